Source: an optimization exercise on an open RTL-to-GDS flow (aim: small area). Production flows keep margins and buffers that such runs may drop. RTL that was checked went through simulation tests only; none was proved equivalent to the original. Runs are listed by start time; runs that overlapped did not see each other's results, and the first one shown may already differ from the original design. Not every run is shown, and edits may drop behaviour that the tests do not exercise. Function not checked in runs 5 to 8 and 10: the RTL went through the layout flow alone. Power figures rest on the tool's default switching activity, not on a simulated workload.

===== design.v =====
package hex_pkg;
  localparam MEM_ADDR_WIDTH = 21;
  localparam MEM_ADDR_MSB = MEM_ADDR_WIDTH-1;
  localparam MEM_ADDR_WORD_LSB = 2;
  localparam MEM_ADDR_BYTE_LSB = 0;
  localparam MEM_WIDTH = 32;
  localparam MEM_DEPTH = 1 << (MEM_ADDR_WIDTH - 2);
  localparam DATA_WIDTH = 32;
  localparam INSTR_OPC_WIDTH = 4;
  localparam INSTR_OPR_WIDTH = 4;
  localparam INSTR_WIDTH = INSTR_OPC_WIDTH + INSTR_OPR_WIDTH;
  localparam SYSCALL_OPC_WIDTH = 2;
  localparam NUM_LINKS = 4;
  localparam NUM_CORES = 4;
  localparam SLOT_W    = $clog2(NUM_LINKS);  
  localparam CID_W     = $clog2(NUM_CORES);  
  typedef logic [MEM_ADDR_WIDTH-1:0]  iaddr_t;  
  typedef logic [MEM_ADDR_WIDTH-1:2]  waddr_t;  
  typedef logic [MEM_WIDTH-1:0]       data_t;
  typedef logic [INSTR_OPR_WIDTH-1:0] operand_t;
  typedef enum logic [INSTR_OPC_WIDTH-1:0] {
    LDAM = 'h0,
    LDBM = 'h1,
    STAM = 'h2,
    LDAC = 'h3,
    LDBC = 'h4,
    LDAP = 'h5,
    LDAI = 'h6,
    LDBI = 'h7,
    STAI = 'h8,
    BR   = 'h9,
    BRZ  = 'hA,
    BRN  = 'hB,
    OPR  = 'hD,
    PFIX = 'hE,
    NFIX = 'hF
  } opcode_t;
  typedef enum logic [INSTR_OPR_WIDTH-1:0] {
    BRB = 0,
    ADD = 1,
    SUB = 2,
    SVC = 3,
    IN  = 4,
    OUT = 5
  } opr_opcode_t;
  typedef enum logic [SYSCALL_OPC_WIDTH-1:0] {
    EXIT  = 0,
    WRITE = 1,
    READ  = 2
  } syscall_t;
  typedef struct packed {
    opcode_t  opcode;
    operand_t operand;
  } instr_t;
  typedef logic [CID_W-1:0]  core_id_t;
  typedef logic [SLOT_W-1:0] slot_t;
  typedef struct packed {
    core_id_t dst_core;
    slot_t    dst_slot;
    core_id_t src_core;
    data_t    word;
  } data_flit_t;
  typedef struct packed {
    core_id_t dst_core;
  } ack_flit_t;
endpackage
module processor
  (
    input logic               i_rst,
    input logic               i_clk,
    output logic              o_f_valid,
    output hex_pkg::iaddr_t   o_f_addr,
    input  hex_pkg::instr_t   i_f_data,
    output logic              o_d_valid,
    output logic              o_d_we,
    output hex_pkg::waddr_t   o_d_addr,
    output hex_pkg::data_t    o_d_data,
    input  hex_pkg::data_t    i_d_data,
    output logic              o_syscall_valid,
    output hex_pkg::syscall_t o_syscall,
    output logic              o_op_out,
    output logic              o_op_in,
    output hex_pkg::slot_t    o_chan_slot,
    output hex_pkg::data_t    o_chan_areg,
    input  logic              i_liu_busy,
    input  hex_pkg::data_t    i_liu_in_word
  );
  hex_pkg::iaddr_t   pc_q;
  hex_pkg::data_t    areg_q;
  hex_pkg::data_t    breg_q;
  hex_pkg::data_t    oreg_q;
  hex_pkg::instr_t   instr;
  logic              instr_svc;
  logic              instr_in;
  logic              instr_out;
  logic              stall;
  hex_pkg::iaddr_t   pc_d;
  hex_pkg::data_t    areg_d;
  hex_pkg::data_t    breg_d;
  hex_pkg::data_t    oreg_d;
  hex_pkg::data_t    opr_d;
  hex_pkg::iaddr_t   opr_iaddr;
  hex_pkg::opcode_t  instr_opc;
  hex_pkg::operand_t instr_opr;
  always_ff @(posedge i_clk or posedge i_rst)
    if (i_rst) begin
      pc_q   <= '0;
      areg_q <= '0;
      breg_q <= '0;
      oreg_q <= '0;
    end else if (!stall) begin
      pc_q   <= pc_d;
      areg_q <= areg_d;
      breg_q <= breg_d;
      oreg_q <= oreg_d;
    end
  assign o_f_valid = 1'b1;
  assign o_f_addr = pc_q;
  assign instr = i_f_data;
  assign instr_opc = instr.opcode;
  assign instr_opr = instr.operand;
  assign instr_svc = instr.opcode == hex_pkg::OPR && instr.operand == hex_pkg::SVC;
  assign instr_in  = instr.opcode == hex_pkg::OPR && instr.operand == hex_pkg::IN;
  assign instr_out = instr.opcode == hex_pkg::OPR && instr.operand == hex_pkg::OUT;
  assign o_op_out    = instr_out;
  assign o_op_in     = instr_in;
  assign o_chan_slot = breg_q[hex_pkg::SLOT_W-1:0];
  assign o_chan_areg = areg_q;
  assign stall       = (instr_in || instr_out) && i_liu_busy;
  assign opr_d = oreg_q | {28'b0, instr.operand};
  always_comb begin
    pc_d = {pc_q + 20'b1};
    unique case (instr.opcode)
      hex_pkg::BR:
        pc_d = {pc_d + signed'(opr_d[hex_pkg::MEM_ADDR_WIDTH-1:0])};
      hex_pkg::BRZ:
        pc_d = (areg_q == '0) ? {pc_d + signed'(opr_d[hex_pkg::MEM_ADDR_WIDTH-1:0])} : pc_d;
      hex_pkg::BRN:
        pc_d = (signed'(areg_q) < 0) ? {pc_d + signed'(opr_d[hex_pkg::MEM_ADDR_WIDTH-1:0])} : pc_d;
      hex_pkg::OPR:
        pc_d = (instr.operand == hex_pkg::BRB) ? breg_q[hex_pkg::MEM_ADDR_WIDTH-1:0] : pc_d;
      default:;
    endcase
  end
  always_comb begin
    unique case (instr.opcode)
      hex_pkg::PFIX: oreg_d = opr_d << 4;
      hex_pkg::NFIX: oreg_d = 32'hFFFFFF00 | (opr_d << 4);
      default:       oreg_d = 0;
    endcase
  end
  always_comb begin
    areg_d = areg_q;
    unique case (instr.opcode)
      hex_pkg::LDAM: areg_d = i_d_data;
      hex_pkg::LDAC: areg_d = opr_d;
      hex_pkg::LDAP: areg_d = {11'b0, pc_d + signed'(opr_d[hex_pkg::MEM_ADDR_WIDTH-1:0])};
      hex_pkg::LDAI: areg_d = i_d_data;
      hex_pkg::OPR:
        unique case(instr.operand)
          hex_pkg::ADD: areg_d = {areg_q + breg_q};
          hex_pkg::SUB: areg_d = {areg_q - breg_q};
          hex_pkg::IN:  areg_d = i_liu_in_word;
          default:;
        endcase
      default:;
    endcase
  end
  always_comb begin
    breg_d = breg_q;
    unique case (instr.opcode)
      hex_pkg::LDBM,
      hex_pkg::LDBI: breg_d = i_d_data;
      hex_pkg::LDBC: breg_d = opr_d;
      default:;
    endcase
  end
  assign o_d_valid = (instr.opcode == hex_pkg::LDAM) || (instr.opcode == hex_pkg::LDBM) ||
                     (instr.opcode == hex_pkg::STAM) || (instr.opcode == hex_pkg::LDAI) ||
                     (instr.opcode == hex_pkg::LDBI) || (instr.opcode == hex_pkg::STAI);
  assign o_d_we = (instr.opcode == hex_pkg::STAM) || (instr.opcode == hex_pkg::STAI);
  always_comb begin
    o_d_addr = '0;
    unique case (instr.opcode)
      hex_pkg::LDAM,
      hex_pkg::LDBM,
      hex_pkg::STAM:
        o_d_addr = opr_d[hex_pkg::MEM_ADDR_WIDTH-3:0];
      hex_pkg::LDAI:
        o_d_addr = {areg_q[hex_pkg::MEM_ADDR_WIDTH-3:0]
                     + signed'(opr_d[hex_pkg::MEM_ADDR_WIDTH-3:0])};
      hex_pkg::LDBI,
      hex_pkg::STAI:
        o_d_addr = {breg_q[hex_pkg::MEM_ADDR_WIDTH-3:0]
                     + signed'(opr_d[hex_pkg::MEM_ADDR_WIDTH-3:0])};
      default:;
    endcase
  end
  assign o_d_data = areg_q;
  assign o_syscall_valid = instr_svc;
  assign o_syscall = hex_pkg::syscall_t'(areg_q);
endmodule
module link_interface (
    input  logic               i_clk,
    input  logic               i_rst,
    input  hex_pkg::core_id_t  i_core_id,
    input  logic               i_op_out,
    input  logic               i_op_in,
    input  hex_pkg::slot_t     i_slot,
    input  hex_pkg::data_t     i_areg,
    output logic               o_busy,
    output logic               o_done,
    output hex_pkg::data_t     o_in_word,
    input  logic               i_cfg_we,
    input  hex_pkg::slot_t     i_cfg_slot,
    input  hex_pkg::core_id_t  i_cfg_dst_core,
    input  hex_pkg::slot_t     i_cfg_dst_slot,
    output logic                o_dnet_valid,
    output hex_pkg::core_id_t   o_dnet_dst,
    output hex_pkg::data_flit_t o_dnet_flit,
    input  logic                i_dnet_in_ready,
    input  logic                i_dnet_valid,
    input  hex_pkg::data_flit_t i_dnet_flit,
    output logic                o_dnet_out_ready,
    output logic               o_anet_valid,
    output hex_pkg::core_id_t  o_anet_dst,
    output hex_pkg::ack_flit_t o_anet_flit,
    input  logic               i_anet_in_ready,
    input  logic               i_anet_valid,
    input  hex_pkg::ack_flit_t i_anet_flit,
    output logic               o_anet_out_ready
  );
  hex_pkg::core_id_t rt_core [hex_pkg::NUM_LINKS];
  hex_pkg::slot_t    rt_slot [hex_pkg::NUM_LINKS];
  always_ff @(posedge i_clk)
    if (i_cfg_we) begin
      rt_core[i_cfg_slot] <= i_cfg_dst_core;
      rt_slot[i_cfg_slot] <= i_cfg_dst_slot;
    end
  logic [hex_pkg::NUM_LINKS-1:0] rx_valid;
  hex_pkg::core_id_t             rx_src  [hex_pkg::NUM_LINKS];
  hex_pkg::data_t                rx_word [hex_pkg::NUM_LINKS];
  assign o_dnet_out_ready = i_dnet_valid && !rx_valid[i_dnet_flit.dst_slot];
  assign o_anet_out_ready = 1'b1;
  typedef enum logic [1:0] { IDLE, OUT_SEND, OUT_WAIT, IN_ACK } state_t;
  state_t st;
  always_comb begin
    o_dnet_valid = 1'b0;
    o_dnet_dst   = '0;
    o_dnet_flit  = '0;
    o_anet_valid = 1'b0;
    o_anet_dst   = '0;
    o_anet_flit  = '0;
    o_done       = 1'b0;
    o_in_word    = rx_word[i_slot];
    o_busy       = (i_op_out || i_op_in);
    unique case (st)
      OUT_SEND: begin
        o_dnet_valid         = 1'b1;
        o_dnet_dst           = rt_core[i_slot];
        o_dnet_flit.dst_core = rt_core[i_slot];
        o_dnet_flit.dst_slot = rt_slot[i_slot];
        o_dnet_flit.src_core = i_core_id;
        o_dnet_flit.word     = i_areg;
      end
      OUT_WAIT: begin
        if (i_anet_valid) o_done = 1'b1;  
      end
      IN_ACK: begin
        o_anet_valid         = 1'b1;
        o_anet_dst           = rx_src[i_slot];
        o_anet_flit.dst_core = rx_src[i_slot];
        if (i_anet_in_ready) o_done = 1'b1;
      end
      default: ;  
    endcase
    if (o_done) o_busy = 1'b0;
  end
  always_ff @(posedge i_clk or posedge i_rst)
    if (i_rst) begin
      st <= IDLE;
      rx_valid <= '0;
    end else begin
      if (i_dnet_valid && o_dnet_out_ready) begin
        rx_valid[i_dnet_flit.dst_slot] <= 1'b1;
        rx_src  [i_dnet_flit.dst_slot] <= i_dnet_flit.src_core;
        rx_word [i_dnet_flit.dst_slot] <= i_dnet_flit.word;
      end
      unique case (st)
        IDLE: begin
          if (i_op_out)                         st <= OUT_SEND;
          else if (i_op_in && rx_valid[i_slot]) st <= IN_ACK;
        end
        OUT_SEND: if (i_dnet_in_ready) st <= OUT_WAIT;
        OUT_WAIT: if (i_anet_valid)    st <= IDLE;
        IN_ACK:   if (i_anet_in_ready) begin
                    rx_valid[i_slot] <= 1'b0;
                    st <= IDLE;
                  end
      endcase
    end
endmodule
module router #(
    parameter int FLIT_W = 32
  ) (
    input  logic                          i_clk,
    input  logic                          i_rst,
    input  logic [hex_pkg::NUM_CORES-1:0] i_in_valid,
    input  logic [hex_pkg::NUM_CORES*hex_pkg::CID_W-1:0] i_in_dst_flat,
    input  logic [hex_pkg::NUM_CORES*FLIT_W-1:0]         i_in_flit_flat,
    output logic [hex_pkg::NUM_CORES-1:0] o_in_ready,
    output logic [hex_pkg::NUM_CORES-1:0] o_out_valid,
    output logic [hex_pkg::NUM_CORES*FLIT_W-1:0]         o_out_flit_flat,
    input  logic [hex_pkg::NUM_CORES-1:0] i_out_ready
  );
  localparam int N = hex_pkg::NUM_CORES;
  hex_pkg::core_id_t    i_in_dst   [N];
  logic [FLIT_W-1:0]    i_in_flit  [N];
  logic [FLIT_W-1:0]    o_out_flit [N];
  always_comb
    for (int i = 0; i < N; i++) begin
      i_in_dst[i]  = i_in_dst_flat[i*hex_pkg::CID_W +: hex_pkg::CID_W];
      i_in_flit[i] = i_in_flit_flat[i*FLIT_W +: FLIT_W];
      o_out_flit_flat[i*FLIT_W +: FLIT_W] = o_out_flit[i];
    end
  logic [N-1:0]         ibuf_valid;
  hex_pkg::core_id_t    ibuf_dst  [N];
  logic [FLIT_W-1:0]    ibuf_flit [N];
  logic [N-1:0]         obuf_valid;
  logic [FLIT_W-1:0]    obuf_flit [N];
  hex_pkg::core_id_t    rr [N];
  always_comb
    for (int i = 0; i < N; i++)
      o_in_ready[i] = !ibuf_valid[i];
  logic [N-1:0]      grant_vld;
  hex_pkg::core_id_t grant_idx [N];
  hex_pkg::core_id_t cand;
  always_comb begin
    cand = '0;
    for (int j = 0; j < N; j++) begin
      grant_vld[j] = 1'b0;
      grant_idx[j] = '0;
      for (int k = 0; k < N; k++) begin
        cand = hex_pkg::core_id_t'((int'(rr[j]) + k) % N);
        if (!grant_vld[j] && ibuf_valid[cand] && (ibuf_dst[cand] == j[hex_pkg::CID_W-1:0])) begin
          grant_vld[j] = 1'b1;
          grant_idx[j] = cand;
        end
      end
    end
  end
  assign o_out_valid = obuf_valid;
  always_comb
    for (int j = 0; j < N; j++)
      o_out_flit[j] = obuf_flit[j];
  always_ff @(posedge i_clk or posedge i_rst)
    if (i_rst) begin
      ibuf_valid <= '0;
      obuf_valid <= '0;
      for (int i = 0; i < N; i++) rr[i] <= '0;
    end else begin
      for (int i = 0; i < N; i++)
        if (!ibuf_valid[i] && i_in_valid[i]) begin
          ibuf_valid[i] <= 1'b1;
          ibuf_dst[i]   <= i_in_dst[i];
          ibuf_flit[i]  <= i_in_flit[i];
        end
      for (int j = 0; j < N; j++) begin
        if (obuf_valid[j] && i_out_ready[j])
          obuf_valid[j] <= 1'b0;
        if ((!obuf_valid[j] || i_out_ready[j]) && grant_vld[j]) begin
          obuf_valid[j]            <= 1'b1;
          obuf_flit[j]             <= ibuf_flit[grant_idx[j]];
          ibuf_valid[grant_idx[j]] <= 1'b0;
          rr[j]                    <= hex_pkg::core_id_t'((int'(grant_idx[j]) + 1) % N);
        end
      end
    end
endmodule
module hex_network
  (
    input  logic               i_clk,
    input  logic               i_rst,
    output logic [hex_pkg::NUM_CORES*hex_pkg::MEM_ADDR_WIDTH-1:0] o_f_addr,
    input  logic [hex_pkg::NUM_CORES*hex_pkg::INSTR_WIDTH-1:0]    i_f_data,
    output logic [hex_pkg::NUM_CORES-1:0]                         o_d_valid,
    output logic [hex_pkg::NUM_CORES-1:0]                         o_d_we,
    output logic [hex_pkg::NUM_CORES*(hex_pkg::MEM_ADDR_WIDTH-2)-1:0] o_d_addr,
    output logic [hex_pkg::NUM_CORES*hex_pkg::DATA_WIDTH-1:0]     o_d_data,
    input  logic [hex_pkg::NUM_CORES*hex_pkg::DATA_WIDTH-1:0]     i_d_data,
    output logic [hex_pkg::NUM_CORES-1:0]                         o_syscall_valid,
    output logic [hex_pkg::NUM_CORES*hex_pkg::SYSCALL_OPC_WIDTH-1:0] o_syscall,
    input  logic               i_cfg_we,
    input  hex_pkg::core_id_t  i_cfg_core,
    input  hex_pkg::slot_t     i_cfg_slot,
    input  hex_pkg::core_id_t  i_cfg_dst_core,
    input  hex_pkg::slot_t     i_cfg_dst_slot
  );
  localparam int N  = hex_pkg::NUM_CORES;
  localparam int DW = 2*hex_pkg::CID_W + hex_pkg::SLOT_W + hex_pkg::DATA_WIDTH;  
  localparam int AW = hex_pkg::CID_W;                                     
  logic [N-1:0]        dnet_in_valid;
  logic [N*hex_pkg::CID_W-1:0] dnet_in_dst;
  logic [N*DW-1:0]     dnet_in_flit;
  logic [N-1:0]        dnet_in_ready;
  logic [N-1:0]        dnet_out_valid;
  logic [N*DW-1:0]     dnet_out_flit;
  logic [N-1:0]        dnet_out_ready;
  logic [N-1:0]        anet_in_valid;
  logic [N*hex_pkg::CID_W-1:0] anet_in_dst;
  logic [N*AW-1:0]     anet_in_flit;
  logic [N-1:0]        anet_in_ready;
  logic [N-1:0]        anet_out_valid;
  logic [N*AW-1:0]     anet_out_flit;
  logic [N-1:0]        anet_out_ready;
  logic [N-1:0] cfg_we;
  always_comb
    for (int k = 0; k < N; k++)
      cfg_we[k] = i_cfg_we && (i_cfg_core == k[hex_pkg::CID_W-1:0]);
  genvar k;
  generate
    for (k = 0; k < N; k++) begin : g_core
      logic           op_out;
      logic           op_in;
      hex_pkg::slot_t chan_slot;
      hex_pkg::data_t chan_areg;
      logic           liu_busy;
      logic           liu_done;
      hex_pkg::data_t liu_in_word;
      logic           f_valid;
      hex_pkg::data_flit_t dflit_in, dflit_out;
      hex_pkg::ack_flit_t  aflit_in, aflit_out;
      assign dnet_in_flit[k*DW +: DW] = dflit_out;
      assign dflit_in = dnet_out_flit[k*DW +: DW];
      assign anet_in_flit[k*AW +: AW] = aflit_out;
      assign aflit_in = anet_out_flit[k*AW +: AW];
      processor u_processor (
        .i_rst           (i_rst),
        .i_clk           (i_clk),
        .o_f_valid       (f_valid),
        .o_f_addr        (o_f_addr[k*hex_pkg::MEM_ADDR_WIDTH +: hex_pkg::MEM_ADDR_WIDTH]),
        .i_f_data        (i_f_data[k*hex_pkg::INSTR_WIDTH +: hex_pkg::INSTR_WIDTH]),
        .o_d_valid       (o_d_valid[k]),
        .o_d_we          (o_d_we[k]),
        .o_d_addr        (o_d_addr[k*(hex_pkg::MEM_ADDR_WIDTH-2) +: (hex_pkg::MEM_ADDR_WIDTH-2)]),
        .o_d_data        (o_d_data[k*hex_pkg::DATA_WIDTH +: hex_pkg::DATA_WIDTH]),
        .i_d_data        (i_d_data[k*hex_pkg::DATA_WIDTH +: hex_pkg::DATA_WIDTH]),
        .o_syscall_valid (o_syscall_valid[k]),
        .o_syscall       (o_syscall[k*hex_pkg::SYSCALL_OPC_WIDTH +: hex_pkg::SYSCALL_OPC_WIDTH]),
        .o_op_out        (op_out),
        .o_op_in         (op_in),
        .o_chan_slot     (chan_slot),
        .o_chan_areg     (chan_areg),
        .i_liu_busy      (liu_busy),
        .i_liu_in_word   (liu_in_word)
      );
      link_interface u_liu (
        .i_clk            (i_clk),
        .i_rst            (i_rst),
        .i_core_id        (k[hex_pkg::CID_W-1:0]),
        .i_op_out         (op_out),
        .i_op_in          (op_in),
        .i_slot           (chan_slot),
        .i_areg           (chan_areg),
        .o_busy           (liu_busy),
        .o_done           (liu_done),
        .o_in_word        (liu_in_word),
        .i_cfg_we         (cfg_we[k]),
        .i_cfg_slot       (i_cfg_slot),
        .i_cfg_dst_core   (i_cfg_dst_core),
        .i_cfg_dst_slot   (i_cfg_dst_slot),
        .o_dnet_valid     (dnet_in_valid[k]),
        .o_dnet_dst       (dnet_in_dst[k*hex_pkg::CID_W +: hex_pkg::CID_W]),
        .o_dnet_flit      (dflit_out),
        .i_dnet_in_ready  (dnet_in_ready[k]),
        .i_dnet_valid     (dnet_out_valid[k]),
        .i_dnet_flit      (dflit_in),
        .o_dnet_out_ready (dnet_out_ready[k]),
        .o_anet_valid     (anet_in_valid[k]),
        .o_anet_dst       (anet_in_dst[k*hex_pkg::CID_W +: hex_pkg::CID_W]),
        .o_anet_flit      (aflit_out),
        .i_anet_in_ready  (anet_in_ready[k]),
        .i_anet_valid     (anet_out_valid[k]),
        .i_anet_flit      (aflit_in),
        .o_anet_out_ready (anet_out_ready[k])
      );
    end
  endgenerate
  router #(.FLIT_W(DW)) u_dnet (
    .i_clk           (i_clk),
    .i_rst           (i_rst),
    .i_in_valid      (dnet_in_valid),
    .i_in_dst_flat   (dnet_in_dst),
    .i_in_flit_flat  (dnet_in_flit),
    .o_in_ready      (dnet_in_ready),
    .o_out_valid     (dnet_out_valid),
    .o_out_flit_flat (dnet_out_flit),
    .i_out_ready     (dnet_out_ready)
  );
  router #(.FLIT_W(AW)) u_anet (
    .i_clk           (i_clk),
    .i_rst           (i_rst),
    .i_in_valid      (anet_in_valid),
    .i_in_dst_flat   (anet_in_dst),
    .i_in_flit_flat  (anet_in_flit),
    .o_in_ready      (anet_in_ready),
    .o_out_valid     (anet_out_valid),
    .o_out_flit_flat (anet_out_flit),
    .i_out_ready     (anet_out_ready)
  );
endmodule

===== run.sh =====
#!/bin/bash
# synth_recipe.tcl (not shown) runs the flow's synth.tcl, then flattens the netlist and writes it again
# the make line also repeats each setting of config.mk as NAME=value (left out here)
make -C /OpenROAD-flow-scripts/flow DESIGN_CONFIG=/design/flow/config.mk WORK_HOME=/design/flow/orfs CLKGATE_MAP_FILE= SYNTH_SCRIPT=/design/flow/synth_recipe.tcl finish

===== config.mk =====
export PLATFORM = sky130hd
export DESIGN_NAME = hex_network
export DESIGN_NICKNAME = hex_network
export VERILOG_FILES = /design/flow/design.v
export SDC_FILE = /design/flow/constraint.sdc
export NUM_CORES = 8
export LEC_CHECK = 0
export CAP_MARGIN = 20
export CORE_MARGIN = 2
export CORE_UTILIZATION = 40
export PLACE_DENSITY = 0.6
export SLEW_MARGIN = 20

===== constraint.sdc =====
create_clock -name core_clock -period 12.0 [get_ports {i_clk}]
set_input_delay 2.4000 -clock core_clock [delete_from_list [all_inputs] [get_ports {i_clk}]]
set_output_delay 2.4000 -clock core_clock [all_outputs]
set_load 0.01 [all_outputs]

==> results.txt, run 1 <==
Crit path max-delay family simple AND/OR/NAND/NOR gates; Sink Count 1,415; first-pass GRT wire length 493 mm; synthesized area 87,800 µm²; slowest stage delay, CP 0.83 ns; TritonRoute pass-1 iters 19; hold_ws 0.485 ns; worst path cell trace clkdlybuf4s50_1 > nor2b_1 > nand2_1 > nand2_1 > mux2_2 > ha_1 > a21oi_1 > nor2b_1 > o21a_1 > o311a_1 > o31ai_4 > o21ai_1 > or4_1 > a31oi_1 > xnor2_1 > a22o_1 > clkdlybuf4s50_1; CP Data Required Time 9.60 ns; share of cells above drive strength 1 7.68%; Worst-Skew Late Latency 0.85 ns; critical path capture point type output pin; worst-margin pin slew 1.10 ns; net count after synthesis 9,374; via density per instance 6.32; Post-synth EDFFs 907; CP max stage cell clkdlybuf4s50_1; Worst VDD drop 0.000260 V; core area 218,000 µm²; leakage 39.8 nW; initial DRC count 10,600; Fin. Hold Viols 0; Die Span X 472 µm; drt wl/cell 28.2 µm; skew final 0.0430 ns; Fin Setup TNS 0 ns; Post-synth ARST share 35.9%; Worst EP arrival 8.09 ns; Rows 171; synthesized flop and latch total 1,415; Clock Root Buffer clkbuf_16; CP Launch Type input port; final wirelength 339 mm; Yosys warnings 23; Vias 76,000; Unique masters post-synth 102; # H-tree levels 4; fmax 0.0954 GHz; Die Area 223,000 µm²; Buffers on Ports 478; CP bufs+invs 2; min Tclk post-route 10.49 ns; initial antenna violation count 25; Max-slew headroom 26.5%; synthesized instance count 8,690; sequential area share after synthesis 45.5%; Post-DP HPWL 246 mm; Routed Antenna Nets 0; status finished clean; io pins 479; Syn-to-layout area delta 15.6%; CTS buffer count 159; CTS tree built; postcts setup bufs 0; gr ovfl total 0; worst-path fanout max 21; CTS Hold Bufs 0; die height 472 µm; gpl congestion 0.977; Hold Path Class flip-flop to flip-flop; CTS clk-pin slew, worst paths 0.06 ns; final worst path period share 87.4%; largest net degree at the start of global routing 139; Top FF cell, synth edfxtp_1; max-slew violations 0; maximum capacitance violations 0; Setup-failing EPs final 0; Power Density 200 nW/µm²; DR DRC count 0; Starting Density 40.3%; post-CTS sizing 0; Avg Cell Area, Syn 10.1 µm²; vias in the first global route 71,700; critical path type input port to output pin; layout net count 9,699; RSZ-0062 raised after global routing no; clock buffer depth 3; Tot GR Track Use 29.4%
[through the flow]
step | worst slack [ns] | utilization (%) | total power (W) | area, µm² | cells
2_1_floorplan | 0.845 | - | 0.0118 | 87800 | 8690
3_3_place_gp | 1.67 | 44.1 | 0.0150 | 96000 | 11700
3_5_place_dp | 1.59 | 44.1 | 0.0150 | 96000 | 11700
4_1_cts | 1.58 | 46.6 | 0.0202 | 101000 | 12000
5_1_grt | 1.13 | 46.6 | 0.0212 | 101000 | 12000
6_report | 1.51 | 46.6 | 0.0203 | 101000 | 12000
[synth_stat cells (19+ instances only)]
cell type	instances	share of area (%)
o211ai_1	74	0.63
nand3_1	129	0.74
and3_1	121	0.86
xor2_1	195	1.9
nand4_1	35	0.25
dfrtp_1	508	14
or3_1	52	0.37
ha_1	497	7.1
mux2_2	101	1.3
o21bai_1	44	0.38
o22ai_1	51	0.36
a221oi_1	65	0.65
mux2i_1	297	3.4
nor2_1	814	3.5
buf_1	22	0.094
a221o_1	30	0.34
a22oi_1	35	0.30
a22o_1	35	0.35
o31ai_1	56	0.48
xnor2_1	287	2.9
nor4_1	40	0.29
o21a_1	71	0.61
inv_1	256	1.1
a211o_1	19	0.19
edfxtp_1	907	31
clkbuf_1	465	2.0
a211oi_1	58	0.50
a222oi_1	338	3.9
o21ai_0	552	3.1
a31oi_1	113	0.81
a21oi_1	703	4.0
mux4_2	45	1.2
and2_1	184	1.3
nor3_1	159	0.91
buf_4	21	0.18
a21o_1	114	0.97
o21ai_1	32	0.18
o221ai_1	30	0.30
nand2b_1	91	0.65
nor2b_1	78	0.56
nand2_1	696	3.0
[cell usage in the layout (no fill, tap or decap), types with 114 or more instances in the layout]
master           count
nor3_1             132
mux2i_1            297
a222oi_1           338
and2_1             184
xnor2_1            287
nand3_1            129
ha_1               478
inv_1              256
a21oi_1            701
nand2_1            696
xor2_1             195
buf_4              193
a21o_1             114
nor2_1             804
dfrtp_1            508
edfxtp_1           907
clkdlybuf4s50_1    478
clkbuf_16          161
o21ai_0            552
and3_1             119
[routing by layer]
metal	up-vias	GRT usage (%)	share of wire, %
li1	33500	-	-
met1	37600	40.8	42
met2	4058	45.8	45
met3	714	5.42	9.3
met4	10	10.7	4.0
met5	-	0	0.025
[worst paths after layout]
| kind | from | to | slack [ns] | depth (start not counted) |
|---|---|---|---|---|
| worst min register to register | u_dnet.obuf_flit[0][24]$_DFFE_PP_ | g_core[0].u_liu.rx_word[3][24]$_DFFE_PP_ | 0.48 | 0 |
| worst min-delay path | u_dnet.obuf_flit[0][24]$_DFFE_PP_ | g_core[0].u_liu.rx_word[3][24]$_DFFE_PP_ | 0.48 | 0 |
| worst max register to register | g_core[3].u_processor.areg_q[26]$_DFFE_PP0P_ | g_core[3].u_processor.areg_q[19]$_DFFE_PP0P_ | 5.19 | 18 |
| worst max-delay path | i_f_data[15] | o_d_addr[36] | 1.51 | 17 |
| max in group asynchronous | i_rst | g_core[2].u_processor.oreg_q[10]$_DFFE_PP0N_ | 7.10 | 6 |
| min in group asynchronous | i_rst | u_anet.ibuf_valid[3]$_DFF_PP0_ | 2.20 | 3 |
[cells by family (layout without fill, tap and decap cells)]
group | count (synthesis) | count (layout) | share of synthesized area (%)
and+or+nand+nor | 2497 | 2497 | 13.3
buffers and inverters | 770 | 1230 | 3.38
DFF | 1415 | 1415 | 45.5
muxes | 443 | 443 | 5.84
xor gates and xnor gates | 484 | 484 | 4.86
other | 0 | 10 | 0
adders and majority gates | 513 | 513 | 7.45
AOI/OAI and AO/OA | 2568 | 2568 | 19.7
[registers in the layout, indices dropped and copies added, names as in the netlist, 16 cells and up]
signal	cells
u_dnet.obuf_flit	144
u_dnet.ibuf_flit	139
g_core.u_processor.pc_q	84
g_core.u_liu.rt_core	32
g_core.u_liu.rx_word	512
g_core.u_processor.oreg_q	112
g_core.u_processor.areg_q	128
g_core.u_liu.rx_valid	16
g_core.u_processor.breg_q	128
g_core.u_liu.rt_slot	32
g_core.u_liu.rx_src	32
[final cells by class]
cell class / instances / area [µm²]
fillers: 20100 / 116000
repair buffers: 673 / 6280
well taps: 2854 / 3570
clock buffers: 206 / 4340
diodes: 10 / 25.0
inverters: 261 / 996
clock inverters: 90 / 1080
flip-flops and latches: 1415 / 39900
multi-input cells: 6505 / 45200
[power by group]
| group | total, W | switching (W) | internal [W] | leakage [nW] |
|---|---|---|---|---|
| Sequential | 0.00647 | 0.000876 | 0.00559 | 14.4 |
| Combinational | 0.00871 | 0.00515 | 0.00356 | 22.8 |
| Clock | 0.00511 | 0.00216 | 0.00294 | 2.61 |
| Total | 0.0203 | 0.00819 | 0.0121 | 39.8 |
==> run 2: changes to the inputs <==
==> design.v (replaced) <==
package hex_pkg;
  localparam MEM_ADDR_WIDTH = 21;
  localparam MEM_ADDR_MSB = MEM_ADDR_WIDTH-1;
  localparam MEM_ADDR_WORD_LSB = 2;
  localparam MEM_ADDR_BYTE_LSB = 0;
  localparam MEM_WIDTH = 32;
  localparam MEM_DEPTH = 1 << (MEM_ADDR_WIDTH - 2);
  localparam DATA_WIDTH = 32;
  localparam INSTR_OPC_WIDTH = 4;
  localparam INSTR_OPR_WIDTH = 4;
  localparam INSTR_WIDTH = INSTR_OPC_WIDTH + INSTR_OPR_WIDTH;
  localparam SYSCALL_OPC_WIDTH = 2;
  localparam NUM_LINKS = 4;
  localparam NUM_CORES = 4;
  localparam SLOT_W    = $clog2(NUM_LINKS);  
  localparam CID_W     = $clog2(NUM_CORES);  
  typedef logic [MEM_ADDR_WIDTH-1:0]  iaddr_t;  
  typedef logic [MEM_ADDR_WIDTH-1:2]  waddr_t;  
  typedef logic [MEM_WIDTH-1:0]       data_t;
  typedef logic [INSTR_OPR_WIDTH-1:0] operand_t;
  typedef enum logic [INSTR_OPC_WIDTH-1:0] {
    LDAM = 'h0,
    LDBM = 'h1,
    STAM = 'h2,
    LDAC = 'h3,
    LDBC = 'h4,
    LDAP = 'h5,
    LDAI = 'h6,
    LDBI = 'h7,
    STAI = 'h8,
    BR   = 'h9,
    BRZ  = 'hA,
    BRN  = 'hB,
    OPR  = 'hD,
    PFIX = 'hE,
    NFIX = 'hF
  } opcode_t;
  typedef enum logic [INSTR_OPR_WIDTH-1:0] {
    BRB = 0,
    ADD = 1,
    SUB = 2,
    SVC = 3,
    IN  = 4,
    OUT = 5
  } opr_opcode_t;
  typedef enum logic [SYSCALL_OPC_WIDTH-1:0] {
    EXIT  = 0,
    WRITE = 1,
    READ  = 2
  } syscall_t;
  typedef struct packed {
    opcode_t  opcode;
    operand_t operand;
  } instr_t;
  typedef logic [CID_W-1:0]  core_id_t;
  typedef logic [SLOT_W-1:0] slot_t;
  typedef struct packed {
    core_id_t dst_core;
    slot_t    dst_slot;
    core_id_t src_core;
    data_t    word;
  } data_flit_t;
  typedef struct packed {
    core_id_t dst_core;
  } ack_flit_t;
endpackage
module hex_network
  (
    input  logic               i_clk,
    input  logic               i_rst,
    output logic [4*21-1:0]    o_f_addr,
    input  logic [4*8-1:0]     i_f_data,
    output logic [3:0]         o_d_valid,
    output logic [3:0]         o_d_we,
    output logic [4*19-1:0]    o_d_addr,
    output logic [4*32-1:0]    o_d_data,
    input  logic [4*32-1:0]    i_d_data,
    output logic [3:0]         o_syscall_valid,
    output logic [4*2-1:0]     o_syscall,
    input  logic               i_cfg_we,
    input  logic [1:0]         i_cfg_core,
    input  logic [1:0]         i_cfg_slot,
    input  logic [1:0]         i_cfg_dst_core,
    input  logic [1:0]         i_cfg_dst_slot
  );
  localparam int N = 4;
  logic [20:0] pc   [N];
  logic [31:0] areg [N];
  logic [31:0] breg [N];
  logic [27:0] oreg [N];    
  localparam logic [1:0] IDLE = 2'd0, OUT_SEND = 2'd1, OUT_WAIT = 2'd2, IN_ACK = 2'd3;
  logic [1:0] st [N];
  logic [1:0] rt_core [N][4];
  logic [1:0] rt_slot [N][4];
  logic [3:0] rx_valid [N];
  logic [1:0] rx_src [N][4];
  logic [N-1:0] ibuf_valid;
  logic [1:0]   ibuf_dst  [N];
  logic [1:0]   ibuf_slot [N];
  logic [N-1:0] obuf_valid;
  logic [1:0]   obuf_slot [N];
  logic [1:0]   obuf_src  [N];
  logic [1:0]   rr [N];
  logic [N-1:0] ack1, ack2;
  logic [1:0]  slot    [N];
  logic        op_in   [N];
  logic        op_out  [N];
  logic        done    [N];
  logic        in_ack  [N];
  logic [1:0]  ack_dst [N];
  logic [31:0] in_word [N];
  logic [N-1:0] out_ready;
  genvar k;
  generate
    for (k = 0; k < N; k++) begin : g_core
      logic [3:0]  op, opd;
      logic [31:0] opr;
      logic        is_opr, alu, sub, taken, stall;
      logic [31:0] x, y, sum;
      logic [20:0] pc_inc;
      assign op     = i_f_data[8*k+4 +: 4];
      assign opd    = i_f_data[8*k +: 4];
      assign opr    = {oreg[k], opd};
      assign is_opr = op == 4'hD;
      assign op_in[k]  = is_opr && opd == 4'd4;
      assign op_out[k] = is_opr && opd == 4'd5;
      assign slot[k]   = breg[k][1:0];
      assign stall  = (op_in[k] || op_out[k]) && !done[k];
      assign alu    = is_opr && (opd == 4'd1 || opd == 4'd2);
      assign sub    = is_opr && opd == 4'd2;
      always_comb begin
        case (op)
          4'h6, 4'hD:         x = areg[k];
          4'h7, 4'h8:         x = breg[k];
          4'h5, 4'h9, 4'hA, 4'hB: x = {11'b0, pc[k]};
          default:            x = '0;
        endcase
        y = alu ? (breg[k] ^ {32{sub}}) : opr;
      end
      assign sum = x + y + {31'b0, sub | (op == 4'h5) | (op == 4'h9) | (op == 4'hA) | (op == 4'hB)};
      assign pc_inc = pc[k] + 21'd1;
      assign taken = (op == 4'h9) || (op == 4'hA && areg[k] == '0) || (op == 4'hB && areg[k][31]);
      always_ff @(posedge i_clk or posedge i_rst)
        if (i_rst) begin
          pc[k]   <= '0;
          areg[k] <= '0;
          breg[k] <= '0;
          oreg[k] <= '0;
        end else if (!stall) begin
          if (taken)                     pc[k] <= sum[20:0];
          else if (is_opr && opd == 4'd0) pc[k] <= breg[k][20:0];
          else                           pc[k] <= pc_inc;
          case (op)
            4'h0, 4'h6: areg[k] <= i_d_data[32*k +: 32];
            4'h3:       areg[k] <= opr;
            4'h5:       areg[k] <= {11'b0, sum[20:0]};
            4'hD: if (alu) areg[k] <= sum;
                  else if (opd == 4'd4) areg[k] <= in_word[k];
            default: ;
          endcase
          case (op)
            4'h1, 4'h7: breg[k] <= i_d_data[32*k +: 32];
            4'h4:       breg[k] <= opr;
            default: ;
          endcase
          case (op)
            4'hE:    oreg[k] <= opr[27:0];
            4'hF:    oreg[k] <= {24'hFFFFFF, opd};
            default: oreg[k] <= '0;
          endcase
        end
      assign o_f_addr[21*k +: 21]  = pc[k];
      assign o_d_valid[k]          = op == 4'h0 || op == 4'h1 || op == 4'h2 ||
                                     op == 4'h6 || op == 4'h7 || op == 4'h8;
      assign o_d_we[k]             = op == 4'h2 || op == 4'h8;
      assign o_d_addr[19*k +: 19]  = sum[18:0];
      assign o_d_data[32*k +: 32]  = areg[k];
      assign o_syscall_valid[k]    = is_opr && opd == 4'd3;
      assign o_syscall[2*k +: 2]   = areg[k][1:0];
      assign in_ack[k]  = st[k] == IN_ACK;
      assign done[k]    = (st[k] == OUT_WAIT && ack2[k]) || in_ack[k];
      assign ack_dst[k] = rx_src[k][slot[k]];
      assign in_word[k] = areg[ack_dst[k]];
      assign out_ready[k] = obuf_valid[k] && !rx_valid[k][obuf_slot[k]];
      always_ff @(posedge i_clk)
        if (i_cfg_we && i_cfg_core == k) begin
          rt_core[k][i_cfg_slot] <= i_cfg_dst_core;
          rt_slot[k][i_cfg_slot] <= i_cfg_dst_slot;
        end
      always_ff @(posedge i_clk)
        if (out_ready[k]) rx_src[k][obuf_slot[k]] <= obuf_src[k];
      always_ff @(posedge i_clk or posedge i_rst)
        if (i_rst) begin
          st[k]       <= IDLE;
          rx_valid[k] <= '0;
        end else begin
          if (out_ready[k]) rx_valid[k][obuf_slot[k]] <= 1'b1;
          case (st[k])
            IDLE:
              if (op_out[k])                                st[k] <= OUT_SEND;
              else if (op_in[k] && rx_valid[k][slot[k]])    st[k] <= IN_ACK;
            OUT_SEND: if (!ibuf_valid[k]) st[k] <= OUT_WAIT;
            OUT_WAIT: if (ack2[k])        st[k] <= IDLE;
            IN_ACK: begin
              rx_valid[k][slot[k]] <= 1'b0;
              st[k] <= IDLE;
            end
          endcase
        end
    end
  endgenerate
  logic [N-1:0] grant_vld;
  logic [1:0]   grant_idx [N];
  always_comb
    for (int j = 0; j < N; j++) begin
      grant_vld[j] = 1'b0;
      grant_idx[j] = '0;
      for (int m = 0; m < N; m++) begin
        logic [1:0] c;
        c = rr[j] + m[1:0];
        if (!grant_vld[j] && ibuf_valid[c] && ibuf_dst[c] == j[1:0]) begin
          grant_vld[j] = 1'b1;
          grant_idx[j] = c;
        end
      end
    end
  always_ff @(posedge i_clk)
    for (int i = 0; i < N; i++)
      if (!ibuf_valid[i] && st[i] == OUT_SEND) begin
        ibuf_dst[i]  <= rt_core[i][slot[i]];
        ibuf_slot[i] <= rt_slot[i][slot[i]];
      end
  always_ff @(posedge i_clk)
    for (int j = 0; j < N; j++)
      if ((!obuf_valid[j] || out_ready[j]) && grant_vld[j]) begin
        obuf_slot[j] <= ibuf_slot[grant_idx[j]];
        obuf_src[j]  <= grant_idx[j];
      end
  always_ff @(posedge i_clk or posedge i_rst)
    if (i_rst) begin
      ibuf_valid <= '0;
      obuf_valid <= '0;
      for (int j = 0; j < N; j++) rr[j] <= '0;
      ack1 <= '0;
      ack2 <= '0;
    end else begin
      for (int i = 0; i < N; i++)
        if (!ibuf_valid[i] && st[i] == OUT_SEND) ibuf_valid[i] <= 1'b1;
      for (int j = 0; j < N; j++) begin
        if (out_ready[j]) obuf_valid[j] <= 1'b0;
        if ((!obuf_valid[j] || out_ready[j]) && grant_vld[j]) begin
          obuf_valid[j]            <= 1'b1;
          ibuf_valid[grant_idx[j]] <= 1'b0;
          rr[j]                    <= grant_idx[j] + 2'd1;
        end
      end
      for (int i = 0; i < N; i++)
        ack1[i] <= in_ack[0] && ack_dst[0] == i || in_ack[1] && ack_dst[1] == i ||
                   in_ack[2] && ack_dst[2] == i || in_ack[3] && ack_dst[3] == i;
      ack2 <= ack1;
    end
endmodule
--- a/config.mk
+++ b/config.mk
@@ -7,2 +7,3 @@
 export LEC_CHECK = 0
+export ABC_AREA = 1
 export CAP_MARGIN = 20
==> run 2 against run 1 <==
Register-to-register slack improved by 1.3 ns. Critical path depth is 1 higher. Largest power group unchanged. Power is 43% lower. Setup slack improved by 0.35 ns. Die area down 40%. Worst hold slack got worse by 0.13 ns. Sequential power shrank 46%. Clock power down 45%. Final area shrank 39%. Clock skew down 0.0052 ns.
==> results.txt, run 2 <==
status finished clean; first-pass GRT wire length 404 mm (-18%); CTS clk-pin slew, worst paths 0.06 ns (about the same); Tot GR Track Use 41.2% (+12 points); Clock Root Buffer clkbuf_16; Starting Density 40.2% (-0.15 points); Worst-Skew Late Latency 0.74 ns (-0.11 ns); synthesized flop and latch total 628 (-56%); Rows 133 (-22%); Worst EP arrival 7.74 ns (-0.35 ns); worst path cell trace clkdlybuf4s50_1 > inv_1 > nor2_2 > nand2_1 > nor2_2 > buf_4 > inv_2 > o21ai_0 > inv_1 > fa_1 > nand3_1 > nand3_1 > nand2_1 > nand2_1 > nand2_1 > nand2_1 > xor2_1 > clkdlybuf4s50_1; Post-synth EDFFs 128 (-86%); Top FF cell, synth dfrtp_1; Yosys top cell by area dfrtp_1; via density per instance 5.85 (-7.5%); Worst VDD drop 0.000158 V (-39%); skew final 0.0377 ns (-0.00523 ns); most frequent cells in the layout nand2_1, inv_1, o21ai_0; core area 131,000 µm² (-40%); number of fill cells in the layout 13,700 (-32%); CP Capture Point o_d_addr[31]; layout net count 8,864 (-8.6%); drt wl/cell 27.8 µm (-1.6%); initial DRC count 7,939 (-25%); Die Span X 367 µm (-22%); RR Endpoint areg[3][2]$_DFFE_PP0P_; critical path capture point type output pin; Worst Setup SP i_f_data[12]; FF+latch area 16,400 µm² (-59%); Vias 60,400 (-21%); Post-synth ARST share 79.6% (+44 points); cell mode on critical path nand2_1; worst r2r src breg[3][1]$_DFFE_PP0P_; synthesized instance count 8,192 (-5.7%); area occupied by multi-input gates 30,300 µm² (-33%); postcts setup bufs 0 (unchanged); vias in the first global route 56,000 (-22%); maximum capacitance violations 0 (unchanged); io pins 479 (unchanged); most frequent cell after synthesis nand2_1; Fin. Hold Viols 0 (unchanged); gpl congestion 1.09 (+12%); # H-tree levels 3 (-1); critical path type input port to output pin; sequential area share after synthesis 31.1% (-14 points); worst-margin pin slew 1.22 ns (+0.124 ns); CTS Hold Bufs 0 (unchanged); worst-path fanout max 53 (+150%); Avg Cell Area, Syn 6.43 µm² (-36%); net count after synthesis 8,559 (-8.7%); final wirelength 287 mm (-15%); Sink Count 628 (-56%); biggest regs areg x128, breg x128, oreg x112; leakage 29.9 nW (-25%); RSZ-0062 raised after global routing no; Hold Path Class flip-flop to flip-flop; Post-DP HPWL 225 mm (-8.3%); synthesized area 52,600 µm² (-40%); post-place setup slack 1.99 ns (+0.404 ns); FF-to-FF path depth 12 (-6); Yosys warnings 20 (-13%); TritonRoute pass-1 iters 9 (-10); max-slew violations 0 (unchanged); CP Data Required Time 9.60 ns (about the same); initial antenna violation count 22 (-12%); Power Density 186 nW/µm² (-7.1%); top-area cell type share of the netlist area 23.8% (-7.3 points); CP max stage cell clkdlybuf4s50_1; synth cell count leaders nand2_1, inv_1, o21ai_0; DR DRC count 0 (unchanged); fmax 0.0986 GHz (+3.4%); slowest stage delay, CP 1.17 ns (+0.34 ns); internal reg-to-reg setup slack 6.44 ns (+1.25 ns); gr ovfl total 0 (unchanged); share of cells above drive strength 1 3.95% (-3.7 points); die height 367 µm (-22%); Max-slew headroom 17.6% (-8.9 points); Fin Setup TNS 0 ns (unchanged); final worst path period share 84.5% (-2.9 points); Unique masters post-synth 62 (-39%); Area contributors post-synth dfrtp_1, nand2_1, inv_1; largest net degree at the start of global routing 146 (+5.0%); CTS buffer count 80 (-50%); Setup-failing EPs final 0 (unchanged); most common cell after layout, fill and taps aside nand2_1; final worst slack 1.86 ns (+0.348 ns); Buffers on Ports 478 (unchanged); CTS tree built; clock buffer depth 3 (unchanged); post-CTS sizing 0 (unchanged); Routed Antenna Nets 0 (unchanged); Syn-to-layout area delta 17.4%; CP Launch Type input port; Die Area 135,000 µm² (-40%); min Tclk post-route 10.14 ns (-0.348 ns)
run 2: changes by cell type in the layout (fill, tap and decap cells not counted), sizes merged, moves of 271 or more:
| cell | change |
|---|---|
| a222oi | -338 |
| mux2i | -297 |
| inv | +939 |
| xnor2 | -271 |
| nand3 | +302 |
| a21oi | -471 |
| nand2 | +1997 |
| edfxtp | -779 |
| ha | -309 |
run 2: logic make-up (layout without fill, tap and decap cells):
group                    after synthesis  after routing  share of synthesized area [%]
AND/OR/NAND/NOR                     4086           4086                           32.0
AO/OA/AOI/OAI                       1562           1562                           17.6
buffers and inverters               1539           1910                           11.6
flip-flops                           628            628                           31.1
adder cells (fa/ha/maj)              196            196                           4.77
XOR/XNOR                             181            181                           3.01
other                                  0              9                              0
run 2: power by group:
part	total (W)	internal (W)	switching, W
registers	0.00349	0.00267	0.000817
clock network	0.00280	0.00167	0.00113
logic	0.00519	0.00172	0.00347
total	0.0115	0.00606	0.00542
run 2: layout make-up:
type	count	share of cell area, %
Sequential cell	628	26.5
Multi-Input combinational cell	6025	49.0
Clock inverter	49	1.35
Clock buffer	99	3.50
Antenna cell	9	0.0364
Tap cell	1755	3.55
Timing Repair Buffer	554	8.74
Inverter	1208	7.35
run 2: critical path, delay by kind of cell:
kind | cells | cell delay (ns)
xor+xnor | 1 | 0.41
fa+ha+maj | 1 | 0.49
simple gates | 9 | 1.35
buf+inv | 6 | 2.69
compound gates | 1 | 0.35
run 2: per-stage QoR:
step           hold slack (ns)  power [W]  utilization, %  instance area, µm²  instances
2_1_floorplan            0.331    0.00599               -               52600       8192
3_3_place_gp             0.341    0.00845            44.9               58700      10200
3_5_place_dp             0.337    0.00850            44.9               58800      10200
4_1_cts                  0.357     0.0113            47.2               61800      10300
5_1_grt                  0.367     0.0120            47.2               61800      10300
6_report                 0.355     0.0115            47.2               61800      10300
run 2: worst min path at each step:
| stage | startpoint | endpoint | slack (ns) | cells past startpoint |
|---|---|---|---|---|
| global placement | ack1[0]$_DFF_PP0_ | ack2[0]$_DFF_PP0_ | 0.34 | 0 |
| detailed placement | ack1[3]$_DFF_PP0_ | ack2[3]$_DFF_PP0_ | 0.34 | 0 |
| finish | ack1[0]$_DFF_PP0_ | ack2[0]$_DFF_PP0_ | 0.36 | 0 |
| CTS | ack1[0]$_DFF_PP0_ | ack2[0]$_DFF_PP0_ | 0.36 | 0 |
| global route | ack1[2]$_DFF_PP0_ | ack2[2]$_DFF_PP0_ | 0.37 | 0 |
| floorplan | ack1[0]$_DFF_PP0_ | ack2[0]$_DFF_PP0_ | 0.33 | 0 |
run 2: metal layers:
metal	vias up	routed length, µm	global-route usage [%]
met5	-	165	0
met4	22	21800	25.9
met3	854	32500	12.4
met2	3753	121000	61.6
met1	28500	112000	51.8
li1	27200	-	-
==> run 3: changes to the inputs <==
==> design.v (replaced) <==
package hex_pkg;
  localparam MEM_ADDR_WIDTH = 21;
  localparam MEM_ADDR_MSB = MEM_ADDR_WIDTH-1;
  localparam MEM_ADDR_WORD_LSB = 2;
  localparam MEM_ADDR_BYTE_LSB = 0;
  localparam MEM_WIDTH = 32;
  localparam MEM_DEPTH = 1 << (MEM_ADDR_WIDTH - 2);
  localparam DATA_WIDTH = 32;
  localparam INSTR_OPC_WIDTH = 4;
  localparam INSTR_OPR_WIDTH = 4;
  localparam INSTR_WIDTH = INSTR_OPC_WIDTH + INSTR_OPR_WIDTH;
  localparam SYSCALL_OPC_WIDTH = 2;
  localparam NUM_LINKS = 4;
  localparam NUM_CORES = 4;
  localparam SLOT_W    = $clog2(NUM_LINKS);  
  localparam CID_W     = $clog2(NUM_CORES);  
  typedef logic [MEM_ADDR_WIDTH-1:0]  iaddr_t;  
  typedef logic [MEM_ADDR_WIDTH-1:2]  waddr_t;  
  typedef logic [MEM_WIDTH-1:0]       data_t;
  typedef logic [INSTR_OPR_WIDTH-1:0] operand_t;
  typedef enum logic [INSTR_OPC_WIDTH-1:0] {
    LDAM = 'h0,
    LDBM = 'h1,
    STAM = 'h2,
    LDAC = 'h3,
    LDBC = 'h4,
    LDAP = 'h5,
    LDAI = 'h6,
    LDBI = 'h7,
    STAI = 'h8,
    BR   = 'h9,
    BRZ  = 'hA,
    BRN  = 'hB,
    OPR  = 'hD,
    PFIX = 'hE,
    NFIX = 'hF
  } opcode_t;
  typedef enum logic [INSTR_OPR_WIDTH-1:0] {
    BRB = 0,
    ADD = 1,
    SUB = 2,
    SVC = 3,
    IN  = 4,
    OUT = 5
  } opr_opcode_t;
  typedef enum logic [SYSCALL_OPC_WIDTH-1:0] {
    EXIT  = 0,
    WRITE = 1,
    READ  = 2
  } syscall_t;
  typedef struct packed {
    opcode_t  opcode;
    operand_t operand;
  } instr_t;
  typedef logic [CID_W-1:0]  core_id_t;
  typedef logic [SLOT_W-1:0] slot_t;
  typedef struct packed {
    core_id_t dst_core;
    slot_t    dst_slot;
    core_id_t src_core;
    data_t    word;
  } data_flit_t;
  typedef struct packed {
    core_id_t dst_core;
  } ack_flit_t;
endpackage
module processor (
    input  logic        i_clk,
    input  logic        i_rst,
    input  logic [7:0]  i_instr,
    input  logic [31:0] i_d_data,
    input  logic        i_done,
    input  logic [2:0]  i_in_sel,
    input  logic [95:0] i_in_words,
    output logic [20:0] o_pc,
    output logic [31:0] o_areg,
    output logic [1:0]  o_slot,
    output logic        o_op_in,
    output logic        o_op_out,
    output logic        o_d_valid,
    output logic        o_d_we,
    output logic [18:0] o_d_addr,
    output logic        o_syscall_valid
  );
  logic [20:0] pc;
  logic [31:0] areg, breg;
  logic [27:0] oreg;    
  logic [3:0]  op, opd;
  logic [31:0] opr, x, y, sum;
  logic [20:0] pc_inc;
  logic        is_opr, alu, sub, cin, taken, brb, stall;
  logic        sel_a, sel_b, sel_pc;
  logic        ld_a_mem, ld_a_sum, ld_a_in, ld_b_mem, ld_b_sum;
  logic [31:0] in_word;
  assign op     = i_instr[7:4];
  assign opd    = i_instr[3:0];
  assign opr    = {oreg, opd};
  assign is_opr = op == 4'hD;
  assign o_op_in  = is_opr && opd == 4'd4;
  assign o_op_out = is_opr && opd == 4'd5;
  assign alu    = is_opr && (opd == 4'd1 || opd == 4'd2);
  assign sub    = is_opr && opd == 4'd2;
  assign brb    = is_opr && opd == 4'd0;
  assign stall  = (o_op_in || o_op_out) && !i_done;
  assign sel_a  = op == 4'h6 || alu;
  assign sel_b  = op == 4'h7 || op == 4'h8;
  assign sel_pc = op == 4'h5 || op == 4'h9 || op == 4'hA || op == 4'hB;
  assign cin    = sub || sel_pc;
  assign x = ({32{sel_a}} & areg) | ({32{sel_b}} & breg) | ({32{sel_pc}} & {11'b0, pc});
  assign y = alu ? (breg ^ {32{sub}}) : opr;
  always_comb begin
    logic c, cb;
    logic [31:0] s0, t;
    s0 = '0;
    t = '0;
    c = cin;
    for (int b = 0; b < 11; b++) begin
      sum[b] = x[b] ^ y[b] ^ c;
      c      = (x[b] & y[b]) | (c & (x[b] ^ y[b]));
    end
    cb = c;
    c = 1'b0;
    for (int b = 11; b < 21; b++) begin
      s0[b] = x[b] ^ y[b] ^ c;
      c     = (x[b] & y[b]) | (c & (x[b] ^ y[b]));
    end
    t[11] = 1'b1;
    for (int b = 12; b < 21; b++) t[b] = t[b-1] & s0[b-1];
    for (int b = 11; b < 21; b++) sum[b] = s0[b] ^ (cb & t[b]);
    cb = c | (cb & t[20] & s0[20]);
    c = 1'b0;
    for (int b = 21; b < 32; b++) begin
      s0[b] = x[b] ^ y[b] ^ c;
      c     = (x[b] & y[b]) | (c & (x[b] ^ y[b]));
    end
    t[21] = 1'b1;
    for (int b = 22; b < 32; b++) t[b] = t[b-1] & s0[b-1];
    for (int b = 21; b < 32; b++) sum[b] = s0[b] ^ (cb & t[b]);
    cb = c | (cb & t[31] & s0[31]);
  end
  always_comb begin
    logic c;
    c = 1'b1;
    for (int b = 0; b < 21; b++) begin
      pc_inc[b] = pc[b] ^ c;
      c         = pc[b] & c;
    end
  end
  assign taken = (op == 4'h9) || (op == 4'hA && areg == '0) || (op == 4'hB && areg[31]);
  assign ld_a_mem = op == 4'h0 || op == 4'h6;
  assign ld_a_sum = op == 4'h3 || op == 4'h5 || alu;
  assign ld_a_in  = |i_in_sel;
  assign ld_b_mem = op == 4'h1 || op == 4'h7;
  assign ld_b_sum = op == 4'h4;
  always_comb begin
    in_word = '0;
    for (int i = 0; i < 3; i++)
      in_word = in_word | ({32{i_in_sel[i]}} & i_in_words[32*i +: 32]);
  end
  always_ff @(posedge i_clk or posedge i_rst)
    if (i_rst) begin
      pc   <= '0;
      areg <= '0;
      breg <= '0;
      oreg <= '0;
    end else begin
      pc <= ({21{!stall && taken}} & sum[20:0]) |
            ({21{!stall && brb}} & breg[20:0]) |
            ({21{!stall && !taken && !brb}} & pc_inc) |
            ({21{stall}} & pc);
      areg <= ({32{ld_a_mem}} & i_d_data) |
              ({32{ld_a_sum}} & {sum[31:21] & {11{op != 4'h5}}, sum[20:0]}) |
              ({32{!(ld_a_mem || ld_a_sum || ld_a_in)}} & areg) |
              in_word;
      breg <= ({32{ld_b_mem}} & i_d_data) | ({32{ld_b_sum}} & sum) |
              ({32{!(ld_b_mem || ld_b_sum)}} & breg);
      case (op)
        4'hE:    oreg <= opr[27:0];
        4'hF:    oreg <= {24'hFFFFFF, opd};
        default: oreg <= '0;
      endcase
    end
  assign o_pc            = pc;
  assign o_areg          = areg;
  assign o_slot          = breg[1:0];
  assign o_d_valid       = op == 4'h0 || op == 4'h1 || op == 4'h2 ||
                           op == 4'h6 || op == 4'h7 || op == 4'h8;
  assign o_d_we          = op == 4'h2 || op == 4'h8;
  assign o_d_addr        = sum[18:0];
  assign o_syscall_valid = is_opr && opd == 4'd3;
endmodule
module router (
    input  logic       i_clk,
    input  logic       i_rst,
    input  logic [3:0] i_op_in,
    input  logic [3:0] i_op_out,
    input  logic [7:0] i_slot,
    input  logic       i_cfg_we,
    input  logic [1:0] i_cfg_core,
    input  logic [1:0] i_cfg_slot,
    input  logic [1:0] i_cfg_dst_core,
    input  logic [1:0] i_cfg_dst_slot,
    output logic [3:0] o_done,
    output logic [15:0] o_in_src    
  );
  localparam int N = 4;
  localparam logic [2:0] IDLE = 3'd0, IN_ACK = 3'd1, SEND = 3'd2, IBUF = 3'd3,
                         OBUF = 3'd4, RX = 3'd5, ACK1 = 3'd6, ACK2 = 3'd7;
  logic [2:0] st [N];
  logic [1:0] dcore [N];    
  logic [1:0] dslot [N];
  logic [1:0] rt_core [N][4];
  logic [1:0] rt_slot [N][4];
  logic [1:0] rr [N];
  logic [1:0]   slot [N];
  logic [N-1:0] in_ibuf, in_obuf, in_rx;
  logic [N-1:0] match [N];      
  logic [N-1:0] deliver;        
  logic [N-1:0] busy_out;       
  logic [N-1:0] grant;          
  logic [N-1:0] win [N];        
  logic [N-1:0] gvld;           
  logic [N-1:0] taken;          
  always_comb begin
    for (int i = 0; i < N; i++) begin
      slot[i]    = i_slot[2*i +: 2];
      in_ibuf[i] = st[i] == IBUF;
      in_obuf[i] = st[i] == OBUF;
      in_rx[i]   = st[i] == RX;
    end
    for (int j = 0; j < N; j++)
      for (int i = 0; i < N; i++)
        match[j][i] = i != j && in_rx[i] && dcore[i] == j && dslot[i] == slot[j];
    for (int i = 0; i < N; i++) begin
      deliver[i] = in_obuf[i];
      for (int m = 0; m < N; m++)
        if (m != i && in_rx[m] && dcore[m] == dcore[i] && dslot[m] == dslot[i])
          deliver[i] = 1'b0;
    end
    for (int j = 0; j < N; j++) begin
      busy_out[j] = 1'b0;
      for (int i = 0; i < N; i++)
        if (in_obuf[i] && !deliver[i] && dcore[i] == j) busy_out[j] = 1'b1;
    end
    for (int j = 0; j < N; j++) begin
      logic [N-1:0] cand;
      for (int i = 0; i < N; i++) cand[i] = in_ibuf[i] && dcore[i] == j;
      win[j] = '0;
      for (int p = 0; p < N; p++)
        if (rr[j] == p) begin
          logic found;
          found = 1'b0;
          for (int m = 0; m < N; m++)
            if (!found && cand[(p + m) % N]) begin
              found = 1'b1;
              win[j][(p + m) % N] = 1'b1;
            end
        end
      gvld[j] = |cand && !busy_out[j];
    end
    for (int i = 0; i < N; i++) begin
      grant[i]  = 1'b0;
      taken[i] = 1'b0;
      for (int j = 0; j < N; j++) begin
        grant[i] = grant[i] || (win[j][i] && gvld[j]);
        taken[i] = taken[i] || (st[j] == IN_ACK && match[j][i]);
      end
    end
    for (int j = 0; j < N; j++) begin
      o_done[j] = st[j] == ACK2 || st[j] == IN_ACK;
      for (int i = 0; i < N; i++)
        o_in_src[4*j+i] = st[j] == IN_ACK && match[j][i];
    end
  end
  always_ff @(posedge i_clk)
    for (int k = 0; k < N; k++)
      if (i_cfg_we && i_cfg_core == k) begin
        rt_core[k][i_cfg_slot] <= i_cfg_dst_core;
        rt_slot[k][i_cfg_slot] <= i_cfg_dst_slot;
      end
  always_ff @(posedge i_clk)
    for (int k = 0; k < N; k++)
      if (st[k] == SEND) begin
        dcore[k] <= rt_core[k][slot[k]];
        dslot[k] <= rt_slot[k][slot[k]];
      end
  always_ff @(posedge i_clk or posedge i_rst)
    if (i_rst) begin
      for (int k = 0; k < N; k++) begin
        st[k] <= IDLE;
        rr[k] <= '0;
      end
    end else begin
      for (int j = 0; j < N; j++)
        if (gvld[j])
          for (int i = 0; i < N; i++)
            if (win[j][i]) rr[j] <= 2'((i + 1) % N);
      for (int k = 0; k < N; k++)
        case (st[k])
          IDLE:
            if (i_op_out[k])                   st[k] <= SEND;
            else if (i_op_in[k] && |match[k]) st[k] <= IN_ACK;
          IN_ACK: st[k] <= IDLE;
          SEND:   st[k] <= IBUF;
          IBUF:   if (grant[k]) st[k] <= OBUF;
          OBUF:   if (deliver[k]) st[k] <= RX;
          RX:     if (taken[k]) st[k] <= ACK1;
          ACK1:   st[k] <= ACK2;
          ACK2:   st[k] <= IDLE;
        endcase
    end
endmodule
module hex_network
  (
    input  logic               i_clk,
    input  logic               i_rst,
    output logic [4*21-1:0]    o_f_addr,
    input  logic [4*8-1:0]     i_f_data,
    output logic [3:0]         o_d_valid,
    output logic [3:0]         o_d_we,
    output logic [4*19-1:0]    o_d_addr,
    output logic [4*32-1:0]    o_d_data,
    input  logic [4*32-1:0]    i_d_data,
    output logic [3:0]         o_syscall_valid,
    output logic [4*2-1:0]     o_syscall,
    input  logic               i_cfg_we,
    input  logic [1:0]         i_cfg_core,
    input  logic [1:0]         i_cfg_slot,
    input  logic [1:0]         i_cfg_dst_core,
    input  logic [1:0]         i_cfg_dst_slot
  );
  logic [3:0]  op_in, op_out, done;
  logic [7:0]  slot;
  logic [15:0] in_src;
  genvar k;
  generate
    for (k = 0; k < 4; k++) begin : g_core
      logic [95:0] in_words;
      logic [2:0]  in_sel;
      for (genvar i = 0; i < 4; i++) begin : g_src
        if (i != k) begin : g_o
          localparam int M = (i < k) ? i : i - 1;
          assign in_words[32*M +: 32] = o_d_data[32*i +: 32];
          assign in_sel[M] = in_src[4*k+i];
        end
      end
      processor u_processor (
        .i_clk           (i_clk),
        .i_rst           (i_rst),
        .i_instr         (i_f_data[8*k +: 8]),
        .i_d_data        (i_d_data[32*k +: 32]),
        .i_done          (done[k]),
        .i_in_sel        (in_sel),
        .i_in_words      (in_words),
        .o_pc            (o_f_addr[21*k +: 21]),
        .o_areg          (o_d_data[32*k +: 32]),
        .o_slot          (slot[2*k +: 2]),
        .o_op_in         (op_in[k]),
        .o_op_out        (op_out[k]),
        .o_d_valid       (o_d_valid[k]),
        .o_d_we          (o_d_we[k]),
        .o_d_addr        (o_d_addr[19*k +: 19]),
        .o_syscall_valid (o_syscall_valid[k])
      );
      assign o_syscall[2*k +: 2] = o_d_data[32*k +: 2];
    end
  endgenerate
  router u_net (
    .i_clk          (i_clk),
    .i_rst          (i_rst),
    .i_op_in        (op_in),
    .i_op_out       (op_out),
    .i_slot         (slot),
    .i_cfg_we       (i_cfg_we),
    .i_cfg_core     (i_cfg_core),
    .i_cfg_slot     (i_cfg_slot),
    .i_cfg_dst_core (i_cfg_dst_core),
    .i_cfg_dst_slot (i_cfg_dst_slot),
    .o_done         (done),
    .o_in_src       (in_src)
  );
endmodule
==> flow/run.sh (new file) <==
#!/bin/bash
# The standard layout, with plain buf_1 cells as the port buffers (the
# standard flow picks a delay cell, clkdlybuf4s50_1, for them) and a clock
# tree of clkbuf_8 cells in larger clusters, without dummy loads.
set -euo pipefail
export BUFFER_PORTS_ARGS="-buffer_cell sky130_fd_sc_hd__buf_1"
export CTS_ARGS="-sink_clustering_enable -repair_clock_nets -dont_use_dummy_load -sink_clustering_size 20 -sink_clustering_max_diameter 60 -buf_list sky130_fd_sc_hd__clkbuf_8"
bash standard.sh > standard_flow.log 2>&1
==> standard.sh (new file) <==
#!/bin/bash
# synth_recipe.tcl (not shown) runs the flow's synth.tcl, then flattens the netlist and writes it again
# the make line also repeats each setting of config.mk as NAME=value (left out here)
make -C /OpenROAD-flow-scripts/flow DESIGN_CONFIG=/design/flow/config.mk WORK_HOME=/design/flow/orfs CLKGATE_MAP_FILE= SYNTH_SCRIPT=/design/flow/synth_recipe.tcl "${@:-finish}"
--- a/config.mk
+++ b/config.mk
@@ -7,3 +7,2 @@
 export LEC_CHECK = 0
-export ABC_AREA = 1
 export CAP_MARGIN = 20
removed: run.sh
==> run 3 against run 2 <==
Global-route usage is 5.4 points lower. Critical endpoint is now o_d_addr[56]. Setup slack worse by 1.7 ns. Highest routed layer unchanged. Synthesized cell count is 53% lower. Via count is 40% lower. Area after synthesis is 31% lower. Power is 42% lower. Worst hold slack better by 0.11 ns. Combinational power is 58% lower. Largest cell class unchanged. Still clean on timing, DRC and antenna.
==> results.txt, run 3 <==
status finished clean; gr ovfl total 0 (unchanged); Post-DP HPWL 128 mm (-43%); synthesized flop and latch total 552 (-12%); final wirelength 172 mm (-40%); drt wl/cell 31.8 µm (+14%); fin area 41,100 µm² (-34%); most frequent cell after synthesis dfrtp_1; Post-Synth XOR/XNOR Area 5.59% (+2.6 points); area share of fa/ha/maj cells after synthesis 9.65% (+4.9 points); maximum capacitance violations 0 (unchanged); gpl congestion 0.995 (-8.8%); biggest regs g_core.u_processor.areg x128, g_core.u_processor.breg x128, g_core.u_processor.oreg x112; Die Area 93,700 µm² (-30%); skew final 0.130 ns (+0.0923 ns); min Tclk post-route 11.79 ns (+1.65 ns); critical path capture point type output pin; CP Launch Type input port; io pins 479 (unchanged); Post-synth ARST share 85.5% (+5.9 points); Worst EP arrival 9.39 ns (+1.65 ns); Post-synth EDFFs 80 (-38%); initial antenna violation count 29 (+32%); share of cells above drive strength 1 9.25% (+5.3 points); Yosys warnings 9 (-55%); hold_ws 0.464 ns (+0.109 ns); Worst VDD drop 0.000102 V (-36%); post-place setup slack -0.120 ns (-2.11 ns); CP Data Required Time 9.60 ns (about the same); worst-margin pin slew 1.05 ns (-0.168 ns); Sink Count 552 (-12%); clock buffer depth 3 (unchanged); critical path type input port to output pin; final worst path period share 98.2% (+14 points); Unique masters post-synth 83 (+34%); Starting Density 40.5% (+0.29 points); Hold Path Class flip-flop to flip-flop; die height 306 µm (-17%); vias in the first global route 34,200 (-39%); Vias 36,100 (-40%); Clock Root Buffer clkbuf_8; Fin Setup TNS 0 ns (unchanged); Area contributors post-synth dfrtp_1, a22oi_1, edfxtp_1; max-slew violations 0 (unchanged); multiplexer share of the synthesized area 1.15% (+1.2 points); CTS tree built; core area 90,100 µm² (-31%); Die Span X 306 µm (-17%); top-area cell type share of the netlist area 32.4% (+8.6 points); net count after synthesis 4,196 (-51%); final worst slack 0.212 ns (-1.65 ns); fmax 0.0848 GHz (-14%); Max-slew headroom 29.5% (+12 points); TritonRoute pass-1 iters 9 (unchanged); leakage 17.3 nW (-42%); final core utilization 45.6% (-1.6 points); sequential area share after synthesis 38.9% (+7.9 points); DR DRC count 0 (unchanged); synth cell count leaders dfrtp_1, nor2_1, a22oi_1; Worst-Skew Late Latency 0.77 ns (+0.03 ns); Yosys top cell by area dfrtp_1; Buffers on Ports 478 (unchanged); largest family of logic cells by synthesized area compound AO/OA/AOI/OAI gates; Top FF cell, synth dfrtp_1; most frequent cells in the layout dfrtp_1, buf_1, nor2_1; first-pass GRT wire length 245 mm (-39%); synthesized instance count 3,813 (-53%); layout net count 4,599 (-48%); simple-gate area share of the yosys netlist 13.8% (-18 points); Setup-failing EPs final 0 (unchanged); CTS buffer count 66 (-18%); Routed Antenna Nets 0 (unchanged); Synth Area in Compound Gates 25.2% (+7.6 points); worst-path fanout max 4 (-92%); CTS Hold Bufs 0 (unchanged); Avg Cell Area, Syn 9.57 µm² (+49%); largest net degree at the start of global routing 150 (+2.7%); via density per instance 6.68 (+14%); initial DRC count 5,482 (-31%); # H-tree levels 3 (unchanged); CTS clk-pin slew, worst paths 0.11 ns (+0.05 ns); synthesized area 36,500 µm² (-31%); Power Density 163 nW/µm² (-12%); Fin. Hold Viols 0 (unchanged); placed inst area 40,000 µm² (-32%); Rows 110 (-17%); Syn-to-layout area delta 12.6%; Tot GR Track Use 35.8% (-5.4 points)
[run 3: repair_timing]
item,CTS,global route
pin swaps,3,8
hold endpoints to repair,0,0
resized for setup,7,29
endpoints found under the setup margin,5,13
buffers inserted,1,2
[run 3: cells by family after synthesis]
group           count (synthesis)
flops                         552
compound gates               1189
simple gates                 1108
mux                            22
buf+inv                       497
xor+xnor                      233
fa+ha+maj                     212
[run 3: worst paths after layout]
kind	slack (ns)	start	end	depth (start not counted)
max	0.21	i_f_data[17]	o_d_addr[56]	24
min	0.46	g_core[3].u_processor.oreg[1]$_DFF_PP0_	g_core[3].u_processor.oreg[5]$_DFF_PP0_	2
max reg2reg	2.95	g_core[3].u_processor.breg[0]$_DFF_PP0_	g_core[3].u_processor.areg[31]$_DFF_PP0_	28
min reg2reg	0.46	g_core[3].u_processor.oreg[1]$_DFF_PP0_	g_core[3].u_processor.oreg[5]$_DFF_PP0_	2
max in group asynchronous	7.84	i_rst	g_core[0].u_processor.breg[15]$_DFF_PP0_	5
min in group asynchronous	1.83	i_rst	g_core[1].u_processor.oreg[15]$_DFF_PP0_	3
[run 3: final cells by class]
type | count | area (µm²)
multi-input combinational | 2764 | 20600
antenna | 19 | 47.5
inverter | 172 | 649
clock buffer | 66 | 908
tap | 1176 | 1470
fill | 8726 | 49100
sequential | 552 | 14200
timing repair buffer | 660 | 3210
[run 3: stage by stage]
stage | cells | power [W]
2_1_floorplan | 3813 | 0.00410
3_3_place_gp | 5320 | 0.00533
3_5_place_dp | 5321 | 0.00536
4_1_cts | 5388 | 0.00655
5_1_grt | 5399 | 0.00690
6_report | 5409 | 0.00668
[run 3: worst max-delay path, stage by stage]
cell and delay, ns:
buf_1 0.11, xor2_1 0.19, or4b_4 0.51, o31ai_4 0.09, a222oi_1 0.18, fa_2 0.42
fa_1 0.47, fa_1 0.46, fa_1 0.47, fa_2 0.41, fa_2 0.40, fa_1 0.46
fa_2 0.41, fa_2 0.40, fa_2 0.40, fa_1 0.42, inv_1 0.09, and3_4 0.21
and3_4 0.20, nand3_2 0.13, nor3_2 0.22, nand2b_4 0.16, inv_1 0.04, clkbuf_2 0.12
[run 3: report_power, final]
| group | switching, W | internal (W) |
|---|---|---|
| clock | 0.000723 | 0.000488 |
| combinational | 0.00133 | 0.000857 |
| sequential | 0.00103 | 0.00225 |
| total | 0.00309 | 0.00360 |
[run 3: routing by layer]
metal	track usage (%)	routed length [µm]	vias to the layer above
li1	-	-	15100
met2	52.2	72600	2719
met3	11.6	22400	605
met1	46.5	64800	17700
met5	0	167	-
met4	20.7	12100	24
==> run 4: changes to the inputs <==
==> flow/run.sh (replaced) <==
#!/bin/bash
# The standard layout, with plain buf_1 cells as the port buffers (the
# standard flow picks a delay cell, clkdlybuf4s50_1, for them).
set -euo pipefail
export BUFFER_PORTS_ARGS="-buffer_cell sky130_fd_sc_hd__buf_1"
bash standard.sh > standard_flow.log 2>&1
==> run 4 against run 3 <==
Cell count rose by 1.2%. Clock skew is 0.091 ns lower. Routed wire length rose by 0.51%. Global-route usage rose by 0.14 points. Area after synthesis stayed put. Clock power grew 82%. Still clean.
==> results.txt, run 4 <==
synth cell count leaders dfrtp_1, nor2_1, a22oi_1; # H-tree levels 3 (unchanged); initial DRC count 5,693 (+3.8%); synthesized flop and latch total 552 (unchanged); gr ovfl total 0 (unchanged); Sink Count 552 (unchanged); post-place setup slack -0.120 ns (unchanged); critical path capture point type output pin; hold path cells 2 (unchanged); Worst VDD drop 0.000114 V (+12%); share of cells above drive strength 1 10.2% (+0.95 points); Top FF cell, synth dfrtp_1; Fin. Hold Viols 0 (unchanged); via density per instance 6.66 (-0.33%); Vias 36,400 (+0.83%); number of fill cells in the layout 8,614 (-1.3%); Yosys warnings 9 (unchanged); Post-synth ARST share 85.5% (unchanged); Power Density 181 nW/µm² (+11%); Worst-Skew Late Latency 0.66 ns (-0.11 ns); io pins 479 (unchanged); synthesized area 36,500 µm² (unchanged); skew final 0.0390 ns (-0.0911 ns); CTS clk-pin slew, worst paths 0.06 ns (-0.05 ns); simple-gate area share of the yosys netlist 13.8% (unchanged); worst r2r src g_core[2].u_processor.breg[0]$_DFF_PP0_; final worst path period share 98.2% (about the same); maximum capacitance violations 0 (unchanged); first-pass GRT wire length 247 mm (+0.56%); Layout Cells excl Fill 5,472 (+1.2%); CTS tree built; Die Area 93,700 µm² (unchanged); Worst Setup SP i_f_data[17]; synthesized instance count 3,813 (unchanged); Setup-failing EPs final 0 (unchanged); biggest regs g_core.u_processor.areg x128, g_core.u_processor.breg x128, g_core.u_processor.oreg x112; Buffers on Ports 478 (unchanged); Post-DP HPWL 128 mm (unchanged); Avg Cell Area, Syn 9.57 µm² (unchanged); largest family of logic cells by synthesized area compound AO/OA/AOI/OAI gates; Starting Density 40.5% (unchanged); worst-path fanout max 4 (unchanged); Worst EP arrival 9.38 ns (about the same); CTS buffer count 69 (+4.5%); worst-margin pin slew 1.06 ns (+0.00377 ns); largest net degree at the start of global routing 150 (unchanged); Clock Root Buffer clkbuf_16; most frequent cells in the layout dfrtp_1, buf_1, nor2_1; Routed Antenna Nets 0 (unchanged); initial antenna violation count 31 (+6.9%); Rows 110 (unchanged); drt wl/cell 31.6 µm (-0.65%); top-area cell type share of the netlist area 32.4% (unchanged); final core utilization 47.2% (+1.6 points); Max-slew headroom 29.2% (-0.25 points); hold wc startpoint g_core[0].u_processor.oreg[17]$_DFF_PP0_; internal reg-to-reg setup slack 2.93 ns (-0.02 ns); FF-to-FF path depth 28 (unchanged); Die Span X 306 µm (unchanged); Yosys top cell by area dfrtp_1; status finished clean; Area contributors post-synth dfrtp_1, a22oi_1, edfxtp_1; final wirelength 173 mm (+0.51%); Unique masters post-synth 83 (unchanged); fmax 0.0849 GHz (about the same); net count after synthesis 4,196 (unchanged); leakage 17.9 nW (+3.8%); min Tclk post-route 11.78 ns (-0.00866 ns); Post-synth EDFFs 80 (unchanged); Hold Path Class flip-flop to flip-flop; FF+latch area 14,200 µm² (unchanged); critical path type input port to output pin; max-slew violations 0 (unchanged); TritonRoute pass-1 iters 13 (+4); DP Cell Count 5,321 (unchanged); Post-Synth XOR/XNOR Area 5.59% (unchanged); area occupied by multi-input gates 20,600 µm² (unchanged); vias in the first global route 34,500 (+1.0%); final worst slack 0.221 ns (+0.00866 ns); clock buffer depth 3 (unchanged); CP Data Required Time 9.60 ns (about the same); multiplexer share of the synthesized area 1.15% (unchanged); die height 306 µm (unchanged); area share of fa/ha/maj cells after synthesis 9.65% (unchanged); DR DRC count 0 (unchanged); RR Endpoint g_core[2].u_processor.areg[31]$_DFF_PP0_; sequential area share after synthesis 38.9% (unchanged); CP Launch Type input port; core area 90,100 µm² (unchanged); Hold EP g_core[0].u_processor.oreg[21]$_DFF_PP0_; gpl congestion 0.995 (unchanged); Tot GR Track Use 35.9% (+0.14 points); Syn-to-layout area delta 16.5%; Synth Area in Compound Gates 25.2% (unchanged); layout net count 4,601 (+0.043%); most frequent cell after synthesis dfrtp_1
==> run 4: cell types whose count changed in the layout (fill, tap and decap cells not counted), sizes merged <==
cell / change
buf: -1
bufinv: +6
clkbuf: +26
clkinv: +18
clkinvlp: +8
diode: +5
inv: +1
==> run 4: layout make-up <==
cell class | instances | share of cell area [%]
inverter | 172 | 1.53
multi-input combinational | 2764 | 48.4
timing repair buffer | 659 | 7.54
sequential | 552 | 33.4
clock inverter | 33 | 0.956
clock buffer | 92 | 4.55
antenna | 24 | 0.141
tap | 1176 | 3.46
==> run 4: repair_timing <==
item                                    4_1_cts  5_1_grt
gates resized for setup                       7       29
endpoints found under the setup margin        5       13
hold buffers                                  0        0
pin swaps                                     3        8
setup buffers                                 1        1
==> run 4: worst max-delay path: stages <==
cell and delay [ns]:
buf_1 0.11, xor2_1 0.19, or4b_4 0.51, o31ai_4 0.09, a222oi_1 0.17, fa_2 0.43
fa_2 0.42, fa_2 0.40, fa_1 0.45, fa_1 0.46, fa_2 0.41, fa_1 0.45
fa_1 0.47, fa_2 0.41, fa_2 0.40, fa_1 0.42, inv_1 0.09, and3_4 0.21
and3_4 0.20, nand3_2 0.13, nor3_2 0.22, nand2b_4 0.17, inv_1 0.04, clkbuf_2 0.12
==> run 4: how the worst max path moves through the flow <==
stage	endpoint
4_1_cts	o_d_addr[56]
2_1_floorplan	o_d_addr[56]
5_1_grt	o_d_addr[56]
3_5_place_dp	o_d_addr[56]
6_report	o_d_addr[56]
3_3_place_gp	o_d_addr[56]
==> run 4: kinds of logic after synthesis <==
logic type,count (synthesis)
AOI/OAI and AO/OA,1189
DFF,552
muxes,22
and+or+nand+nor,1108
buffers and inverters,497
xor gates and xnor gates,233
adders and majority gates,212
==> run 4: per-stage QoR <==
step	power (W)	TNS, ns	hold slack (ns)	instance area [µm²]
floorplan	0.00410	0	0.455	36500
global placement	0.00533	-0.0334	0.474	40000
detailed placement	0.00536	-0.187	0.484	40000
CTS	0.00755	-0.0225	0.485	42400
global route	0.00790	-0.0399	0.523	42500
finish	0.00768	0	0.481	42500
==> run 4: power by group <==
part / switching [W] / leakage [nW] / internal [W]
Clock: 0.000923 / 1.13 / 0.00128
Combinational: 0.00133 / 9.97 / 0.000857
Sequential: 0.00104 / 6.84 / 0.00225
Total: 0.00329 / 17.9 / 0.00439
==> run 4: metal layers <==
| layer | vias up | share of wire (%) | wire length (µm) | global-route usage [%] |
|---|---|---|---|---|
| met4 | 20 | 7.3 | 12700 | 21.7 |
| met1 | 17800 | 38 | 65100 | 46.9 |
| met2 | 2819 | 42 | 72700 | 51.9 |
| li1 | 15100 | - | - | - |
| met5 | - | 0.090 | 155 | 0 |
| met3 | 604 | 13 | 22300 | 11.5 |
==> run 5: changes to the inputs <==
--- a/design.v
+++ b/design.v
@@ -112,5 +112,5 @@
     logic c, cb;
-    logic [31:0] s0, t;
+    logic [31:0] s0, u;
     s0 = '0;
-    t = '0;
+    u = '0;
     c = cin;
@@ -126,6 +126,6 @@
     end
-    t[11] = 1'b1;
-    for (int b = 12; b < 21; b++) t[b] = t[b-1] & s0[b-1];
-    for (int b = 11; b < 21; b++) sum[b] = s0[b] ^ (cb & t[b]);
-    cb = c | (cb & t[20] & s0[20]);
+    u[11] = cb;
+    for (int b = 12; b < 21; b++) u[b] = u[b-1] & s0[b-1];
+    for (int b = 11; b < 21; b++) sum[b] = s0[b] ^ u[b];
+    cb = c | (u[20] & s0[20]);
     c = 1'b0;
@@ -135,6 +135,6 @@
     end
-    t[21] = 1'b1;
-    for (int b = 22; b < 32; b++) t[b] = t[b-1] & s0[b-1];
-    for (int b = 21; b < 32; b++) sum[b] = s0[b] ^ (cb & t[b]);
-    cb = c | (cb & t[31] & s0[31]);
+    u[21] = cb;
+    for (int b = 22; b < 32; b++) u[b] = u[b-1] & s0[b-1];
+    for (int b = 21; b < 32; b++) sum[b] = s0[b] ^ u[b];
+    cb = c | (u[31] & s0[31]);
   end
==> flow/run.sh (replaced) <==
#!/bin/bash
# The standard layout with three changes:
#  - the combinational logic of the standard synthesis is mapped again with
#    an area-oriented ABC script (flow/remap.tcl, flow/area.abc); registers
#    and adder cells are kept as the standard synthesis made them, with
#    their names;
#  - plain buf_1 cells as the port buffers (the standard flow picks a delay
#    cell, clkdlybuf4s50_1, for them);
#  - a clock tree of clkbuf_8 cells in larger clusters, without dummy loads.
# Each tool's output goes to a log file here (and ORFS's own logs under orfs/).
set -euo pipefail
export BUFFER_PORTS_ARGS="-buffer_cell sky130_fd_sc_hd__buf_1"
export CTS_ARGS="-sink_clustering_enable -repair_clock_nets -dont_use_dummy_load -sink_clustering_size 12 -sink_clustering_max_diameter 60 -buf_list sky130_fd_sc_hd__clkbuf_8"
YOSYS=$(command -v yosys || echo "$FLOW_HOME/../tools/install/yosys/bin/yosys")
R=orfs/results/$FLOW_PLATFORM/hex_network/base

bash standard.sh synth > flow_1_standard_synth.log 2>&1
cp "$R/1_2_yosys.v" "$R/1_2_yosys_standard.v"
LIB="$FLOW_HOME/platforms/$FLOW_PLATFORM/lib/sky130_fd_sc_hd__tt_025C_1v80.lib" \
IN_V="$R/1_2_yosys_standard.v" OUT_V="$R/1_2_yosys.v" TOP="$FLOW_TOP" \
ABC_SCRIPT="$PWD/flow/area.abc" STAT="$PWD/flow_2_remap_stat.txt" \
  "$YOSYS" -c flow/remap.tcl > flow_2_remap.log 2>&1
bash standard.sh > flow_3_standard_layout.log 2>&1
==> flow/area.abc (new file) <==
strash
&get -n
&st
&syn2
&dch
&nf -a
&st
&syn2
&dch
&nf -a
&put
topo
==> flow/remap.tcl (new file) <==
# Re-map the combinational logic of the standard synthesis with an
# area-oriented ABC script. Registers (and the full/half adder cells) are
# kept as they are, with their names.
yosys read_liberty -ignore_miss_func $::env(LIB)
yosys read_verilog $::env(IN_V)
yosys hierarchy -top $::env(TOP)
yosys blackbox sky130_fd_sc_hd__dfrtp_1 sky130_fd_sc_hd__dfstp_1 sky130_fd_sc_hd__dfxtp_1 sky130_fd_sc_hd__edfxtp_1 sky130_fd_sc_hd__fa_1 sky130_fd_sc_hd__fa_2 sky130_fd_sc_hd__ha_1 sky130_fd_sc_hd__conb_1
yosys flatten
yosys opt_clean -purge
yosys abc -script $::env(ABC_SCRIPT) -liberty $::env(LIB) -dont_use sky130_fd_sc_hd__probe_p_8 -dont_use sky130_fd_sc_hd__probec_p_8 -dont_use sky130_fd_sc_hd__lpflow_bleeder_1 -dont_use sky130_fd_sc_hd__lpflow_clkbufkapwr_1 -dont_use sky130_fd_sc_hd__lpflow_clkbufkapwr_16 -dont_use sky130_fd_sc_hd__lpflow_clkbufkapwr_2 -dont_use sky130_fd_sc_hd__lpflow_clkbufkapwr_4 -dont_use sky130_fd_sc_hd__lpflow_clkbufkapwr_8 -dont_use sky130_fd_sc_hd__lpflow_clkinvkapwr_1 -dont_use sky130_fd_sc_hd__lpflow_clkinvkapwr_16 -dont_use sky130_fd_sc_hd__lpflow_clkinvkapwr_2 -dont_use sky130_fd_sc_hd__lpflow_clkinvkapwr_4 -dont_use sky130_fd_sc_hd__lpflow_clkinvkapwr_8 -dont_use sky130_fd_sc_hd__lpflow_decapkapwr_12 -dont_use sky130_fd_sc_hd__lpflow_decapkapwr_3 -dont_use sky130_fd_sc_hd__lpflow_decapkapwr_4 -dont_use sky130_fd_sc_hd__lpflow_decapkapwr_6 -dont_use sky130_fd_sc_hd__lpflow_decapkapwr_8 -dont_use sky130_fd_sc_hd__lpflow_inputiso0n_1 -dont_use sky130_fd_sc_hd__lpflow_inputiso0p_1 -dont_use sky130_fd_sc_hd__lpflow_inputiso1n_1 -dont_use sky130_fd_sc_hd__lpflow_inputiso1p_1 -dont_use sky130_fd_sc_hd__lpflow_inputisolatch_1 -dont_use sky130_fd_sc_hd__lpflow_isobufsrc_1 -dont_use sky130_fd_sc_hd__lpflow_isobufsrc_16 -dont_use sky130_fd_sc_hd__lpflow_isobufsrc_2 -dont_use sky130_fd_sc_hd__lpflow_isobufsrc_4 -dont_use sky130_fd_sc_hd__lpflow_isobufsrc_8 -dont_use sky130_fd_sc_hd__lpflow_isobufsrckapwr_16 -dont_use sky130_fd_sc_hd__lpflow_lsbuf_lh_hl_isowell_tap_1 -dont_use sky130_fd_sc_hd__lpflow_lsbuf_lh_hl_isowell_tap_2 -dont_use sky130_fd_sc_hd__lpflow_lsbuf_lh_hl_isowell_tap_4 -dont_use sky130_fd_sc_hd__lpflow_lsbuf_lh_isowell_4 -dont_use sky130_fd_sc_hd__lpflow_lsbuf_lh_isowell_tap_1 -dont_use sky130_fd_sc_hd__lpflow_lsbuf_lh_isowell_tap_2 -dont_use sky130_fd_sc_hd__lpflow_lsbuf_lh_isowell_tap_4 
yosys setundef -zero
yosys hilomap -singleton -hicell sky130_fd_sc_hd__conb_1 HI -locell sky130_fd_sc_hd__conb_1 LO
yosys splitnets
yosys rename -hide w:_*
yosys opt_clean -purge
yosys tee -o $::env(STAT) stat -liberty $::env(LIB)
yosys select $::env(TOP)
yosys write_verilog -noattr -nohex -nodec -selected $::env(OUT_V)
==> run 5 against run 4 <==
Flip-flop and latch count stayed put. Sequential power is 7.9% lower. First-iteration DRC count is 1.1% higher.
==> results.txt, run 5 <==
biggest regs g_core.u_processor.areg x128, g_core.u_processor.breg x128, g_core.u_processor.oreg x112; synthesized area 34,400 µm² (-5.9%); DR DRC count 0 (unchanged); hold_ws 0.481 ns (-0.0000190 ns); Hold EP g_core[1].u_processor.oreg[7]$_DFF_PP0_; worst r2r src g_core[3].u_processor.areg[0]$_DFF_PP0_; M3 GR Usage 17.2% (+5.7 points); Worst EP arrival 9.35 ns (-0.03 ns); max-slew violations 0 (unchanged); GR Layer Usage met2 54.9% (+3.0 points); Routed Antenna Nets 0 (unchanged); vias in the first global route 34,500 (+0.049%); synthesized instance count 3,430 (-10%); first-pass GRT wire length 251 mm (+1.6%); Avg Cell Area, Syn 10.0 µm² (+4.6%); status finished clean; final worst path period share 97.9% (-0.27 points); CTS clk-pin slew, worst paths 0.08 ns (+0.02 ns); Power Density 165 nW/µm² (-8.5%); Clock Root Buffer clkbuf_8; most common cell after layout, fill and taps aside nand2_1; initial DRC count 5,753 (+1.1%); Syn-to-layout area delta 19.0%; leakage 17.1 nW (-4.7%); # H-tree levels 3 (unchanged); Die Span X 297 µm (-2.9%); share of cells above drive strength 1 9.90% (-0.30 points); critical path type input port to output pin; met1 Usage GRT 46.7% (-0.17 points); RSZ-0062 raised after global routing no; worst-path fanout max 11 (+7); CTS buffer count 66 (-4.3%); hold path cells 2 (unchanged); Yosys warnings 9 (unchanged); slowest stage delay, CP 0.42 ns (-0.09 ns); RR Endpoint g_core[3].u_processor.areg[31]$_DFF_PP0_; worst-margin pin slew 1.14 ns (+0.0851 ns); CP max stage cell fa_2; die height 297 µm (-2.9%); final wirelength 177 mm (+2.1%); internal reg-to-reg setup slack 2.44 ns (-0.49 ns); Worst VDD drop 0.0000725 V (-37%); io pins 479 (unchanged); layout net count 4,614 (+0.28%); fmax 0.0851 GHz (+0.27%); net count after synthesis 3,881 (-7.5%); hold wc startpoint g_core[1].u_processor.oreg[3]$_DFF_PP0_; Rows 107 (-2.7%); DP Cell Count 5,237 (-1.6%); gr ovfl total 0 (unchanged); Hold Path Class flip-flop to flip-flop; GRT Max-Usage Layer met2; Setup-failing EPs final 0 (unchanged); Fin. Hold Viols 0 (unchanged); Layout Cells excl Fill 5,341 (-2.4%); Tot GR Track Use 39.1% (+3.1 points); Worst-Skew Late Latency 0.73 ns (+0.07 ns); Buffers on Ports 478 (unchanged); TritonRoute pass-1 iters 13 (unchanged); min Tclk post-route 11.75 ns (-0.0320 ns); initial antenna violation count 24 (-23%); largest net degree at the start of global routing 137 (-8.7%); CP Data Required Time 9.60 ns (about the same); gpl congestion 0.974 (-2.1%); CTS Hold Bufs 0 (unchanged); most frequent cells in the layout nand2_1, dfrtp_1, buf_1; clock buffer depth 3 (unchanged); CTS tree built; FF-to-FF path depth 39 (+39%); Post-DP HPWL 122 mm (-4.5%); drt wl/cell 33.0 µm (+4.6%); Max-slew headroom 23.7% (-5.5 points); CP Launch Type input port; final core utilization 48.0% (+0.83 points); Die Area 88,200 µm² (-5.8%); cell mode on critical path fa_2; Starting Density 40.3% (-0.14 points); via density per instance 6.72 (+0.94%); Sink Count 552 (unchanged); skew final 0.111 ns (+0.0716 ns); core area 85,100 µm² (-5.5%); maximum capacitance violations 0 (unchanged); critical path capture point type output pin; Vias 35,900 (-1.5%)
[run 5: worst max-delay path: cells and delay by family]
family        cells  cell delay (ns)
buf+inv           4             0.65
fa+ha+maj        19             5.58
simple gates      3             0.72
[run 5: cell type report]
type	instances	area, µm²
fill	8419	44300
multi-input combinational	2736	20500
sequential	552	14200
antenna	36	90.1
clock buffer	66	908
inverter	142	542
timing repair buffer	665	3230
tap	1144	1430
[run 5: metal layers]
metal	part of all wire, %	up-vias
met1	36	17800
met3	14	635
met5	0.21	-
met2	42	2633
met4	8.3	15
li1	-	14800
[run 5: where the power goes]
| group | switching [W] | internal, W |
|---|---|---|
| clock | 0.000727 | 0.000490 |
| combinational | 0.00167 | 0.000843 |
| sequential | 0.000770 | 0.00226 |
| total | 0.00317 | 0.00359 |
[run 5: worst max path at each step]
| stage | start | to | slack [ns] |
|---|---|---|---|
| detailed placement | i_f_data[21] | o_d_addr[56] | 0.10 |
| global route | i_f_data[28] | o_d_addr[75] | 0.009 |
| CTS | i_f_data[21] | o_d_addr[56] | 0.12 |
| finish | i_f_data[16] | o_d_addr[56] | 0.25 |
| global placement | i_f_data[28] | o_d_addr[75] | 0.20 |
| floorplan | i_f_data[3] | o_d_addr[18] | -0.29 |
[run 5: stage by stage]
step	setup TNS [ns]	total power [W]	instance area [µm²]	worst slack [ns]
after floorplan	-0.535	0.00393	34900	-0.285
after global placement	0	0.00537	39800	0.205
after detailed placement	0	0.00540	39800	0.102
after CTS	0	0.00660	40700	0.120
after global routing	0	0.00695	40800	0.00886
final	0	0.00676	40900	0.253
[run 5: timing repair]
item / 4_1_cts / 5_1_grt
gates resized for setup: 0 / 8
endpoints found under the setup margin: 0 / 4
setup buffers: 0 / 2
==> run 6: changes to the inputs <==
--- a/flow/run.sh
+++ b/flow/run.sh
@@ -1,3 +1,3 @@
 #!/bin/bash
-# The standard layout with three changes:
+# The standard layout with these changes:
 #  - the combinational logic of the standard synthesis is mapped again with
@@ -8,2 +8,3 @@
 #    cell, clkdlybuf4s50_1, for them);
+#  - no timing repair at the floorplan (later steps repair timing);
 #  - a clock tree of clkbuf_8 cells in larger clusters, without dummy loads.
@@ -12,2 +13,3 @@
 export BUFFER_PORTS_ARGS="-buffer_cell sky130_fd_sc_hd__buf_1"
+export REMOVE_ABC_BUFFERS=1
 export CTS_ARGS="-sink_clustering_enable -repair_clock_nets -dont_use_dummy_load -sink_clustering_size 12 -sink_clustering_max_diameter 60 -buf_list sky130_fd_sc_hd__clkbuf_8"
==> run 6 against run 5 <==
Worst hold slack worse by 0.0018 ns. Cell count shrank 0.15%. Clock power is essentially flat. Routed wire length decreased by 4.3%. Final area decreased by 0.83%. Global-route usage down 1.8 points. Sequential share of layout area increased by 0.29 points. First-iteration DRC count rose by 0.59%.
==> results.txt, run 6 <==
Worst-Skew Late Latency 0.72 ns (about the same); DR DRC count 0 (unchanged); synthesized area 34,400 µm² (unchanged); share of cells above drive strength 1 9.17% (-0.73 points); first-pass GRT wire length 243 mm (-2.9%); Worst EP arrival 9.38 ns (+0.03 ns); final wirelength 169 mm (-4.3%); Power Density 160 nW/µm² (-2.9%); CTS buffer count 68 (+3.0%); via density per instance 6.66 (-0.83%); Clock Root Buffer clkbuf_8; initial DRC count 5,787 (+0.59%); TritonRoute pass-1 iters 11 (-2); Crit path max-delay family adder cells; fmax 0.0849 GHz (-0.27%); Starting Density 40.3% (unchanged); min Tclk post-route 11.78 ns (+0.0318 ns); leakage 17.2 nW (+0.54%); CTS tree built; CTS clk-pin slew, worst paths 0.09 ns (about the same); clock buffer depth 3 (unchanged); Max-slew headroom 25.7% (+2.0 points); CP bufs+invs 4 (unchanged); gr ovfl total 0 (unchanged); Yosys warnings 9 (unchanged); Tot GR Track Use 37.3% (-1.8 points); synthesized instance count 3,430 (unchanged); Vias 35,500 (-0.98%); Syn-to-layout area delta 18.0%; drt wl/cell 31.7 µm (-4.2%); gpl congestion 0.989 (+1.5%); critical path capture point type output pin; # H-tree levels 3 (unchanged); Fin. Hold Viols 0 (unchanged); core area 85,100 µm² (unchanged); status finished clean; biggest regs g_core.u_processor.areg x128, g_core.u_processor.breg x128, g_core.u_processor.oreg x112; CP max stage cell fa_1; worst-path fanout max 9 (-2); Power Total 0.00650 W (-3.8%); Post-DP HPWL 126 mm (+3.1%); most frequent cells in the layout nand2_1, dfrtp_1, buf_1; critical path type input port to output pin; CP Data Required Time 9.60 ns (about the same); maximum capacitance violations 0 (unchanged); worst-margin pin slew 1.11 ns (-0.0296 ns); final worst path period share 98.2% (+0.26 points); final core utilization 47.6% (-0.40 points); RSZ-0062 raised after global routing no; largest net degree at the start of global routing 164 (+20%); initial antenna violation count 27 (+13%); most common cell after layout, fill and taps aside nand2_1; cell mode on critical path fa_1; skew final 0.0865 ns (-0.0241 ns); Worst VDD drop 0.0000830 V (+14%); slowest stage delay, CP 0.47 ns (+0.05 ns); Die Area 88,200 µm² (unchanged); layout net count 4,629 (+0.33%); Rows 107 (unchanged); Hold Path Class flip-flop to flip-flop; io pins 479 (unchanged); CTS Hold Bufs 0 (unchanged); vias in the first global route 33,600 (-2.6%); CP Launch Type input port; die height 297 µm (unchanged); max-slew violations 0 (unchanged); Routed Antenna Nets 0 (unchanged); Buffers on Ports 478 (unchanged); Setup-failing EPs final 0 (unchanged); number of fill cells in the layout 8,332 (-1.0%); Avg Cell Area, Syn 10.0 µm² (unchanged); Sink Count 552 (unchanged); Die Span X 297 µm (unchanged)
-- run 6: worst register-to-register path: cells and delay by family (launching register included) --
family / cells / cell delay, ns
xor gates and xnor gates: 3 / 0.52
DFF: 1 / 0.86
and+or+nand+nor: 4 / 0.59
buffers and inverters: 1 / 0.07
adders and majority gates: 31 / 7.53
muxes: 1 / 0.18
-- run 6: path summary, 6_finish.rpt --
check                           slack, ns                                     from  cells past startpoint                                  endpoint
max in group asynchronous            7.88                                    i_rst                      4    g_core[0].u_processor.pc[14]$_DFF_PP0_
worst min register to register       0.48  g_core[2].u_processor.oreg[1]$_DFF_PP0_                      2   g_core[2].u_processor.oreg[5]$_DFF_PP0_
worst min-delay path                 0.48  g_core[2].u_processor.oreg[1]$_DFF_PP0_                      2   g_core[2].u_processor.oreg[5]$_DFF_PP0_
worst max register to register       2.12  g_core[3].u_processor.breg[0]$_DFF_PP0_                     40  g_core[3].u_processor.areg[31]$_DFF_PP0_
worst max-delay path                 0.22                              i_f_data[7]                     27                              o_d_addr[18]
min in group asynchronous            1.88                                    i_rst                      2     g_core[1].u_processor.pc[1]$_DFF_PP0_
-- run 6: final cells by class --
class	instances	area, µm²	share of cell area [%]
Antenna cell	13	32.5	0.0803
Inverter	142	541	1.33
Sequential cell	552	14200	35.1
Clock buffer	68	936	2.31
Multi-Input combinational cell	2736	20000	49.4
Tap cell	1144	1430	3.53
Timing Repair Buffer	678	3340	8.24
-- run 6: stage by stage --
step | std cells | hold WS, ns | instance area (µm²) | TNS [ns] | worst slack [ns]
3_5_place_dp | 5251 | 0.479 | 39400 | -3.62 | -0.671
3_3_place_gp | 5251 | 0.474 | 39400 | -2.69 | -0.596
5_1_grt | 5326 | 0.501 | 40500 | 0 | 0.000702
2_1_floorplan | 3430 | 0.455 | 34400 | -306.89 | -3.48
4_1_cts | 5318 | 0.475 | 40400 | 0 | 0.0165
6_report | 5333 | 0.479 | 40500 | 0 | 0.221
-- run 6: routing by layer --
layer  part of all wire, %  up-vias  wire length (µm)  GRT usage [%]
li1                      -    14800                 -              -
met1                    39    17600             65200           50.5
met2                    42     2625             70500           53.3
met3                    14      452             23100           11.8
met4                   5.8       28              9840           19.4
met5                  0.10        -               172              0
-- run 6: power by group --
part,internal [W],leakage [nW],total (W),switching (W)
sequential,0.00225,6.84,0.00321,0.000954
combinational,0.000789,9.87,0.00207,0.00129
clock,0.000503,0.489,0.00122,0.000717
-- run 6: timing repair --
item / 4_1_cts / 5_1_grt
endpoints found under the setup margin: 7 / 8
pin swaps: 4 / 10
gates resized for setup: 17 / 29
gates cloned: 0 / 0
buffers inserted: 0 / 2
==> run 7: changes to the inputs <==
--- a/config.mk
+++ b/config.mk
@@ -7,3 +7,3 @@
 export LEC_CHECK = 0
-export CAP_MARGIN = 20
+export CAP_MARGIN = 0
 export CORE_MARGIN = 2
@@ -11,2 +11,2 @@
 export PLACE_DENSITY = 0.6
-export SLEW_MARGIN = 20
+export SLEW_MARGIN = 0
==> run 7 against run 6 <==
Utilization unchanged. Routed wire length unchanged. Still clean. Worst hold slack unchanged. Cell count unchanged. Highest routed layer unchanged. Clock skew unchanged. Synthesized cell count unchanged. Final area unchanged. Clock power about the same. Flip-flop and latch count unchanged. Area after synthesis unchanged. Fmax unchanged.
==> results.txt, run 7 <==
Yosys warnings 9 (unchanged); CTS tree built; RSZ-0062 raised after global routing no; Die Area 88,200 µm² (unchanged); hold_ws 0.479 ns (unchanged); Buffers on Ports 478 (unchanged); DR DRC count 0 (unchanged); Sink Count 552 (unchanged); worst-margin pin slew 1.11 ns (unchanged); worst r2r src g_core[3].u_processor.breg[0]$_DFF_PP0_; Syn-to-layout area delta 18.0% (unchanged); Vias 35,500 (unchanged); gr ovfl total 0 (unchanged); WL met2 70.5 mm (unchanged); maximum capacitance violations 0 (unchanged); Setup-failing EPs final 0 (unchanged); Worst VDD drop 0.0000830 V (unchanged); top layer in use met5; wire length on met1 65.2 mm (unchanged); Starting Density 40.3% (unchanged); Max-slew headroom 25.7% (unchanged); Worst Setup SP i_f_data[7]; Clock Root Buffer clkbuf_8; CTS buffer count 68 (unchanged); largest net degree at the start of global routing 164 (unchanged); Rows 107 (unchanged); worst-path fanout max 9 (unchanged); drt wl/cell 31.7 µm (unchanged); Post-DP HPWL 126 mm (unchanged); CP max stage cell fa_1; skew final 0.0865 ns (unchanged); Worst-Skew Late Latency 0.72 ns (about the same); Worst EP arrival 9.38 ns (about the same); first-pass GRT wire length 243 mm (unchanged); via density per instance 6.66 (unchanged); CP bufs+invs 4 (unchanged); share of cells above drive strength 1 9.17% (unchanged); biggest regs g_core.u_processor.areg x128, g_core.u_processor.breg x128, g_core.u_processor.oreg x112; die height 297 µm (unchanged); Power Total 0.00650 W (unchanged); final wirelength 169 mm (unchanged); CP Launch Type input port; most frequent cells in the layout nand2_1, dfrtp_1, buf_1; Crit path max-delay family adder cells; fin area 40,500 µm² (unchanged); slowest stage delay, CP 0.47 ns (about the same); leakage 17.2 nW (unchanged); placed inst area 39,400 µm² (unchanged); Fin Setup TNS 0 ns (unchanged); Avg Cell Area, Syn 10.0 µm² (unchanged); Hold Path Class flip-flop to flip-flop; synthesized instance count 3,430 (unchanged); io pins 479 (unchanged); cell mode on critical path fa_1; Die Span X 297 µm (unchanged); wire length on met3 23.1 mm (unchanged); status finished clean; Tot GR Track Use 37.3% (unchanged); critical path capture point type output pin; CP Data Required Time 9.60 ns (about the same); gpl congestion 0.989 (unchanged); clock buffer depth 3 (unchanged); vias in the first global route 33,600 (unchanged); final worst path period share 98.2% (unchanged); Routed Antenna Nets 0 (unchanged); Power Density 160 nW/µm² (unchanged); core area 85,100 µm² (unchanged); TritonRoute pass-1 iters 11 (unchanged); CTS clk-pin slew, worst paths 0.09 ns (about the same); initial antenna violation count 27 (unchanged); min Tclk post-route 11.78 ns (unchanged); max-slew violations 0 (unchanged); most common cell after layout, fill and taps aside nand2_1; critical path type input port to output pin; synthesized area 34,400 µm² (unchanged); layout net count 4,629 (unchanged); initial DRC count 5,787 (unchanged); # H-tree levels 3 (unchanged); final core utilization 47.6% (unchanged); Fin. Hold Viols 0 (unchanged); fmax 0.0849 GHz (unchanged); hold wc startpoint g_core[2].u_processor.oreg[1]$_DFF_PP0_
## run 7: per-layer routing
layer	vias up	global-route usage, %
li1	14800	-
met1	17600	50.5
met2	2625	53.3
met3	452	11.8
met4	28	19.4
met5	-	0
## run 7: area by class of cell
| class | count | area (µm²) |
|---|---|---|
| inverters | 142 | 541 |
| clock buffers | 68 | 936 |
| multi-input cells | 2736 | 20000 |
| repair buffers | 678 | 3340 |
| well taps | 1144 | 1430 |
| flip-flops and latches | 552 | 14200 |
| fillers | 8332 | 44600 |
| diodes | 13 | 32.5 |
## run 7: power breakdown
group,internal [W],switching [W]
registers,0.00225,0.000954
logic,0.000789,0.00129
clock network,0.000503,0.000717
## run 7: repair_timing
item                                    in CTS  in global routing
gates resized for setup                     17                 29
hold buffers                                 0                  0
buffers inserted                             0                  2
pin swaps                                    4                 10
endpoints found under the setup margin       7                  8
## run 7: metrics by stage
step	worst slack, ns	std cells
after floorplan	-3.48	3430
final	0.221	5333
after global placement	-0.596	5251
after detailed placement	-0.671	5251
after CTS	0.0165	5318
after global routing	0.000702	5326
## run 7: path summary, 6_finish.rpt
| kind | end | slack (ns) | cells after the start |
|---|---|---|---|
| max in group asynchronous | g_core[0].u_processor.pc[14]$_DFF_PP0_ | 7.88 | 4 |
| hold / removal | g_core[2].u_processor.oreg[5]$_DFF_PP0_ | 0.48 | 2 |
| min in group asynchronous | g_core[1].u_processor.pc[1]$_DFF_PP0_ | 1.88 | 2 |
| hold reg to reg | g_core[2].u_processor.oreg[5]$_DFF_PP0_ | 0.48 | 2 |
| setup / recovery | o_d_addr[18] | 0.22 | 27 |
| setup reg to reg | g_core[3].u_processor.areg[31]$_DFF_PP0_ | 2.12 | 40 |
## run 7: tightest hold or removal path: stages, from the launching register on
cell and delay (ns):
dfrtp_1 0.37, nor2_1 0.06, nor2_1 0.08
==> run 8: changes to the inputs <==
--- a/config.mk
+++ b/config.mk
@@ -7,6 +7,6 @@
 export LEC_CHECK = 0
-export CAP_MARGIN = 0
+export CAP_MARGIN = 20
 export CORE_MARGIN = 2
-export CORE_UTILIZATION = 40
-export PLACE_DENSITY = 0.6
-export SLEW_MARGIN = 0
+export CORE_UTILIZATION = 50
+export PLACE_DENSITY = 0.65
+export SLEW_MARGIN = 20
==> run 8 against run 7 <==
First-iteration DRC count rose by 12%. Synthesized cell count unchanged. Sequential power decreased by 2%. Die area down 20%.
==> results.txt, run 8 <==
initial DRC count 6,490 (+12%); largest net degree at the start of global routing 174 (+6.1%); drt wl/cell 31.9 µm (+0.78%); Rows 96 (-10%); CTS Hold Bufs 0 (unchanged); status finished clean; DR DRC count 0 (unchanged); Worst Setup SP i_f_data[7]; internal reg-to-reg setup slack 2.32 ns (+0.20 ns); Avg Cell Area, Syn 10.0 µm² (unchanged); synthesized instance count 3,430 (unchanged); initial antenna violation count 11 (-59%); CTS tree built; skew final 0.101 ns (+0.0141 ns); via density per instance 7.02 (+5.4%); fin area 40,100 µm² (-0.96%); CP max stage cell or3_1; TritonRoute pass-1 iters 13 (+2); worst r2r src g_core[1].u_processor.breg[0]$_DFF_PP0_; FF+latch area 14,200 µm² (unchanged); Routed Antenna Nets 0 (unchanged); Max-slew headroom 22.3% (-3.4 points); Buffers on Ports 478 (unchanged); Fin. Hold Viols 0 (unchanged); # H-tree levels 2 (-1); post-place setup slack -0.497 ns (+0.174 ns); Fin Setup TNS 0 ns (unchanged); layout net count 4,626 (-0.065%); Layout Cells excl Fill 5,066 (-5.0%); Setup-failing EPs final 0 (unchanged); maximum capacitance violations 0 (unchanged); RSZ-0062 raised after global routing no; CP Launch Type input port; share of cells above drive strength 1 9.18% (about the same); fmax 0.0849 GHz (about the same); biggest regs g_core.u_processor.areg x128, g_core.u_processor.breg x128, g_core.u_processor.oreg x112; die height 266 µm (-10%); gpl congestion 0.989 (about the same); most common cell after layout, fill and taps aside nand2_1; Tot GR Track Use 44.9% (+7.6 points); Sink Count 552 (unchanged); slowest stage delay, CP 0.44 ns (-0.03 ns); Worst VDD drop 0.000125 V (+50%); Syn-to-layout area delta 16.9%; min Tclk post-route 11.78 ns (+0.00116 ns); Worst EP arrival 9.38 ns (about the same); Post-DP HPWL 121 mm (-4.0%); max-slew violations 0 (unchanged); gr ovfl total 0 (unchanged); io pins 479 (unchanged); Starting Density 50.3% (+9.9 points); Yosys warnings 9 (unchanged); Die Span X 266 µm (-10%); most frequent cells in the layout nand2_1, dfrtp_1, buf_1; area occupied by multi-input gates 20,000 µm² (about the same); Power Total 0.00642 W (-1.2%); worst-path fanout max 5 (-4); final worst path period share 98.2% (about the same); number of fill cells in the layout 6,242 (-25%); synthesized area 34,400 µm² (unchanged); Clock Root Buffer clkbuf_8; first-pass GRT wire length 234 mm (-3.9%); cell mode on critical path fa_1; Hold Path Class flip-flop to flip-flop; Vias 35,600 (+0.084%); CTS buffer count 60 (-12%); worst-margin pin slew 1.15 ns (+0.0386 ns); Worst-Skew Late Latency 0.75 ns (+0.03 ns); DP Cell Count 4,989 (-5.0%); FF-to-FF path depth 38 (-5.0%); Power Density 160 nW/µm² (-0.23%); CTS clk-pin slew, worst paths 0.08 ns (about the same); vias in the first global route 33,500 (-0.47%); clock buffer depth 3 (unchanged); final wirelength 162 mm (-4.3%); critical path capture point type output pin; placed inst area 39,100 µm² (-0.81%); leakage 17.2 nW (-0.15%); CP Capture Point o_d_addr[18]; CP Data Required Time 9.60 ns (about the same); Die Area 70,800 µm² (-20%); critical path type input port to output pin; final worst slack 0.220 ns (-0.00116 ns); RR Endpoint g_core[1].u_processor.areg[31]$_DFF_PP0_; core area 68,300 µm² (-20%)
run 8: cell count changes in the layout (fill, tap and decap cells not counted), sizes merged:
cell / change
clkbuf: -6
diode: -2
buf: +3
run 8: per-stage QoR:
stage	util (%)	hold WS, ns
5_1_grt	58.7	0.525
3_5_place_dp	57.2	0.478
6_report	58.7	0.495
2_1_floorplan	-	0.455
3_3_place_gp	57.2	0.470
4_1_cts	58.5	0.491
run 8: critical path, delay by kind of cell:
| kind | cells | cell delay [ns] |
|---|---|---|
| and+or+nand+nor | 3 | 0.81 |
| adders and majority gates | 19 | 5.60 |
| buffers and inverters | 3 | 0.46 |
| muxes | 1 | 0.11 |
run 8: area by class of cell:
type	count	area share (%)
multi-input combinational	2736	49.9
sequential	552	35.4
timing repair buffer	683	8.46
tap	882	2.75
clock buffer	60	2.06
inverter	142	1.35
antenna	11	0.0686
run 8: timing repair:
action	CTS	global route
endpoints found under the setup margin	6	9
gates resized for setup	15	33
pin swaps	3	12
buffers inserted	1	5
run 8: layer usage:
layer  global-route usage [%]  wire length [µm]
met1                     60.9             61200
met4                     26.4             10900
met5                        0                69
met3                     14.1             22500
met2                     63.1             67000
run 8: how the worst min path moves through the flow:
| stage | start | end | slack [ns] | cells after the start |
|---|---|---|---|---|
| after floorplan | g_core[0].u_processor.oreg[14]$_DFF_PP0_ | g_core[0].u_processor.oreg[18]$_DFF_PP0_ | 0.45 | 2 |
| after detailed placement | g_core[0].u_processor.oreg[17]$_DFF_PP0_ | g_core[0].u_processor.oreg[21]$_DFF_PP0_ | 0.48 | 2 |
| final | g_core[0].u_processor.oreg[17]$_DFF_PP0_ | g_core[0].u_processor.oreg[21]$_DFF_PP0_ | 0.50 | 2 |
| after global placement | g_core[1].u_processor.oreg[16]$_DFF_PP0_ | g_core[1].u_processor.oreg[20]$_DFF_PP0_ | 0.47 | 2 |
| after global routing | g_core[0].u_processor.oreg[9]$_DFF_PP0_ | g_core[0].u_processor.oreg[13]$_DFF_PP0_ | 0.53 | 2 |
| after CTS | g_core[2].u_processor.oreg[6]$_DFF_PP0_ | g_core[2].u_processor.oreg[10]$_DFF_PP0_ | 0.49 | 2 |
run 8: report_power, final:
group	total [W]	internal, W	switching (W)
clock	0.00114	0.000440	0.000697
combinational	0.00215	0.000803	0.00134
sequential	0.00314	0.00225	0.000886
==> run 9: changes to the inputs <==
--- a/design.v
+++ b/design.v
@@ -109,3 +109,3 @@
   assign x = ({32{sel_a}} & areg) | ({32{sel_b}} & breg) | ({32{sel_pc}} & {11'b0, pc});
-  assign y = alu ? (breg ^ {32{sub}}) : opr;
+  assign y = (alu ? breg : opr) ^ {32{sub}};
   always_comb begin
==> flow/area.abc (replaced) <==
strash
&get -n
&st
&deepsyn -T 120
&dch
&nf -a
&put
topo
--- a/config.mk
+++ b/config.mk
@@ -9,4 +9,4 @@
 export CORE_MARGIN = 2
-export CORE_UTILIZATION = 50
-export PLACE_DENSITY = 0.65
+export CORE_UTILIZATION = 40
+export PLACE_DENSITY = 0.6
 export SLEW_MARGIN = 20
==> run 9 against run 8 <==
Final area grew 0.45%. Cell count up 2.4%. Area after synthesis fell by 2.7%. Register-to-register slack worse by 0.12 ns. Critical path depth increased by 5. First-iteration DRC count shrank 3.1%. Routed wire length rose by 7.8%. Synthesized cell count down 4.7%. Clock power rose by 6%.
==> results.txt, run 9 <==
status finished clean; slowest stage delay, CP 0.41 ns (-0.03 ns); Crit path max-delay family adder cells; critical path type input port to output pin; Worst VDD drop 0.0000749 V (-40%); via density per instance 6.83 (-2.7%); Max-slew headroom 17.2% (-5.1 points); critical path capture point type output pin; maximum capacitance violations 0 (unchanged); synthesized area 33,400 µm² (-2.7%); Vias 35,500 (-0.31%); Hold Path Class flip-flop to flip-flop; clock buffer depth 3 (unchanged); final worst slack 0.237 ns (+0.0168 ns); worst r2r src g_core[0].u_processor.areg[0]$_DFF_PP0_; Post-DP HPWL 119 mm (-1.5%); initial DRC count 6,288 (-3.1%); Worst-Skew Late Latency 0.73 ns (-0.02 ns); Pint 0.00349 W (-0.25%); CP Capture Point o_d_addr[75]; layout net count 4,544 (-1.8%); Routed Antenna Nets 0 (unchanged); first-pass GRT wire length 243 mm (+4.0%); Die Area 85,900 µm² (+21%); FF-to-FF path depth 39 (+2.6%); leakage 17.2 nW (+0.20%); TritonRoute pass-1 iters 14 (+1); min Tclk post-route 11.76 ns (-0.0168 ns); CTS Hold Bufs 0 (unchanged); Die Span X 293 µm (+10%); RR Endpoint g_core[0].u_processor.areg[31]$_DFF_PP0_; CTS clk-pin slew, worst paths 0.09 ns (about the same); Crit path depth 31 (+19%); DP Cell Count 5,078 (+1.8%); worst-path fanout max 30 (+25); Clock Root Buffer clkbuf_8; Setup-failing EPs final 0 (unchanged); internal reg-to-reg setup slack 2.20 ns (-0.12 ns); CTS tree built; die height 293 µm (+10%); Buffers on Ports 478 (unchanged); most common cell after layout, fill and taps aside nand2_1; fin area 40,300 µm² (+0.45%); CP Data Required Time 9.60 ns (about the same); Rows 105 (+9.4%); gr ovfl total 0 (unchanged); Fin Setup TNS 0 ns (unchanged); Sw Pwr 0.00299 W (+2.0%); RSZ-0062 raised after global routing no; Layout Cells excl Fill 5,189 (+2.4%); CP max stage cell fa_2; final worst path period share 98.0% (-0.14 points); max-slew violations 0 (unchanged); Comb pwr share 34.4% (+1.0 points); initial antenna violation count 27 (+16); Power Density 161 nW/µm² (+0.33%); Sink Count 552 (unchanged); worst-margin pin slew 1.24 ns (+0.0893 ns); core area 82,400 µm² (+21%); Net Sw Frac 46.1% (+0.55 points); Clock power frac 18.8% (+1.1 points); most frequent cells in the layout nand2_1, dfrtp_1, buf_1; CP bufs+invs 6 (+3); DR DRC count 0 (unchanged); Starting Density 40.6% (-9.7 points); biggest regs g_core.u_processor.areg x128, g_core.u_processor.breg x128, g_core.u_processor.oreg x112; gpl congestion 0.972 (-1.7%); synthesized instance count 3,269 (-4.7%); placed inst area 38,800 µm² (-0.62%); Fin. Hold Viols 0 (unchanged); Syn-to-layout area delta 20.7%; share of power burned in registers 46.9% (-2.0 points); CP Launch Type input port; largest net degree at the start of global routing 131 (-25%); Worst EP arrival 9.36 ns (-0.02 ns); # H-tree levels 3 (+1); Tot GR Track Use 39.4% (-5.5 points); drt wl/cell 33.6 µm (+5.2%); Avg Cell Area, Syn 10.2 µm² (+2.0%); skew final 0.0945 ns (-0.00604 ns); Worst Setup SP i_f_data[29]; cell mode on critical path fa_2; io pins 479 (unchanged); final wirelength 174 mm (+7.8%); share of cells above drive strength 1 12.1% (+2.9 points); fmax 0.0850 GHz (+0.14%); vias in the first global route 32,900 (-1.6%); final core utilization 48.9% (-9.8 points); Yosys warnings 9 (unchanged); post-place setup slack -1.08 ns (-0.587 ns); CTS buffer count 66 (+10%)
-- run 9: final cells by class --
class                      instances  area (µm²)
timing repair buffer             756        3950
clock buffer                      66         908
inverter                         147         559
antenna                           28        70.1
tap                             1070        1340
sequential                       552       14200
multi-input combinational       2570       19300
fill                            7934       42100
-- run 9: metal layers --
metal / track usage [%] / share of wire (%) / wire length (µm) / vias up
met5: 0 / 0.11 / 194 / -
li1: - / - / - / 14500
met4: 27.5 / 8.2 / 14200 / 24
met2: 55.5 / 41 / 71900 / 2945
met1: 50.0 / 36 / 63100 / 17300
met3: 14.4 / 14 / 24900 / 677
-- run 9: worst min-delay path by stage --
| stage | end | slack, ns | depth (start not counted) | from |
|---|---|---|---|---|
| 3_3_place_gp | g_core[0].u_processor.oreg[13]$_DFF_PP0_ | 0.47 | 2 | g_core[0].u_processor.oreg[9]$_DFF_PP0_ |
| 5_1_grt | g_core[2].u_processor.oreg[5]$_DFF_PP0_ | 0.52 | 2 | g_core[2].u_processor.oreg[1]$_DFF_PP0_ |
| 6_report | g_core[0].u_processor.oreg[27]$_DFF_PP0_ | 0.48 | 2 | g_core[0].u_processor.oreg[23]$_DFF_PP0_ |
| 4_1_cts | g_core[0].u_processor.oreg[27]$_DFF_PP0_ | 0.48 | 2 | g_core[0].u_processor.oreg[23]$_DFF_PP0_ |
| 3_5_place_dp | g_core[0].u_processor.oreg[13]$_DFF_PP0_ | 0.47 | 2 | g_core[0].u_processor.oreg[9]$_DFF_PP0_ |
| 2_1_floorplan | g_core[0].u_processor.oreg[18]$_DFF_PP0_ | 0.46 | 2 | g_core[0].u_processor.oreg[14]$_DFF_PP0_ |
-- run 9: stage by stage --
step                power [W]  hold WS, ns
detailed placement    0.00512        0.474
finish                0.00647        0.483
floorplan             0.00375        0.460
CTS                   0.00631        0.480
global route          0.00665        0.521
global placement      0.00509        0.470
-- run 9: power by group through the flow --
stage / clock (W) / combinational, W / sequential, W
floorplan: 0 / 0.000976 / 0.00277
global placement: 0 / 0.00209 / 0.00300
detailed placement: 0 / 0.00212 / 0.00300
CTS: 0.00121 / 0.00213 / 0.00297
global route: 0.00128 / 0.00234 / 0.00303
finish: 0.00121 / 0.00222 / 0.00304
-- run 9: what timing repair did --
item	4_1_cts	5_1_grt
gates cloned	0	0
setup endpoints to repair	14	16
resized for setup	35	52
setup buffers	15	2
pin swaps	15	35
-- run 9: worst register-to-register path: cells and delay by family (launching register included) --
| family | cells | cell delay, ns |
|---|---|---|
| AND/OR/NAND/NOR | 4 | 0.64 |
| buffers and inverters | 1 | 0.07 |
| XOR/XNOR | 2 | 0.38 |
| adder cells (fa/ha/maj) | 31 | 7.32 |
| AO/OA/AOI/OAI | 1 | 0.23 |
| flip-flops | 1 | 1.01 |
==> run 10: changes to the inputs <==
--- a/design.v
+++ b/design.v
@@ -116,3 +116,3 @@
     c = cin;
-    for (int b = 0; b < 11; b++) begin
+    for (int b = 0; b < 8; b++) begin
       sum[b] = x[b] ^ y[b] ^ c;
@@ -122,3 +122,3 @@
     c = 1'b0;
-    for (int b = 11; b < 21; b++) begin
+    for (int b = 8; b < 19; b++) begin
       s0[b] = x[b] ^ y[b] ^ c;
@@ -126,8 +126,8 @@
     end
-    u[11] = cb;
-    for (int b = 12; b < 21; b++) u[b] = u[b-1] & s0[b-1];
-    for (int b = 11; b < 21; b++) sum[b] = s0[b] ^ u[b];
-    cb = c | (u[20] & s0[20]);
+    u[8] = cb;
+    for (int b = 9; b < 19; b++) u[b] = u[b-1] & s0[b-1];
+    for (int b = 8; b < 19; b++) sum[b] = s0[b] ^ u[b];
+    cb = c | (u[18] & s0[18]);
     c = 1'b0;
-    for (int b = 21; b < 32; b++) begin
+    for (int b = 19; b < 32; b++) begin
       s0[b] = x[b] ^ y[b] ^ c;
@@ -135,5 +135,5 @@
     end
-    u[21] = cb;
-    for (int b = 22; b < 32; b++) u[b] = u[b-1] & s0[b-1];
-    for (int b = 21; b < 32; b++) sum[b] = s0[b] ^ u[b];
+    u[19] = cb;
+    for (int b = 20; b < 32; b++) u[b] = u[b-1] & s0[b-1];
+    for (int b = 19; b < 32; b++) sum[b] = s0[b] ^ u[b];
     cb = c | (u[31] & s0[31]);
==> run 10 against run 9 <==
Flip-flop and latch count unchanged. First-iteration DRC count down 3.8%. Sequential power up 4%. Final area down 0.67%. Power up 0.69%. Count of clock-buffer cells in the layout up 1. Cell count down 0.69%. Synthesized cell count up 0.61%. Global-route usage down 1.7 points. Die area up 0.95%. Clock power about the same. Critical path type unchanged. Critical endpoint unchanged. Largest cell class unchanged.
==> results.txt, run 10 <==
status finished clean; Pint 0.00353 W (+1.3%); Syn-to-layout area delta 18.7%; Clock power frac 18.8% (about the same); Rows 106 (+0.95%); drt wl/cell 32.4 µm (-3.4%); initial antenna violation count 27 (unchanged); CP max stage cell fa_1; core area 83,600 µm² (+1.4%); Clock Root Buffer clkbuf_8; Sw Pwr 0.00298 W (about the same); critical path capture point type output pin; hold wc startpoint g_core[3].u_processor.oreg[3]$_DFF_PP0_; die height 294 µm (+0.47%); DR DRC count 0 (unchanged); worst-path fanout max 8 (-73%); Hold Path Class flip-flop to flip-flop; Power Density 163 nW/µm² (+1.4%); RR Endpoint g_core[1].u_processor.areg[31]$_DFF_PP0_; layout net count 4,523 (-0.46%); gr ovfl total 0 (unchanged); clock buffer depth 3 (unchanged); Starting Density 40.4% (-0.19 points); Tot GR Track Use 37.7% (-1.7 points); internal reg-to-reg setup slack 2.07 ns (-0.13 ns); max-slew violations 0 (unchanged); io pins 479 (unchanged); synthesized area 33,700 µm² (+0.96%); CP Launch Type input port; CP bufs+invs 5 (-1); via density per instance 6.79 (-0.59%); hold path cells 2 (unchanged); Fin. Hold Viols 0 (unchanged); worst-margin pin slew 1.20 ns (-0.0403 ns); Hold EP g_core[3].u_processor.oreg[7]$_DFF_PP0_; Max-slew headroom 19.1% (+1.9 points); Buffers on Ports 478 (unchanged); most common cell after layout, fill and taps aside nand2_1; Post-DP HPWL 122 mm (+2.5%); share of cells above drive strength 1 9.64% (-2.4 points); CTS clk-pin slew, worst paths 0.07 ns (-0.02 ns); FF-to-FF path depth 34 (-13%); Worst-Skew Late Latency 0.72 ns (about the same); CTS Hold Bufs 0 (unchanged); biggest regs g_core.u_processor.areg x128, g_core.u_processor.breg x128, g_core.u_processor.oreg x112; Die Area 86,700 µm² (+0.95%); # H-tree levels 3 (unchanged); Crit path max-delay family adder cells; skew final 0.0691 ns (-0.0254 ns); initial DRC count 6,052 (-3.8%); CP Data Required Time 9.60 ns (about the same); maximum capacitance violations 0 (unchanged); Setup-failing EPs final 0 (unchanged); Worst VDD drop 0.0000897 V (+20%); cell mode on critical path ha_1; Routed Antenna Nets 0 (unchanged); number of fill cells in the layout 8,133 (+2.5%); Vias 35,000 (-1.3%); share of power burned in registers 48.3% (+1.4 points); gpl congestion 1.01 (+4.1%); synthesized instance count 3,289 (+0.61%); Comb pwr share 32.9% (-1.5 points); CTS tree built; Yosys warnings 9 (unchanged); Die Span X 294 µm (+0.47%); worst r2r src g_core[1].u_processor.areg[8]$_DFF_PP0_; first-pass GRT wire length 237 mm (-2.6%); TritonRoute pass-1 iters 15 (+1); Net Sw Frac 45.8% (-0.33 points); slowest stage delay, CP 0.49 ns (+0.08 ns); fmax 0.0856 GHz (+0.70%); CTS buffer count 67 (+1.5%); Avg Cell Area, Syn 10.3 µm² (+0.35%); Crit path depth 30 (-3.2%); fin area 40,000 µm² (-0.67%); critical path type input port to output pin; Worst EP arrival 9.28 ns (-0.08 ns); largest net degree at the start of global routing 151 (+15%); Fin Setup TNS 0 ns (unchanged); final wirelength 167 mm (-4.1%); most frequent cells in the layout nand2_1, buf_1, dfrtp_1; final worst path period share 97.3% (-0.68 points); vias in the first global route 32,900 (+0.061%); placed inst area 38,800 µm² (-0.10%); min Tclk post-route 11.68 ns (-0.0819 ns); leakage 17.5 nW (+1.6%); Sink Count 552 (unchanged)
run 10: what timing repair did:
| item | 4_1_cts | 5_1_grt |
|---|---|---|
| gates cloned | 0 | 2 |
| hold endpoints to repair | 0 | 0 |
| gates resized for setup | 3 | 43 |
| buffers inserted | 0 | 5 |
| pin swaps | 0 | 9 |
| setup endpoints to repair | 3 | 15 |
run 10: cell type report:
class,instances,area [µm²],area share [%]
well taps,1080,1350,3.37
multi-input cells,2602,19400,48.5
inverters,135,514,1.28
repair buffers,702,3580,8.94
flip-flops and latches,552,14200,35.5
diodes,15,37.5,0.0937
clock buffers,67,922,2.30
run 10: power groups by stage:
stage / sequential (W) / clock, W / combinational (W)
final: 0.00315 / 0.00122 / 0.00214
after floorplan: 0.00283 / 0 / 0.00104
after detailed placement: 0.00312 / 0 / 0.00208
after global routing: 0.00315 / 0.00129 / 0.00230
after CTS: 0.00308 / 0.00122 / 0.00208
after global placement: 0.00311 / 0 / 0.00205
run 10: tightest hold or removal path, cell delays in order, from the launching register on:
cell and delay (ns):
dfrtp_1 0.35, nor2_1 0.04, nor2_1 0.08
run 10: how the worst max path moves through the flow:
stage                             from                                        to  slack, ns
after floorplan           i_f_data[12]  g_core[1].u_processor.breg[31]$_DFF_PP0_      -1.71
after detailed placement  i_f_data[20]  g_core[2].u_processor.areg[31]$_DFF_PP0_      -0.62
after global placement    i_f_data[28]  g_core[3].u_processor.areg[31]$_DFF_PP0_      -0.47
after global routing      i_f_data[20]  g_core[2].u_processor.areg[31]$_DFF_PP0_      -0.01
final                     i_f_data[28]                              o_d_addr[75]       0.32
after CTS                 i_f_data[20]                              o_d_addr[56]       0.03
run 10: per-stage QoR:
| stage | hold slack, ns | utilization [%] | power (W) | setup WS, ns | instances |
|---|---|---|---|---|---|
| 3_5_place_dp | 0.479 | 46.4 | 0.00520 | -0.619 | 5064 |
| 6_report | 0.480 | 47.9 | 0.00652 | 0.319 | 5153 |
| 5_1_grt | 0.511 | 47.9 | 0.00673 | -0.0144 | 5147 |
| 2_1_floorplan | 0.460 | - | 0.00387 | -1.71 | 3289 |
| 4_1_cts | 0.455 | 47.6 | 0.00639 | 0.0300 | 5131 |
| 3_3_place_gp | 0.477 | 46.4 | 0.00517 | -0.473 | 5064 |
run 10: metal layers:
layer | GRT usage, % | share of wire, % | wire length [µm] | up-vias
li1 | - | - | - | 14500
met1 | 48.8 | 37 | 62100 | 17300
met2 | 54.8 | 43 | 71100 | 2673
met3 | 12.7 | 13 | 22300 | 553
met4 | 22.0 | 6.9 | 11500 | 24
met5 | 0 | 0.086 | 144 | -
==> run 11: changes to the inputs <==
--- a/design.v
+++ b/design.v
@@ -116,3 +116,3 @@
     c = cin;
-    for (int b = 0; b < 8; b++) begin
+    for (int b = 0; b < 11; b++) begin
       sum[b] = x[b] ^ y[b] ^ c;
@@ -122,3 +122,3 @@
     c = 1'b0;
-    for (int b = 8; b < 19; b++) begin
+    for (int b = 11; b < 21; b++) begin
       s0[b] = x[b] ^ y[b] ^ c;
@@ -126,8 +126,8 @@
     end
-    u[8] = cb;
-    for (int b = 9; b < 19; b++) u[b] = u[b-1] & s0[b-1];
-    for (int b = 8; b < 19; b++) sum[b] = s0[b] ^ u[b];
-    cb = c | (u[18] & s0[18]);
+    u[11] = cb;
+    for (int b = 12; b < 21; b++) u[b] = u[b-1] & s0[b-1];
+    for (int b = 11; b < 21; b++) sum[b] = s0[b] ^ u[b];
+    cb = c | (u[20] & s0[20]);
     c = 1'b0;
-    for (int b = 19; b < 32; b++) begin
+    for (int b = 21; b < 32; b++) begin
       s0[b] = x[b] ^ y[b] ^ c;
@@ -135,5 +135,5 @@
     end
-    u[19] = cb;
-    for (int b = 20; b < 32; b++) u[b] = u[b-1] & s0[b-1];
-    for (int b = 19; b < 32; b++) sum[b] = s0[b] ^ u[b];
+    u[21] = cb;
+    for (int b = 22; b < 32; b++) u[b] = u[b-1] & s0[b-1];
+    for (int b = 21; b < 32; b++) sum[b] = s0[b] ^ u[b];
     cb = c | (u[31] & s0[31]);
--- a/config.mk
+++ b/config.mk
@@ -9,4 +9,4 @@
 export CORE_MARGIN = 2
-export CORE_UTILIZATION = 40
-export PLACE_DENSITY = 0.6
+export CORE_UTILIZATION = 45
+export PLACE_DENSITY = 0.8
 export SLEW_MARGIN = 20
==> run 11 against run 10 <==
Count of clock-buffer cells in the layout is 9 lower. Area after synthesis is 0.95% lower. Final area down 0.59%. Register-to-register slack worse by 0.10 ns. Setup slack worse by 0.17 ns. Clock power fell by 9%. Critical path depth unchanged. Sequential share of layout area grew 0.21 points. Largest power group unchanged. Worst hold slack got worse by 0.010 ns. Die area fell by 12%. Synthesized cell count shrank 0.61%. Global-route usage grew 4.2 points. Still clean on timing, DRC and antenna.
==> results.txt, run 11 <==
status finished clean; leakage 17.0 nW (-2.9%); critical path capture point type output pin; Die Span X 276 µm (-6.1%); Syn-to-layout area delta 19.2%; CP Data Required Time 9.60 ns (about the same); CTS buffer count 58 (-13%); most frequent cells in the layout nand2_1, dfrtp_1, buf_1; Pint 0.00342 W (-3.2%); final worst path period share 98.7% (+1.4 points); fmax 0.0844 GHz (-1.4%); die height 276 µm (-6.1%); hold_ws 0.469 ns (-0.0103 ns); first-pass GRT wire length 236 mm (-0.31%); share of cells above drive strength 1 11.0% (+1.3 points); Crit path max-delay family adder cells; internal reg-to-reg setup slack 1.97 ns (-0.10 ns); Tot GR Track Use 41.9% (+4.2 points); clock buffer depth 3 (unchanged); synthesized instance count 3,269 (-0.61%); skew final 0.0949 ns (+0.0259 ns); Crit path depth 30 (unchanged); Routed Antenna Nets 0 (unchanged); Clock power frac 17.5% (-1.3 points); slowest stage delay, CP 0.42 ns (-0.07 ns); RR Endpoint g_core[1].u_processor.areg[31]$_DFF_PP0_; gr ovfl total 0 (unchanged); Hold Path Class flip-flop to flip-flop; gpl congestion 1.06 (+4.8%); fin area 39,800 µm² (-0.59%); initial DRC count 7,112 (+18%); Max-slew headroom 17.9% (-1.2 points); TritonRoute pass-1 iters 15 (unchanged); Vias 35,900 (+2.5%); final worst slack 0.151 ns (-0.168 ns); DR DRC count 0 (unchanged); most common cell after layout, fill and taps aside nand2_1; CTS tree built; final core utilization 54.4% (+6.5 points); Avg Cell Area, Syn 10.2 µm² (-0.35%); Net Sw Frac 45.9% (+0.10 points); CTS clk-pin slew, worst paths 0.09 ns (+0.02 ns); Rows 99 (-6.6%); drt wl/cell 32.7 µm (+0.92%); Sw Pwr 0.00290 W (-2.8%); Worst EP arrival 9.45 ns (+0.17 ns); biggest regs g_core.u_processor.areg x128, g_core.u_processor.breg x128, g_core.u_processor.oreg x112; core area 73,200 µm² (-12%); Post-DP HPWL 115 mm (-5.8%); Clock Root Buffer clkbuf_8; via density per instance 7.10 (+4.6%); share of power burned in registers 47.6% (-0.7 points); CP Launch Type input port; CP max stage cell fa_2; Buffers on Ports 478 (unchanged); placed inst area 38,500 µm² (-0.67%); Setup-failing EPs final 0 (unchanged); worst-margin pin slew 1.23 ns (+0.0297 ns); post-place setup slack -1.07 ns (-0.447 ns); CP Capture Point o_d_addr[75]; cell mode on critical path fa_2; worst-path fanout max 5 (-3); number of fill cells in the layout 6,425 (-21%); layout net count 4,506 (-0.38%); min Tclk post-route 11.85 ns (+0.168 ns); Die Area 76,400 µm² (-12%); largest net degree at the start of global routing 151 (unchanged); maximum capacitance violations 0 (unchanged); Power Total 0.00632 W (-3.0%); critical path type input port to output pin; Worst VDD drop 0.0000772 V (-14%); Power Density 159 nW/µm² (-2.4%); Worst-Skew Late Latency 0.77 ns (+0.05 ns); io pins 479 (unchanged); Worst Setup SP i_f_data[29]; FF-to-FF path depth 40 (+18%); # H-tree levels 2 (-1); vias in the first global route 34,000 (+3.1%); synthesized area 33,400 µm² (-0.95%); max-slew violations 0 (unchanged); worst r2r src g_core[1].u_processor.breg[0]$_DFF_PP0_; Sink Count 552 (unchanged); Comb pwr share 34.9% (+2.0 points); CP bufs+invs 4 (-1); Starting Density 45.6% (+5.3 points); Fin. Hold Viols 0 (unchanged); Yosys warnings 9 (unchanged); final wirelength 165 mm (-1.1%); initial antenna violation count 28 (+3.7%)
[run 11: worst min path at each step]
stage,startpoint,to,slack [ns],cells after the start
detailed placement,g_core[0].u_processor.oreg[8]$_DFF_PP0_,g_core[0].u_processor.oreg[12]$_DFF_PP0_,0.48,2
CTS,g_core[2].u_processor.oreg[22]$_DFF_PP0_,g_core[2].u_processor.oreg[26]$_DFF_PP0_,0.46,2
floorplan,g_core[0].u_processor.oreg[14]$_DFF_PP0_,g_core[0].u_processor.oreg[18]$_DFF_PP0_,0.46,2
finish,g_core[1].u_processor.oreg[6]$_DFF_PP0_,g_core[1].u_processor.oreg[10]$_DFF_PP0_,0.47,2
global route,g_core[2].u_processor.oreg[22]$_DFF_PP0_,g_core[2].u_processor.oreg[26]$_DFF_PP0_,0.50,2
global placement,g_core[0].u_processor.oreg[21]$_DFF_PP0_,g_core[0].u_processor.oreg[25]$_DFF_PP0_,0.47,2
[run 11: repair_timing]
action | CTS | global route
setup endpoints to repair | 16 | 11
pin swaps | 16 | 30
hold buffers | 0 | 0
buffers inserted | 3 | 3
resized for setup | 38 | 42
[run 11: worst min-delay path, cell delays in order, from the launching register on]
cell     delay (ns)
dfrtp_1        0.34
nor2_1         0.04
nor2_1         0.08
[run 11: layer usage]
metal / up-vias / wire, µm / global-route usage, % / part of all wire, %
li1: 14400 / - / - / -
met1: 17200 / 55700 / 50.3 / 34
met2: 3354 / 67100 / 57.5 / 41
met3: 844 / 26300 / 19.1 / 16
met4: 16 / 15900 / 33.9 / 9.6
met5: - / 167 / 0.688 / 0.10
[run 11: cell type report]
cell class	instances	area, µm²	share of cell area, %
antenna	37	92.6	0.233
clock buffer	58	798	2.01
inverter	147	559	1.40
multi-input combinational	2570	19200	48.3
sequential	552	14200	35.7
tap	959	1200	3.01
timing repair buffer	726	3720	9.34
[run 11: power groups by stage]
stage                     clock (W)  combinational [W]  sequential (W)
after global routing        0.00116            0.00232         0.00301
after global placement            0            0.00204         0.00297
after detailed placement          0            0.00208         0.00298
after CTS                   0.00110            0.00210         0.00294
after floorplan                   0           0.000976         0.00277
final                       0.00111            0.00221         0.00301
[run 11: per-stage QoR]
step,std cells,TNS [ns]
after floorplan,3269,-168.81
after global placement,4948,-6.83
after detailed placement,4948,-10.31
after CTS,5009,0
after global routing,5026,-0.0343
final,5049,0
==> run 12: changes to the inputs <==
--- a/flow/run.sh
+++ b/flow/run.sh
@@ -9,2 +9,4 @@
 #  - no timing repair at the floorplan (later steps repair timing);
+#  - after global routing, gates off the critical paths are downsized
+#    (RECOVER_POWER);
 #  - a clock tree of clkbuf_8 cells in larger clusters, without dummy loads.
@@ -14,2 +16,3 @@
 export REMOVE_ABC_BUFFERS=1
+export RECOVER_POWER=100
 export CTS_ARGS="-sink_clustering_enable -repair_clock_nets -dont_use_dummy_load -sink_clustering_size 12 -sink_clustering_max_diameter 60 -buf_list sky130_fd_sc_hd__clkbuf_8"
--- a/config.mk
+++ b/config.mk
@@ -9,4 +9,4 @@
 export CORE_MARGIN = 2
-export CORE_UTILIZATION = 45
-export PLACE_DENSITY = 0.8
+export CORE_UTILIZATION = 40
+export PLACE_DENSITY = 0.6
 export SLEW_MARGIN = 20
==> run 12 against run 11 <==
The layout now fails its checks (max-capacitance violations, max-slew violations). Critical endpoint is now o_d_addr[18]. Clock skew up 0.039 ns. Utilization down 6.7 points. Synthesized cell count up 1.1%. Critical path type unchanged. Clock power about the same. Worst hold slack better by 0.0094 ns.
==> results.txt, run 12 <==
status complete, but fails checks; Violated Checks max-capacitance violations, max-slew violations; internal reg-to-reg setup slack 2.10 ns (+0.13 ns); Power Density 162 nW/µm² (+1.7%); Syn-to-layout area delta 18.6%; worst-path fanout max 4 (-1); Buffers on Ports 478 (unchanged); Die Span X 293 µm (+6.1%); Power Total 0.00642 W (+1.6%); CP Capture Point o_d_addr[18]; Post-DP HPWL 120 mm (+3.9%); CP max stage cell fa_1; fmax 0.0850 GHz (+0.72%); max-slew violations 298 (+298); FF-to-FF path depth 43 (+7.5%); CTS tree built; drt wl/cell 33.2 µm (+1.5%); Comb pwr share 34.6% (-0.3 points); most common cell after layout, fill and taps aside nand2_1; Avg Cell Area, Syn 10.1 µm² (-0.81%); die height 293 µm (+6.1%); Sw Pwr 0.00300 W (+3.3%); area occupied by multi-input gates 19,300 µm² (+0.16%); # H-tree levels 2 (unchanged); cell mode on critical path fa_1; final worst path period share 98.0% (-0.71 points); RR Endpoint g_core[3].u_processor.areg[31]$_DFF_PP0_; Worst EP arrival 9.36 ns (-0.09 ns); Setup-failing EPs final 0 (unchanged); Fin. Hold Viols 0 (unchanged); synthesized area 33,500 µm² (+0.31%); DR DRC count 0 (unchanged); Worst VDD drop 0.0000810 V (+4.9%); Clock power frac 17.6% (about the same); synthesized instance count 3,306 (+1.1%); FF+latch area 14,200 µm² (unchanged); CP Launch Type input port; CTS clk-pin slew, worst paths 0.09 ns (about the same); initial DRC count 6,252 (-12%); min Tclk post-route 11.76 ns (-0.0848 ns); layout net count 4,531 (+0.55%); slowest stage delay, CP 0.46 ns (+0.04 ns); maximum capacitance violations 4 (+4); CTS buffer count 59 (+1.7%); number of fill cells in the layout 8,152 (+27%); worst r2r src g_core[3].u_processor.areg[0]$_DFF_PP0_; skew final 0.134 ns (+0.0394 ns); Layout Cells excl Fill 5,182 (+2.6%); Rows 106 (+7.1%); final wirelength 172 mm (+4.2%); Die Area 86,100 µm² (+13%); TritonRoute pass-1 iters 14 (-1); Yosys warnings 9 (unchanged); critical path type input port to output pin; DP Cell Count 5,095 (+3.0%); Vias 35,200 (-1.9%); clock buffer depth 3 (unchanged); Clock Root Buffer clkbuf_8; first-pass GRT wire length 243 mm (+2.9%); via density per instance 6.79 (-4.4%); io pins 479 (unchanged); Hold Path Class flip-flop to flip-flop; hold_ws 0.479 ns (+0.00936 ns); most frequent cells in the layout nand2_1, dfrtp_1, buf_1; worst-margin pin slew 5.77 ns (+4.54 ns); gpl congestion 0.974 (-8.1%); Starting Density 40.2% (-5.4 points); Sink Count 552 (unchanged); core area 83,300 µm² (+14%); CP Data Required Time 9.60 ns (about the same); vias in the first global route 33,300 (-2.1%); Worst-Skew Late Latency 0.80 ns (+0.03 ns); Max-slew headroom -285% (-300 points); Routed Antenna Nets 0 (unchanged); share of cells above drive strength 1 10.0% (-0.95 points); Pint 0.00342 W (about the same); Net Sw Frac 46.7% (+0.79 points); largest net degree at the start of global routing 113 (-25%); Tot GR Track Use 39.0% (-2.9 points); initial antenna violation count 26 (-7.1%); critical path capture point type output pin; share of power burned in registers 47.8% (+0.2 points); biggest regs g_core.u_processor.areg x128, g_core.u_processor.breg x128, g_core.u_processor.oreg x112; gr ovfl total 0 (unchanged); Worst Setup SP i_f_data[5]; leakage 16.7 nW (-1.4%)
## run 12: cell count changes in the layout (fill, tap and decap cells not counted), moves of 24 or more
cell	previous run	this run
a211oi_1	23	47
nor2_1	339	389
buf_4	244	213
a222oi_1	209	234
a22oi_1	295	218
nand3_1	56	82
clkbuf_1	0	30
nand2_1	603	571
## run 12: repair_timing
action                                  4_1_cts  5_1_grt
endpoints found under the setup margin       14       10
gates resized for setup                      38       33
buffers inserted                              0        4
hold buffers                                  0        0
gates cloned                                  0        0
hold endpoints to repair                      0        0
pin swaps                                     6       20
## run 12: per-stage QoR
stage | instance area (µm²) | setup TNS [ns] | utilization [%] | setup WS, ns
floorplan | 33500 | -187.10 | - | -3.03
global placement | 38700 | -8.87 | 46.4 | -1.19
detailed placement | 38700 | -10.23 | 46.4 | -1.19
CTS | 39600 | 0 | 47.6 | 0.00707
global route | 39700 | -0.0439 | 47.7 | -0.0251
finish | 39700 | 0 | 47.7 | 0.236
## run 12: worst min path at each step
stage,from,endpoint,slack (ns),cells after the start
final,g_core[2].u_processor.oreg[14]$_DFF_PP0_,g_core[2].u_processor.oreg[18]$_DFF_PP0_,0.48,2
after CTS,g_core[2].u_processor.oreg[15]$_DFF_PP0_,g_core[2].u_processor.oreg[19]$_DFF_PP0_,0.46,2
after global routing,g_core[0].u_processor.breg[31]$_DFF_PP0_,g_core[0].u_processor.breg[31]$_DFF_PP0_,0.50,2
after floorplan,g_core[0].u_processor.breg[31]$_DFF_PP0_,g_core[0].u_processor.breg[31]$_DFF_PP0_,0.44,2
after global placement,g_core[0].u_processor.breg[31]$_DFF_PP0_,g_core[0].u_processor.breg[31]$_DFF_PP0_,0.45,2
after detailed placement,g_core[0].u_processor.breg[31]$_DFF_PP0_,g_core[0].u_processor.breg[31]$_DFF_PP0_,0.46,2
## run 12: final cells by class
class | count | share of cell area [%]
sequential | 552 | 35.8
antenna | 24 | 0.151
multi-input combinational | 2608 | 48.5
inverter | 146 | 1.38
clock buffer | 59 | 2.04
timing repair buffer | 713 | 8.81
tap | 1080 | 3.40
## run 12: critical path, delay by kind of cell
kind                     cells  cell delay [ns]
buffers and inverters        4             0.49
AO/OA/AOI/OAI                2             0.34
adder cells (fa/ha/maj)     19             5.55
AND/OR/NAND/NOR              3             0.57
## run 12: routing by layer
metal | vias to the layer above | part of all wire [%] | track usage, %
met3 | 583 | 15 | 16.8
met4 | 20 | 6.8 | 23.9
met2 | 2657 | 42 | 55.9
met1 | 17400 | 36 | 48.5
li1 | 14500 | - | -
met5 | - | 0.083 | 0
## run 12: power groups by stage
stage,registers (W),clock network (W),logic (W)
finish,0.00307,0.00113,0.00222
global route,0.00307,0.00119,0.00235
CTS,0.00300,0.00113,0.00215
detailed placement,0.00304,0,0.00213
global placement,0.00304,0,0.00211
floorplan,0.00279,0,0.000981
==> run 13: changes to the inputs <==
--- a/flow/run.sh
+++ b/flow/run.sh
@@ -9,4 +9,3 @@
 #  - no timing repair at the floorplan (later steps repair timing);
-#  - after global routing, gates off the critical paths are downsized
-#    (RECOVER_POWER);
+#  - the large buffers are not used, so that repairs use small ones;
 #  - a clock tree of clkbuf_8 cells in larger clusters, without dummy loads.
@@ -16,3 +15,4 @@
 export REMOVE_ABC_BUFFERS=1
-export RECOVER_POWER=100
+# The platform's own don't-use cells, and the large buffers.
+DONT_USE="sky130_fd_sc_hd__probe_p_8 sky130_fd_sc_hd__probec_p_8 sky130_fd_sc_hd__lpflow_bleeder_1 sky130_fd_sc_hd__lpflow_clkbufkapwr_1 sky130_fd_sc_hd__lpflow_clkbufkapwr_16 sky130_fd_sc_hd__lpflow_clkbufkapwr_2 sky130_fd_sc_hd__lpflow_clkbufkapwr_4 sky130_fd_sc_hd__lpflow_clkbufkapwr_8 sky130_fd_sc_hd__lpflow_clkinvkapwr_1 sky130_fd_sc_hd__lpflow_clkinvkapwr_16 sky130_fd_sc_hd__lpflow_clkinvkapwr_2 sky130_fd_sc_hd__lpflow_clkinvkapwr_4 sky130_fd_sc_hd__lpflow_clkinvkapwr_8 sky130_fd_sc_hd__lpflow_decapkapwr_12 sky130_fd_sc_hd__lpflow_decapkapwr_3 sky130_fd_sc_hd__lpflow_decapkapwr_4 sky130_fd_sc_hd__lpflow_decapkapwr_6 sky130_fd_sc_hd__lpflow_decapkapwr_8 sky130_fd_sc_hd__lpflow_inputiso0n_1 sky130_fd_sc_hd__lpflow_inputiso0p_1 sky130_fd_sc_hd__lpflow_inputiso1n_1 sky130_fd_sc_hd__lpflow_inputiso1p_1 sky130_fd_sc_hd__lpflow_inputisolatch_1 sky130_fd_sc_hd__lpflow_isobufsrc_1 sky130_fd_sc_hd__lpflow_isobufsrc_16 sky130_fd_sc_hd__lpflow_isobufsrc_2 sky130_fd_sc_hd__lpflow_isobufsrc_4 sky130_fd_sc_hd__lpflow_isobufsrc_8 sky130_fd_sc_hd__lpflow_isobufsrckapwr_16 sky130_fd_sc_hd__lpflow_lsbuf_lh_hl_isowell_tap_1 sky130_fd_sc_hd__lpflow_lsbuf_lh_hl_isowell_tap_2 sky130_fd_sc_hd__lpflow_lsbuf_lh_hl_isowell_tap_4 sky130_fd_sc_hd__lpflow_lsbuf_lh_isowell_4 sky130_fd_sc_hd__lpflow_lsbuf_lh_isowell_tap_1 sky130_fd_sc_hd__lpflow_lsbuf_lh_isowell_tap_2 sky130_fd_sc_hd__lpflow_lsbuf_lh_isowell_tap_4 sky130_fd_sc_hd__fill_1 sky130_fd_sc_hd__fill_2 sky130_fd_sc_hd__fill_4 sky130_fd_sc_hd__fill_8 sky130_fd_sc_hd__buf_4 sky130_fd_sc_hd__buf_6 sky130_fd_sc_hd__buf_8 sky130_fd_sc_hd__buf_12 sky130_fd_sc_hd__buf_16 sky130_fd_sc_hd__clkbuf_4 sky130_fd_sc_hd__clkbuf_16 sky130_fd_sc_hd__bufbuf_8 sky130_fd_sc_hd__bufbuf_16"
 export CTS_ARGS="-sink_clustering_enable -repair_clock_nets -dont_use_dummy_load -sink_clustering_size 12 -sink_clustering_max_diameter 60 -buf_list sky130_fd_sc_hd__clkbuf_8"
@@ -27,2 +27,2 @@
   "$YOSYS" -c flow/remap.tcl > flow_2_remap.log 2>&1
-bash standard.sh > flow_3_standard_layout.log 2>&1
+bash standard.sh "DONT_USE_CELLS=$DONT_USE" finish > flow_3_standard_layout.log 2>&1
==> run 13 against run 12 <==
Critical path type unchanged. Utilization decreased by 0.67 points. Count of clock-buffer cells in the layout increased by 1. Largest power group unchanged. First-iteration DRC count about the same. Via count about the same. Now clean on timing, DRC and antenna. Largest cell class unchanged. Final area decreased by 1.4%.
==> results.txt, run 13 <==
core area 83,300 µm² (unchanged); io pins 479 (unchanged); biggest regs g_core.u_processor.areg x128, g_core.u_processor.breg x128, g_core.u_processor.oreg x112; leakage 16.3 nW (-2.4%); drt wl/cell 33.1 µm (-0.34%); gr ovfl total 0 (unchanged); CTS tree built; Hold Path Class flip-flop to flip-flop; CTS clk-pin slew, worst paths 0.09 ns (about the same); CTS Hold Bufs 0 (unchanged); Yosys warnings 9 (unchanged); Vias 35,200 (-0.071%); Worst EP arrival 9.41 ns (+0.05 ns); Worst VDD drop 0.000132 V (+63%); Clock Root Buffer clkbuf_8; share of cells above drive strength 1 7.89% (-2.1 points); Fin. Hold Viols 0 (unchanged); # H-tree levels 2 (unchanged); internal reg-to-reg setup slack 2.38 ns (+0.28 ns); gpl congestion 1.02 (+4.7%); TritonRoute pass-1 iters 13 (-1); worst-margin pin slew 1.19 ns (-4.58 ns); Setup-failing EPs final 0 (unchanged); Tot GR Track Use 39.0% (about the same); Buffers on Ports 478 (unchanged); synthesized instance count 3,306 (unchanged); initial DRC count 6,250 (-0.032%); clock buffer depth 3 (unchanged); fmax 0.0847 GHz (-0.37%); maximum capacitance violations 0 (-4); Avg Cell Area, Syn 10.1 µm² (unchanged); largest net degree at the start of global routing 38 (-66%); Die Span X 293 µm (unchanged); Rows 106 (unchanged); cell mode on critical path fa_1; min Tclk post-route 11.81 ns (+0.0435 ns); Syn-to-layout area delta 16.9%; Max-slew headroom 20.5% (+310 points); layout net count 4,547 (+0.35%); slowest stage delay, CP 0.45 ns (about the same); most frequent cells in the layout buf_1, nand2_1, dfrtp_1; synthesized area 33,500 µm² (unchanged); Die Area 86,100 µm² (unchanged); Worst-Skew Late Latency 0.79 ns (about the same); Crit path depth 28 (unchanged); DR DRC count 0 (unchanged); CP Launch Type input port; via density per instance 6.77 (-0.28%); CP Data Required Time 9.60 ns (about the same); critical path capture point type output pin; initial antenna violation count 19 (-27%); RSZ-0062 raised after global routing yes; hold path cells 2 (unchanged); status finished clean; Layout Cells excl Fill 5,193 (+0.21%); final worst path period share 98.4% (+0.36 points); vias in the first global route 33,100 (-0.38%); Routed Antenna Nets 0 (unchanged); FF-to-FF path depth 42 (-2.3%); critical path type input port to output pin; CP max stage cell fa_2; skew final 0.142 ns (+0.00783 ns); most common cell after layout, fill and taps aside buf_1; Post-DP HPWL 125 mm (+4.3%); Crit path max-delay family adder cells; Starting Density 40.2% (unchanged); first-pass GRT wire length 243 mm (about the same); CP bufs+invs 4 (unchanged); number of fill cells in the layout 8,000 (-1.9%); final wirelength 172 mm (-0.13%); Power Density 162 nW/µm² (+0.36%); worst-path fanout max 4 (unchanged); Sink Count 552 (unchanged); die height 293 µm (unchanged); CTS buffer count 60 (+1.7%); max-slew violations 0 (-100%); DP Cell Count 5,109 (+0.27%); Fin Setup TNS 0 ns (unchanged)
==> run 13: final timing paths <==
| kind | startpoint | to |
|---|---|---|
| max reg2reg | g_core[3].u_processor.areg[0]$_DFF_PP0_ | g_core[3].u_processor.breg[31]$_DFF_PP0_ |
| max | i_f_data[6] | o_d_addr[18] |
| max in group asynchronous | i_rst | g_core[0].u_processor.oreg[21]$_DFF_PP0_ |
| min in group asynchronous | i_rst | g_core[2].u_processor.pc[10]$_DFF_PP0_ |
| min | g_core[2].u_processor.oreg[20]$_DFF_PP0_ | g_core[2].u_processor.oreg[24]$_DFF_PP0_ |
| min reg2reg | g_core[2].u_processor.oreg[20]$_DFF_PP0_ | g_core[2].u_processor.oreg[24]$_DFF_PP0_ |
==> run 13: cell type report <==
class	count	area, µm²	share of cell area (%)
Inverter	146	556	1.42
Timing Repair Buffer	728	2910	7.43
Tap cell	1080	1350	3.45
Sequential cell	552	14200	36.3
Antenna cell	19	47.5	0.121
Multi-Input combinational cell	2608	19300	49.2
Clock buffer	60	826	2.11
==> run 13: repair_timing <==
item / 4_1_cts / 5_1_grt
setup buffers: 0 / 3
pin swaps: 6 / 24
setup endpoints to repair: 16 / 14
resized for setup: 32 / 42
hold endpoints to repair: 0 / 0
==> run 13: per-stage QoR <==
stage | total power (W) | util [%] | worst slack, ns | hold slack (ns) | cell area, µm²
after floorplan | 0.00377 | - | -3.03 | 0.438 | 33500
after global placement | 0.00508 | 45.6 | -1.14 | 0.453 | 38000
after detailed placement | 0.00510 | 45.6 | -1.18 | 0.460 | 38000
final | 0.00636 | 47.1 | 0.192 | 0.448 | 39200
after global routing | 0.00655 | 47.0 | -0.0426 | 0.484 | 39100
after CTS | 0.00621 | 46.8 | 0.00621 | 0.449 | 38900
==> run 13: worst register-to-register path: cells and delay by family (launching register included) <==
family / cells / cell delay [ns]
buf+inv: 2 / 0.23
simple gates: 2 / 0.16
xor+xnor: 2 / 0.34
compound gates: 5 / 0.77
fa+ha+maj: 31 / 7.16
flops: 1 / 0.84
==> run 13: per-layer routing <==
metal | global-route usage [%] | wire length, µm
met1 | 49.6 | 62600
met4 | 24.2 | 12600
met2 | 55.8 | 71600
met5 | 0.908 | 205
met3 | 15.0 | 25000
==> run 13: power by group <==
group / total [W] / switching (W) / internal, W
sequential: 0.00330 / 0.00107 / 0.00223
clock: 0.00113 / 0.000694 / 0.000440
combinational: 0.00192 / 0.00122 / 0.000700
total: 0.00636 / 0.00298 / 0.00337
==> run 14: changes to the inputs <==
==> flow/run.sh (replaced) <==
#!/bin/bash
# The standard layout with these changes:
#  - the combinational logic of the standard synthesis is mapped again with
#    an area-oriented ABC script (flow/remap.tcl, flow/area.abc); registers
#    and adder cells are kept as the standard synthesis made them, with
#    their names;
#  - plain buf_1 cells as the port buffers (the standard flow picks a delay
#    cell, clkdlybuf4s50_1, for them);
#  - no timing repair at the floorplan (later steps repair timing);
#  - the large buffers are not used, so that repairs use small ones;
#  - a clock tree of clkbuf_8 cells in larger clusters, without dummy loads.
# Each tool's output goes to a log file here (and ORFS's own logs under orfs/).
set -euo pipefail
export BUFFER_PORTS_ARGS="-buffer_cell sky130_fd_sc_hd__buf_1"
export REMOVE_ABC_BUFFERS=1
# The platform's own don't-use cells, and the large buffers.
DONT_USE="sky130_fd_sc_hd__probe_p_8 sky130_fd_sc_hd__probec_p_8 sky130_fd_sc_hd__lpflow_bleeder_1 sky130_fd_sc_hd__lpflow_clkbufkapwr_1 sky130_fd_sc_hd__lpflow_clkbufkapwr_16 sky130_fd_sc_hd__lpflow_clkbufkapwr_2 sky130_fd_sc_hd__lpflow_clkbufkapwr_4 sky130_fd_sc_hd__lpflow_clkbufkapwr_8 sky130_fd_sc_hd__lpflow_clkinvkapwr_1 sky130_fd_sc_hd__lpflow_clkinvkapwr_16 sky130_fd_sc_hd__lpflow_clkinvkapwr_2 sky130_fd_sc_hd__lpflow_clkinvkapwr_4 sky130_fd_sc_hd__lpflow_clkinvkapwr_8 sky130_fd_sc_hd__lpflow_decapkapwr_12 sky130_fd_sc_hd__lpflow_decapkapwr_3 sky130_fd_sc_hd__lpflow_decapkapwr_4 sky130_fd_sc_hd__lpflow_decapkapwr_6 sky130_fd_sc_hd__lpflow_decapkapwr_8 sky130_fd_sc_hd__lpflow_inputiso0n_1 sky130_fd_sc_hd__lpflow_inputiso0p_1 sky130_fd_sc_hd__lpflow_inputiso1n_1 sky130_fd_sc_hd__lpflow_inputiso1p_1 sky130_fd_sc_hd__lpflow_inputisolatch_1 sky130_fd_sc_hd__lpflow_isobufsrc_1 sky130_fd_sc_hd__lpflow_isobufsrc_16 sky130_fd_sc_hd__lpflow_isobufsrc_2 sky130_fd_sc_hd__lpflow_isobufsrc_4 sky130_fd_sc_hd__lpflow_isobufsrc_8 sky130_fd_sc_hd__lpflow_isobufsrckapwr_16 sky130_fd_sc_hd__lpflow_lsbuf_lh_hl_isowell_tap_1 sky130_fd_sc_hd__lpflow_lsbuf_lh_hl_isowell_tap_2 sky130_fd_sc_hd__lpflow_lsbuf_lh_hl_isowell_tap_4 sky130_fd_sc_hd__lpflow_lsbuf_lh_isowell_4 sky130_fd_sc_hd__lpflow_lsbuf_lh_isowell_tap_1 sky130_fd_sc_hd__lpflow_lsbuf_lh_isowell_tap_2 sky130_fd_sc_hd__lpflow_lsbuf_lh_isowell_tap_4 sky130_fd_sc_hd__fill_1 sky130_fd_sc_hd__fill_2 sky130_fd_sc_hd__fill_4 sky130_fd_sc_hd__fill_8 sky130_fd_sc_hd__buf_4 sky130_fd_sc_hd__buf_6 sky130_fd_sc_hd__buf_8 sky130_fd_sc_hd__buf_12 sky130_fd_sc_hd__buf_16 sky130_fd_sc_hd__clkbuf_4 sky130_fd_sc_hd__clkbuf_16 sky130_fd_sc_hd__bufbuf_8 sky130_fd_sc_hd__bufbuf_16 sky130_fd_sc_hd__buf_2 sky130_fd_sc_hd__clkbuf_2"
export CTS_ARGS="-sink_clustering_enable -repair_clock_nets -dont_use_dummy_load -sink_clustering_size 12 -sink_clustering_max_diameter 60 -buf_list sky130_fd_sc_hd__clkbuf_8"
YOSYS=$(command -v yosys || echo "$FLOW_HOME/../tools/install/yosys/bin/yosys")
R=orfs/results/$FLOW_PLATFORM/hex_network/base

bash standard.sh synth > flow_1_standard_synth.log 2>&1
cp "$R/1_2_yosys.v" "$R/1_2_yosys_standard.v"
LIB="$FLOW_HOME/platforms/$FLOW_PLATFORM/lib/sky130_fd_sc_hd__tt_025C_1v80.lib" \
IN_V="$R/1_2_yosys_standard.v" OUT_V="$R/1_2_yosys.v" TOP="$FLOW_TOP" \
ABC_SCRIPT="$PWD/flow/area.abc" STAT="$PWD/flow_2_remap_stat.txt" \
  "$YOSYS" -c flow/remap.tcl > flow_2_remap.log 2>&1
bash standard.sh "DONT_USE_CELLS=$DONT_USE" finish > flow_3_standard_layout.log 2>&1
==> run 14 against run 13 <==
Still clean on timing, DRC and antenna. Clock power about the same. Via count increased by 2.3%. Register-to-register slack got worse by 0.20 ns. Sequential power increased by 2%. Final area increased by 0.52%. Die area unchanged. Routed wire length increased by 1.6%. Cell count increased by 1.2%. Worst hold slack improved by 0.025 ns. Non-clock buffer count increased by 63. Count of clock-buffer cells in the layout decreased by 2. Synthesized cell count unchanged. Critical path type unchanged. Largest cell class unchanged. Highest routed layer unchanged.
==> results.txt, run 14 <==
Tot GR Track Use 39.6% (+0.53 points); Syn-to-layout area delta 17.6%; max-slew violations 0 (unchanged); area occupied by multi-input gates 19,400 µm² (+0.36%); critical path type input port to output pin; final wirelength 175 mm (+1.6%); clock buffer depth 3 (unchanged); Routed Antenna Nets 0 (unchanged); via density per instance 6.84 (+1.1%); initial antenna violation count 25 (+6); initial DRC count 6,679 (+6.9%); Fin. Hold Viols 0 (unchanged); final worst path period share 98.6% (+0.17 points); Yosys warnings 9 (unchanged); Buffers on Ports 478 (unchanged); Starting Density 40.2% (unchanged); gpl congestion 1.02 (+0.28%); Rows 106 (unchanged); CTS buffer count 58 (-3.3%); biggest regs g_core.u_processor.areg x128, g_core.u_processor.breg x128, g_core.u_processor.oreg x112; io pins 479 (unchanged); share of cells above drive strength 1 4.84% (-3.1 points); synthesized area 33,500 µm² (unchanged); skew final 0.146 ns (+0.00338 ns); Die Area 86,100 µm² (unchanged); DR DRC count 0 (unchanged); FF+latch area 14,200 µm² (unchanged); CTS tree built; maximum capacitance violations 0 (unchanged); placed inst area 38,100 µm² (+0.27%); layout net count 4,608 (+1.3%); min Tclk post-route 11.83 ns (+0.0202 ns); Vias 36,000 (+2.3%); Avg Cell Area, Syn 10.1 µm² (unchanged); Hold Path Class flip-flop to flip-flop; final worst slack 0.172 ns (-0.0202 ns); Post-DP HPWL 128 mm (+2.7%); Sink Count 552 (unchanged); Worst VDD drop 0.000102 V (-23%); Power Density 162 nW/µm² (-0.39%); CP Launch Type input port; Die Span X 293 µm (unchanged); core area 83,300 µm² (unchanged); worst-path fanout max 3 (-1); Max-slew headroom 15.9% (-4.6 points); CTS clk-pin slew, worst paths 0.09 ns (about the same); most frequent cells in the layout buf_1, nand2_1, dfrtp_1; critical path capture point type output pin; leakage 16.0 nW (-1.9%); synthesized instance count 3,306 (unchanged); most common cell after layout, fill and taps aside buf_1; largest net degree at the start of global routing 36 (-5.3%); die height 293 µm (unchanged); Worst-Skew Late Latency 0.76 ns (-0.03 ns); CP Data Required Time 9.60 ns (about the same); Setup-failing EPs final 0 (unchanged); TritonRoute pass-1 iters 12 (-1); fin area 39,400 µm² (+0.52%); number of fill cells in the layout 8,138 (+1.7%); worst-margin pin slew 1.26 ns (+0.0714 ns); status finished clean; Clock Root Buffer clkbuf_8; gr ovfl total 0 (unchanged); post-place setup slack -1.13 ns (+0.0510 ns); Worst EP arrival 9.43 ns (+0.02 ns); first-pass GRT wire length 246 mm (+1.4%); vias in the first global route 33,500 (+1.1%); drt wl/cell 33.3 µm (+0.43%); fmax 0.0845 GHz (-0.17%); # H-tree levels 2 (unchanged)
[run 14: path summary, 6_finish.rpt]
kind / start / to / slack, ns / cells after the start
worst max-delay path: i_f_data[4] / o_d_addr[18] / 0.17 / 28
worst min-delay path: g_core[2].u_processor.oreg[20]$_DFF_PP0_ / g_core[2].u_processor.oreg[24]$_DFF_PP0_ / 0.47 / 2
worst max register to register: g_core[3].u_processor.areg[0]$_DFF_PP0_ / g_core[3].u_processor.breg[31]$_DFF_PP0_ / 2.18 / 42
worst min register to register: g_core[2].u_processor.oreg[20]$_DFF_PP0_ / g_core[2].u_processor.oreg[24]$_DFF_PP0_ / 0.47 / 2
max in group asynchronous: i_rst / g_core[1].u_processor.breg[21]$_DFF_PP0_ / 7.52 / 5
min in group asynchronous: i_rst / g_core[2].u_processor.oreg[17]$_DFF_PP0_ / 1.65 / 2
[run 14: timing repair]
| item | CTS | global route |
|---|---|---|
| pin swaps | 13 | 31 |
| hold buffers | 0 | 0 |
| buffers inserted | 7 | 15 |
| gates resized for setup | 30 | 46 |
| endpoints found under the setup margin | 13 | 15 |
[run 14: critical path: stages]
cell	delay [ns]
buf_1	0.26
nand2b_1	0.18
nor3_4	0.28
buf_1	0.15
nand2_1	0.09
nor2_2	0.15
nor2_1	0.09
fa_2	0.39
fa_1	0.42
fa_1	0.42
fa_1	0.41
fa_1	0.41
fa_1	0.41
fa_1	0.42
fa_1	0.40
fa_1	0.41
fa_1	0.38
clkinv_1	0.06
fa_1	0.16
ha_1	0.15
ha_1	0.16
ha_1	0.16
ha_1	0.16
ha_1	0.16
ha_1	0.16
ha_1	0.17
ha_1	0.26
buf_1	0.14
[run 14: metal layers]
layer	up-vias	track usage, %	part of all wire (%)
li1	14700	-	-
met1	17600	51.0	36
met2	2987	56.0	41
met3	624	15.6	16
met4	18	23.3	7.1
met5	-	0	0.077
[run 14: area by class of cell]
type	instances	area share [%]
multi-input combinational	2608	49.1
sequential	552	36.1
timing repair buffer	791	7.81
tap	1080	3.43
clock buffer	58	2.03
inverter	146	1.41
antenna	20	0.127
[run 14: stage by stage]
step	hold WS [ns]	std cells	total power, W	utilization [%]	TNS [ns]
after CTS	0.469	5219	0.00620	46.8	0
after detailed placement	0.460	5155	0.00509	45.8	-9.64
after floorplan	0.438	3306	0.00377	-	-187.10
after global placement	0.454	5155	0.00508	45.7	-8.86
after global routing	0.489	5236	0.00655	47.2	-0.0426
final	0.473	5255	0.00636	47.3	0
[run 14: where the power goes]
| group | leakage (nW) | total, W | switching [W] | internal (W) |
|---|---|---|---|---|
| Clock | 0.417 | 0.00112 | 0.000692 | 0.000426 |
| Combinational | 8.79 | 0.00190 | 0.00120 | 0.000701 |
| Sequential | 6.82 | 0.00335 | 0.00112 | 0.00223 |
| Total | 16.0 | 0.00636 | 0.00301 | 0.00336 |
==> run 15: changes to the inputs <==
==> flow/run.sh (replaced) <==
#!/bin/bash
# The standard layout with these changes:
#  - the combinational logic of the standard synthesis is mapped again with
#    an area-oriented ABC script (flow/remap.tcl, flow/area.abc); registers
#    and adder cells are kept as the standard synthesis made them, with
#    their names;
#  - plain buf_1 cells as the port buffers (the standard flow picks a delay
#    cell, clkdlybuf4s50_1, for them);
#  - no timing repair at the floorplan (later steps repair timing);
#  - the large buffers are not used, so that repairs use small ones;
#  - a clock tree of clkbuf_4 leaf and clkbuf_8 trunk buffers, without dummy
#    loads.
# Each tool's output goes to a log file here (and ORFS's own logs under orfs/).
set -euo pipefail
export BUFFER_PORTS_ARGS="-buffer_cell sky130_fd_sc_hd__buf_1"
export REMOVE_ABC_BUFFERS=1
# The platform's own don't-use cells, and the large buffers.
DONT_USE="sky130_fd_sc_hd__probe_p_8 sky130_fd_sc_hd__probec_p_8 sky130_fd_sc_hd__lpflow_bleeder_1 sky130_fd_sc_hd__lpflow_clkbufkapwr_1 sky130_fd_sc_hd__lpflow_clkbufkapwr_16 sky130_fd_sc_hd__lpflow_clkbufkapwr_2 sky130_fd_sc_hd__lpflow_clkbufkapwr_4 sky130_fd_sc_hd__lpflow_clkbufkapwr_8 sky130_fd_sc_hd__lpflow_clkinvkapwr_1 sky130_fd_sc_hd__lpflow_clkinvkapwr_16 sky130_fd_sc_hd__lpflow_clkinvkapwr_2 sky130_fd_sc_hd__lpflow_clkinvkapwr_4 sky130_fd_sc_hd__lpflow_clkinvkapwr_8 sky130_fd_sc_hd__lpflow_decapkapwr_12 sky130_fd_sc_hd__lpflow_decapkapwr_3 sky130_fd_sc_hd__lpflow_decapkapwr_4 sky130_fd_sc_hd__lpflow_decapkapwr_6 sky130_fd_sc_hd__lpflow_decapkapwr_8 sky130_fd_sc_hd__lpflow_inputiso0n_1 sky130_fd_sc_hd__lpflow_inputiso0p_1 sky130_fd_sc_hd__lpflow_inputiso1n_1 sky130_fd_sc_hd__lpflow_inputiso1p_1 sky130_fd_sc_hd__lpflow_inputisolatch_1 sky130_fd_sc_hd__lpflow_isobufsrc_1 sky130_fd_sc_hd__lpflow_isobufsrc_16 sky130_fd_sc_hd__lpflow_isobufsrc_2 sky130_fd_sc_hd__lpflow_isobufsrc_4 sky130_fd_sc_hd__lpflow_isobufsrc_8 sky130_fd_sc_hd__lpflow_isobufsrckapwr_16 sky130_fd_sc_hd__lpflow_lsbuf_lh_hl_isowell_tap_1 sky130_fd_sc_hd__lpflow_lsbuf_lh_hl_isowell_tap_2 sky130_fd_sc_hd__lpflow_lsbuf_lh_hl_isowell_tap_4 sky130_fd_sc_hd__lpflow_lsbuf_lh_isowell_4 sky130_fd_sc_hd__lpflow_lsbuf_lh_isowell_tap_1 sky130_fd_sc_hd__lpflow_lsbuf_lh_isowell_tap_2 sky130_fd_sc_hd__lpflow_lsbuf_lh_isowell_tap_4 sky130_fd_sc_hd__fill_1 sky130_fd_sc_hd__fill_2 sky130_fd_sc_hd__fill_4 sky130_fd_sc_hd__fill_8 sky130_fd_sc_hd__buf_4 sky130_fd_sc_hd__buf_6 sky130_fd_sc_hd__buf_8 sky130_fd_sc_hd__buf_12 sky130_fd_sc_hd__buf_16 sky130_fd_sc_hd__clkbuf_16 sky130_fd_sc_hd__bufbuf_8 sky130_fd_sc_hd__bufbuf_16"
export CTS_ARGS="-sink_clustering_enable -repair_clock_nets -dont_use_dummy_load -sink_clustering_size 8 -sink_clustering_max_diameter 50 -buf_list \"sky130_fd_sc_hd__clkbuf_4 sky130_fd_sc_hd__clkbuf_8\" -sink_clustering_buffer sky130_fd_sc_hd__clkbuf_4"
YOSYS=$(command -v yosys || echo "$FLOW_HOME/../tools/install/yosys/bin/yosys")
R=orfs/results/$FLOW_PLATFORM/hex_network/base

bash standard.sh synth > flow_1_standard_synth.log 2>&1
cp "$R/1_2_yosys.v" "$R/1_2_yosys_standard.v"
LIB="$FLOW_HOME/platforms/$FLOW_PLATFORM/lib/sky130_fd_sc_hd__tt_025C_1v80.lib" \
IN_V="$R/1_2_yosys_standard.v" OUT_V="$R/1_2_yosys.v" TOP="$FLOW_TOP" \
ABC_SCRIPT="$PWD/flow/area.abc" STAT="$PWD/flow_2_remap_stat.txt" \
  "$YOSYS" -c flow/remap.tcl > flow_2_remap.log 2>&1
bash standard.sh "DONT_USE_CELLS=$DONT_USE" finish > flow_3_standard_layout.log 2>&1
==> run 15 against run 14 <==
Critical endpoint is now o_d_addr[37]. Global-route usage hardly changed. Sequential share of layout area up 0.23 points. Clock power about the same. Combinational power rose by 4%. Highest routed layer unchanged. Non-clock buffer count fell by 51. Area after synthesis did not move. Register-to-register slack improved by 0.15 ns. Still clean. Power fell by 0.55%. Die area is the same. Clock skew shrank 0.057 ns. Via count is 0.35% lower. Setup slack better by 0.087 ns.
==> results.txt, run 15 <==
status finished clean; vias in the first global route 33,900 (+1.2%); gpl congestion 1.02 (-0.57%); slowest stage delay, CP 0.50 ns (+0.08 ns); clock buffer depth 3 (unchanged); share of power burned in registers 51.5% (-1.1 points); Clock power frac 17.3% (-0.3 points); CP Launch Type input port; Fin Setup TNS 0 ns (unchanged); Post-DP HPWL 126 mm (-2.0%); # H-tree levels 3 (+1); worst-margin pin slew 1.18 ns (-0.0821 ns); Die Area 86,100 µm² (unchanged); fmax 0.0852 GHz (+0.74%); Yosys warnings 9 (unchanged); Worst VDD drop 0.0000975 V (-4.6%); hold_ws 0.476 ns (+0.00267 ns); worst-path fanout max 2 (-1); RSZ-0062 raised after global routing no; Sink Count 552 (unchanged); Max-slew headroom 21.5% (+5.6 points); layout net count 4,589 (-0.41%); GRT Max-Usage Layer met2; DR DRC count 0 (unchanged); skew final 0.0886 ns (-0.0569 ns); maximum capacitance violations 0 (unchanged); TritonRoute pass-1 iters 11 (-1); gr ovfl total 0 (unchanged); critical path capture point type output pin; Syn-to-layout area delta 16.8%; largest net degree at the start of global routing 39 (+8.3%); final wirelength 174 mm (-0.51%); Hold Path Class flip-flop to flip-flop; Clock Root Buffer clkbuf_8; Rows 106 (unchanged); min Tclk post-route 11.74 ns (-0.0865 ns); synthesized instance count 3,306 (unchanged); CP Data Required Time 9.60 ns (about the same); final worst path period share 97.8% (-0.72 points); biggest regs g_core.u_processor.areg x128, g_core.u_processor.breg x128, g_core.u_processor.oreg x112; io pins 479 (unchanged); Fin. Hold Viols 0 (unchanged); most common cell after layout, fill and taps aside buf_1; Die Span X 293 µm (unchanged); Comb pwr share 31.2% (+1.4 points); Vias 35,800 (-0.35%); Avg Cell Area, Syn 10.1 µm² (unchanged); met1 Usage GRT 49.0% (-2.0 points); Sw Pwr 0.00301 W (+0.24%); core area 83,300 µm² (unchanged); Routed Antenna Nets 0 (unchanged); Pint 0.00332 W (-1.3%); first-pass GRT wire length 246 mm (about the same); Power Density 162 nW/µm² (about the same); share of cells above drive strength 1 8.70% (+3.9 points); Worst EP arrival 9.34 ns (-0.09 ns); synthesized area 33,500 µm² (unchanged); Worst-Skew Late Latency 0.73 ns (-0.03 ns); die height 293 µm (unchanged); leakage 16.4 nW (+2.2%); initial DRC count 6,043 (-9.5%); max-slew violations 0 (unchanged); placed inst area 38,100 µm² (-0.10%); Net Sw Frac 47.6% (+0.38 points); initial antenna violation count 23 (-8.0%); fin area 39,200 µm² (-0.63%); Tot GR Track Use 39.6% (about the same); CTS buffer count 90 (+55%); most frequent cells in the layout buf_1, nand2_1, dfrtp_1; CTS tree built; Setup-failing EPs final 0 (unchanged); critical path type input port to output pin; M3 GR Usage 15.8% (+0.23 points); via density per instance 6.84 (about the same); CP max stage cell or4_4; Buffers on Ports 478 (unchanged); cell mode on critical path fa_2; drt wl/cell 33.2 µm (-0.17%); CTS clk-pin slew, worst paths 0.09 ns (about the same); GR Layer Usage met2 56.3% (+0.25 points); number of fill cells in the layout 8,175 (+0.45%); Starting Density 40.2% (unchanged)
## run 15: repair_timing
action,4_1_cts,5_1_grt
cloned,0,0
setup buffers,1,2
gates resized for setup,33,44
pin swaps,5,21
endpoints found under the hold margin,0,0
hold buffers,0,0
setup endpoints to repair,15,14
## run 15: metrics by stage
stage	power (W)	cells	util, %	setup WS, ns
global placement	0.00508	5121	45.7	-1.12
CTS	0.00618	5212	46.7	0.00584
detailed placement	0.00511	5121	45.7	-1.16
global route	0.00653	5220	47.0	0.00424
finish	0.00633	5237	47.0	0.259
floorplan	0.00377	3306	-	-3.03
## run 15: final timing paths
check | end | depth (start not counted) | start | slack (ns)
hold reg to reg | g_core[0].u_processor.breg[31]$_DFF_PP0_ | 2 | g_core[0].u_processor.breg[31]$_DFF_PP0_ | 0.48
setup reg to reg | g_core[3].u_processor.breg[31]$_DFF_PP0_ | 42 | g_core[3].u_processor.areg[0]$_DFF_PP0_ | 2.33
hold / removal | g_core[0].u_processor.breg[31]$_DFF_PP0_ | 2 | g_core[0].u_processor.breg[31]$_DFF_PP0_ | 0.48
max in group asynchronous | g_core[3].u_processor.pc[12]$_DFF_PP0_ | 5 | i_rst | 7.68
min in group asynchronous | g_core[0].u_processor.areg[4]$_DFF_PP0_ | 2 | i_rst | 1.66
setup / recovery | o_d_addr[37] | 29 | i_f_data[13] | 0.26
## run 15: critical path, delay by kind of cell
family	cells	cell delay, ns
adders and majority gates	19	5.28
buffers and inverters	4	0.45
AOI/OAI and AO/OA	2	0.22
and+or+nand+nor	4	0.99
## run 15: final cells by class
class / instances / area (µm²) / share of cell area, %
well taps: 1080 / 1350 / 3.45
diodes: 21 / 52.6 / 0.134
multi-input cells: 2608 / 19300 / 49.2
flip-flops and latches: 552 / 14200 / 36.3
clock buffers: 90 / 732 / 1.87
repair buffers: 740 / 2970 / 7.57
inverters: 146 / 556 / 1.42
## run 15: per-layer routing
metal	up-vias	share of wire, %
met5	-	0.13
met4	20	7.6
met3	657	15
met2	2947	41
met1	17500	36
li1	14700	-
## run 15: power groups by stage
stage	registers [W]	clock network [W]	logic, W
CTS	0.00317	0.00110	0.00192
global placement	0.00321	0	0.00188
detailed placement	0.00321	0	0.00190
floorplan	0.00279	0	0.000981
global route	0.00324	0.00117	0.00212
finish	0.00326	0.00110	0.00197

afterwards: timing with drivers on the ports:
In the flow no input, the clock included, has a driving cell. The finished layouts below were timed again as built, in two steps.
Step 1 assumes that a clkbuf_16 drives the clock port and a buf_2 every other input.
Step 2 moves the port delays by t, midway between the first and last clock arrival at a register: inputs arrive t later, outputs are due t later. That takes back most of the time a late clock gives input paths.
a / b / c = ideal ports / drivers / drivers and shift; a / b = the first two.
run	shift t [ns]	setup WS [ns]	worst setup path at the end
run 1	0.907	1.515 / 1.439 / 1.439	input to output
run 2	0.808	1.863 / 1.841 / 1.841	input to output
run 3	0.776	0.212 / 0.186 / 0.186	input to output
run 4	0.714	0.221 / 0.197 / 0.197	input to output
run 5	0.728	0.253 / 0.167 / 0.095	input to register
run 6	0.740	0.221 / 0.113 / -0.067	input to register
run 7	0.740	0.221 / 0.113 / -0.067	input to register
run 8	0.768	0.220 / 0.194 / 0.194	input to output
run 9	0.748	0.237 / 0.190 / -0.302	input to register
run 10	0.746	0.319 / 0.289 / -0.353	input to register
run 11	0.785	0.151 / 0.112 / -0.453	input to register
run 12	0.791	0.236 / 0.198 / -0.345	input to register
run 13	0.785	0.192 / 0.164 / -0.246	input to register
run 14	0.754	0.172 / 0.143 / -0.234	input to register
run 15	0.754	0.259 / 0.228 / -0.306	input to register
The setup slack of run 10, which loses most, moves by -0.030 ns with the drivers and by -0.672 ns with both steps.
